What follows belongs to an exercise in optimizing a design on an open flow for small area; a production flow would make more cautious choices.
Function was checked by simulation only, so behaviour that the tests miss may differ from the original.
Order is by start time. A run may have started before the one above it ended, and the first run may already hold edits.
Some runs may be left out. An edit can pass the tests and still lose a function that they never use.
The clock cells of runs 13 and 14 come from the design's own scripts or RTL, not from TritonCTS.
The flow treats the clock pin as an ideal source. Dropping or thinning the clock tree relies on that and would not hold on a real chip.

==> flow/design.v <==
`timescale 1ns / 1ps
module basic_uart_transmitter(
    input                   clk,
    input                   rst,
    input                   tx_wr_ev,
    input       [7 :0]      tx_dat,
	input       [15:0]      divisor,  
	input       [1 :0]      stop_bit_num,
	input                   trans_bit_order, 
    output  reg             tx_dat_ser,
    output  reg             tx_done_ev,
    output  reg             tx_ready
    );
    parameter IDLE          = 2'b00;
    parameter START         = 2'b01;
    parameter TRANSMIT      = 2'b10;
    parameter STOP          = 2'b11;
    reg [15:0]      trans_cnt;
   	reg [7 :0]      tx_dat_vault;
   	reg [3 :0]      trans_bit_cnt;
    reg [1 :0]      state;
    reg [1 :0]      stop_bit_cnt;
    always@(posedge clk or posedge rst) begin
        if(rst) begin
            state           <= IDLE;
            tx_dat_ser      <= 1'b1; 
            tx_done_ev      <= 1'b0;
            tx_dat_vault    <= 8'h00;
            tx_ready        <= 1'b1;
            stop_bit_cnt    <= 2'b0;
            trans_cnt       <= 16'b0;
            trans_bit_cnt   <= 4'b0;
        end else begin
            case(state) 
                IDLE    : begin
                              if(tx_wr_ev) begin   
                                  state        <= START;
                                  tx_dat_vault <= tx_dat;
                                  tx_dat_ser   <= 1'b0; 
                                  tx_ready     <= 1'b0;
                              end else begin
                                  state        <= IDLE;
                                  tx_dat_vault <= tx_dat_vault;
                                  tx_dat_ser   <= 1'b1; 
                                  tx_ready     <= 1'b1;
                              end
                          end
                START   : begin
                              if(trans_cnt == divisor - 1'b1) begin
                                  trans_cnt  <= 16'b0;
                                  state      <= TRANSMIT;
                                  if(trans_bit_order)
                                      tx_dat_ser <= tx_dat_vault[7]; 
                                  else
                                      tx_dat_ser <= tx_dat_vault[0]; 
                              end else begin
                                  trans_cnt  <= trans_cnt + 1'b1;
                                  state      <= START;
                                  tx_dat_ser <= 1'b0; 
                              end
                          end
                TRANSMIT: begin
                              if(trans_cnt == divisor - 1'b1) begin
                                  trans_cnt  <= 16'b0;
                                  if(trans_bit_cnt == 4'd7) begin
                                      trans_bit_cnt <= 4'd0;
                                      state         <= STOP;
                                      tx_done_ev    <= 1'b1;
                                      tx_dat_ser    <= 1'b1; 
                                  end else begin
                                      trans_bit_cnt <= trans_bit_cnt + 1'b1;
                                      state         <= TRANSMIT;
                                      tx_done_ev    <= 1'b0;
                                      if(trans_bit_order)
                                          tx_dat_ser <= tx_dat_vault[4'd6 - trans_bit_cnt]; 
                                      else
                                          tx_dat_ser <= tx_dat_vault[trans_bit_cnt + 4'd1]; 
                                  end
                              end else begin
                                  trans_cnt  <= trans_cnt + 1'b1;
                                  state      <= TRANSMIT;
                                  tx_done_ev <= tx_done_ev;
                                  if(trans_bit_order) 
                                      tx_dat_ser <= tx_dat_vault[4'd7 - trans_bit_cnt];
                                  else
                                      tx_dat_ser <= tx_dat_vault[trans_bit_cnt];
                              end
                          end
                STOP    : begin
                              tx_done_ev    <= 1'b0;
                              if(trans_cnt == divisor - 1'b1) begin
                                  trans_cnt  <= 16'b0;
                                  if(stop_bit_cnt == stop_bit_num - 1'b1) begin
                                      stop_bit_cnt <= 2'b0;
                                      state     <= IDLE;
                                      tx_ready  <= 1'b1;
                                  end else begin
                                      state     <= STOP;
                                      tx_ready  <= 1'b0;
                                      stop_bit_cnt <= stop_bit_cnt + 1'b1;
                                  end
                              end else begin
                                  trans_cnt  <= trans_cnt + 1'b1;
                                  state      <= STOP;
                                  tx_ready   <= tx_ready;
                              end
                              tx_dat_ser <= 1'b1; 
                          end
                default : begin
                              state           <= IDLE;
                              tx_dat_ser      <= 1'b1; 
                              tx_done_ev      <= 1'b0;
                              tx_dat_vault    <= 8'h00;
                              tx_ready        <= 1'b1;
                              stop_bit_cnt    <= 2'b0;
                              trans_cnt       <= 16'b0;
                              trans_bit_cnt   <= 4'b0;
                          end
            endcase
        end
    end
endmodule
`timescale 1ns / 1ps
module basic_uart_receiver
(
	input                        clk,               
	input                        rst,             
	input                        rx_dat_ser,             
    input         [15:0]         divisor,      
    input                        rec_bit_order,
	output reg    [7:0]          rx_dat,           
	output reg                   rx_dat_ev     
);
    localparam                       IDLE      = 1;
    localparam                       START     = 2;  
    localparam                       RECEIVE   = 3;  
    localparam                       STOP      = 4;  
    reg     [2 :0]                   state;
    reg                              rx_d0;          
    reg                              rx_d1;        
    reg     [7 :0]                   rx_bits;        
    reg     [15:0]                   rec_cnt;        
    reg     [2 :0]                   bit_cnt;        
    reg                              rx_done;         
    always@(posedge clk or posedge rst) begin
    	if(rst) begin
    		rx_d0 <= 1'b1;
    		rx_d1 <= 1'b1;	
    	end else begin
    		rx_d0 <= rx_dat_ser;
    		rx_d1 <= rx_d0;
    	end
    end
    always@(posedge clk or posedge rst) begin
        if(rst) begin
    		state      <= IDLE;
            rec_cnt    <= 16'b0;
            bit_cnt    <= 3'b0;
            rx_dat <= 7'b0;
            rx_dat_ev   <= 1'b0;
            rx_done    <= 1'b0;
            rx_bits    <= 8'b0;
        end else begin
            rx_dat_ev <= 1'b0;
    	    case(state)
                IDLE:begin
                           if(rx_d1 == 1'b0) begin
    	    		       	state <= START;
                           end else begin
    	    		       	state <= IDLE;
                           end
                     end
    	    	START:
                    if(rec_cnt == divisor - 1) begin
                        rec_cnt  <= 16'b0;
    	    			state    <= RECEIVE;
                    end else begin
    	    			state    <= START;
                        rec_cnt  <= rec_cnt + 1'b1;
                    end
                RECEIVE:begin
                            if(rec_cnt == divisor - 1) begin
                                rec_cnt <= 16'b0;
                                if(bit_cnt == 3'd7) begin
                                    bit_cnt  <= 3'd0;
    	    		        	    state    <= STOP;
                                    rx_done  <= 1'b1;
                                end else begin
                                    bit_cnt  <= bit_cnt + 1'b1;
                                    rx_done  <= 1'b0;
                                end
                            end else begin
                                rec_cnt  <= rec_cnt + 1'b1;
    	    		        	state    <= RECEIVE;
                                rx_done  <= 1'b0;
                            end
                            if(rec_cnt == divisor/2) begin
                                if(rec_bit_order) 
                                    rx_bits[3'd7 - bit_cnt] <= rx_d1;
                                else
                                    rx_bits[bit_cnt] <= rx_d1;
                            end else begin
                                rx_bits <= rx_bits;
                            end
                        end
                STOP:begin
                            if(rx_done) begin 
    	    	                rx_dat <= rx_bits; 
                                rx_dat_ev <= 1'b1; 
                            end else begin
                                rx_dat <= rx_dat; 
                            end
                            rx_done  <= 1'b0;
                            if(rec_cnt == divisor - 1) begin
                                rec_cnt  <= 16'b0;
    	    		        	state    <= IDLE;
                            end else begin
                                rec_cnt  <= rec_cnt + 1'b1;
    	    		        	state    <= STOP;
                            end
                       end
    	    	default:
    	    		state <= IDLE;
    	    endcase
        end
    end
endmodule 
`timescale 1ns / 1ps
module basic_uart_transceiver(
    input                   clk,
    input                   rst,
    input                   tx_wr_ev,
    input                   rx_dat_ser,
	input       [15:0]      divisor,      
    input       [7 :0]      tx_dat,
	input                   trans_bit_order,
	input       [1 :0]      trans_stop_bit_num,
	input                   rec_bit_order,
    output      [7 :0]      rx_dat, 
    output                  tx_dat_ser,
    output                  rx_dat_ev,
    output                  tx_done_ev,
    output                  tx_ready
    );
    basic_uart_transmitter uart_transmitter_i(
                     .clk(clk),
                     .rst(rst),
                     .tx_wr_ev(tx_wr_ev),
                     .tx_dat(tx_dat),
					 .divisor(divisor),
					 .stop_bit_num(trans_stop_bit_num),
					 .trans_bit_order(trans_bit_order),
                     .tx_dat_ser(tx_dat_ser),
                     .tx_done_ev(tx_done_ev),
                     .tx_ready(tx_ready));
    basic_uart_receiver uart_receiver_i(
                  .clk(clk),
                  .rst(rst),
                  .rx_dat_ser(rx_dat_ser),
			      .rec_bit_order(rec_bit_order),
			      .divisor(divisor),
                  .rx_dat(rx_dat), 
                  .rx_dat_ev(rx_dat_ev));
endmodule
==> flow/run.sh <==
#!/bin/bash
# synth_recipe.tcl (not shown) runs the flow's synth.tcl, then flattens the netlist and writes it again
# the make line also repeats each setting of config.mk as NAME=value (left out here)
make -C /OpenROAD-flow-scripts/flow DESIGN_CONFIG=/design/flow/config.mk WORK_HOME=/design/flow/orfs CLKGATE_MAP_FILE= SYNTH_SCRIPT=/design/flow/synth_recipe.tcl finish
==> flow/config.mk <==
export PLATFORM = sky130hd
export DESIGN_NAME = basic_uart_transceiver
export DESIGN_NICKNAME = basic_uart_transceiver
export VERILOG_FILES = /design/flow/design.v
export SDC_FILE = /design/flow/constraint.sdc
export NUM_CORES = 4
export LEC_CHECK = 0
export CAP_MARGIN = 20
export CORE_MARGIN = 2
export CORE_UTILIZATION = 40
export SLEW_MARGIN = 20
==> flow/constraint.sdc <==
create_clock -name core_clock -period 6.0 [get_ports {clk}]
set_input_delay 1.2000 -clock core_clock [delete_from_list [all_inputs] [get_ports {clk}]]
set_output_delay 1.2000 -clock core_clock [all_outputs]
set_load 0.01 [all_outputs]
==> results of run 1 <==
[layer usage]
layer,wire [um],vias to the layer above
li1,-,2186
met1,6260,2201
met2,6020,58
met3,317,17
met4,242,0
met5,0,-
[area by class of cell]
class                      instances  area [um^2]
timing repair buffer              48          468
clock buffer                      12          246
inverter                          19         72.6
fill                            1339         7360
multi-input combinational        472         3370
tap                              180          225
sequential                        77         1930
clock inverter                     4         50.0
[flip-flops by register name, summed over array words and instances (netlist names)]
register,count
uart_transmitter_i.stop_bit_cnt,2
uart_receiver_i.rx_bits,8
uart_receiver_i.rx_dat,8
uart_receiver_i.state,3
uart_transmitter_i.trans_bit_cnt,4
uart_transmitter_i.tx_ready,1
uart_receiver_i.bit_cnt,3
uart_receiver_i.rx_d0,1
uart_transmitter_i.state,2
uart_transmitter_i.tx_dat_ser,1
uart_receiver_i.rx_dat_ev,1
uart_transmitter_i.tx_done_ev,1
uart_receiver_i.rec_cnt,16
uart_transmitter_i.tx_dat_vault,8
uart_transmitter_i.trans_cnt,16
uart_receiver_i.rx_done,1
uart_receiver_i.rx_d1,1
[cells by family after synthesis]
family	share of synthesized area
multiplexers	0.0795
flip-flops	0.349
AND/OR/NAND/NOR	0.247
XOR/XNOR	0.130
adder cells (fa/ha/maj)	0.0271
AO/OA/AOI/OAI	0.124
buffers and inverters	0.0436
[cells in the mapped netlist (all sizes together) (6+ instances only)]
cell	count	share of area
xor2	35	0.055
nand2b	10	0.011
nand3	25	0.023
o22ai	6	0.0068
xnor2	42	0.066
o21ai	27	0.024
or3	8	0.0090
nand2	44	0.030
nand4	18	0.020
nor4	10	0.019
mux2i	8	0.014
or3b	9	0.014
inv	19	0.013
a21o	6	0.0081
clkbuf	27	0.018
ha	12	0.027
a21oi	16	0.014
dfrtp	72	0.33
mux2	26	0.053
nor2b	14	0.016
buf	9	0.012
nor3	19	0.019
nor2	61	0.041
[per-stage QoR]
step / worst slack [ps] / hold slack (ps) / instances
6_report: 1270 / 360 / 812
5_1_grt: 1020 / 368 / 812
4_1_cts: 1290 / 363 / 812
3_5_place_dp: 928 / 354 / 796
3_3_place_gp: 1050 / 349 / 796
2_1_floorplan: 1870 / 345 / 604
[cell usage in the layout (no fill, tap or decap), types with 5 or more instances in the layout]
cell	instances
sky130_fd_sc_hd__dfrtp_1	72
sky130_fd_sc_hd__mux2i_1	8
sky130_fd_sc_hd__nor2_1	61
sky130_fd_sc_hd__or3_1	8
sky130_fd_sc_hd__and2_1	5
sky130_fd_sc_hd__clkdlybuf4s50_1	43
sky130_fd_sc_hd__o21ai_0	24
sky130_fd_sc_hd__buf_4	5
sky130_fd_sc_hd__nor3_1	18
sky130_fd_sc_hd__nand2b_1	10
sky130_fd_sc_hd__o22ai_1	6
sky130_fd_sc_hd__clkbuf_16	9
sky130_fd_sc_hd__a21o_1	6
sky130_fd_sc_hd__nor4_1	6
sky130_fd_sc_hd__nand2_1	43
sky130_fd_sc_hd__nor2b_1	14
sky130_fd_sc_hd__a211oi_1	5
sky130_fd_sc_hd__a21oi_1	16
sky130_fd_sc_hd__mux2_2	22
sky130_fd_sc_hd__ha_1	12
sky130_fd_sc_hd__nand4_1	18
sky130_fd_sc_hd__xnor2_1	42
sky130_fd_sc_hd__xor2_1	35
sky130_fd_sc_hd__inv_1	18
sky130_fd_sc_hd__or3b_2	7
sky130_fd_sc_hd__dfstp_2	5
sky130_fd_sc_hd__nand3_1	24
[how the worst max path moves through the flow]
stage / slack, ps / to / startpoint
after floorplan: 1870 / uart_transmitter_i.stop_bit_cnt[0] / divisor[0]
after global placement: 1050 / uart_transmitter_i.trans_bit_cnt[1] / divisor[0]
after detailed placement: 930 / uart_transmitter_i.trans_bit_cnt[1] / divisor[5]
after CTS: 1290 / uart_transmitter_i.trans_bit_cnt[1] / divisor[5]
after global routing: 1020 / uart_transmitter_i.trans_bit_cnt[1] / divisor[0]
final: 1270 / uart_transmitter_i.trans_bit_cnt[1] / divisor[5]
==> summary.txt, run 1 <==
Global routing
Entering global routing, the biggest net connects 53 pins. The via count of the first global-routing pass was 4385. The initial antenna violation count came to 0. The met3 track demand over resource in global routing is 0.0286. For met1 alone, demand over resource in global routing was 0.251. The leftover overflow at the end of global routing is 0. For met2 alone, demand over resource in global routing was 0.292. After global routing, the most crowded layer is met2. Across every metal layer, demand over resource in global routing totals 0.183. The global-route wire length before repair is 21.7 mm.

Timing
The minimum period implied by the final worst setup slack is 4730 ps. The final clock skew is 5.84 ps. The count of pins over their slew limit is 0. The actual transition at the worst max-transition pin is 935 ps.

For this run, the top clock speed supported by timing is 211 MHz. The final-report setup violation count is 0. The aggregate negative setup slack is 0 ps. The relative slew slack is 0.376.

Setup repair after global routing left no endpoint under its margin. The final hold violation count came to 0. Dividing the final minimum period by the clock period gives 0.789.

Run
The tool flagged a number of max-cap violations equal to 0.

Clocking
The clock tree from TritonCTS is yes. Clock tree synthesis selected as its root buffer the cell sky130_fd_sc_hd__clkbuf_16. The insertion delay to the later sink of the worst-skew pair is 340 ps. The number of H-tree levels is 3.

CTS saw 77 sinks. The total clock buffers created by CTS is 9. No sink is reached through more buffers than the 2 on the longest clock path. For this design, the CTS-stage hold fixing added 0 buffers. The number of cells upsized or downsized after cts is 0. Once the clock tree was built, the setup fixing pass inserted 0 buffers.

After clock tree synthesis, the clock-pin slew on the worst setup and hold paths is 60 ps.

Cells and area
The area of all placed cells without fillers is 6360 um^2. The count of antenna diodes in the layout is 0. The final standard cell utilization of the core is 0.464. The growth of design area from synthesis to finish is 14.8%. Of the cells placed in the final design, the portion with a size suffix greater than 1 is 0.117. The net count of the finished layout is 671.

Drt
The routed layout has 4462 vias. The count of routing violations after the opening detailed-route iteration is 221. The final wirelength is 12.8 mm. The remaining antenna violation count is 0.

In the final routed layout, each cell accounts on average for 15.8 um. The first detailed-routing pass took 4 iterations. The DRC violation count after routing is 0. In the routed layout, each cell is associated on average with a via count of 5.50.

Synthesis
The area of the mapped netlist is 5540 um^2. The mean instance size in the synthesized netlist is 9.17 um^2. The most used flip-flop cell after synthesis is sky130_fd_sc_hd__dfrtp_1. The flip-flop and latch count after synthesis is 77. Yosys mapped the design onto 73 distinct sky130hd cell types. The Yosys warning count is 2. The portion of the post-synthesis area used by sequential elements is 0.349. Counting every instance in the synthesized netlist gives 604. Of all flip-flops after synthesis, the portion carrying an async set or reset was 1.00. The number of enable flip-flop cells after synthesis is 0. The net count of the mapped netlist is 648.

Worst setup path
The worst setup path is launched from an input port. The top cell family by delay on the critical path is simple AND/OR/NAND/NOR gates. The cell with the biggest individual delay on the critical path is sky130_fd_sc_hd__clkdlybuf4s50_1. The setup slack on the worst flop-to-flop path is 3120 ps. The critical register-to-register path endpoint is uart_transmitter_i.stop_bit_cnt[0]. The endpoint type of the worst setup path is a flip-flop. The arrival time at the worst endpoint is 4960 ps.

The maximum cell stage delay along the critical path is 700 ps. The number of cell instances on the worst register-to-register path is 8. The worst setup path is of the in2reg kind. The critical path goes through clkdlybuf4s50_1 > or4_4 > or3_1 > o31ai_2 > o31ai_1 > or4_4 > nor3_4 > nand3_2 > mux2_1. The endpoint required time on the critical path is 6220 ps. The largest fanout on the critical path is 13.

The critical path runs through a total of 9 cells. The beginning of the worst register-to-register path is uart_transmitter_i.trans_cnt[6]. By instance count, the cell type seen most on the critical path is sky130_fd_sc_hd__or4_4. The number of buffers and inverters on the critical path is 1.

Floorplan
The floorplan step set the die height to 122 um. The core region is 13700 um^2. The x dimension of the die is 122 um.

The area of the die is 14800 um^2. The floorplan has 43 rows. The starting density of the core is 0.404. 44 I/O pins were placed.

Placement
In this run the cell area measured after placement is 6060 um^2. Buffers placed on the I/O ports in this run total 43. The congestion estimate from routability-driven global placement came to 0.903. The HPWL after detailed placement is 9.54 mm.

Hold path
For hold timing, the worst endpoint is uart_receiver_i.rx_d1. In this run the most critical hold path is launched from uart_receiver_i.rx_d0. The worst hold path belongs to the class reg2reg. The number of stages on the worst hold path is 0.

Status
The flow ran to the end and the layout has no timing, DRC or antenna violations.
Power of run 1 is not shown: the default activity estimate is doubtful for this run.
==> inputs of run 2 (changes only) <==
==> flow/design.v (replaced) <==
`timescale 1ns / 1ps
module basic_uart_transmitter(
    input                   clk,
    input                   rst,
    input                   tx_wr_ev,
    input       [7 :0]      tx_dat,
    input       [15:0]      divisor,
    input       [1 :0]      stop_bit_num,
    input                   trans_bit_order,
    output                  tx_dat_ser,
    output                  tx_done_ev,
    output                  tx_ready
    );
    localparam P_IDLE  = 4'b0110;
    localparam P_START = 4'b0111;
    localparam P_DONE  = 4'b0000;
    localparam P_STOP1 = 4'b0001;
    reg [3 :0]  ph;
    reg [15:0]  cnt;
    reg [7 :0]  vault;
    wire idle = (ph == P_IDLE);
    wire done = (ph == P_DONE);
    wire term = (cnt == 16'd1);
    wire stop = ~ph[3] & ~idle & ~done & (ph != P_START);
    always @(posedge clk) begin
        if (idle)
            vault <= tx_dat;
        if (idle | term)
            cnt <= divisor;
        else
            cnt <= cnt - 1'b1;
    end
    always @(posedge clk or posedge rst) begin
        if (rst)
            ph <= P_IDLE;
        else if (idle) begin
            if (tx_wr_ev)
                ph <= P_START;
        end else if (done)
            ph <= P_STOP1;
        else if (term) begin
            if (stop & (ph[1:0] == stop_bit_num))
                ph <= P_IDLE;
            else
                ph <= ph + 1'b1;
        end
    end
    assign tx_ready   = idle;
    assign tx_done_ev = done;
    assign tx_dat_ser = ph[3] ? vault[ph[2:0] ^ {3{trans_bit_order}}] : (ph != P_START);
endmodule
`timescale 1ns / 1ps
module basic_uart_receiver
(
    input                        clk,
    input                        rst,
    input                        rx_dat_ser,
    input         [15:0]         divisor,
    input                        rec_bit_order,
    output reg    [7:0]          rx_dat,
    output reg                   rx_dat_ev
);
    localparam R_IDLE = 4'b0110;
    localparam R_S1   = 4'b0111;
    localparam R_T1   = 4'b0000;
    localparam R_T2   = 4'b0001;
    reg             rx_d0;
    reg             rx_d1;
    reg     [3 :0]  ph;
    reg     [15:0]  cnt;
    reg     [7 :0]  rx_bits;
    wire idle = (ph == R_IDLE);
    wire half = (ph[2:0] == 3'b000);
    wire z    = (cnt[15:2] == 14'd0);
    wire term = ph[3] ? (ph[2:0] == 3'b000 ? z & ~cnt[1]
                                           : z & ~cnt[1] & cnt[0])
                      : (ph == R_T1 ? z & (cnt[1] ^ cnt[0]) :
                         ph == R_T2 ? z & cnt[1] & ~cnt[0]
                                    : z & ~cnt[1] & cnt[0]);
    always@(posedge clk or posedge rst) begin
        if(rst) begin
            rx_d0 <= 1'b1;
            rx_d1 <= 1'b1;
        end else begin
            rx_d0 <= rx_dat_ser;
            rx_d1 <= rx_d0;
        end
    end
    always @(posedge clk) begin
        if (idle | term)
            cnt <= divisor;
        else if (half)
            cnt <= {cnt[15:1] - 1'b1, cnt[0]};
        else
            cnt <= cnt - 1'b1;
        if (ph[3] & term)
            rx_bits[ph[2:0] ^ {3{rec_bit_order}}] <= rx_d1;
    end
    always @(posedge clk or posedge rst) begin
        if (rst) begin
            ph        <= R_IDLE;
            rx_dat    <= 8'b0;
            rx_dat_ev <= 1'b0;
        end else begin
            rx_dat_ev <= (ph == R_T1) & term;
            if ((ph == R_T1) & term)
                rx_dat <= rx_bits;
            if (idle) begin
                if (~rx_d1)
                    ph <= R_S1;
            end else if (term) begin
                if (ph == R_T2)
                    ph <= R_IDLE;
                else
                    ph <= ph + 1'b1;
            end
        end
    end
endmodule
`timescale 1ns / 1ps
module basic_uart_transceiver(
    input                   clk,
    input                   rst,
    input                   tx_wr_ev,
    input                   rx_dat_ser,
	input       [15:0]      divisor,      
    input       [7 :0]      tx_dat,
	input                   trans_bit_order,
	input       [1 :0]      trans_stop_bit_num,
	input                   rec_bit_order,
    output      [7 :0]      rx_dat, 
    output                  tx_dat_ser,
    output                  rx_dat_ev,
    output                  tx_done_ev,
    output                  tx_ready
    );
    basic_uart_transmitter uart_transmitter_i(
                     .clk(clk),
                     .rst(rst),
                     .tx_wr_ev(tx_wr_ev),
                     .tx_dat(tx_dat),
					 .divisor(divisor),
					 .stop_bit_num(trans_stop_bit_num),
					 .trans_bit_order(trans_bit_order),
                     .tx_dat_ser(tx_dat_ser),
                     .tx_done_ev(tx_done_ev),
                     .tx_ready(tx_ready));
    basic_uart_receiver uart_receiver_i(
                  .clk(clk),
                  .rst(rst),
                  .rx_dat_ser(rx_dat_ser),
			      .rec_bit_order(rec_bit_order),
			      .divisor(divisor),
                  .rx_dat(rx_dat), 
                  .rx_dat_ev(rx_dat_ev));
endmodule
==> summary.txt, run 2 <==
Status
Run status: finished clean (unchanged).

Synthesis
The Yosys warning count was 2 (unchanged). The net count of the mapped netlist came to 416 (was 648). The flip-flop and latch count after synthesis is 67 (was 77). The library cell with the largest summed area after synthesis is sky130_fd_sc_hd__dfxtp_1 (was sky130_fd_sc_hd__dfrtp_1).

The mean instance size in the synthesized netlist is 10.0 um^2 (was 9.17 um^2). The area of the mapped netlist is 3730 um^2 (was 5540 um^2). The cell with the most instances after synthesis is sky130_fd_sc_hd__nand2_1 (was sky130_fd_sc_hd__dfrtp_1).

The post-synthesis instance total is 372 (was 604). The share of synthesized flip-flops with an asynchronous set or reset is 0.284 (was 1.00). The number of distinct library cells after synthesis is 62 (was 73).

Largest cells by area after synthesis: sky130_fd_sc_hd__dfxtp_1, sky130_fd_sc_hd__edfxtp_1, sky130_fd_sc_hd__dfrtp_1 (was sky130_fd_sc_hd__dfrtp_1, sky130_fd_sc_hd__xnor2_1, sky130_fd_sc_hd__xor2_1). The proportion of netlist area held by the largest area contributor is 0.166 (was 0.325). The portion of the post-synthesis area used by sequential elements is 0.432 (was 0.349).

The number of enable flip-flop cells after synthesis is 17 (was 0). Leading cell types by count after synthesis: sky130_fd_sc_hd__nand2_1, sky130_fd_sc_hd__dfxtp_1, sky130_fd_sc_hd__nor2_1 (was sky130_fd_sc_hd__dfrtp_1, sky130_fd_sc_hd__nor2_1, sky130_fd_sc_hd__nand2_1). The most used flip-flop cell after synthesis is sky130_fd_sc_hd__dfxtp_1 (was sky130_fd_sc_hd__dfrtp_1).

Floorplan
The x dimension of the die is 101 um (was 122 um). The starting density of the core is 0.408 (was 0.404). The area of the core region is 9150 um^2 (was 13700 um^2). The vertical extent of the die is 101 um (was 122 um). The area of the die came to 10100 um^2 (was 14800 um^2). The count of pins on the block boundary was 44 (unchanged). The number of rows created at floorplan is 35 (was 43).

Placement
The global placement routability congestion is 0.840 (was 0.903). The worst setup slack before clock tree synthesis is 1450 ps (was 928 ps). The count of input and output buffers is 43 (unchanged). The HPWL after detailed placement is 5.35 mm (was 9.54 mm).

The number of placed cells counting well taps is 513 (was 796).

Drt
The first-pass detailed-route iteration total was 5 (was 4). The final wirelength is 7.57 mm (was 12.8 mm). The remaining antenna violation count is 0 (unchanged).

The DRC violation count after routing is 0 (unchanged). The total number of vias is 2755 (was 4462). The post-detailed-route via-to-cell ratio is 5.21 (was 5.50). The wire length per cell after detailed routing is 14.3 um (was 15.8 um).

The count of routing violations after the opening detailed-route iteration is 62 (was 221).

Timing
The actual transition at the worst max-transition pin is 815 ps (was 935 ps). The final-report setup violation count is 0 (unchanged). The relative slew slack is 0.451 (was 0.376).

The maximum clock frequency is 220 MHz (was 211 MHz). The share of the clock period used by the worst path is 0.759 (was 0.789). The aggregate negative setup slack is 0 ps (unchanged). The count of pins over their slew limit is 0 (unchanged). The final hold violation count is 0 (unchanged). The setup slack after layout came to 1450 ps (was 1270 ps). The final clock skew came to 11.6 ps (was 5.84 ps). The minimum period implied by the final worst setup slack was 4550 ps (was 4730 ps). RSZ-0062 raised after global routing: false (unchanged).

Worst setup path
The beginning of the worst register-to-register path is uart_receiver_i.ph[0] (was uart_transmitter_i.trans_cnt[6]). The endpoint required time on the critical path is 4800 ps (was 6220 ps). The setup slack on the worst flop-to-flop path is 2810 ps (was 3120 ps).

The kind of launch point of the worst setup path is an input port (unchanged). The largest fanout on the critical path is 10 (was 13). The critical register-to-register path endpoint is uart_receiver_i.rx_bits[3] (was uart_transmitter_i.stop_bit_cnt[0]).

The endpoint type of the worst setup path is an output port (was flip-flop). The kind of critical path is in2out (was in2reg). The worst setup path startpoint is trans_bit_order (was divisor[5]). The arrival time at the worst endpoint is 3350 ps (was 4960 ps). The last element of the critical path is tx_dat_ser (was uart_transmitter_i.trans_bit_cnt[1]).

The number of cell instances on the worst register-to-register path was 7 (was 8).

Global routing
The global-route wire length before repair is 13.3 mm (was 21.7 mm). The via count of the first global-routing pass is 2771 (was 4385). The leftover overflow at the end of global routing was 0 (unchanged).

The initial antenna violation count is 0 (unchanged). The global-route usage over all layers is 0.165 (was 0.183). The maximum number of pins on one net before global-route repair is 33 (was 53).

Run
The count of maximum capacitance violations was 0 (unchanged).

Cells and area
The most common cell after layout, fill and taps aside is sky130_fd_sc_hd__clkdlybuf4s50_1 (was sky130_fd_sc_hd__dfrtp_1). Highest-count cells in the layout ignoring fill and taps: sky130_fd_sc_hd__clkdlybuf4s50_1, sky130_fd_sc_hd__nand2_1, sky130_fd_sc_hd__dfxtp_1, sky130_fd_sc_hd__nor2_1, sky130_fd_sc_hd__xnor2_1 (was sky130_fd_sc_hd__dfrtp_1, sky130_fd_sc_hd__nor2_1, sky130_fd_sc_hd__nand2_1, sky130_fd_sc_hd__clkdlybuf4s50_1, sky130_fd_sc_hd__xnor2_1). The total number of nets in the final design was 457 (was 671).

Largest registers: uart_receiver_i.cnt (16), uart_transmitter_i.cnt (16) (was uart_receiver_i.rec_cnt (16), uart_transmitter_i.trans_cnt (16)). The final standard cell utilization of the core is 0.486 (was 0.464). The number of cells in the finished layout apart from fillers is 529 (was 812). The count of antenna diodes in the layout is 0 (unchanged). The share of final-layout standard cells stronger than drive strength 1 is 0.129 (was 0.117). The growth of design area from synthesis to finish is 19.2% (was 14.8%).

The count of fill cells added during filler insertion was 848 (was 1339).

Clocking
The number of H-tree levels was 3 (unchanged). The number of buffers between clock root and the deepest sink is 2 (unchanged). The post-CTS clock slew at the launch and capture registers of the worst setup and hold paths is 70 ps (was 60 ps). The quantity of hold-fixing buffers added after cts is 0 (unchanged). The insertion delay to the later sink of the worst-skew pair is 350 ps (was 340 ps). The number of clock sinks is 67 (was 77). The number of cells upsized or downsized after cts was 0 (unchanged). The clock tree from TritonCTS is yes (unchanged). The total clock buffers created by CTS is 9 (unchanged). The clock tree root buffer cell is sky130_fd_sc_hd__clkbuf_8 (was sky130_fd_sc_hd__clkbuf_16).

The buffer count from post-CTS setup fixing was 0 (unchanged).

Hold path
The worst min-delay path class is reg2reg (unchanged). The startpoint of the lowest-slack hold path is uart_receiver_i.rx_d0 (unchanged). The number of stages on the worst hold path is 0 (unchanged).
## run 2: cell types whose count changed in the layout (fill, tap and decap cells not counted), sizes merged, moves of 9 or more
cell    delta
a21oi      -9
dfrtp     -59
dfxtp     +31
edfxtp    +17
nand3     -15
nand4     -15
nor2      -33
nor2b      -9
nor3      -10
or3b       -9
xnor2     -18
xor2      -28
## run 2: worst min-delay path by stage
stage,endpoint,slack (ps)
finish,uart_receiver_i.rx_d1,360
global route,uart_receiver_i.rx_d1,370
CTS,uart_receiver_i.rx_d1,360
detailed placement,uart_receiver_i.rx_d1,350
global placement,uart_receiver_i.rx_d1,350
floorplan,uart_receiver_i.rx_d1,350
## run 2: critical path, cell delays in order
cell and delay (ps):
sky130_fd_sc_hd__clkdlybuf4s50_1 650, sky130_fd_sc_hd__nor2b_1 330, sky130_fd_sc_hd__a31oi_1 130, sky130_fd_sc_hd__a221o_1 340
sky130_fd_sc_hd__a41o_1 230, sky130_fd_sc_hd__clkdlybuf4s50_1 480
## run 2: routing by layer
layer,GRT usage,vias up,share of wire
met5,0,-,0
met4,0.0569,0,0.017
met3,0.0458,11,0.038
met2,0.253,57,0.44
met1,0.225,1286,0.51
li1,-,1401,-
## run 2: stage by stage
| stage | hold slack [ps] | instance area (um^2) |
|---|---|---|
| floorplan | 345 | 3730 |
| global placement | 346 | 4240 |
| detailed placement | 347 | 4240 |
| CTS | 356 | 4450 |
| global route | 370 | 4450 |
| finish | 356 | 4450 |
## run 2: cells by family (layout without fill, tap and decap cells)
| kind of cell | Yosys count | after routing | synth area share |
|---|---|---|---|
| simple gates | 127 | 127 | 0.180 |
| compound gates | 67 | 67 | 0.126 |
| flops | 67 | 67 | 0.432 |
| buf+inv | 35 | 81 | 0.0412 |
| mux | 32 | 32 | 0.105 |
| xor+xnor | 31 | 31 | 0.0727 |
| fa+ha+maj | 13 | 13 | 0.0429 |
## run 2: cell type report
cell class / count / area, um^2 / share of cell area
multi-input cells: 270 / 1970 / 0.444
flip-flops and latches: 67 / 1610 / 0.363
repair buffers: 44 / 438 / 0.0984
clock buffers: 14 / 173 / 0.0388
well taps: 111 / 139 / 0.0312
inverters: 21 / 78.8 / 0.0177
clock inverters: 2 / 35.0 / 0.00787
Power of run 2 is not shown: the default activity estimate is doubtful for this run.
==> inputs of run 3 (changes only) <==
==> flow/flow/run.sh (new file) <==
#!/bin/bash
# Own layout flow: the standard flow (standard.sh, unchanged synthesis) with
# area-oriented knobs: small port buffers, a CTS without dummy loads and with
# small clock buffers, and power/area recovery (downsizing) after global route.
set -euo pipefail
W=$PWD
cp config.mk config_own.mk
cat >> config_own.mk <<EOC
export BUFFER_PORTS_ARGS = -buffer_cell sky130_fd_sc_hd__buf_1
export CTS_ARGS = -sink_clustering_enable -repair_clock_nets -dont_use_dummy_load -buf_list {sky130_fd_sc_hd__clkbuf_2 sky130_fd_sc_hd__clkbuf_4 sky130_fd_sc_hd__clkbuf_8}
export RECOVER_POWER = 100
EOC
sed "s|DESIGN_CONFIG=[^ ]*|DESIGN_CONFIG=$W/config_own.mk|" standard.sh > standard_own.sh
bash standard_own.sh > make_flow.log 2>&1
==> flow/standard.sh (new file) <==
#!/bin/bash
# synth_recipe.tcl (not shown) runs the flow's synth.tcl, then flattens the netlist and writes it again
# the make line also repeats each setting of config.mk as NAME=value (left out here)
make -C /OpenROAD-flow-scripts/flow DESIGN_CONFIG=/design/flow/config.mk WORK_HOME=/design/flow/orfs CLKGATE_MAP_FILE= SYNTH_SCRIPT=/design/flow/synth_recipe.tcl "${@:-finish}"
removed: flow/run.sh
==> summary.txt, run 3 <==
Cells and area
The count of antenna diodes in the layout came to 0 (unchanged). The most common cell after layout, fill and taps aside was sky130_fd_sc_hd__buf_1 (was sky130_fd_sc_hd__clkdlybuf4s50_1). The growth of design area from synthesis to finish is 8.11% (was 19.2%). Highest-count cells in the layout ignoring fill and taps: sky130_fd_sc_hd__buf_1, sky130_fd_sc_hd__nand2_1, sky130_fd_sc_hd__dfxtp_1, sky130_fd_sc_hd__o21ai_0, sky130_fd_sc_hd__nor2_1 (was sky130_fd_sc_hd__clkdlybuf4s50_1, sky130_fd_sc_hd__nand2_1, sky130_fd_sc_hd__dfxtp_1, sky130_fd_sc_hd__nor2_1, sky130_fd_sc_hd__xnor2_1). Largest registers: uart_receiver_i.cnt (16), uart_transmitter_i.cnt (16) (unchanged).

The final standard cell utilization of the core came to 0.441 (was 0.486). The share of final-layout standard cells stronger than drive strength 1 came to 0.102 (was 0.129). The total number of nets in the final design is 457 (unchanged).

Drt
The wire length per cell after detailed routing is 14.2 um (was 14.3 um). The remaining antenna violation count came to 0 (unchanged). The DRC violation count after routing is 0 (unchanged). The post-detailed-route via-to-cell ratio is 5.30 (was 5.21). The first-pass detailed-route iteration total is 5 (unchanged).

The final wirelength came to 7.40 mm (was 7.57 mm). The total number of vias is 2764 (was 2755). The count of routing violations after the opening detailed-route iteration is 75 (was 62).

Timing
The relative slew slack is -0.221 (was 0.451). RSZ-0062 raised after global routing: false (unchanged). The share of the clock period used by the worst path came to 0.721 (was 0.759). The final-report setup violation count is 0 (unchanged). The minimum period implied by the final worst setup slack came to 4330 ps (was 4550 ps). The final hold violation count is 0 (unchanged).

The actual transition at the worst max-transition pin came to 1830 ps (was 815 ps). The final hold slack came to 355 ps (was 356 ps). The count of pins over their slew limit is 26 (was 0).

The final clock skew is 16.3 ps (was 11.6 ps). The maximum clock frequency came to 231 MHz (was 220 MHz). The aggregate negative setup slack is 0 ps (unchanged).

Worst setup path
The top cell family by delay on the critical path is compound AO/OA/AOI/OAI gates (was buffers and inverters). The cell with the biggest individual delay on the critical path is sky130_fd_sc_hd__o311ai_0 (was sky130_fd_sc_hd__clkdlybuf4s50_1). The beginning of the worst register-to-register path is uart_receiver_i.ph[0] (unchanged).

The kind of critical path is reg2reg (was in2out). The endpoint required time on the critical path is 6080 ps (was 4800 ps). The arrival time at the worst endpoint is 4410 ps (was 3350 ps). The kind of launch point of the worst setup path was a flip-flop (was input port). The setup slack on the worst flop-to-flop path is 1670 ps (was 2810 ps).

The maximum cell stage delay along the critical path came to 1250 ps (was 650 ps). Cell-by-cell trace of the critical path: inv_1 > ha_1 > and2b_1 > nor2_1 > o311ai_0 > a21boi_1 > mux2_2 (was clkdlybuf4s50_1 > nor2b_1 > a31oi_1 > a221o_1 > a41o_1 > clkdlybuf4s50_1). The critical register-to-register path endpoint was uart_receiver_i.cnt[0] (was uart_receiver_i.rx_bits[3]). The buffering stage count on the worst path with inverters included was 1 (was 2). The number of cell instances on the worst register-to-register path is 7 (unchanged). The endpoint type of the worst setup path is a flip-flop (was output port).

The largest fanout on the critical path is 16 (was 10).

Placement
The global placement routability congestion is 0.832 (was 0.840). The count of input and output buffers came to 43 (unchanged). The HPWL after detailed placement was 5.37 mm (was 5.35 mm).

Global routing
The initial antenna violation count is 0 (unchanged). The via count of the first global-routing pass was 2793 (was 2771). The global-route wire length before repair was 12.9 mm (was 13.3 mm). The global-route usage over all layers is 0.162 (was 0.165).

The maximum number of pins on one net before global-route repair is 33 (unchanged). The leftover overflow at the end of global routing came to 0 (unchanged).

Synthesis
Leading cell types by count after synthesis: sky130_fd_sc_hd__nand2_1, sky130_fd_sc_hd__dfxtp_1, sky130_fd_sc_hd__nor2_1 (unchanged). The net count of the mapped netlist came to 416 (unchanged). The area of the mapped netlist is 3730 um^2 (unchanged). The cell with the most instances after synthesis is sky130_fd_sc_hd__nand2_1 (unchanged). The post-synthesis instance total is 372 (unchanged). The number of enable flip-flop cells after synthesis is 17 (unchanged). The flip-flop and latch count after synthesis is 67 (unchanged).

Largest cells by area after synthesis: sky130_fd_sc_hd__dfxtp_1, sky130_fd_sc_hd__edfxtp_1, sky130_fd_sc_hd__dfrtp_1 (unchanged). The portion of the post-synthesis area used by sequential elements is 0.432 (unchanged). The number of distinct library cells after synthesis came to 62 (unchanged). The library cell with the largest summed area after synthesis is sky130_fd_sc_hd__dfxtp_1 (unchanged).

The most used flip-flop cell after synthesis is sky130_fd_sc_hd__dfxtp_1 (unchanged). The mean instance size in the synthesized netlist is 10.0 um^2 (unchanged). The share of synthesized flip-flops with an asynchronous set or reset is 0.284 (unchanged). The proportion of netlist area held by the largest area contributor is 0.166 (unchanged). The Yosys warning count came to 2 (unchanged).

Clocking
The total clock buffers created by CTS was 9 (unchanged). The number of clock sinks came to 67 (unchanged). The clock tree from TritonCTS is yes (unchanged). The clock tree root buffer cell is sky130_fd_sc_hd__clkbuf_8 (unchanged).

The insertion delay to the later sink of the worst-skew pair is 340 ps (was 350 ps). The buffer count from post-CTS setup fixing is 0 (unchanged). The number of buffers between clock root and the deepest sink is 2 (unchanged). The quantity of hold-fixing buffers added after cts came to 0 (unchanged). The post-CTS clock slew at the launch and capture registers of the worst setup and hold paths was 70 ps (about the same). The number of H-tree levels is 3 (unchanged). The number of cells upsized or downsized after cts is 0 (unchanged).

Floorplan
The vertical extent of the die is 101 um (unchanged). The x dimension of the die came to 101 um (unchanged). The area of the core region is 9150 um^2 (unchanged).

The number of rows created at floorplan is 35 (unchanged). The area of the die was 10100 um^2 (unchanged). The count of pins on the block boundary came to 44 (unchanged). The starting density of the core was 0.408 (unchanged).

Hold path
The endpoint of the worst hold path is uart_receiver_i.rx_d1 (unchanged). The worst min-delay path class is reg2reg (unchanged). The startpoint of the lowest-slack hold path is uart_receiver_i.rx_d0 (unchanged). The number of stages on the worst hold path came to 0 (unchanged).

Status
The checks that failed: max-capacitance violations, max-slew violations. Run status: finished with violations (was finished clean).

Run
The count of maximum capacitance violations is 2 (was 0).
[run 3: final cells by class]
type	count	area, um^2
well taps	111	139
clock buffers	9	124
flip-flops and latches	67	1610
multi-input cells	270	1920
fillers	918	5110
repair buffers	44	165
inverters	21	78.8
[run 3: cell families after synthesis]
group                    Yosys count  synth area share
AND/OR/NAND/NOR                  127             0.180
AO/OA/AOI/OAI                     67             0.126
XOR/XNOR                          31            0.0727
flip-flops                        67             0.432
buffers and inverters             35            0.0412
adder cells (fa/ha/maj)           13            0.0429
multiplexers                      32             0.105
[run 3: how the worst max path moves through the flow]
| stage | startpoint | to | slack, ps | cells after the start |
|---|---|---|---|---|
| 2_1_floorplan | trans_bit_order | tx_dat_ser | 2450 | 5 |
| 3_3_place_gp | trans_bit_order | tx_dat_ser | 2280 | 6 |
| 3_5_place_dp | trans_bit_order | tx_dat_ser | 2210 | 6 |
| 4_1_cts | trans_bit_order | tx_dat_ser | 2210 | 6 |
| 5_1_grt | uart_receiver_i.ph[0] | uart_receiver_i.cnt[0] | 1240 | 7 |
| 6_report | uart_receiver_i.ph[0] | uart_receiver_i.cnt[0] | 1670 | 7 |
[run 3: worst register-to-register path, cell delays in order (launching register included)]
cell,delay (ps)
sky130_fd_sc_hd__dfrtp_1,490
sky130_fd_sc_hd__inv_1,170
sky130_fd_sc_hd__ha_1,250
sky130_fd_sc_hd__and2b_1,280
sky130_fd_sc_hd__nor2_1,100
sky130_fd_sc_hd__o311ai_0,1250
sky130_fd_sc_hd__a21boi_1,990
sky130_fd_sc_hd__mux2_2,540
[run 3: metal layers]
layer | vias to the layer above | share of wire | wire length (um) | track usage
met5 | - | 0 | 0 | 0
met4 | 0 | 0.016 | 120 | 0.0611
met3 | 11 | 0.034 | 249 | 0.0430
met2 | 53 | 0.47 | 3450 | 0.266
met1 | 1313 | 0.48 | 3580 | 0.204
li1 | 1387 | - | - | -
[run 3: per-stage QoR]
step                      cells  setup WS, ps  instance area (um^2)
after floorplan             372          2450                  3730
after global placement      513          2280                  3970
after detailed placement    513          2210                  3980
after CTS                   522          2210                  4100
after global routing        522          1240                  4040
final                       522          1670                  4040
Power of run 3 is not shown: the default activity estimate is doubtful for this run.
==> inputs of run 4 (changes only) <==
==> flow/flow/run.sh (replaced) <==
#!/bin/bash
# Own layout flow: the standard flow (standard.sh) with area-oriented knobs:
#  - synthesis: the standard flow's script, but ABC maps for area (flow/synth.tcl, flow/area.abc)
#  - port buffers: sky130_fd_sc_hd__buf_1
#  - CTS: no dummy loads, small clock buffers
#  - after CTS: downsizing of cells with spare slack (flow/post_cts.tcl)
# Each tool's output goes to the ORFS logs under orfs/logs; make's to make_flow.log.
set -euo pipefail
W=$PWD
cp config.mk config_own.mk
cat >> config_own.mk <<EOC
export OWN_ABC_SCRIPT = $W/flow/area.abc
export BUFFER_PORTS_ARGS = -buffer_cell sky130_fd_sc_hd__buf_1
export CTS_ARGS = -sink_clustering_enable -repair_clock_nets -dont_use_dummy_load -buf_list {sky130_fd_sc_hd__clkbuf_2 sky130_fd_sc_hd__clkbuf_4 sky130_fd_sc_hd__clkbuf_8}
export POST_CTS_TCL = $W/flow/post_cts.tcl
EOC
sed -e "s|DESIGN_CONFIG=[^ ]*|DESIGN_CONFIG=$W/config_own.mk|" \
    -e "s|SYNTH_SCRIPT=[^ ]*|SYNTH_SCRIPT=$W/flow/synth.tcl|" standard.sh > standard_own.sh
grep -q "SYNTH_SCRIPT=$W/flow/synth.tcl" standard_own.sh
bash standard_own.sh > make_flow.log 2>&1
==> flow/flow/area.abc (new file) <==
strash
&get -n
&st
&dch
&nf -R 1000 -p
&put
topo
==> flow/flow/post_cts.tcl (new file) <==
# Downsize cells that have slack to spare; the global-route step's repair_design
# that follows fixes any slew or capacitance this leaves.
log_cmd repair_timing -recover_power 100
==> flow/flow/synth.tcl (new file) <==
# The standard synthesis script (synth_recipe.tcl), with one change: ABC maps the
# logic with area.abc (area-oriented mapping, no buffering or upsizing) instead of
# ORFS's speed script. Registers are mapped before ABC runs, so they are unchanged.
proc synth {args} { yosys synth -nofsm -noshare {*}$args }
proc abc {args} {
  set i [lsearch $args -script]
  if { $i >= 0 } { lset args [expr {$i+1}] $::env(OWN_ABC_SCRIPT) }
  yosys abc {*}$args
}
source $::env(SCRIPTS_DIR)/synth.tcl
# left out here: clear keep_hierarchy, flatten, clean up, hide names made inside functions, write 1_2_yosys.v
==> summary.txt, run 4 <==
Placement
The worst setup slack before clock tree synthesis is 2130 ps (was 2210 ps). The global placement routability congestion is 0.857 (was 0.832). The count of input and output buffers is 43 (unchanged). The HPWL after detailed placement came to 4.66 mm (was 5.37 mm).

Global routing
The global-route usage over all layers was 0.157 (was 0.162). The global-route wire length before repair is 10.8 mm (was 12.9 mm). The via count of the first global-routing pass is 2410 (was 2793). The maximum number of pins on one net before global-route repair came to 35 (was 33).

The initial antenna violation count is 0 (unchanged). The leftover overflow at the end of global routing is 0 (unchanged).

Drt
The remaining antenna violation count is 0 (unchanged). The wire length per cell after detailed routing is 12.5 um (was 14.2 um). The total number of vias is 2538 (was 2764). The post-detailed-route via-to-cell ratio is 4.99 (was 5.30). The DRC violation count after routing was 0 (unchanged). The count of routing violations after the opening detailed-route iteration is 108 (was 75). The final wirelength is 6.34 mm (was 7.40 mm).

The first-pass detailed-route iteration total was 4 (was 5).

Cells and area
The most common cell after layout, fill and taps aside is sky130_fd_sc_hd__o21ai_0 (was sky130_fd_sc_hd__buf_1). Highest-count cells in the layout ignoring fill and taps: sky130_fd_sc_hd__o21ai_0, sky130_fd_sc_hd__nand2_1, sky130_fd_sc_hd__buf_1, sky130_fd_sc_hd__nor2_1, sky130_fd_sc_hd__dfxtp_1 (was sky130_fd_sc_hd__buf_1, sky130_fd_sc_hd__nand2_1, sky130_fd_sc_hd__dfxtp_1, sky130_fd_sc_hd__o21ai_0, sky130_fd_sc_hd__nor2_1). The share of final-layout standard cells stronger than drive strength 1 was 0.0396 (was 0.102). The total number of nets in the final design is 450 (was 457).

The growth of design area from synthesis to finish came to 13.4% (was 8.11%). The count of antenna diodes in the layout was 0 (unchanged). Largest registers: uart_receiver_i.cnt (16), uart_transmitter_i.cnt (16) (unchanged). The count of fill cells added during filler insertion was 845 (was 918).

Floorplan
The area of the core region was 8090 um^2 (was 9150 um^2). The area of the die was 9000 um^2 (was 10100 um^2). The count of pins on the block boundary is 44 (unchanged). The vertical extent of the die is 94.9 um (was 101 um). The starting density of the core was 0.408 (about the same). The number of rows created at floorplan is 33 (was 35). The x dimension of the die is 94.9 um (was 101 um).

Clocking
The number of clock sinks was 67 (unchanged). The insertion delay to the later sink of the worst-skew pair was 350 ps (was 340 ps). The clock tree from TritonCTS is yes (unchanged).

The post-CTS clock slew at the launch and capture registers of the worst setup and hold paths came to 50 ps (was 70 ps).

Synthesis
Largest cells by area after synthesis: sky130_fd_sc_hd__dfxtp_1, sky130_fd_sc_hd__edfxtp_1, sky130_fd_sc_hd__dfrtp_1 (unchanged). The flip-flop and latch count after synthesis is 67 (unchanged). The Yosys warning count came to 2 (unchanged). The number of distinct library cells after synthesis is 34 (was 62). The library cell with the largest summed area after synthesis is sky130_fd_sc_hd__dfxtp_1 (unchanged). Leading cell types by count after synthesis: sky130_fd_sc_hd__o21ai_0, sky130_fd_sc_hd__nand2_1, sky130_fd_sc_hd__nor2_1 (was sky130_fd_sc_hd__nand2_1, sky130_fd_sc_hd__dfxtp_1, sky130_fd_sc_hd__nor2_1). The net count of the mapped netlist came to 395 (was 416). The portion of the post-synthesis area used by sequential elements is 0.488 (was 0.432). The proportion of netlist area held by the largest area contributor is 0.188 (was 0.166).

The cell with the most instances after synthesis is sky130_fd_sc_hd__o21ai_0 (was sky130_fd_sc_hd__nand2_1). The number of enable flip-flop cells after synthesis is 17 (unchanged). The post-synthesis instance total was 351 (was 372). The area of the mapped netlist is 3300 um^2 (was 3730 um^2). The share of synthesized flip-flops with an asynchronous set or reset was 0.284 (unchanged). The mean instance size in the synthesized netlist is 9.41 um^2 (was 10.0 um^2).

The most used flip-flop cell after synthesis was sky130_fd_sc_hd__dfxtp_1 (unchanged).

Timing
The aggregate negative setup slack is 0 ps (unchanged). The setup slack after layout was 2110 ps (was 1670 ps). The maximum clock frequency is 257 MHz (was 231 MHz). The actual transition at the worst max-transition pin is 714 ps (was 1830 ps). The final clock skew is 26.0 ps (was 16.3 ps).

The final hold violation count is 0 (unchanged). The final-report setup violation count came to 0 (unchanged). The relative slew slack came to 0.523 (was -0.221). The minimum period implied by the final worst setup slack is 3890 ps (was 4330 ps). RSZ-0062 raised after global routing: false (unchanged). The share of the clock period used by the worst path was 0.649 (was 0.721). The count of pins over their slew limit came to 0 (was 26).

Worst setup path
The largest fanout on the critical path is 5 (was 16). The endpoint required time on the critical path is 4800 ps (was 6080 ps). The maximum cell stage delay along the critical path came to 450 ps (was 1250 ps).

The arrival time at the worst endpoint is 2690 ps (was 4410 ps). The beginning of the worst register-to-register path is uart_receiver_i.ph[0] (unchanged). The buffering stage count on the worst path with inverters included is 2 (was 1). The cell with the biggest individual delay on the critical path is sky130_fd_sc_hd__xnor2_1 (was sky130_fd_sc_hd__o311ai_0). The setup slack on the worst flop-to-flop path is 2920 ps (was 1670 ps).

The kind of launch point of the worst setup path is an input port (was flip-flop). The kind of critical path is in2out (was reg2reg). Cell-by-cell trace of the critical path: buf_1 > xnor2_1 > mux2_1 > a21oi_1 > o21ai_0 > a21o_1 > buf_1 (was inv_1 > ha_1 > and2b_1 > nor2_1 > o311ai_0 > a21boi_1 > mux2_2).

The number of cell instances on the worst register-to-register path was 8 (was 7). The top cell family by delay on the critical path is XOR/XNOR gates (was compound AO/OA/AOI/OAI gates). The endpoint type of the worst setup path was an output port (was flip-flop). The critical register-to-register path endpoint was uart_receiver_i.cnt[0] (unchanged). The library cell appearing most often on the critical path is sky130_fd_sc_hd__buf_1.

Hold path
The startpoint of the lowest-slack hold path is uart_receiver_i.rx_d0 (unchanged). The number of stages on the worst hold path is 0 (unchanged). The worst min-delay path class is reg2reg (unchanged). The endpoint of the worst hold path is uart_receiver_i.rx_d1 (unchanged).

Status
Run status: finished clean (was finished with violations).

Run
The count of maximum capacitance violations is 0 (was 2).
-- run 4: changes by cell type in the layout (fill, tap and decap cells not counted), sizes merged, moves of 4 or more --
cell    previous run  this run
xnor2             24        19
inv               21         0
nor4               4         8
clkinv             0        12
nor2              28        36
xor2               7        21
nand2             39        49
o21ai             33        56
mux2              30        11
-- run 4: worst max-delay path by stage --
stage / startpoint / cells past startpoint / to
after floorplan: trans_bit_order / 5 / tx_dat_ser
after global placement: trans_bit_order / 7 / tx_dat_ser
after detailed placement: trans_bit_order / 7 / tx_dat_ser
after global routing: trans_bit_order / 7 / tx_dat_ser
final: trans_bit_order / 7 / tx_dat_ser
-- run 4: metal layers --
layer	vias to the layer above	track usage	wire, um
li1	1327	-	-
met1	1157	0.203	3220
met2	44	0.243	2760
met3	10	0.0391	235
met4	0	0.0797	123
met5	-	0	0
-- run 4: cells by family after synthesis --
logic type	synth area share
adder cells (fa/ha/maj)	0.0454
flip-flops	0.488
AO/OA/AOI/OAI	0.120
multiplexers	0.0435
XOR/XNOR	0.106
buffers and inverters	0.0136
AND/OR/NAND/NOR	0.183
-- run 4: stage by stage --
stage | hold WS (ps) | std cells | utilization | cell area, um^2
after floorplan | 345 | 351 | - | 3300
after global placement | 347 | 500 | 0.446 | 3610
after detailed placement | 348 | 500 | 0.446 | 3610
after global routing | 362 | 509 | 0.463 | 3750
final | 354 | 509 | 0.463 | 3750
-- run 4: final cells by class --
class / count / area (um^2) / area share
clock buffers: 9 / 124 / 0.0331
inverters: 12 / 45.0 / 0.0120
multi-input cells: 272 / 1670 / 0.445
flip-flops and latches: 67 / 1610 / 0.431
well taps: 105 / 131 / 0.0351
repair buffers: 44 / 165 / 0.0441
Power of run 4 is not shown: the default activity estimate is doubtful for this run.
==> inputs of run 5 (changes only) <==
--- a/flow/flow/run.sh
+++ b/flow/flow/run.sh
@@ -11,7 +11,7 @@
 cat >> config_own.mk <<EOC
 export OWN_ABC_SCRIPT = $W/flow/area.abc
 export BUFFER_PORTS_ARGS = -buffer_cell sky130_fd_sc_hd__buf_1
-export CTS_ARGS = -sink_clustering_enable -repair_clock_nets -dont_use_dummy_load -buf_list {sky130_fd_sc_hd__clkbuf_2 sky130_fd_sc_hd__clkbuf_4 sky130_fd_sc_hd__clkbuf_8}
+export CTS_ARGS = -sink_clustering_enable -repair_clock_nets -dont_use_dummy_load -buf_list {sky130_fd_sc_hd__clkbuf_2 sky130_fd_sc_hd__clkbuf_4} -sink_clustering_size 30 -sink_clustering_max_diameter 200
 export POST_CTS_TCL = $W/flow/post_cts.tcl
 EOC
 sed -e "s|DESIGN_CONFIG=[^ ]*|DESIGN_CONFIG=$W/config_own.mk|" \
==> summary.txt, run 5 <==
Run
The count of maximum capacitance violations came to 0 (unchanged).

Worst setup path
The kind of critical path is in2out (unchanged). The arrival time at the worst endpoint was 2670 ps (was 2690 ps). The largest fanout on the critical path was 5 (unchanged).

The kind of launch point of the worst setup path is an input port (unchanged). The endpoint type of the worst setup path is an output port (unchanged). The endpoint required time on the critical path is 4800 ps (about the same).

Clocking
The insertion delay to the later sink of the worst-skew pair came to 420 ps (was 350 ps). The post-CTS clock slew at the launch and capture registers of the worst setup and hold paths is 70 ps (was 50 ps). The clock tree from TritonCTS is yes (unchanged). The number of clock sinks is 67 (unchanged).

Synthesis
The most used flip-flop cell after synthesis is sky130_fd_sc_hd__dfxtp_1 (unchanged). The post-synthesis instance total came to 351 (unchanged). The number of enable flip-flop cells after synthesis is 17 (unchanged). Largest cells by area after synthesis: sky130_fd_sc_hd__dfxtp_1, sky130_fd_sc_hd__edfxtp_1, sky130_fd_sc_hd__dfrtp_1 (unchanged). The mean instance size in the synthesized netlist is 9.41 um^2 (unchanged). The Yosys warning count is 2 (unchanged). The area of the mapped netlist came to 3300 um^2 (unchanged). The net count of the mapped netlist is 395 (unchanged).

The proportion of netlist area held by the largest area contributor is 0.188 (unchanged). The library cell with the largest summed area after synthesis is sky130_fd_sc_hd__dfxtp_1 (unchanged). The share of synthesized flip-flops with an asynchronous set or reset is 0.284 (unchanged). The portion of the post-synthesis area used by sequential elements is 0.488 (unchanged). The number of distinct library cells after synthesis is 34 (unchanged). The cell with the most instances after synthesis is sky130_fd_sc_hd__o21ai_0 (unchanged).

The flip-flop and latch count after synthesis is 67 (unchanged). Leading cell types by count after synthesis: sky130_fd_sc_hd__o21ai_0, sky130_fd_sc_hd__nand2_1, sky130_fd_sc_hd__nor2_1 (unchanged).

Timing
The share of the clock period used by the worst path is 0.645 (was 0.649). The minimum period implied by the final worst setup slack is 3870 ps (was 3890 ps). The final clock skew is 42.6 ps (was 26.0 ps). The final hold violation count is 0 (unchanged). The final-report setup violation count was 0 (unchanged). The maximum clock frequency is 258 MHz (was 257 MHz).

RSZ-0062 raised after global routing: false (unchanged). The actual transition at the worst max-transition pin is 716 ps (was 714 ps). The aggregate negative setup slack is 0 ps (unchanged). The relative slew slack came to 0.521 (was 0.523). The count of pins over their slew limit is 0 (unchanged).

Cells and area
The count of fill cells added during filler insertion came to 850 (was 845). The count of antenna diodes in the layout is 0 (unchanged). Largest registers: uart_receiver_i.cnt (16), uart_transmitter_i.cnt (16) (unchanged). The most common cell after layout, fill and taps aside was sky130_fd_sc_hd__o21ai_0 (unchanged). The total number of nets in the final design was 450 (unchanged). The share of final-layout standard cells stronger than drive strength 1 was 0.0396 (unchanged).

Highest-count cells in the layout ignoring fill and taps: sky130_fd_sc_hd__o21ai_0, sky130_fd_sc_hd__nand2_1, sky130_fd_sc_hd__buf_1, sky130_fd_sc_hd__nor2_1, sky130_fd_sc_hd__dfxtp_1 (unchanged). The growth of design area from synthesis to finish was 11.7% (was 13.4%).

Drt
The post-detailed-route via-to-cell ratio was 4.95 (was 4.99). The final wirelength is 6.28 mm (was 6.34 mm). The wire length per cell after detailed routing is 12.3 um (was 12.5 um).

The remaining antenna violation count is 0 (unchanged). The first-pass detailed-route iteration total came to 4 (unchanged). The DRC violation count after routing is 0 (unchanged). The total number of vias is 2518 (was 2538).

The count of routing violations after the opening detailed-route iteration is 92 (was 108).

Floorplan
The number of rows created at floorplan is 33 (unchanged). The area of the core region is 8090 um^2 (unchanged). The x dimension of the die is 94.9 um (unchanged). The area of the die is 9000 um^2 (unchanged).

The starting density of the core is 0.408 (unchanged). The vertical extent of the die is 94.9 um (unchanged). The count of pins on the block boundary was 44 (unchanged).

Global routing
The global-route wire length before repair came to 10.8 mm (about the same). The via count of the first global-routing pass came to 2417 (was 2410). The leftover overflow at the end of global routing is 0 (unchanged). The maximum number of pins on one net before global-route repair is 35 (unchanged). The global-route usage over all layers is 0.154 (was 0.157). The initial antenna violation count is 0 (unchanged).

Placement
The global placement routability congestion is 0.857 (unchanged). The HPWL after detailed placement is 4.66 mm (unchanged). The count of input and output buffers is 43 (unchanged).

Hold path
The worst min-delay path class is reg2reg (unchanged).

Status
Run status: finished clean (unchanged).
==> run 5: cell counts after synthesis <==
No cell type changed its count.
==> run 5: cell type report <==
class                           count  area [um^2]  area share
Inverter                           12         45.0      0.0122
Timing Repair Buffer               44          165      0.0447
Sequential cell                    67         1610       0.437
Tap cell                          105          131      0.0356
Clock buffer                        9         67.6      0.0183
Multi-Input combinational cell    272         1670       0.452
==> run 5: per-layer routing <==
metal,vias up,share of wire,global-route usage
met5,-,0,0
met4,0,0.015,0.0580
li1,1326,-,-
met3,10,0.038,0.0415
met2,43,0.44,0.243
met1,1139,0.51,0.203
==> run 5: cell families after synthesis <==
family | after synthesis | share of synthesized area
compound gates | 74 | 0.120
xor+xnor | 40 | 0.106
fa+ha+maj | 12 | 0.0454
buf+inv | 12 | 0.0136
flops | 67 | 0.488
mux | 13 | 0.0435
simple gates | 133 | 0.183
==> run 5: worst max-delay path: stages <==
cell                      delay, ps
sky130_fd_sc_hd__buf_1          130
sky130_fd_sc_hd__xnor2_1        440
sky130_fd_sc_hd__mux2_1         370
sky130_fd_sc_hd__a21oi_1        150
sky130_fd_sc_hd__o21ai_0         90
sky130_fd_sc_hd__a21o_1         180
sky130_fd_sc_hd__buf_1          120
==> run 5: metrics by stage <==
step,setup WS (ps),cell area [um^2],cells,hold slack (ps),util
finish,2130,3690,509,357,0.456
global route,2040,3690,509,365,0.456
detailed placement,2130,3610,500,348,0.446
global placement,2230,3610,500,347,0.446
floorplan,2490,3300,351,345,-
==> run 5: worst paths after layout <==
path | from | endpoint | slack (ps) | cells past startpoint
setup reg to reg | uart_receiver_i.ph[0] | uart_receiver_i.ph[0] | 2900 | 10
min in group asynchronous | rst | uart_receiver_i.rx_dat[1] | 770 | 2
setup / recovery | trans_bit_order | tx_dat_ser | 2130 | 7
hold reg to reg | uart_receiver_i.rx_d0 | uart_receiver_i.rx_d1 | 360 | 0
max in group asynchronous | rst | uart_receiver_i.rx_d0 | 4830 | 2
hold / removal | uart_receiver_i.rx_d0 | uart_receiver_i.rx_d1 | 360 | 0
Power of run 5 is not shown: the default activity estimate is doubtful for this run.
==> inputs of run 6 (changes only) <==
--- a/flow/flow/run.sh
+++ b/flow/flow/run.sh
@@ -11,7 +11,7 @@
 cat >> config_own.mk <<EOC
 export OWN_ABC_SCRIPT = $W/flow/area.abc
 export BUFFER_PORTS_ARGS = -buffer_cell sky130_fd_sc_hd__buf_1
-export CTS_ARGS = -sink_clustering_enable -repair_clock_nets -dont_use_dummy_load -buf_list {sky130_fd_sc_hd__clkbuf_2 sky130_fd_sc_hd__clkbuf_4} -sink_clustering_size 30 -sink_clustering_max_diameter 200
+export CTS_ARGS = -sink_clustering_enable -repair_clock_nets -dont_use_dummy_load -buf_list {sky130_fd_sc_hd__clkbuf_4} -sink_clustering_size 25 -sink_clustering_max_diameter 100
 export POST_CTS_TCL = $W/flow/post_cts.tcl
 EOC
 sed -e "s|DESIGN_CONFIG=[^ ]*|DESIGN_CONFIG=$W/config_own.mk|" \
==> summary.txt, run 6 <==
Drt
The final wirelength is 6.28 mm (unchanged). The DRC violation count after routing is 0 (unchanged). The total number of vias was 2518 (unchanged). The wire length per cell after detailed routing is 12.3 um (unchanged). The first-pass detailed-route iteration total is 4 (unchanged). The count of routing violations after the opening detailed-route iteration is 92 (unchanged). The post-detailed-route via-to-cell ratio is 4.95 (unchanged). The remaining antenna violation count is 0 (unchanged).

Worst setup path
The critical register-to-register path endpoint is uart_receiver_i.ph[0] (unchanged). Cell-by-cell trace of the critical path: buf_1 > xnor2_1 > mux2_1 > a21oi_1 > o21ai_0 > a21o_1 > buf_1 (unchanged). The kind of launch point of the worst setup path is an input port (unchanged). The worst setup path startpoint is trans_bit_order (unchanged). The top cell family by delay on the critical path is XOR/XNOR gates (unchanged). The kind of critical path is in2out (unchanged). The total number of cells along the worst setup path is 7 (unchanged). The maximum cell stage delay along the critical path came to 440 ps (about the same). The endpoint type of the worst setup path is an output port (unchanged). The arrival time at the worst endpoint is 2670 ps (about the same).

The largest fanout on the critical path came to 5 (unchanged). The setup slack on the worst flop-to-flop path is 2900 ps (about the same). The beginning of the worst register-to-register path is uart_receiver_i.ph[0] (unchanged). The library cell appearing most often on the critical path is sky130_fd_sc_hd__buf_1 (unchanged). The cell with the biggest individual delay on the critical path was sky130_fd_sc_hd__xnor2_1 (unchanged). The endpoint required time on the critical path is 4800 ps (about the same). The buffering stage count on the worst path with inverters included is 2 (unchanged). The number of cell instances on the worst register-to-register path was 10 (unchanged).

Floorplan
The area of the core region is 8090 um^2 (unchanged). The area of the die is 9000 um^2 (unchanged). The x dimension of the die is 94.9 um (unchanged). The count of pins on the block boundary is 44 (unchanged).

The starting density of the core is 0.408 (unchanged). The number of rows created at floorplan is 33 (unchanged). The vertical extent of the die is 94.9 um (unchanged).

Timing
The count of pins over their slew limit was 0 (unchanged). The aggregate negative setup slack is 0 ps (unchanged). The final-report setup violation count came to 0 (unchanged). The final hold violation count is 0 (unchanged). The share of the clock period used by the worst path is 0.645 (unchanged).

The maximum clock frequency is 258 MHz (unchanged). The actual transition at the worst max-transition pin was 716 ps (unchanged). RSZ-0062 raised after global routing: false (unchanged). The final clock skew is 42.6 ps (unchanged). The minimum period implied by the final worst setup slack is 3870 ps (unchanged). The relative slew slack is 0.521 (unchanged).

Cells and area
The growth of design area from synthesis to finish is 11.7% (unchanged). The share of final-layout standard cells stronger than drive strength 1 is 0.0396 (unchanged). The most common cell after layout, fill and taps aside was sky130_fd_sc_hd__o21ai_0 (unchanged).

The count of fill cells added during filler insertion is 850 (unchanged). Largest registers: uart_receiver_i.cnt (16), uart_transmitter_i.cnt (16) (unchanged). Highest-count cells in the layout ignoring fill and taps: sky130_fd_sc_hd__o21ai_0, sky130_fd_sc_hd__nand2_1, sky130_fd_sc_hd__buf_1, sky130_fd_sc_hd__nor2_1, sky130_fd_sc_hd__dfxtp_1 (unchanged).

The count of antenna diodes in the layout is 0 (unchanged). The number of cells in the finished layout apart from fillers is 509 (unchanged). The total number of nets in the final design is 450 (unchanged).

Hold path
The number of stages on the worst hold path came to 0 (unchanged). The endpoint of the worst hold path was uart_receiver_i.rx_d1 (unchanged). The startpoint of the lowest-slack hold path is uart_receiver_i.rx_d0 (unchanged). The worst min-delay path class is reg2reg (unchanged).

Synthesis
The number of enable flip-flop cells after synthesis came to 17 (unchanged). The mean instance size in the synthesized netlist came to 9.41 um^2 (unchanged). The area of the mapped netlist is 3300 um^2 (unchanged). The share of synthesized flip-flops with an asynchronous set or reset is 0.284 (unchanged). The proportion of netlist area held by the largest area contributor is 0.188 (unchanged).

The Yosys warning count is 2 (unchanged). The flip-flop and latch count after synthesis came to 67 (unchanged). The net count of the mapped netlist came to 395 (unchanged). The most used flip-flop cell after synthesis was sky130_fd_sc_hd__dfxtp_1 (unchanged). The library cell with the largest summed area after synthesis is sky130_fd_sc_hd__dfxtp_1 (unchanged). Leading cell types by count after synthesis: sky130_fd_sc_hd__o21ai_0, sky130_fd_sc_hd__nand2_1, sky130_fd_sc_hd__nor2_1 (unchanged). The post-synthesis instance total is 351 (unchanged). Largest cells by area after synthesis: sky130_fd_sc_hd__dfxtp_1, sky130_fd_sc_hd__edfxtp_1, sky130_fd_sc_hd__dfrtp_1 (unchanged). The cell with the most instances after synthesis is sky130_fd_sc_hd__o21ai_0 (unchanged). The portion of the post-synthesis area used by sequential elements came to 0.488 (unchanged).

The number of distinct library cells after synthesis is 34 (unchanged).

Run
The count of maximum capacitance violations is 0 (unchanged).

Placement
The count of input and output buffers is 43 (unchanged). The global placement routability congestion is 0.857 (unchanged). The HPWL after detailed placement is 4.66 mm (unchanged).

The number of placed cells counting well taps is 500 (unchanged).

Global routing
The via count of the first global-routing pass is 2417 (unchanged). The leftover overflow at the end of global routing was 0 (unchanged). The global-route wire length before repair is 10.8 mm (unchanged). The initial antenna violation count is 0 (unchanged). The global-route usage over all layers is 0.154 (unchanged).

The maximum number of pins on one net before global-route repair was 35 (unchanged).

Status
Run status: finished clean (unchanged).

Clocking
The insertion delay to the later sink of the worst-skew pair is 420 ps (about the same). The post-CTS clock slew at the launch and capture registers of the worst setup and hold paths was 70 ps (about the same). The clock tree from TritonCTS is yes (unchanged). The number of clock sinks is 67 (unchanged).
[run 6: cell counts after synthesis]
Identical to the previous run, type by type.
[run 6: worst reg2reg max path, delay by kind of cell (launching register included)]
family	cells	cell delay [ps]
AO/OA/AOI/OAI	6	1680
buffers and inverters	1	110
adder cells (fa/ha/maj)	1	170
flip-flops	1	470
AND/OR/NAND/NOR	2	530
[run 6: layout make-up]
cell class,instances,area [um^2],share of cell area
Clock buffer,9,67.6,0.0183
Sequential cell,67,1610,0.437
Timing Repair Buffer,44,165,0.0447
Tap cell,105,131,0.0356
Inverter,12,45.0,0.0122
Multi-Input combinational cell,272,1670,0.452
[run 6: worst max-delay path by stage]
stage,end,slack [ps]
floorplan,tx_dat_ser,2490
global placement,tx_dat_ser,2230
detailed placement,tx_dat_ser,2130
global route,tx_dat_ser,2040
finish,tx_dat_ser,2130
[run 6: per-stage QoR]
stage	utilization	cell area [um^2]	hold WS [ps]	worst slack, ps
floorplan	-	3300	345	2490
global placement	0.446	3610	347	2230
detailed placement	0.446	3610	348	2130
global route	0.456	3690	365	2040
finish	0.456	3690	357	2130
[run 6: cell families after synthesis]
family,share of synthesized area
flip-flops,0.488
buffers and inverters,0.0136
adder cells (fa/ha/maj),0.0454
multiplexers,0.0435
XOR/XNOR,0.106
AND/OR/NAND/NOR,0.183
AO/OA/AOI/OAI,0.120
[run 6: routing by layer]
| layer | GRT usage | vias to the layer above | share of wire |
|---|---|---|---|
| met5 | 0 | - | 0 |
| met4 | 0.0580 | 0 | 0.015 |
| met3 | 0.0415 | 10 | 0.038 |
| met2 | 0.243 | 43 | 0.44 |
| met1 | 0.203 | 1139 | 0.51 |
| li1 | - | 1326 | - |
Power of run 6 is not shown: the default activity estimate is doubtful for this run.
==> inputs of run 7 (changes only) <==
--- a/flow/flow/run.sh
+++ b/flow/flow/run.sh
@@ -11,7 +11,7 @@
 cat >> config_own.mk <<EOC
 export OWN_ABC_SCRIPT = $W/flow/area.abc
 export BUFFER_PORTS_ARGS = -buffer_cell sky130_fd_sc_hd__buf_1
-export CTS_ARGS = -sink_clustering_enable -repair_clock_nets -dont_use_dummy_load -buf_list {sky130_fd_sc_hd__clkbuf_4} -sink_clustering_size 25 -sink_clustering_max_diameter 100
+export CTS_ARGS = -sink_clustering_enable -repair_clock_nets -dont_use_dummy_load -buf_list {sky130_fd_sc_hd__clkbuf_4 sky130_fd_sc_hd__clkbuf_8}
 export POST_CTS_TCL = $W/flow/post_cts.tcl
 EOC
 sed -e "s|DESIGN_CONFIG=[^ ]*|DESIGN_CONFIG=$W/config_own.mk|" \
--- a/flow/config.mk
+++ b/flow/config.mk
@@ -7,5 +7,5 @@
 export LEC_CHECK = 0
 export CAP_MARGIN = 20
 export CORE_MARGIN = 2
-export CORE_UTILIZATION = 40
+export CORE_UTILIZATION = 70
 export SLEW_MARGIN = 20
==> summary.txt, run 7 <==
Timing
The minimum period implied by the final worst setup slack was 3900 ps (was 3870 ps). The final clock skew came to 22.4 ps (was 42.6 ps). The maximum clock frequency is 256 MHz (was 258 MHz). The actual transition at the worst max-transition pin was 700 ps (was 716 ps).

The relative slew slack is 0.533 (was 0.521). The final hold slack is 355 ps (was 357 ps). The final hold violation count is 0 (unchanged).

The aggregate negative setup slack is 0 ps (unchanged). RSZ-0062 raised after global routing: false (unchanged). The final-report setup violation count is 0 (unchanged).

The share of the clock period used by the worst path is 0.650 (was 0.645). The count of pins over their slew limit is 0 (unchanged).

Floorplan
The starting density of the core came to 0.744 (was 0.408). The x dimension of the die is 72.7 um (was 94.9 um). The count of pins on the block boundary came to 44 (unchanged). The vertical extent of the die is 72.7 um (was 94.9 um). The number of rows created at floorplan is 24 (was 33).

The area of the die is 5290 um^2 (was 9000 um^2). The area of the core region came to 4440 um^2 (was 8090 um^2).

Synthesis
The net count of the mapped netlist was 395 (unchanged). The mean instance size in the synthesized netlist was 9.41 um^2 (unchanged). The number of enable flip-flop cells after synthesis came to 17 (unchanged). The area of the mapped netlist is 3300 um^2 (unchanged). The share of synthesized flip-flops with an asynchronous set or reset came to 0.284 (unchanged).

The Yosys warning count is 2 (unchanged). The post-synthesis instance total was 351 (unchanged). The cell with the most instances after synthesis was sky130_fd_sc_hd__o21ai_0 (unchanged).

Leading cell types by count after synthesis: sky130_fd_sc_hd__o21ai_0, sky130_fd_sc_hd__nand2_1, sky130_fd_sc_hd__nor2_1 (unchanged). The most used flip-flop cell after synthesis is sky130_fd_sc_hd__dfxtp_1 (unchanged). Largest cells by area after synthesis: sky130_fd_sc_hd__dfxtp_1, sky130_fd_sc_hd__edfxtp_1, sky130_fd_sc_hd__dfrtp_1 (unchanged).

The flip-flop and latch count after synthesis is 67 (unchanged). The proportion of netlist area held by the largest area contributor was 0.188 (unchanged). The number of distinct library cells after synthesis is 34 (unchanged). The library cell with the largest summed area after synthesis was sky130_fd_sc_hd__dfxtp_1 (unchanged).

The portion of the post-synthesis area used by sequential elements is 0.488 (unchanged).

Global routing
The global-route wire length before repair is 10.6 mm (was 10.8 mm). The initial antenna violation count came to 0 (unchanged). The global-route usage over all layers came to 0.265 (was 0.154). The via count of the first global-routing pass was 2420 (was 2417). The maximum number of pins on one net before global-route repair is 35 (unchanged). The leftover overflow at the end of global routing is 0 (unchanged).

Cells and area
The number of cells in the finished layout apart from fillers came to 456 (was 509). The count of antenna diodes in the layout is 0 (unchanged). The count of fill cells added during filler insertion is 290 (was 850).

Largest registers: uart_receiver_i.cnt (16), uart_transmitter_i.cnt (16) (unchanged). The total number of nets in the final design came to 450 (unchanged). The most common cell after layout, fill and taps aside is sky130_fd_sc_hd__o21ai_0 (unchanged).

The share of final-layout standard cells stronger than drive strength 1 is 0.0421 (was 0.0396). The growth of design area from synthesis to finish came to 11.4% (was 11.7%). Highest-count cells in the layout ignoring fill and taps: sky130_fd_sc_hd__o21ai_0, sky130_fd_sc_hd__nand2_1, sky130_fd_sc_hd__buf_1, sky130_fd_sc_hd__nor2_1, sky130_fd_sc_hd__dfxtp_1 (unchanged).

Worst setup path
The arrival time at the worst endpoint is 2700 ps (was 2670 ps). The kind of launch point of the worst setup path is an input port (unchanged). Cell-by-cell trace of the critical path: buf_1 > xnor2_1 > mux2_1 > a21oi_1 > o21ai_0 > a21o_1 > buf_1 (unchanged). The cell with the biggest individual delay on the critical path is sky130_fd_sc_hd__xnor2_1 (unchanged).

The library cell appearing most often on the critical path was sky130_fd_sc_hd__buf_1 (unchanged). The buffering stage count on the worst path with inverters included is 2 (unchanged). The endpoint type of the worst setup path is an output port (unchanged). The endpoint required time on the critical path is 4800 ps (about the same). The maximum cell stage delay along the critical path is 460 ps (was 440 ps). The kind of critical path was in2out (unchanged). The largest fanout on the critical path is 5 (unchanged).

The top cell family by delay on the critical path is XOR/XNOR gates (unchanged).

Drt
The count of routing violations after the opening detailed-route iteration is 151 (was 92). The post-detailed-route via-to-cell ratio was 5.77 (was 4.95). The final wirelength came to 6.48 mm (was 6.28 mm). The wire length per cell after detailed routing was 14.2 um (was 12.3 um).

The first-pass detailed-route iteration total came to 4 (unchanged). The remaining antenna violation count is 0 (unchanged). The DRC violation count after routing came to 0 (unchanged). The total number of vias came to 2632 (was 2518).

Status
Run status: finished clean (unchanged).

Clocking
The clock tree from TritonCTS is yes (unchanged). The insertion delay to the later sink of the worst-skew pair is 350 ps (was 420 ps). The post-CTS clock slew at the launch and capture registers of the worst setup and hold paths was 50 ps (was 70 ps).

The number of clock sinks is 67 (unchanged).

Placement
The count of input and output buffers came to 43 (unchanged). The global placement routability congestion is 0.871 (was 0.857). The number of placed cells counting well taps is 447 (was 500). The HPWL after detailed placement is 4.65 mm (was 4.66 mm).

Run
The count of maximum capacitance violations is 0 (unchanged).

Hold path
The worst min-delay path class is reg2reg (unchanged).
==> run 7: worst paths after layout <==
check	startpoint	end	slack [ps]	depth (start not counted)
worst min-delay path	uart_receiver_i.rx_d0	uart_receiver_i.rx_d1	360	0
worst min register to register	uart_receiver_i.rx_d0	uart_receiver_i.rx_d1	360	0
worst max register to register	uart_receiver_i.ph[0]	uart_receiver_i.ph[0]	2860	10
worst max-delay path	trans_bit_order	tx_dat_ser	2100	7
max in group asynchronous	rst	uart_receiver_i.ph[2]	4790	2
min in group asynchronous	rst	uart_receiver_i.rx_dat[1]	840	2
==> run 7: layout make-up <==
| class | count | area (um^2) | share of cell area |
|---|---|---|---|
| clock buffer | 9 | 124 | 0.0337 |
| inverter | 12 | 45.0 | 0.0122 |
| sequential | 67 | 1610 | 0.438 |
| timing repair buffer | 44 | 165 | 0.0449 |
| multi-input combinational | 272 | 1670 | 0.453 |
| tap | 52 | 65.1 | 0.0177 |
==> run 7: kinds of logic after synthesis <==
| logic type | Yosys count | synth area share |
|---|---|---|
| xor+xnor | 40 | 0.106 |
| simple gates | 133 | 0.183 |
| mux | 13 | 0.0435 |
| compound gates | 74 | 0.120 |
| fa+ha+maj | 12 | 0.0454 |
| flops | 67 | 0.488 |
| buf+inv | 12 | 0.0136 |
==> run 7: per-layer routing <==
| metal | share of wire | vias up | wire length (um) | GRT usage |
|---|---|---|---|---|
| li1 | - | 1332 | - | - |
| met1 | 0.48 | 1221 | 3090 | 0.345 |
| met2 | 0.47 | 65 | 3050 | 0.427 |
| met3 | 0.030 | 14 | 194 | 0.0456 |
| met4 | 0.023 | 0 | 151 | 0.136 |
| met5 | 0 | - | 0 | 0 |
==> run 7: metrics by stage <==
stage	worst slack [ps]	instance area, um^2	util
final	2100	3680	0.828
after detailed placement	2100	3550	0.798
after floorplan	2490	3300	-
after global placement	2220	3550	0.798
after global routing	2050	3680	0.828
Power of run 7 is not shown: the default activity estimate is doubtful for this run.
==> inputs of run 8 (changes only) <==
--- a/flow/flow/run.sh
+++ b/flow/flow/run.sh
@@ -11,7 +11,7 @@
 cat >> config_own.mk <<EOC
 export OWN_ABC_SCRIPT = $W/flow/area.abc
 export BUFFER_PORTS_ARGS = -buffer_cell sky130_fd_sc_hd__buf_1
-export CTS_ARGS = -sink_clustering_enable -repair_clock_nets -dont_use_dummy_load -buf_list {sky130_fd_sc_hd__clkbuf_4 sky130_fd_sc_hd__clkbuf_8}
+export CTS_ARGS = -sink_clustering_enable -repair_clock_nets -dont_use_dummy_load -buf_list {sky130_fd_sc_hd__clkbuf_4} -root_buf sky130_fd_sc_hd__clkbuf_8
 export POST_CTS_TCL = $W/flow/post_cts.tcl
 EOC
 sed -e "s|DESIGN_CONFIG=[^ ]*|DESIGN_CONFIG=$W/config_own.mk|" \
==> summary.txt, run 8 <==
Cells and area
The total number of nets in the final design is 450 (unchanged). The area of all placed cells without fillers is 3680 um^2 (unchanged). The count of fill cells added during filler insertion is 290 (unchanged). Largest registers: uart_receiver_i.cnt (16), uart_transmitter_i.cnt (16) (unchanged). The growth of design area from synthesis to finish came to 11.4% (unchanged).

The count of antenna diodes in the layout is 0 (unchanged). The share of final-layout standard cells stronger than drive strength 1 was 0.0421 (unchanged). The final standard cell utilization of the core is 0.828 (unchanged). The most common cell after layout, fill and taps aside is sky130_fd_sc_hd__o21ai_0 (unchanged). Highest-count cells in the layout ignoring fill and taps: sky130_fd_sc_hd__o21ai_0, sky130_fd_sc_hd__nand2_1, sky130_fd_sc_hd__buf_1, sky130_fd_sc_hd__nor2_1, sky130_fd_sc_hd__dfxtp_1 (unchanged).

Floorplan
The x dimension of the die was 72.7 um (unchanged). The area of the core region is 4440 um^2 (unchanged). The number of rows created at floorplan is 24 (unchanged). The count of pins on the block boundary is 44 (unchanged). The area of the die is 5290 um^2 (unchanged).

The starting density of the core came to 0.744 (unchanged). The vertical extent of the die is 72.7 um (unchanged).

Clocking
The insertion delay to the later sink of the worst-skew pair is 350 ps (about the same). The number of clock sinks came to 67 (unchanged). The post-CTS clock slew at the launch and capture registers of the worst setup and hold paths is 50 ps (about the same). The clock tree from TritonCTS is yes (unchanged).

Synthesis
The proportion of netlist area held by the largest area contributor is 0.188 (unchanged). The portion of the post-synthesis area used by sequential elements came to 0.488 (unchanged). The number of distinct library cells after synthesis is 34 (unchanged). Leading cell types by count after synthesis: sky130_fd_sc_hd__o21ai_0, sky130_fd_sc_hd__nand2_1, sky130_fd_sc_hd__nor2_1 (unchanged). The post-synthesis instance total came to 351 (unchanged). Largest cells by area after synthesis: sky130_fd_sc_hd__dfxtp_1, sky130_fd_sc_hd__edfxtp_1, sky130_fd_sc_hd__dfrtp_1 (unchanged). The most used flip-flop cell after synthesis is sky130_fd_sc_hd__dfxtp_1 (unchanged).

The number of enable flip-flop cells after synthesis is 17 (unchanged). The area of the mapped netlist is 3300 um^2 (unchanged). The cell with the most instances after synthesis is sky130_fd_sc_hd__o21ai_0 (unchanged). The library cell with the largest summed area after synthesis is sky130_fd_sc_hd__dfxtp_1 (unchanged). The mean instance size in the synthesized netlist was 9.41 um^2 (unchanged). The net count of the mapped netlist is 395 (unchanged).

The flip-flop and latch count after synthesis is 67 (unchanged). The Yosys warning count is 2 (unchanged). The share of synthesized flip-flops with an asynchronous set or reset came to 0.284 (unchanged).

Worst setup path
The kind of critical path is in2out (unchanged). The cell with the biggest individual delay on the critical path is sky130_fd_sc_hd__xnor2_1 (unchanged). The maximum cell stage delay along the critical path came to 460 ps (about the same).

The arrival time at the worst endpoint came to 2700 ps (about the same). Cell-by-cell trace of the critical path: buf_1 > xnor2_1 > mux2_1 > a21oi_1 > o21ai_0 > a21o_1 > buf_1 (unchanged). The largest fanout on the critical path is 5 (unchanged). The number of cell instances on the worst register-to-register path is 10 (unchanged). The worst setup path startpoint is trans_bit_order (unchanged). The endpoint type of the worst setup path is an output port (unchanged). The kind of launch point of the worst setup path is an input port (unchanged). The beginning of the worst register-to-register path is uart_receiver_i.ph[0] (unchanged). The endpoint required time on the critical path came to 4800 ps (about the same). The library cell appearing most often on the critical path is sky130_fd_sc_hd__buf_1 (unchanged).

Timing
The final hold violation count is 0 (unchanged). The share of the clock period used by the worst path came to 0.650 (unchanged). The setup slack after layout was 2100 ps (unchanged). The final-report setup violation count is 0 (unchanged). The count of pins over their slew limit came to 0 (unchanged). The maximum clock frequency is 256 MHz (unchanged).

The minimum period implied by the final worst setup slack is 3900 ps (unchanged). The aggregate negative setup slack is 0 ps (unchanged). The actual transition at the worst max-transition pin is 700 ps (unchanged). RSZ-0062 raised after global routing: false (unchanged). The final clock skew was 22.4 ps (unchanged). The relative slew slack came to 0.533 (unchanged).

Drt
The count of routing violations after the opening detailed-route iteration is 151 (unchanged). The wire length per cell after detailed routing came to 14.2 um (unchanged). The post-detailed-route via-to-cell ratio is 5.77 (unchanged). The total number of vias was 2632 (unchanged).

The remaining antenna violation count is 0 (unchanged). The DRC violation count after routing came to 0 (unchanged). The first-pass detailed-route iteration total is 4 (unchanged). The final wirelength is 6.48 mm (unchanged).

Global routing
The via count of the first global-routing pass is 2420 (unchanged). The global-route wire length before repair was 10.6 mm (unchanged). The global-route usage over all layers is 0.265 (unchanged). The leftover overflow at the end of global routing was 0 (unchanged).

The maximum number of pins on one net before global-route repair is 35 (unchanged). The initial antenna violation count is 0 (unchanged).

Placement
The instance area at placement was 3550 um^2 (unchanged). The worst setup slack before clock tree synthesis is 2100 ps (unchanged). The global placement routability congestion is 0.871 (unchanged).

The HPWL after detailed placement came to 4.65 mm (unchanged). The count of input and output buffers came to 43 (unchanged).

Run
The count of maximum capacitance violations was 0 (unchanged).

Hold path
The worst min-delay path class is reg2reg (unchanged). The startpoint of the lowest-slack hold path is uart_receiver_i.rx_d0 (unchanged). The number of stages on the worst hold path was 0 (unchanged).

Status
Run status: finished clean (unchanged).
==> run 8: cell counts after synthesis <==
Identical to the previous run, type by type.
==> run 8: final timing paths <==
| check | to | slack, ps |
|---|---|---|
| max | tx_dat_ser | 2100 |
| min | uart_receiver_i.rx_d1 | 360 |
| max reg2reg | uart_receiver_i.ph[0] | 2860 |
| min reg2reg | uart_receiver_i.rx_d1 | 360 |
| max in group asynchronous | uart_receiver_i.ph[2] | 4790 |
| min in group asynchronous | uart_receiver_i.rx_dat[1] | 840 |
==> run 8: stage by stage <==
step	std cells	hold slack, ps
finish	456	355
global route	456	358
detailed placement	447	349
global placement	447	345
floorplan	351	345
==> run 8: critical path, delay by kind of cell <==
| family | cells | cell delay, ps |
|---|---|---|
| compound gates | 3 | 410 |
| xor+xnor | 1 | 460 |
| buf+inv | 2 | 250 |
| mux | 1 | 380 |
==> run 8: layer usage <==
layer | GRT usage | vias to the layer above | part of all wire
met2 | 0.427 | 65 | 0.47
met4 | 0.136 | 0 | 0.023
met1 | 0.345 | 1221 | 0.48
met5 | 0 | - | 0
li1 | - | 1332 | -
met3 | 0.0456 | 14 | 0.030
==> run 8: logic make-up (layout without fill, tap and decap cells) <==
family | Yosys count | after routing | synth area share
XOR/XNOR | 40 | 40 | 0.106
flip-flops | 67 | 67 | 0.488
AND/OR/NAND/NOR | 133 | 133 | 0.183
AO/OA/AOI/OAI | 74 | 74 | 0.120
buffers and inverters | 12 | 65 | 0.0136
adder cells (fa/ha/maj) | 12 | 12 | 0.0454
multiplexers | 13 | 13 | 0.0435
==> run 8: final cells by class <==
| cell class | count | area, um^2 | area share |
|---|---|---|---|
| clock buffer | 9 | 124 | 0.0337 |
| inverter | 12 | 45.0 | 0.0122 |
| multi-input combinational | 272 | 1670 | 0.453 |
| sequential | 67 | 1610 | 0.438 |
| tap | 52 | 65.1 | 0.0177 |
| timing repair buffer | 44 | 165 | 0.0449 |
Power of run 8 is not shown: the default activity estimate is doubtful for this run.
==> inputs of run 9 (changes only) <==
--- a/flow/design.v
+++ b/flow/design.v
@@ -94,7 +94,7 @@
         else
             cnt <= cnt - 1'b1;
         if (ph[3] & term)
-            rx_bits[ph[2:0] ^ {3{rec_bit_order}}] <= rx_d1;
+            rx_bits <= rec_bit_order ? {rx_bits[6:0], rx_d1} : {rx_d1, rx_bits[7:1]};
     end
     always @(posedge clk or posedge rst) begin
         if (rst) begin
==> flow/flow/run.sh (replaced) <==
#!/bin/bash
# Own layout flow: the standard flow (standard.sh) with area-oriented knobs:
#  - synthesis: the standard flow's script, but ABC maps for area (flow/synth.tcl, flow/area.abc)
#  - port buffers: sky130_fd_sc_hd__buf_1
#  - CTS: no dummy loads, clkbuf_4 clock buffers
#  - after CTS: downsizing of cells with spare slack (flow/post_cts.tcl)
# Each tool's output goes to the ORFS logs under orfs/logs; make's to make_flow.log.
set -euo pipefail
W=$PWD
cp config.mk config_own.mk
cat >> config_own.mk <<EOC
export OWN_ABC_SCRIPT = $W/flow/area.abc
export BUFFER_PORTS_ARGS = -buffer_cell sky130_fd_sc_hd__buf_1
export CTS_ARGS = -sink_clustering_enable -repair_clock_nets -dont_use_dummy_load -buf_list {sky130_fd_sc_hd__clkbuf_4} -sink_clustering_size 25 -sink_clustering_max_diameter 100
export POST_CTS_TCL = $W/flow/post_cts.tcl
EOC
sed -e "s|DESIGN_CONFIG=[^ ]*|DESIGN_CONFIG=$W/config_own.mk|" \
    -e "s|SYNTH_SCRIPT=[^ ]*|SYNTH_SCRIPT=$W/flow/synth.tcl|" standard.sh > standard_own.sh
grep -q "SYNTH_SCRIPT=$W/flow/synth.tcl" standard_own.sh
bash standard_own.sh > make_flow.log 2>&1
--- a/flow/config.mk
+++ b/flow/config.mk
@@ -7,5 +7,5 @@
 export LEC_CHECK = 0
 export CAP_MARGIN = 20
 export CORE_MARGIN = 2
-export CORE_UTILIZATION = 70
+export CORE_UTILIZATION = 40
 export SLEW_MARGIN = 20
==> summary.txt, run 9 <==
Worst setup path
The total number of cells along the worst setup path is 6 (was 7). The top cell family by delay on the critical path is multiplexers (was XOR/XNOR gates). The library cell appearing most often on the critical path is sky130_fd_sc_hd__buf_1 (unchanged). The maximum cell stage delay along the critical path is 480 ps (was 460 ps).

The endpoint required time on the critical path is 4800 ps (about the same). The last element of the critical path is tx_dat_ser (unchanged). The number of cell instances on the worst register-to-register path is 13 (was 10). The beginning of the worst register-to-register path is uart_receiver_i.cnt[12] (was uart_receiver_i.ph[0]).

The buffering stage count on the worst path with inverters included came to 2 (unchanged). The kind of launch point of the worst setup path is an input port (unchanged). Cell-by-cell trace of the critical path: buf_1 > xnor2_1 > mux2i_1 > mux4_2 > o21bai_1 > buf_1 (was buf_1 > xnor2_1 > mux2_1 > a21oi_1 > o21ai_0 > a21o_1 > buf_1).

The worst setup path startpoint is trans_bit_order (unchanged). The endpoint type of the worst setup path was an output port (unchanged). The arrival time at the worst endpoint was 2700 ps (about the same). The cell with the biggest individual delay on the critical path was sky130_fd_sc_hd__mux4_2 (was sky130_fd_sc_hd__xnor2_1).

The critical register-to-register path endpoint is uart_receiver_i.ph[0] (unchanged). The setup slack on the worst flop-to-flop path is 2830 ps (was 2860 ps). The kind of critical path was in2out (unchanged).

The largest fanout on the critical path is 4 (was 5).

Floorplan
The starting density of the core is 0.415 (was 0.744). The area of the die is 8790 um^2 (was 5290 um^2). The count of pins on the block boundary is 44 (unchanged).

The vertical extent of the die is 93.7 um (was 72.7 um). The x dimension of the die was 93.7 um (was 72.7 um). The number of rows created at floorplan is 32 (was 24).

The area of the core region is 7770 um^2 (was 4440 um^2).

Run
The count of maximum capacitance violations came to 0 (unchanged).

Synthesis
The most used flip-flop cell after synthesis is sky130_fd_sc_hd__dfxtp_1 (unchanged). The proportion of netlist area held by the largest area contributor came to 0.193 (was 0.188). The area of the mapped netlist is 3220 um^2 (was 3300 um^2). Leading cell types by count after synthesis: sky130_fd_sc_hd__nand2_1, sky130_fd_sc_hd__o21ai_0, sky130_fd_sc_hd__dfxtp_1 (was sky130_fd_sc_hd__o21ai_0, sky130_fd_sc_hd__nand2_1, sky130_fd_sc_hd__nor2_1). The net count of the mapped netlist is 365 (was 395).

The share of synthesized flip-flops with an asynchronous set or reset is 0.284 (unchanged). The number of enable flip-flop cells after synthesis came to 17 (unchanged). The post-synthesis instance total is 321 (was 351). The number of distinct library cells after synthesis is 34 (unchanged).

Largest cells by area after synthesis: sky130_fd_sc_hd__dfxtp_1, sky130_fd_sc_hd__edfxtp_1, sky130_fd_sc_hd__dfrtp_1 (unchanged). The flip-flop and latch count after synthesis was 67 (unchanged). The portion of the post-synthesis area used by sequential elements is 0.501 (was 0.488).

The library cell with the largest summed area after synthesis is sky130_fd_sc_hd__dfxtp_1 (unchanged). The mean instance size in the synthesized netlist is 10.0 um^2 (was 9.41 um^2). The Yosys warning count is 2 (unchanged).

The cell with the most instances after synthesis was sky130_fd_sc_hd__nand2_1 (was sky130_fd_sc_hd__o21ai_0).

Placement
The global placement routability congestion is 0.762 (was 0.871). The count of input and output buffers was 43 (unchanged). The instance area at placement is 3520 um^2 (was 3550 um^2).

The HPWL after detailed placement came to 4.72 mm (was 4.65 mm). The worst setup slack before clock tree synthesis is 2080 ps (was 2100 ps).

Global routing
The via count of the first global-routing pass is 2450 (was 2420). The leftover overflow at the end of global routing is 0 (unchanged). The global-route usage over all layers is 0.162 (was 0.265). The maximum number of pins on one net before global-route repair is 36 (was 35). The initial antenna violation count was 0 (unchanged). The global-route wire length before repair is 11.0 mm (was 10.6 mm).

Drt
The DRC violation count after routing came to 0 (unchanged). The count of routing violations after the opening detailed-route iteration is 94 (was 151). The remaining antenna violation count is 0 (unchanged).

The total number of vias came to 2407 (was 2632). The wire length per cell after detailed routing is 13.4 um (was 14.2 um). The post-detailed-route via-to-cell ratio is 5.07 (was 5.77).

The final wirelength is 6.34 mm (was 6.48 mm). The first-pass detailed-route iteration total came to 6 (was 4).

Timing
The maximum clock frequency is 256 MHz (about the same). The final hold violation count was 0 (unchanged). The count of pins over their slew limit is 0 (unchanged). The final-report setup violation count is 0 (unchanged). The aggregate negative setup slack came to 0 ps (unchanged). The setup slack after layout is 2100 ps (about the same). The share of the clock period used by the worst path is 0.651 (was 0.650).

The minimum period implied by the final worst setup slack is 3900 ps (about the same). RSZ-0062 raised after global routing: false (unchanged). The actual transition at the worst max-transition pin is 853 ps (was 700 ps). The final clock skew is 27.2 ps (was 22.4 ps). The final hold slack was 372 ps (was 355 ps). The relative slew slack was 0.423 (was 0.533).

Clocking
The clock tree from TritonCTS is yes (unchanged). The insertion delay to the later sink of the worst-skew pair came to 410 ps (was 350 ps). The post-CTS clock slew at the launch and capture registers of the worst setup and hold paths is 100 ps (was 50 ps). The number of clock sinks was 67 (unchanged).

Cells and area
The area of all placed cells without fillers was 3600 um^2 (was 3680 um^2). Largest registers: uart_receiver_i.cnt (16), uart_transmitter_i.cnt (16) (unchanged). The count of antenna diodes in the layout is 0 (unchanged). The most common cell after layout, fill and taps aside is sky130_fd_sc_hd__nand2_1 (was sky130_fd_sc_hd__o21ai_0).

The growth of design area from synthesis to finish is 11.8% (was 11.4%). Highest-count cells in the layout ignoring fill and taps: sky130_fd_sc_hd__nand2_1, sky130_fd_sc_hd__buf_1, sky130_fd_sc_hd__o21ai_0, sky130_fd_sc_hd__dfxtp_1, sky130_fd_sc_hd__nor2_1 (was sky130_fd_sc_hd__o21ai_0, sky130_fd_sc_hd__nand2_1, sky130_fd_sc_hd__buf_1, sky130_fd_sc_hd__nor2_1, sky130_fd_sc_hd__dfxtp_1). The share of final-layout standard cells stronger than drive strength 1 is 0.0456 (was 0.0421). The total number of nets in the final design came to 419 (was 450).

Hold path
The worst min-delay path class is reg2reg (unchanged).

Status
Run status: finished clean (unchanged).
==> run 9: cell types whose count changed in the layout (fill, tap and decap cells not counted), moves of 5 or more <==
cell                       before  now
sky130_fd_sc_hd__or4_1          0    5
sky130_fd_sc_hd__o21ai_0       54   39
sky130_fd_sc_hd__xor2_1        21   16
sky130_fd_sc_hd__mux2_1        11   16
sky130_fd_sc_hd__clkbuf_8       9    0
sky130_fd_sc_hd__clkbuf_4       0    9
sky130_fd_sc_hd__nor2_1        36   23
==> run 9: metrics by stage <==
stage	util	std cells
after floorplan	-	321
after global placement	0.453	466
after detailed placement	0.454	466
after global routing	0.463	475
final	0.463	475
==> run 9: per-layer routing <==
layer | track usage | wire (um) | share of wire
met1 | 0.192 | 2940 | 0.46
met2 | 0.279 | 3050 | 0.48
met3 | 0.0441 | 228 | 0.036
met4 | 0.0616 | 118 | 0.019
met5 | 0 | 0 | 0
==> run 9: worst reg2reg max path: stages, from the launching register on <==
cell and delay, ps:
sky130_fd_sc_hd__dfxtp_1 360, sky130_fd_sc_hd__or4_1 530, sky130_fd_sc_hd__nor2_1 150, sky130_fd_sc_hd__and4_1 280, sky130_fd_sc_hd__and2_0 180, sky130_fd_sc_hd__a21oi_1 70
sky130_fd_sc_hd__a21oi_1 140, sky130_fd_sc_hd__nor2_1 50, sky130_fd_sc_hd__a21oi_1 110, sky130_fd_sc_hd__o21ai_0 160, sky130_fd_sc_hd__o21ai_4 330, sky130_fd_sc_hd__a21boi_0 490
sky130_fd_sc_hd__o21ai_0 150, sky130_fd_sc_hd__o21ai_0 100
==> run 9: final cells by class <==
type	instances	area [um^2]
tap	102	128
clock buffer	9	67.6
multi-input combinational	241	1580
fill	784	4170
inverter	13	48.8
timing repair buffer	43	161
sequential	67	1610
==> run 9: kinds of logic after synthesis <==
| kind of cell | Yosys count | share of synthesized area |
|---|---|---|
| buf+inv | 13 | 0.0152 |
| mux | 21 | 0.0754 |
| compound gates | 59 | 0.0967 |
| simple gates | 113 | 0.167 |
| flops | 67 | 0.501 |
| fa+ha+maj | 12 | 0.0466 |
| xor+xnor | 36 | 0.0979 |
==> run 9: how the worst min path moves through the flow <==
stage	to	startpoint	slack, ps	cells past startpoint
5_1_grt	uart_receiver_i.rx_d1	uart_receiver_i.rx_d0	390	0
2_1_floorplan	uart_receiver_i.rx_d1	uart_receiver_i.rx_d0	350	0
3_3_place_gp	uart_receiver_i.rx_d1	uart_receiver_i.rx_d0	350	0
6_report	uart_receiver_i.rx_d1	uart_receiver_i.rx_d0	370	0
3_5_place_dp	uart_receiver_i.rx_d1	uart_receiver_i.rx_d0	350	0
Power of run 9 is not shown: the default activity estimate is doubtful for this run.
==> inputs of run 10 (changes only) <==
==> flow/flow/area.abc (replaced) <==
strash
&get -n
&deepsyn -J 20 -T 300
&st
&dch
&nf -R 1000 -p
&put
topo
==> summary.txt, run 10 <==
Cells and area
The share of final-layout standard cells stronger than drive strength 1 is 0.0401 (was 0.0456). The most common cell after layout, fill and taps aside is sky130_fd_sc_hd__nor2_1 (was sky130_fd_sc_hd__nand2_1). The area of all placed cells without fillers is 3540 um^2 (was 3600 um^2). Largest registers: uart_receiver_i.cnt (16), uart_transmitter_i.cnt (16) (unchanged). The count of fill cells added during filler insertion is 779 (was 784). The growth of design area from synthesis to finish was 11.9% (was 11.8%).

The count of antenna diodes in the layout is 0 (unchanged). The total number of nets in the final design is 420 (was 419). Highest-count cells in the layout ignoring fill and taps: sky130_fd_sc_hd__nor2_1, sky130_fd_sc_hd__buf_1, sky130_fd_sc_hd__dfxtp_1, sky130_fd_sc_hd__o21ai_0 (was sky130_fd_sc_hd__nand2_1, sky130_fd_sc_hd__buf_1, sky130_fd_sc_hd__o21ai_0, sky130_fd_sc_hd__dfxtp_1, sky130_fd_sc_hd__nor2_1).

Drt
The post-detailed-route via-to-cell ratio was 5.16 (was 5.07). The DRC violation count after routing came to 0 (unchanged). The count of routing violations after the opening detailed-route iteration is 103 (was 94). The total number of vias is 2458 (was 2407). The remaining antenna violation count was 0 (unchanged). The final wirelength is 6.44 mm (was 6.34 mm).

The wire length per cell after detailed routing was 13.5 um (was 13.4 um). The first-pass detailed-route iteration total was 4 (was 6).

Global routing
The layer carrying the most global-route usage is met2 (unchanged). The via count of the first global-routing pass is 2426 (was 2450). The fraction of met1 tracks used by global routing is 0.206 (was 0.192). The global-route usage over all layers is 0.159 (was 0.162). The met3 track demand over resource in global routing is 0.0358 (was 0.0441). The met2 routing resource usage after global routing came to 0.254 (was 0.279).

The maximum number of pins on one net before global-route repair was 34 (was 36). The leftover overflow at the end of global routing was 0 (unchanged). The initial antenna violation count was 0 (unchanged).

The global-route wire length before repair came to 10.8 mm (was 11.0 mm).

Worst setup path
The library cell appearing most often on the critical path is sky130_fd_sc_hd__buf_1 (unchanged). The maximum cell stage delay along the critical path is 350 ps (was 480 ps). Cell-by-cell trace of the critical path: buf_1 > xnor2_1 > nor2_1 > nor3_1 > or3_1 > a31o_1 > buf_1 (was buf_1 > xnor2_1 > mux2i_1 > mux4_2 > o21bai_1 > buf_1). The top cell family by delay on the critical path is simple AND/OR/NAND/NOR gates (was multiplexers). The kind of launch point of the worst setup path is an input port (unchanged). The largest fanout on the critical path is 4 (unchanged).

The arrival time at the worst endpoint is 2510 ps (was 2700 ps). The endpoint required time on the critical path was 4800 ps (about the same). The buffering stage count on the worst path with inverters included is 2 (unchanged).

The cell with the biggest individual delay on the critical path was sky130_fd_sc_hd__or3_1 (was sky130_fd_sc_hd__mux4_2). The endpoint type of the worst setup path is an output port (unchanged). The kind of critical path was in2out (unchanged).

Synthesis
The number of enable flip-flop cells after synthesis is 17 (unchanged). The library cell with the largest summed area after synthesis was sky130_fd_sc_hd__dfxtp_1 (unchanged). Leading cell types by count after synthesis: sky130_fd_sc_hd__nor2_1, sky130_fd_sc_hd__dfxtp_1, sky130_fd_sc_hd__o21ai_0 (was sky130_fd_sc_hd__nand2_1, sky130_fd_sc_hd__o21ai_0, sky130_fd_sc_hd__dfxtp_1). The most used flip-flop cell after synthesis is sky130_fd_sc_hd__dfxtp_1 (unchanged). The flip-flop and latch count after synthesis is 67 (unchanged). Largest cells by area after synthesis: sky130_fd_sc_hd__dfxtp_1, sky130_fd_sc_hd__edfxtp_1, sky130_fd_sc_hd__dfrtp_1 (unchanged). The number of distinct library cells after synthesis is 37 (was 34). The Yosys warning count is 2 (unchanged).

The share of synthesized flip-flops with an asynchronous set or reset is 0.284 (unchanged). The post-synthesis instance total is 319 (was 321). The mean instance size in the synthesized netlist is 9.92 um^2 (was 10.0 um^2).

The portion of the post-synthesis area used by sequential elements came to 0.510 (was 0.501). The net count of the mapped netlist is 363 (was 365). The area of the mapped netlist is 3170 um^2 (was 3220 um^2). The cell with the most instances after synthesis is sky130_fd_sc_hd__nor2_1 (was sky130_fd_sc_hd__nand2_1). The proportion of netlist area held by the largest area contributor is 0.196 (was 0.193).

Placement
The HPWL after detailed placement is 4.78 mm (was 4.72 mm). The global placement routability congestion is 0.768 (was 0.762). The instance area at placement is 3480 um^2 (was 3520 um^2).

The count of input and output buffers is 43 (unchanged).

Status
Run status: finished clean (unchanged).

Timing
The final hold slack is 361 ps (was 372 ps). The maximum clock frequency came to 270 MHz (was 256 MHz). RSZ-0062 raised after global routing: false (unchanged).

The relative slew slack is 0.489 (was 0.423). The minimum period implied by the final worst setup slack is 3710 ps (was 3900 ps). The share of the clock period used by the worst path came to 0.618 (was 0.651). The final-report setup violation count is 0 (unchanged).

The actual transition at the worst max-transition pin came to 766 ps (was 853 ps). The count of pins over their slew limit is 0 (unchanged). The final hold violation count is 0 (unchanged). The final clock skew is 24.4 ps (was 27.2 ps).

The aggregate negative setup slack is 0 ps (unchanged).

Floorplan
The x dimension of the die is 93.0 um (was 93.7 um). The vertical extent of the die is 93.0 um (was 93.7 um). The count of pins on the block boundary is 44 (unchanged). The number of rows created at floorplan is 32 (unchanged). The area of the die is 8640 um^2 (was 8790 um^2).

The starting density of the core is 0.412 (was 0.415). The area of the core region was 7690 um^2 (was 7770 um^2).

Clocking
The insertion delay to the later sink of the worst-skew pair came to 400 ps (was 410 ps). The post-CTS clock slew at the launch and capture registers of the worst setup and hold paths is 100 ps (about the same). The clock tree from TritonCTS is yes (unchanged). The number of clock sinks is 67 (unchanged).

Hold path
The worst min-delay path class was reg2reg (unchanged).

Run
The count of maximum capacitance violations is 0 (unchanged).
## run 10: metal layers
layer / share of wire / up-vias
met5: 0 / -
met2: 0.45 / 44
met1: 0.49 / 1136
met4: 0.016 / 0
li1: - / 1269
met3: 0.039 / 9
## run 10: cell type report
class,count,area (um^2),share of cell area
Multi-Input combinational cell,238,1510,0.425
Tap cell,102,128,0.0360
Sequential cell,67,1610,0.456
Clock buffer,9,67.6,0.0191
Timing Repair Buffer,46,174,0.0491
Inverter,14,52.6,0.0148
## run 10: cells by family after synthesis
group / after synthesis / synth area share
buffers and inverters: 14 / 0.0166
AO/OA/AOI/OAI: 68 / 0.127
adder cells (fa/ha/maj): 12 / 0.0474
multiplexers: 17 / 0.0605
AND/OR/NAND/NOR: 120 / 0.181
XOR/XNOR: 21 / 0.0581
flip-flops: 67 / 0.510
## run 10: path summary, 6_finish.rpt
check	startpoint	to	slack, ps	depth (start not counted)
setup reg to reg	uart_receiver_i.ph[0]	uart_receiver_i.cnt[15]	2420	10
max in group asynchronous	rst	uart_receiver_i.ph[1]	4860	2
min in group asynchronous	rst	uart_receiver_i.rx_dat[1]	770	2
hold reg to reg	uart_receiver_i.rx_d0	uart_receiver_i.rx_d1	360	0
hold / removal	uart_receiver_i.rx_d0	uart_receiver_i.rx_d1	360	0
setup / recovery	trans_bit_order	tx_dat_ser	2290	7
## run 10: stage by stage
step / util / worst slack, ps / std cells
2_1_floorplan: - / 2530 / 319
3_5_place_dp: 0.453 / 2330 / 467
6_report: 0.461 / 2290 / 476
5_1_grt: 0.461 / 2160 / 476
3_3_place_gp: 0.453 / 2420 / 467
Power of run 10 is not shown: the default activity estimate is doubtful for this run.
==> inputs of run 11 (changes only) <==
--- a/flow/design.v
+++ b/flow/design.v
@@ -20,7 +20,7 @@
     reg [7 :0]  vault;
     wire idle = (ph == P_IDLE);
     wire done = (ph == P_DONE);
-    wire term = (cnt == 16'd1);
+    wire term = (cnt[15:1] == 15'd0);
     wire stop = ~ph[3] & ~idle & ~done & (ph != P_START);
     always @(posedge clk) begin
         if (idle)
@@ -72,11 +72,10 @@
     wire idle = (ph == R_IDLE);
     wire half = (ph[2:0] == 3'b000);
     wire z    = (cnt[15:2] == 14'd0);
-    wire term = ph[3] ? (ph[2:0] == 3'b000 ? z & ~cnt[1]
-                                           : z & ~cnt[1] & cnt[0])
+    wire term = ph[3] ? z & ~cnt[1]
                       : (ph == R_T1 ? z & (cnt[1] ^ cnt[0]) :
                          ph == R_T2 ? z & cnt[1] & ~cnt[0]
-                                    : z & ~cnt[1] & cnt[0]);
+                                    : z & ~cnt[1]);
     always@(posedge clk or posedge rst) begin
         if(rst) begin
             rx_d0 <= 1'b1;
==> summary.txt, run 11 <==
Worst setup path
The number of cell instances on the worst register-to-register path came to 12 (was 10). The beginning of the worst register-to-register path is uart_receiver_i.ph[0] (unchanged). The kind of critical path is in2out (unchanged).

The largest fanout on the critical path is 3 (was 4). The endpoint required time on the critical path came to 4800 ps (about the same). The endpoint type of the worst setup path was an output port (unchanged).

The arrival time at the worst endpoint is 2430 ps (was 2510 ps). The kind of launch point of the worst setup path is an input port (unchanged). The critical register-to-register path endpoint is uart_receiver_i.cnt[15] (unchanged). The setup slack on the worst flop-to-flop path is 3020 ps (was 2420 ps).

Global routing
The leftover overflow at the end of global routing is 0 (unchanged). The global-route usage over all layers is 0.169 (was 0.159). The via count of the first global-routing pass is 2424 (was 2426). The maximum number of pins on one net before global-route repair is 33 (was 34).

The initial antenna violation count was 0 (unchanged). The global-route wire length before repair is 11.3 mm (was 10.8 mm).

Cells and area
The area of all placed cells without fillers is 3500 um^2 (was 3540 um^2). The count of antenna diodes in the layout is 0 (unchanged). Largest registers: uart_receiver_i.cnt (16), uart_transmitter_i.cnt (16) (unchanged). The growth of design area from synthesis to finish came to 12.1% (was 11.9%). The most common cell after layout, fill and taps aside was sky130_fd_sc_hd__nor2_1 (unchanged). The total number of nets in the final design is 415 (was 420). The share of final-layout standard cells stronger than drive strength 1 was 0.0405 (was 0.0401). Highest-count cells in the layout ignoring fill and taps: sky130_fd_sc_hd__nor2_1, sky130_fd_sc_hd__buf_1, sky130_fd_sc_hd__dfxtp_1, sky130_fd_sc_hd__a21oi_1 (was sky130_fd_sc_hd__nor2_1, sky130_fd_sc_hd__buf_1, sky130_fd_sc_hd__dfxtp_1, sky130_fd_sc_hd__o21ai_0).

Synthesis
The area of the mapped netlist is 3120 um^2 (was 3170 um^2). The complex-gate fraction of the synthesized area is 0.122 (was 0.127). The net count of the mapped netlist is 359 (was 363). The multiplexer share of the synthesized area was 0.0609 (was 0.0605). The cell with the most instances after synthesis is sky130_fd_sc_hd__nor2_1 (unchanged). The number of enable flip-flop cells after synthesis is 17 (unchanged). The portion of the post-synthesis area used by sequential elements is 0.517 (was 0.510). The largest family of logic cells by synthesized area is simple AND/OR/NAND/NOR gates (unchanged). The Yosys warning count was 2 (unchanged).

The mean instance size in the synthesized netlist is 9.87 um^2 (was 9.92 um^2). The post-synthesis simple-gate area fraction came to 0.177 (was 0.181). The most used flip-flop cell after synthesis was sky130_fd_sc_hd__dfxtp_1 (unchanged). The library cell with the largest summed area after synthesis was sky130_fd_sc_hd__dfxtp_1 (unchanged). The synthesized-area fraction occupied by adder cells is 0.0441 (was 0.0474). The proportion of netlist area held by the largest area contributor came to 0.199 (was 0.196). Largest cells by area after synthesis: sky130_fd_sc_hd__dfxtp_1, sky130_fd_sc_hd__edfxtp_1, sky130_fd_sc_hd__dfrtp_1 (unchanged). The post-synthesis instance total was 316 (was 319).

Leading cell types by count after synthesis: sky130_fd_sc_hd__nor2_1, sky130_fd_sc_hd__dfxtp_1, sky130_fd_sc_hd__a21oi_1 (was sky130_fd_sc_hd__nor2_1, sky130_fd_sc_hd__dfxtp_1, sky130_fd_sc_hd__o21ai_0). The share of synthesized flip-flops with an asynchronous set or reset is 0.284 (unchanged). The flip-flop and latch count after synthesis is 67 (unchanged). The number of distinct library cells after synthesis is 37 (unchanged). The post-synthesis share of cell area spent on xor and xnor gates is 0.0617 (was 0.0581).

Timing
The final hold violation count came to 0 (unchanged). The aggregate negative setup slack is 0 ps (unchanged). The final clock skew came to 26.3 ps (was 24.4 ps).

The final hold slack is 365 ps (was 361 ps). RSZ-0062 raised after global routing: false (unchanged). The final-report setup violation count is 0 (unchanged).

The actual transition at the worst max-transition pin is 1040 ps (was 766 ps). The minimum period implied by the final worst setup slack is 3630 ps (was 3710 ps). The share of the clock period used by the worst path was 0.604 (was 0.618).

The count of pins over their slew limit is 0 (unchanged). The relative slew slack is 0.305 (was 0.489). The maximum clock frequency came to 276 MHz (was 270 MHz).

Placement
The instance area at placement is 3430 um^2 (was 3480 um^2). The count of input and output buffers came to 43 (unchanged). The HPWL after detailed placement came to 4.95 mm (was 4.78 mm). The global placement routability congestion is 0.812 (was 0.768).

Hold path
The number of stages on the worst hold path is 0 (unchanged). The worst min-delay path class was reg2reg (unchanged). The startpoint of the lowest-slack hold path is uart_receiver_i.rx_d0 (unchanged). The endpoint of the worst hold path was uart_receiver_i.rx_d1 (unchanged).

Clocking
The insertion delay to the later sink of the worst-skew pair came to 400 ps (about the same). The post-CTS clock slew at the launch and capture registers of the worst setup and hold paths is 90 ps (was 100 ps). The number of clock sinks is 67 (unchanged). The clock tree from TritonCTS is yes (unchanged).

Floorplan
The x dimension of the die came to 92.3 um (was 93.0 um). The starting density of the core is 0.408 (was 0.412). The number of rows created at floorplan is 32 (unchanged). The area of the core region was 7650 um^2 (was 7690 um^2). The area of the die was 8520 um^2 (was 8640 um^2). The vertical extent of the die came to 92.3 um (was 93.0 um).

The count of pins on the block boundary came to 44 (unchanged).

Run
The count of maximum capacitance violations came to 0 (unchanged).

Drt
The remaining antenna violation count came to 0 (unchanged). The post-detailed-route via-to-cell ratio was 5.16 (about the same). The first-pass detailed-route iteration total is 4 (unchanged). The final wirelength came to 6.53 mm (was 6.44 mm). The wire length per cell after detailed routing was 13.8 um (was 13.5 um).

The count of routing violations after the opening detailed-route iteration is 102 (was 103). The DRC violation count after routing came to 0 (unchanged). The total number of vias is 2435 (was 2458).

Status
Run status: finished clean (unchanged).
## run 11: cells by family (layout without fill, tap and decap cells)
logic type / count (synthesis) / after routing
flip-flops: 67 / 67
multiplexers: 17 / 17
buffers and inverters: 14 / 68
adder cells (fa/ha/maj): 11 / 11
XOR/XNOR: 22 / 22
AO/OA/AOI/OAI: 66 / 66
AND/OR/NAND/NOR: 119 / 119
## run 11: worst max-delay path by stage
stage | slack (ps) | cells after the start | start | endpoint
2_1_floorplan | 2850 | 5 | trans_bit_order | tx_dat_ser
3_3_place_gp | 2540 | 7 | trans_bit_order | tx_dat_ser
3_5_place_dp | 2440 | 7 | trans_bit_order | tx_dat_ser
5_1_grt | 2360 | 7 | trans_bit_order | tx_dat_ser
6_report | 2370 | 7 | trans_bit_order | tx_dat_ser
## run 11: final cells by class
type                    instances  area (um^2)
well taps                     102          128
fillers                       762         4150
multi-input cells             235         1470
flip-flops and latches         67         1610
repair buffers                 45          169
inverters                      14         52.6
clock buffers                   9         67.6
## run 11: stage by stage
step / setup slack (ps) / util / cells
after floorplan: 2850 / - / 316
after global placement: 2540 / 0.448 / 463
after detailed placement: 2440 / 0.448 / 463
after global routing: 2360 / 0.457 / 472
final: 2370 / 0.457 / 472
## run 11: layer usage
metal	global-route usage	share of wire	up-vias
li1	-	-	1246
met1	0.221	0.48	1141
met5	0	0	-
met3	0.0448	0.038	9
met2	0.269	0.46	39
met4	0.0597	0.017	0
## run 11: worst max-delay path: stages
cell	delay (ps)
sky130_fd_sc_hd__buf_1	180
sky130_fd_sc_hd__xor2_1	230
sky130_fd_sc_hd__nor2_1	90
sky130_fd_sc_hd__a22oi_1	230
sky130_fd_sc_hd__nand4_1	140
sky130_fd_sc_hd__a31o_1	240
sky130_fd_sc_hd__buf_1	120
Power of run 11 is not shown: the default activity estimate is doubtful for this run.
==> inputs of run 12 (changes only) <==
--- a/flow/flow/run.sh
+++ b/flow/flow/run.sh
@@ -13,6 +13,7 @@
 export BUFFER_PORTS_ARGS = -buffer_cell sky130_fd_sc_hd__buf_1
 export CTS_ARGS = -sink_clustering_enable -repair_clock_nets -dont_use_dummy_load -buf_list {sky130_fd_sc_hd__clkbuf_4} -sink_clustering_size 25 -sink_clustering_max_diameter 100
 export POST_CTS_TCL = $W/flow/post_cts.tcl
+export GPL_TIMING_DRIVEN = 0
 EOC
 sed -e "s|DESIGN_CONFIG=[^ ]*|DESIGN_CONFIG=$W/config_own.mk|" \
     -e "s|SYNTH_SCRIPT=[^ ]*|SYNTH_SCRIPT=$W/flow/synth.tcl|" standard.sh > standard_own.sh
==> flow/flow/area.abc (replaced) <==
strash
&get -n
&deepsyn -J 20 -T 300
&st
&dch -f
&nf -R 1000 -p -C 32 -F 10 -A 10
&put
topo
==> summary.txt, run 12 <==
Timing
The aggregate negative setup slack is 0 ps (unchanged). The final clock skew was 27.8 ps (was 26.3 ps). The maximum clock frequency is 271 MHz (was 276 MHz).

The setup slack after layout came to 2310 ps (was 2370 ps). The relative slew slack came to 0.339 (was 0.305). The actual transition at the worst max-transition pin is 988 ps (was 1040 ps). The share of the clock period used by the worst path came to 0.615 (was 0.604). RSZ-0062 raised after global routing: false (unchanged). The minimum period implied by the final worst setup slack is 3690 ps (was 3630 ps). The count of pins over their slew limit is 0 (unchanged). The final-report setup violation count is 0 (unchanged). The final hold violation count was 0 (unchanged).

Clocking
The insertion delay to the later sink of the worst-skew pair is 410 ps (was 400 ps). The number of clock sinks is 67 (unchanged). The post-CTS clock slew at the launch and capture registers of the worst setup and hold paths is 90 ps (about the same). The clock tree from TritonCTS is yes (unchanged).

Floorplan
The vertical extent of the die was 92.1 um (was 92.3 um). The count of pins on the block boundary is 44 (unchanged). The area of the core region is 7610 um^2 (was 7650 um^2). The starting density of the core is 0.408 (about the same).

The x dimension of the die came to 92.1 um (was 92.3 um). The area of the die is 8480 um^2 (was 8520 um^2). The number of rows created at floorplan was 32 (unchanged).

Synthesis
The mean instance size in the synthesized netlist came to 9.76 um^2 (was 9.87 um^2). The proportion of netlist area held by the largest area contributor is 0.200 (was 0.199). The library cell with the largest summed area after synthesis is sky130_fd_sc_hd__dfxtp_1 (unchanged). Leading cell types by count after synthesis: sky130_fd_sc_hd__nor2_1, sky130_fd_sc_hd__dfxtp_1, sky130_fd_sc_hd__nand2_1 (was sky130_fd_sc_hd__nor2_1, sky130_fd_sc_hd__dfxtp_1, sky130_fd_sc_hd__a21oi_1). The Yosys warning count is 2 (unchanged). The flip-flop and latch count after synthesis is 67 (unchanged). The post-synthesis instance total is 318 (was 316).

The net count of the mapped netlist is 361 (was 359). Largest cells by area after synthesis: sky130_fd_sc_hd__dfxtp_1, sky130_fd_sc_hd__edfxtp_1, sky130_fd_sc_hd__dfrtp_1 (unchanged). The share of synthesized flip-flops with an asynchronous set or reset is 0.284 (unchanged). The area of the mapped netlist is 3100 um^2 (was 3120 um^2).

The portion of the post-synthesis area used by sequential elements is 0.520 (was 0.517). The most used flip-flop cell after synthesis is sky130_fd_sc_hd__dfxtp_1 (unchanged). The cell with the most instances after synthesis is sky130_fd_sc_hd__nor2_1 (unchanged). The number of distinct library cells after synthesis was 33 (was 37). The number of enable flip-flop cells after synthesis is 17 (unchanged).

Drt
The remaining antenna violation count was 0 (unchanged). The DRC violation count after routing is 0 (unchanged). The post-detailed-route via-to-cell ratio is 5.09 (was 5.16). The wire length per cell after detailed routing came to 13.1 um (was 13.8 um).

The count of routing violations after the opening detailed-route iteration is 94 (was 102). The first-pass detailed-route iteration total is 5 (was 4). The total number of vias is 2413 (was 2435).

The final wirelength came to 6.23 mm (was 6.53 mm).

Global routing
The initial antenna violation count is 0 (unchanged). The leftover overflow at the end of global routing came to 0 (unchanged). The global-route wire length before repair is 10.6 mm (was 11.3 mm).

The global-route usage over all layers is 0.158 (was 0.169). The via count of the first global-routing pass is 2350 (was 2424). The maximum number of pins on one net before global-route repair is 25 (was 33).

Worst setup path
The worst setup path startpoint is trans_bit_order (unchanged). The arrival time at the worst endpoint was 2490 ps (was 2430 ps). The maximum cell stage delay along the critical path came to 340 ps (was 240 ps). The beginning of the worst register-to-register path is uart_transmitter_i.ph[1] (was uart_receiver_i.ph[0]). Cell-by-cell trace of the critical path: buf_1 > xor2_1 > nor2_1 > a222oi_1 > nand3_1 > a31o_1 > buf_1 (was buf_1 > xor2_1 > nor2_1 > a22oi_1 > nand4_1 > a31o_1 > buf_1). The kind of launch point of the worst setup path is an input port (unchanged). The library cell appearing most often on the critical path is sky130_fd_sc_hd__buf_1 (unchanged). The cell with the biggest individual delay on the critical path was sky130_fd_sc_hd__a222oi_1 (was sky130_fd_sc_hd__a31o_1).

The endpoint type of the worst setup path is an output port (unchanged). The endpoint required time on the critical path is 4800 ps (about the same). The kind of critical path is in2out (unchanged). The largest fanout on the critical path was 3 (unchanged).

Cells and area
Largest registers: uart_receiver_i.cnt (16), uart_transmitter_i.cnt (16) (unchanged). The count of fill cells added during filler insertion was 760 (was 762). Highest-count cells in the layout ignoring fill and taps: sky130_fd_sc_hd__nor2_1, sky130_fd_sc_hd__buf_1, sky130_fd_sc_hd__dfxtp_1, sky130_fd_sc_hd__nand2_1, sky130_fd_sc_hd__a21oi_1 (was sky130_fd_sc_hd__nor2_1, sky130_fd_sc_hd__buf_1, sky130_fd_sc_hd__dfxtp_1, sky130_fd_sc_hd__a21oi_1).

The total number of nets in the final design came to 417 (was 415). The growth of design area from synthesis to finish came to 12.2% (was 12.1%). The share of final-layout standard cells stronger than drive strength 1 is 0.0430 (was 0.0405). The final standard cell utilization of the core is 0.458 (was 0.457). The count of antenna diodes in the layout is 0 (unchanged). The most common cell after layout, fill and taps aside is sky130_fd_sc_hd__nor2_1 (unchanged).

Placement
The global placement routability congestion is 0.855 (was 0.812). The count of input and output buffers is 43 (unchanged). The worst setup slack before clock tree synthesis came to 2350 ps (was 2440 ps). The HPWL after detailed placement came to 4.61 mm (was 4.95 mm).

Status
Run status: finished clean (unchanged).

Run
The count of maximum capacitance violations is 0 (unchanged).

Hold path
The worst min-delay path class is reg2reg (unchanged). The startpoint of the lowest-slack hold path is uart_receiver_i.rx_d0 (unchanged).
[run 12: kinds of logic after synthesis]
family	share of synthesized area
flops	0.520
mux	0.0581
buf+inv	0.0169
compound gates	0.129
fa+ha+maj	0.0444
xor+xnor	0.0593
simple gates	0.173
[run 12: path summary, 6_finish.rpt]
path                            cells after the start  slack, ps                         end
worst max-delay path                                7       2310                  tx_dat_ser
worst min-delay path                                0        360       uart_receiver_i.rx_d1
worst max register to register                      7       2940  uart_transmitter_i.cnt[14]
worst min register to register                      0        360       uart_receiver_i.rx_d1
max in group asynchronous                           2       4850    uart_transmitter_i.ph[2]
min in group asynchronous                           2        770   uart_receiver_i.rx_dat[3]
[run 12: area by class of cell]
cell class              instances  area (um^2)  share of cell area
repair buffers                 45          176              0.0507
multi-input cells             237         1440               0.415
flip-flops and latches         67         1610               0.464
clock buffers                   9         67.6              0.0194
well taps                     102          128              0.0367
inverters                      14         52.6              0.0151
[run 12: per-stage QoR]
step                      hold slack, ps  cell area (um^2)  std cells
after detailed placement             347              3410        464
after floorplan                      345              3100        318
after global routing                 365              3480        474
after global placement               348              3390        463
final                                360              3480        474
[run 12: critical path, delay by kind of cell]
kind | cells | cell delay, ps
compound gates | 2 | 570
buf+inv | 2 | 290
simple gates | 2 | 220
xor+xnor | 1 | 210
[run 12: layer usage]
layer / global-route usage / up-vias / part of all wire
met5: 0 / - / 0
met3: 0.0279 / 10 / 0.032
li1: - / 1249 / -
met4: 0.0784 / 0 / 0.019
met1: 0.208 / 1112 / 0.50
met2: 0.249 / 42 / 0.45
Power of run 12 is not shown: the default activity estimate is doubtful for this run.
==> inputs of run 13 (changes only) <==
==> flow/flow/run.sh (replaced) <==
#!/bin/bash
# Own layout flow: the standard flow (standard.sh) with area-oriented knobs:
#  - synthesis: the standard flow's script, but ABC maps for area (flow/synth.tcl, flow/area.abc)
#  - port buffers: sky130_fd_sc_hd__buf_1
#  - CTS: a one-level tree of 4 clkbuf_8 cells built by flow/pre_cts.tcl
#  - after CTS: downsizing of cells with spare slack (flow/post_cts.tcl)
# Each tool's output goes to the ORFS logs under orfs/logs; make's to make_flow.log.
set -euo pipefail
W=$PWD
cp config.mk config_own.mk
cat >> config_own.mk <<EOC
export OWN_ABC_SCRIPT = $W/flow/area.abc
export BUFFER_PORTS_ARGS = -buffer_cell sky130_fd_sc_hd__buf_1
export OWN_FLOW_DIR = $W/flow
export PRE_CTS_TCL = $W/flow/pre_cts.tcl
export POST_CTS_TCL = $W/flow/post_cts.tcl
export GPL_TIMING_DRIVEN = 0
EOC
sed -e "s|DESIGN_CONFIG=[^ ]*|DESIGN_CONFIG=$W/config_own.mk|" \
    -e "s|SYNTH_SCRIPT=[^ ]*|SYNTH_SCRIPT=$W/flow/synth.tcl|" standard.sh > standard_own.sh
grep -q "SYNTH_SCRIPT=$W/flow/synth.tcl" standard_own.sh
bash standard_own.sh > make_flow.log 2>&1
==> flow/flow/manual_cts.tcl (new file) <==
proc mct_split { items k } {
  # items: list of {x y idx}; returns k groups of near-equal size
  if { $k <= 1 } { return [list $items] }
  set xs [lmap p $items {lindex $p 0}]
  set ys [lmap p $items {lindex $p 1}]
  set dx [expr {[tcl::mathfunc::max {*}$xs] - [tcl::mathfunc::min {*}$xs]}]
  set dy [expr {[tcl::mathfunc::max {*}$ys] - [tcl::mathfunc::min {*}$ys]}]
  set key [expr {$dx >= $dy ? 0 : 1}]
  set sorted [lsort -real -index $key $items]
  set k1 [expr {$k / 2}]
  set h [expr {([llength $sorted] * $k1 + $k / 2) / $k}]
  return [concat [mct_split [lrange $sorted 0 [expr {$h-1}]] $k1] \
                 [mct_split [lrange $sorted $h end] [expr {$k - $k1}]]]
}

proc manual_clock_tree { {k 4} {cell sky130_fd_sc_hd__clkbuf_4} } {
  set block [ord::get_db_block]
  set clk [$block findNet clk]
  set master [[ord::get_db] findMaster $cell]
  set sinks [$clk getITerms]
  set items {}
  set i 0
  foreach it $sinks {
    set b [[$it getInst] getBBox]
    lappend items [list [expr {([$b xMin]+[$b xMax])/2.0}] [expr {([$b yMin]+[$b yMax])/2.0}] $i]
    incr i
  }
  set j 0
  foreach grp [mct_split $items $k] {
    set sx 0; set sy 0
    foreach p $grp { set sx [expr {$sx+[lindex $p 0]}]; set sy [expr {$sy+[lindex $p 1]}] }
    set n [llength $grp]
    set inst [odb::dbInst_create $block $master "clkbuf_leaf_$j"]
    $inst setLocation [expr {int($sx/$n)}] [expr {int($sy/$n)}]
    $inst setPlacementStatus PLACED
    set net [odb::dbNet_create $block "clknet_leaf_$j"]
    $net setSigType CLOCK
    [$inst findITerm A] connect $clk
    [$inst findITerm X] connect $net
    foreach p $grp {
      set it [lindex $sinks [lindex $p 2]]
      $it disconnect
      $it connect $net
    }
    puts "manual_clock_tree: clkbuf_leaf_$j ($cell) drives $n sinks"
    incr j
  }
  $clk setSigType CLOCK
}
==> flow/flow/pre_cts.tcl (new file) <==
# Replace TritonCTS with a one-level clock tree: the clock port drives 4
# clkbuf_8 cells, each feeding an equal-sized group of nearby flip-flops
# (flow/manual_cts.tcl). The rest of ORFS's CTS step (legalisation, timing
# repair) runs unchanged.
source $::env(OWN_FLOW_DIR)/manual_cts.tcl
proc clock_tree_synthesis { args } {
  manual_clock_tree 4 sky130_fd_sc_hd__clkbuf_8
  set_propagated_clock [all_clocks]
}
==> summary.txt, run 13 <==
Timing
The count of pins over their slew limit is 0 (unchanged). The minimum period implied by the final worst setup slack is 3670 ps (was 3690 ps). The actual transition at the worst max-transition pin is 996 ps (was 988 ps). The aggregate negative setup slack came to 0 ps (unchanged). The maximum clock frequency was 272 MHz (was 271 MHz). The final hold violation count is 0 (unchanged).

The final clock skew came to 8.41 ps (was 27.8 ps). The relative slew slack is 0.334 (was 0.339). RSZ-0062 raised after global routing: false (unchanged).

The final-report setup violation count is 0 (unchanged). The share of the clock period used by the worst path came to 0.612 (was 0.615).

Hold path
The worst min-delay path class is reg2reg (unchanged). The startpoint of the lowest-slack hold path was uart_receiver_i.rx_d0 (unchanged).

Drt
The final wirelength was 6.12 mm (was 6.23 mm). The DRC violation count after routing came to 0 (unchanged). The first-pass detailed-route iteration total is 4 (was 5). The total number of vias is 2358 (was 2413). The wire length per cell after detailed routing was 13.0 um (was 13.1 um).

The remaining antenna violation count came to 0 (unchanged). The post-detailed-route via-to-cell ratio came to 5.03 (was 5.09). The count of routing violations after the opening detailed-route iteration came to 91 (was 94).

Floorplan
The count of pins on the block boundary is 44 (unchanged). The vertical extent of the die was 92.1 um (unchanged). The area of the core region is 7610 um^2 (unchanged).

The x dimension of the die is 92.1 um (unchanged). The number of rows created at floorplan is 32 (unchanged). The area of the die was 8480 um^2 (unchanged). The starting density of the core is 0.408 (unchanged).

Clocking
The post-CTS clock slew at the launch and capture registers of the worst setup and hold paths is 100 ps (was 90 ps). The insertion delay to the later sink of the worst-skew pair came to 160 ps (was 410 ps).

Status
Run status: finished clean (unchanged).

Placement
The count of input and output buffers is 43 (unchanged). The HPWL after detailed placement is 4.61 mm (unchanged). The global placement routability congestion is 0.855 (unchanged).

The number of placed cells counting well taps is 464 (unchanged).

Cells and area
The count of antenna diodes in the layout is 0 (unchanged). The number of cells in the finished layout apart from fillers is 469 (was 474). The sequential cell area came to 1610 um^2 (unchanged).

The share of final-layout standard cells stronger than drive strength 1 is 0.0300 (was 0.0430). The growth of design area from synthesis to finish is 11.8% (was 12.2%). Highest-count cells in the layout ignoring fill and taps: sky130_fd_sc_hd__nor2_1, sky130_fd_sc_hd__buf_1, sky130_fd_sc_hd__dfxtp_1, sky130_fd_sc_hd__nand2_1, sky130_fd_sc_hd__a21oi_1 (unchanged). The count of fill cells added during filler insertion is 761 (was 760). The most common cell after layout, fill and taps aside is sky130_fd_sc_hd__nor2_1 (unchanged). The area occupied by multi-input gates is 1440 um^2 (unchanged). The total number of nets in the final design is 412 (was 417).

Largest registers: uart_receiver_i.cnt (16), uart_transmitter_i.cnt (16) (unchanged).

Synthesis
The most used flip-flop cell after synthesis is sky130_fd_sc_hd__dfxtp_1 (unchanged). The number of enable flip-flop cells after synthesis came to 17 (unchanged). The library cell with the largest summed area after synthesis is sky130_fd_sc_hd__dfxtp_1 (unchanged).

The mean instance size in the synthesized netlist is 9.76 um^2 (unchanged). The number of distinct library cells after synthesis came to 33 (unchanged). The flip-flop and latch count after synthesis was 67 (unchanged). Leading cell types by count after synthesis: sky130_fd_sc_hd__nor2_1, sky130_fd_sc_hd__dfxtp_1, sky130_fd_sc_hd__nand2_1 (unchanged).

The Yosys warning count was 2 (unchanged). The proportion of netlist area held by the largest area contributor came to 0.200 (unchanged). The post-synthesis instance total is 318 (unchanged). Largest cells by area after synthesis: sky130_fd_sc_hd__dfxtp_1, sky130_fd_sc_hd__edfxtp_1, sky130_fd_sc_hd__dfrtp_1 (unchanged). The cell with the most instances after synthesis is sky130_fd_sc_hd__nor2_1 (unchanged). The share of synthesized flip-flops with an asynchronous set or reset is 0.284 (unchanged). The portion of the post-synthesis area used by sequential elements is 0.520 (unchanged).

The area of the mapped netlist is 3100 um^2 (unchanged). The net count of the mapped netlist is 361 (unchanged).

Global routing
The global-route usage over all layers is 0.145 (was 0.158). The global-route wire length before repair is 10.5 mm (was 10.6 mm). The via count of the first global-routing pass is 2328 (was 2350). The leftover overflow at the end of global routing is 0 (unchanged). The maximum number of pins on one net before global-route repair is 25 (unchanged). The initial antenna violation count is 0 (unchanged).

Worst setup path
The maximum cell stage delay along the critical path is 330 ps (was 340 ps). The largest fanout on the critical path is 3 (unchanged). The arrival time at the worst endpoint came to 2470 ps (was 2490 ps). The kind of launch point of the worst setup path is an input port (unchanged). The beginning of the worst register-to-register path is uart_transmitter_i.ph[0] (was uart_transmitter_i.ph[1]).

The library cell appearing most often on the critical path is sky130_fd_sc_hd__buf_1 (unchanged). The buffering stage count on the worst path with inverters included came to 2 (unchanged). The cell with the biggest individual delay on the critical path was sky130_fd_sc_hd__a222oi_1 (unchanged). The kind of critical path was in2out (unchanged). The worst setup path startpoint is trans_bit_order (unchanged). Cell-by-cell trace of the critical path: buf_1 > xor2_1 > nor2_1 > a222oi_1 > nand3_1 > a31o_1 > buf_1 (unchanged).

The endpoint type of the worst setup path is an output port (unchanged). The top cell family by delay on the critical path is compound AO/OA/AOI/OAI gates (unchanged). The endpoint required time on the critical path is 4800 ps (about the same).

Run
The count of maximum capacitance violations is 0 (unchanged).
run 13: worst paths after layout:
path	endpoint	slack, ps	cells after the start
hold / removal	uart_receiver_i.rx_d1	360	0
min in group asynchronous	uart_receiver_i.rx_dat[7]	1020	2
hold reg to reg	uart_receiver_i.rx_d1	360	0
max in group asynchronous	uart_transmitter_i.ph[2]	4620	2
setup reg to reg	uart_transmitter_i.cnt[8]	2920	9
setup / recovery	tx_dat_ser	2330	7
run 13: metrics by stage:
stage	hold WS (ps)	worst slack [ps]	util	cell area [um^2]
5_1_grt	366	2220	0.456	3470
3_5_place_dp	347	2350	0.449	3410
3_3_place_gp	348	2360	0.446	3390
2_1_floorplan	345	2710	-	3100
6_report	361	2330	0.456	3470
run 13: cells by family after synthesis:
logic type,Yosys count,share of synthesized area
flops,67,0.520
xor+xnor,21,0.0593
buf+inv,14,0.0169
simple gates,120,0.173
mux,16,0.0581
fa+ha+maj,11,0.0444
compound gates,69,0.129
run 13: final cells by class:
| class | instances | area share |
|---|---|---|
| Tap cell | 102 | 0.0368 |
| Timing Repair Buffer | 45 | 0.0508 |
| Multi-Input combinational cell | 237 | 0.416 |
| Inverter | 14 | 0.0151 |
| Sequential cell | 67 | 0.465 |
| Buffer | 4 | 0.0159 |
run 13: worst register-to-register path: stages (launching register included):
cell                       delay, ps
sky130_fd_sc_hd__dfrtp_1         530
sky130_fd_sc_hd__clkinv_1        150
sky130_fd_sc_hd__ha_1            210
sky130_fd_sc_hd__nand2_1          60
sky130_fd_sc_hd__nor2_1          200
sky130_fd_sc_hd__nor2b_1         760
sky130_fd_sc_hd__clkbuf_1        660
sky130_fd_sc_hd__o21ai_0         200
sky130_fd_sc_hd__a21oi_1         170
sky130_fd_sc_hd__nor2_1           50
run 13: layer usage:
metal	vias up	share of wire	GRT usage
li1	1228	-	-
met1	1081	0.48	0.203
met2	43	0.46	0.252
met3	6	0.044	0.0123
met4	0	0.015	0.0174
met5	-	0	0
Power of run 13 is not shown: the default activity estimate is doubtful for this run.
==> inputs of run 14 (changes only) <==
--- a/flow/config.mk
+++ b/flow/config.mk
@@ -5,7 +5,7 @@
 export SDC_FILE = /design/flow/constraint.sdc
 export NUM_CORES = 4
 export LEC_CHECK = 0
-export CAP_MARGIN = 20
+export CAP_MARGIN = 0
 export CORE_MARGIN = 2
 export CORE_UTILIZATION = 40
-export SLEW_MARGIN = 20
+export SLEW_MARGIN = 0
==> summary.txt, run 14 <==
Synthesis
The number of enable flip-flop cells after synthesis is 17 (unchanged). The area of the mapped netlist is 3100 um^2 (unchanged). The Yosys warning count is 2 (unchanged). The cell with the most instances after synthesis is sky130_fd_sc_hd__nor2_1 (unchanged).

The share of synthesized flip-flops with an asynchronous set or reset came to 0.284 (unchanged). The proportion of netlist area held by the largest area contributor is 0.200 (unchanged). The post-synthesis instance total was 318 (unchanged). Leading cell types by count after synthesis: sky130_fd_sc_hd__nor2_1, sky130_fd_sc_hd__dfxtp_1, sky130_fd_sc_hd__nand2_1 (unchanged). The flip-flop and latch count after synthesis is 67 (unchanged). The portion of the post-synthesis area used by sequential elements is 0.520 (unchanged). The number of distinct library cells after synthesis is 33 (unchanged). The net count of the mapped netlist is 361 (unchanged). The library cell with the largest summed area after synthesis is sky130_fd_sc_hd__dfxtp_1 (unchanged).

The mean instance size in the synthesized netlist is 9.76 um^2 (unchanged). The most used flip-flop cell after synthesis is sky130_fd_sc_hd__dfxtp_1 (unchanged). Largest cells by area after synthesis: sky130_fd_sc_hd__dfxtp_1, sky130_fd_sc_hd__edfxtp_1, sky130_fd_sc_hd__dfrtp_1 (unchanged).

Floorplan
The count of pins on the block boundary is 44 (unchanged). The area of the core region is 7610 um^2 (unchanged). The number of rows created at floorplan is 32 (unchanged). The area of the die is 8480 um^2 (unchanged). The vertical extent of the die was 92.1 um (unchanged). The starting density of the core came to 0.408 (unchanged). The x dimension of the die is 92.1 um (unchanged).

Drt
The count of routing violations after the opening detailed-route iteration is 103 (was 91). The remaining antenna violation count was 0 (unchanged). The wire length per cell after detailed routing is 13.0 um (about the same). The total number of vias is 2335 (was 2358). The first-pass detailed-route iteration total is 4 (unchanged). The final wirelength came to 6.08 mm (was 6.12 mm). The post-detailed-route via-to-cell ratio is 4.99 (was 5.03). The DRC violation count after routing is 0 (unchanged).

Global routing
The leftover overflow at the end of global routing was 0 (unchanged). The initial antenna violation count is 0 (unchanged). The via count of the first global-routing pass is 2360 (was 2328). The global-route usage over all layers is 0.147 (was 0.145). The maximum number of pins on one net before global-route repair is 25 (unchanged). The global-route wire length before repair was 10.6 mm (was 10.5 mm).

Cells and area
Highest-count cells in the layout ignoring fill and taps: sky130_fd_sc_hd__nor2_1, sky130_fd_sc_hd__buf_1, sky130_fd_sc_hd__dfxtp_1, sky130_fd_sc_hd__nand2_1, sky130_fd_sc_hd__a21oi_1 (unchanged). The area occupied by multi-input gates is 1440 um^2 (about the same). The total number of nets in the final design came to 411 (was 412).

The growth of design area from synthesis to finish is 11.3% (was 11.8%). The count of fill cells added during filler insertion came to 770 (was 761). The sequential cell area is 1610 um^2 (unchanged).

The most common cell after layout, fill and taps aside is sky130_fd_sc_hd__nor2_1 (unchanged). The share of final-layout standard cells stronger than drive strength 1 came to 0.0246 (was 0.0300). The number of cells in the finished layout apart from fillers is 468 (was 469). Largest registers: uart_receiver_i.cnt (16), uart_transmitter_i.cnt (16) (unchanged). The count of antenna diodes in the layout was 0 (unchanged).

Clocking
The insertion delay to the later sink of the worst-skew pair is 160 ps (about the same). The post-CTS clock slew at the launch and capture registers of the worst setup and hold paths was 100 ps (about the same).

Timing
RSZ-0062 raised after global routing: false (unchanged). The relative slew slack was 0.269 (was 0.334). The actual transition at the worst max-transition pin is 1090 ps (was 996 ps). The count of pins over their slew limit is 0 (unchanged). The final clock skew is 7.85 ps (was 8.41 ps).

The maximum clock frequency was 272 MHz (about the same). The share of the clock period used by the worst path came to 0.612 (about the same). The final hold slack was 361 ps (about the same).

The final hold violation count is 0 (unchanged). The final-report setup violation count came to 0 (unchanged). The aggregate negative setup slack came to 0 ps (unchanged). The minimum period implied by the final worst setup slack was 3670 ps (about the same). The setup slack after layout is 2330 ps (about the same).

Placement
The worst setup slack before clock tree synthesis is 2350 ps (about the same). The count of input and output buffers is 43 (unchanged). The number of placed cells counting well taps was 464 (unchanged).

The HPWL after detailed placement is 4.60 mm (was 4.61 mm). The global placement routability congestion is 0.855 (unchanged).

Hold path
The worst min-delay path class is reg2reg (unchanged).

Worst setup path
The arrival time at the worst endpoint was 2470 ps (about the same). The endpoint type of the worst setup path was an output port (unchanged). The worst setup path startpoint is trans_bit_order (unchanged). The beginning of the worst register-to-register path is uart_transmitter_i.ph[0] (unchanged). The kind of critical path is in2out (unchanged). The setup slack on the worst flop-to-flop path is 2930 ps (was 2920 ps). The largest fanout on the critical path is 3 (unchanged). The kind of launch point of the worst setup path is an input port (unchanged). The last element of the critical path is tx_dat_ser (unchanged). The endpoint required time on the critical path was 4800 ps (about the same).

The number of cell instances on the worst register-to-register path is 9 (unchanged). The critical register-to-register path endpoint is uart_transmitter_i.cnt[8] (unchanged).

Run
The count of maximum capacitance violations is 0 (unchanged).

Status
Run status: finished clean (unchanged).
run 14: cell counts after synthesis:
No cell type changed its count.
run 14: worst min path at each step:
stage | endpoint | cells past startpoint | slack [ps] | start
2_1_floorplan | uart_receiver_i.rx_d1 | 0 | 350 | uart_receiver_i.rx_d0
3_3_place_gp | uart_receiver_i.rx_d1 | 0 | 350 | uart_receiver_i.rx_d0
3_5_place_dp | uart_receiver_i.rx_d1 | 0 | 350 | uart_receiver_i.rx_d0
5_1_grt | uart_receiver_i.rx_d1 | 0 | 370 | uart_receiver_i.rx_d0
6_report | uart_receiver_i.rx_d1 | 0 | 360 | uart_receiver_i.rx_d0
run 14: per-layer routing:
metal  routed length, um  track usage
met1                3010        0.207
met4                  89       0.0199
met2                2760        0.252
met3                 217       0.0131
met5                   0            0
run 14: worst max-delay path, stage by stage:
cell                       delay [ps]
sky130_fd_sc_hd__buf_1            170
sky130_fd_sc_hd__xor2_1           220
sky130_fd_sc_hd__nor2_1            80
sky130_fd_sc_hd__a222oi_1         330
sky130_fd_sc_hd__nand3_1          130
sky130_fd_sc_hd__a31o_1           230
sky130_fd_sc_hd__buf_1            120
run 14: cell type report:
class                      count  share of cell area
buffer                         4              0.0159
inverter                      14              0.0152
multi-input combinational    237               0.417
sequential                    67               0.467
tap                          102              0.0370
timing repair buffer          44              0.0478
run 14: logic make-up after synthesis:
group           Yosys count  share of synthesized area
simple gates            120                      0.173
buf+inv                  14                     0.0169
mux                      16                     0.0581
xor+xnor                 21                     0.0593
fa+ha+maj                11                     0.0444
compound gates           69                      0.129
flops                    67                      0.520
run 14: per-stage QoR:
stage | cell area (um^2) | utilization
floorplan | 3100 | -
global placement | 3390 | 0.446
detailed placement | 3410 | 0.448
global route | 3450 | 0.454
finish | 3450 | 0.454
Power of run 14 is not shown: the default activity estimate is doubtful for this run.

## port drivers added, routing unchanged
Ports are ideal in the flow. The routed layouts listed here were re-timed in OpenROAD.
Step 1 assumes that a clkbuf_16 drives the clock port and a buf_2 every other input.
Step 2 adds t to the input delays and takes it off the output delays; t is the mean of the earliest and latest rising clock arrival at the registers after step 1. Input paths then give back, and output paths get back, about the clock's delay inside the block.
Three values: ideal, step 1, step 2; two values: the first two.
| run | shift t [ns] | setup slack, ns | latest minus earliest clock arrival (ns) | worst data-port slew with drivers (ns) |
|---|---|---|---|---|
| run 1 | 0.377 | 1.268 / 1.284 / 0.907 | 0.006 / 0.006 | 0.05 |
| run 2 | 0.372 | 1.447 / 1.421 / 1.421 | 0.012 / 0.012 | 0.03 |
| run 3 | 0.361 | 1.674 / 1.674 / 1.674 | 0.016 / 0.016 | 0.03 |
| run 4 | 0.364 | 2.109 / 2.086 / 2.086 | 0.026 / 0.026 | 0.06 |
| run 5 | 0.421 | 2.131 / 2.108 / 2.108 | 0.043 / 0.043 | 0.06 |
| run 6 | 0.421 | 2.131 / 2.108 / 2.108 | 0.043 / 0.043 | 0.06 |
| run 7 | 0.370 | 2.101 / 2.080 / 2.080 | 0.022 / 0.023 | 0.05 |
| run 8 | 0.370 | 2.101 / 2.080 / 2.080 | 0.022 / 0.023 | 0.05 |
| run 9 | 0.420 | 2.096 / 2.076 / 2.076 | 0.027 / 0.027 | 0.05 |
| run 10 | 0.416 | 2.294 / 2.273 / 2.273 | 0.024 / 0.024 | 0.05 |
| run 11 | 0.413 | 2.374 / 2.352 / 2.352 | 0.032 / 0.033 | 0.04 |
| run 12 | 0.422 | 2.308 / 2.287 / 2.287 | 0.027 / 0.028 | 0.04 |
| run 13 | 0.214 | 2.327 / 2.306 / 2.306 | 0.011 / 0.011 | 0.04 |
| run 14 | 0.215 | 2.329 / 2.307 / 2.307 | 0.010 / 0.010 | 0.04 |
For run 1, which loses most, drivers alone change the setup slack by +0.016 ns; drivers and shift together by -0.361 ns.
